Background: an optimization exercise with open tools, aiming at small area and a short achievable clock period. Do not read the settings as production practice.
Where RTL was checked, it was by simulation tests only, not by an equivalence proof against the original.
Runs are listed by start time; runs that overlapped did not see each other's results, and the first one shown may already differ from the original design.
The series may have gaps, and a smaller design here may also do less where the tests do not look.
No functional check of the RTL was part of runs 2 to 4 and 8.
Power and IR drop assume default switching activity.

**flow/config.mk**
```make
export PLATFORM = sky130hd
export DESIGN_NAME = panda_exec
export DESIGN_NICKNAME = panda_exec
export VERILOG_FILES = /design/flow/design.v
export SDC_FILE = /design/flow/constraint.sdc
export NUM_CORES = 4
export LEC_CHECK = 0
export CAP_MARGIN = 20
export CORE_MARGIN = 2
export CORE_UTILIZATION = 40
export SLEW_MARGIN = 20
```
**flow/constraint.sdc**
```tcl
create_clock -name core_clock -period 7.5 [get_ports {clk_i}]
set_input_delay 1.5000 -clock core_clock [delete_from_list [all_inputs] [get_ports {clk_i}]]
set_output_delay 1.5000 -clock core_clock [all_outputs]
set_load 0.01 [all_outputs]
```
**flow/run.sh**
```bash
#!/bin/bash
# synth_recipe.tcl (not shown) runs the flow's synth.tcl, then flattens the netlist and writes it again
# the make line also repeats each setting of config.mk as NAME=value (left out here)
make -C /OpenROAD-flow-scripts/flow DESIGN_CONFIG=/design/flow/config.mk WORK_HOME=/design/flow/orfs CLKGATE_MAP_FILE= SYNTH_SCRIPT=/design/flow/synth_recipe.tcl finish
```
**flow/design.v**
```verilog
package panda_pkg;
  typedef enum logic [3:0] {
    ALU_ADD,
    ALU_SUB,
    ALU_AND,
    ALU_OR,
    ALU_XOR,
    ALU_SLL,
    ALU_SRL,
    ALU_SRA,
    ALU_EQ,
    ALU_NE,
    ALU_LT,
    ALU_LTU,
    ALU_GE,
    ALU_GEU
  } alu_operator_e;
  typedef enum logic [6:0] {
    OPCODE_LOAD     = 7'b0000011,
    OPCODE_MISC_MEM = 7'b0001111,
    OPCODE_OP_IMM   = 7'b0010011,
    OPCODE_AUIPC    = 7'b0010111,
    OPCODE_STORE    = 7'b0100011,
    OPCODE_OP       = 7'b0110011,
    OPCODE_LUI      = 7'b0110111,
    OPCODE_BRANCH   = 7'b1100011,
    OPCODE_JALR     = 7'b1100111,
    OPCODE_JAL      = 7'b1101111,
    OPCODE_SYSTEM   = 7'b1110011
  } opcode_e;
endpackage
module panda_adder #(
  parameter int unsigned Width = 32
) (
  input  logic [Width-1:0] operand_a_i,
  input  logic [Width-1:0] operand_b_i,
  input  logic             subtract_i,
  output logic [Width-1:0] result_o
);
  logic [Width:0] operand_a_ext;
  logic [Width:0] operand_b_ext;
  logic [Width:0] result_ext;
  assign operand_a_ext = {operand_a_i, 1'b1};
  assign operand_b_ext = {operand_b_i ^ {Width{subtract_i}}, subtract_i};
  assign result_ext    = $unsigned(operand_a_ext) + $unsigned(operand_b_ext);
  assign result_o      = result_ext[Width:1];
endmodule
module panda_comparator_sub #(
  parameter int unsigned Width = 32
) (
  input  logic [Width-1:0] sub_result_i,  
  input  logic             msb_a_i,       
  input  logic             msb_b_i,       
  input  logic             sign_i,        
  output logic             is_equal_o,    
  output logic             is_less_o      
);
  assign is_equal_o = sub_result_i == {Width{1'b0}};
  always_comb begin
    if (msb_a_i ^ msb_b_i) begin
      is_less_o = msb_b_i ^ sign_i;
    end else begin
      is_less_o = sub_result_i[Width-1];
    end
  end
endmodule
module panda_shifter #(
  parameter int unsigned Width       = 32,
  parameter int unsigned AmountWidth = $clog2(Width)
) (
  input  logic                   left_i,
  input  logic                   arithmetic_i,
  input  logic [      Width-1:0] operand_i,
  input  logic [AmountWidth-1:0] amount_i,
  output logic [      Width-1:0] result_o
);
  logic [Width-1:0] operand_rev;
  logic [  Width:0] operand_ext;
  logic [  Width:0] result_ext;
  logic [Width-1:0] result_rev;
  for (genvar i = 0; i < Width; i++) begin
    assign operand_rev[i] = operand_i[Width-1-i];
  end
  assign operand_ext[Width-1:0] = left_i ? operand_rev : operand_i;
  assign operand_ext[Width] = arithmetic_i & operand_ext[Width-1];
  assign result_ext         = $signed(operand_ext) >>> amount_i;
  for (genvar i = 0; i < Width; i++) begin
    assign result_rev[i] = result_ext[Width-1-i];
  end
  assign result_o = left_i ? result_rev : result_ext[Width-1:0];
endmodule
module panda_alu #(
  parameter int unsigned Width = 32
) (
  input  panda_pkg::alu_operator_e operator_i,
  input  logic [Width-1:0]         operand_a_i,
  input  logic [Width-1:0]         operand_b_i,
  output logic [Width-1:0]         result_o
);
  logic             adder_sub;
  logic [Width-1:0] adder_result;
  always_comb begin
    adder_sub = 1'b0;
    unique case (operator_i)
      panda_pkg::ALU_SUB,
      panda_pkg::ALU_EQ,
      panda_pkg::ALU_NE,
      panda_pkg::ALU_LT,
      panda_pkg::ALU_LTU,
      panda_pkg::ALU_GE,
      panda_pkg::ALU_GEU : adder_sub = 1'b1;
      default : ;
    endcase
  end
  panda_adder #(
    .Width(Width)
  ) i_adder (
    .operand_a_i(operand_a_i ),
    .operand_b_i(operand_b_i ),
    .subtract_i (adder_sub   ),
    .result_o   (adder_result)
  );
  logic cmp_signed;
  logic is_equal;
  logic is_less;
  logic cmp_result;
  always_comb begin
    cmp_signed = 1'b0;
    unique case (operator_i)
      panda_pkg::ALU_LT,
      panda_pkg::ALU_GE  : cmp_signed = 1'b1;
      default : ;
    endcase
  end
  panda_comparator_sub #(
    .Width(Width)
  ) i_comparator (
    .sub_result_i(adder_result        ),
    .msb_a_i     (operand_a_i[Width-1]),
    .msb_b_i     (operand_b_i[Width-1]),
    .sign_i      (cmp_signed          ),
    .is_equal_o  (is_equal            ),
    .is_less_o   (is_less             )
  );
  always_comb begin
    cmp_result = is_equal;
    unique case (operator_i)
      panda_pkg::ALU_EQ  : cmp_result = is_equal;
      panda_pkg::ALU_NE  : cmp_result = ~is_equal;
      panda_pkg::ALU_LT,
      panda_pkg::ALU_LTU : cmp_result = is_less;
      panda_pkg::ALU_GE,
      panda_pkg::ALU_GEU : cmp_result = ~is_less;
      default : ;
    endcase
  end
  logic                     shift_left;
  logic                     shift_arithmetic;
  logic [$clog2(Width)-1:0] shift_amount;
  logic [        Width-1:0] shift_result;
  assign shift_left       = operator_i == panda_pkg::ALU_SLL;
  assign shift_arithmetic = operator_i == panda_pkg::ALU_SRA;
  assign shift_amount     = operand_b_i[$clog2(Width)-1:0];
  panda_shifter #(
    .Width(Width)
  ) i_shifter (
    .left_i      (shift_left      ),
    .arithmetic_i(shift_arithmetic),
    .operand_i   (operand_a_i     ),
    .amount_i    (shift_amount    ),
    .result_o    (shift_result    )
  );
  always_comb begin : proc_result_mux
    result_o = '0;
    unique case (operator_i)
      panda_pkg::ALU_ADD,
      panda_pkg::ALU_SUB : result_o = adder_result;
      panda_pkg::ALU_AND : result_o = operand_a_i & operand_b_i;
      panda_pkg::ALU_OR  : result_o = operand_a_i | operand_b_i;
      panda_pkg::ALU_XOR : result_o = operand_a_i ^ operand_b_i;
      panda_pkg::ALU_SLL,
      panda_pkg::ALU_SRL,
      panda_pkg::ALU_SRA : result_o = shift_result;
      panda_pkg::ALU_EQ,
      panda_pkg::ALU_NE,
      panda_pkg::ALU_LT,
      panda_pkg::ALU_LTU,
      panda_pkg::ALU_GE,
      panda_pkg::ALU_GEU : result_o = {{Width-1{1'b0}}, cmp_result};
      default : ;
    endcase
  end : proc_result_mux
endmodule
module panda_register_file #(
  parameter int unsigned Width = 32,
  parameter int unsigned Depth = 32
) (
  input  logic                     clk_i,
  input  logic                     rst_ni,
  input  logic [$clog2(Depth)-1:0] rs1_addr_i,
  output logic [        Width-1:0] rs1_data_o,
  input  logic [$clog2(Depth)-1:0] rs2_addr_i,
  output logic [        Width-1:0] rs2_data_o,
  input  logic [$clog2(Depth)-1:0] rd_addr_i,
  input  logic [        Width-1:0] rd_data_i,
  input  logic                     rd_we_i
);
  logic [Depth-1:0][Width-1:0] registers;
  logic [Depth-1:1][Width-1:0] registers_tmp;
  logic [Depth-1:0]            we;
  assign registers[0]         = '0;
  assign registers[Depth-1:1] = registers_tmp;
  assign rs1_data_o = registers[rs1_addr_i];
  assign rs2_data_o = registers[rs2_addr_i];
  assign we = ({{Depth-1{1'b0}}, 1'b1} << rd_addr_i) & {Depth{rd_we_i}};
  always_ff @(posedge clk_i or negedge rst_ni) begin
    if (~rst_ni) begin
      registers_tmp <= '0;
    end else begin
      for (int i = 1; i < Depth; i++) begin
        if (we[i]) begin
          registers_tmp[i] <= rd_data_i;
        end
      end
    end
  end
endmodule
module panda_exec (
  input  logic        clk_i,
  input  logic        rst_ni,
  input  logic [ 3:0] operator_i,
  input  logic [ 4:0] rs1_addr_i,
  input  logic [ 4:0] rs2_addr_i,
  input  logic [ 4:0] rd_addr_i,
  input  logic        rd_we_i,
  input  logic        use_imm_i,
  input  logic [31:0] imm_i,
  output logic [31:0] result_o
);
  logic [31:0] rs1_data;
  logic [31:0] rs2_data;
  logic [31:0] operand_b;
  logic [31:0] alu_result;
  logic [31:0] result_q;
  panda_register_file #(
    .Width(32),
    .Depth(32)
  ) i_register_file (
    .clk_i     (clk_i     ),
    .rst_ni    (rst_ni    ),
    .rs1_addr_i(rs1_addr_i),
    .rs1_data_o(rs1_data  ),
    .rs2_addr_i(rs2_addr_i),
    .rs2_data_o(rs2_data  ),
    .rd_addr_i (rd_addr_i ),
    .rd_data_i (alu_result),
    .rd_we_i   (rd_we_i   )
  );
  assign operand_b = use_imm_i ? imm_i : rs2_data;
  panda_alu #(
    .Width(32)
  ) i_alu (
    .operator_i (panda_pkg::alu_operator_e'(operator_i)),
    .operand_a_i(rs1_data  ),
    .operand_b_i(operand_b ),
    .result_o   (alu_result)
  );
  always_ff @(posedge clk_i or negedge rst_ni) begin
    if (~rst_ni) begin
      result_q <= '0;
    end else begin
      result_q <= alu_result;
    end
  end
  assign result_o = result_q;
endmodule
```
==> results.txt, run 1 <==
Outcome: timing/DRC/antenna clean
CP endpoint: i_register_file.registers_tmp[32]
Site Rows: 145
Worst IR drop on VDD: 0.2012 mV
Non-filler cells, final: 8366
Post-synth ARST share: 1.000
Endpoint type of the worst setup path: register
Initial DRT Pass Iterations: 6
Kind of critical path: input port to register
Placed Area: 0.07078 mm^2
Initial DRC count: 7337
Die ar.: 0.1599 mm^2
Total Power: 20.44 mW
Yosys reg bits: 1024
Vias per std cell: 6.463
CP arrival: 7.95 ns
Clock slew at reported path FFs: 0.06 ns
Post-DRT Antenna Nets: 0
Worst path most repeated cell: buf_4
Clock root buffer: clkbuf_16
Pre-CTS WS: -0.8603 ns
Die H: 399.9 um
First-pass GRT wire length: 377.9 mm
Initial antenna violation count: 11
Area growth syn-to-layout: 19.49%
F_max: 137.8 MHz
Die X: 399.9 um
Final-report max-slew violation count: 0
Startpoint type of the worst setup path: input port
Post-synth EDFFs: 0
IO Pins: 87
RSZ-0062 raised after global routing: no
Syn. warnings: 4
Syn nets: 6051
Rel. slew slack: 0.1613
Maximum fanout along the worst path: 32
PortBufs: 86
Commonest non-fill, non-tap cell in the layout: dfrtp_1
Number of placed instances, taps included: 8149
Routed WL per cell: 31.36 um
CP Launch Point: rs2_addr_i[0]
Gr ovfl total: 0
Top-area cell type share of the netlist area: 0.4086
Area of the multi-input gates: 0.03492 mm^2
Final net count: 6364
CTS max path bufs: 3
Vias in the first global route: 52440
Critical-path top delay cell: or4b_1
Layout Skew: 0.06351 ns
CTS Sinks: 1024
Vias post-DR: 54070
# setup viols final: 0
Max-Cap Viols: 0
Period utilisation layout: 0.9675
Register Area: 0.02562 mm^2
Slowest Stage Delay on Critical Path: 0.61 ns
Htree depth: 3
Reg2reg start: i_register_file.registers_tmp[456]
Worst path cell trace: buf_8, buf_4, buf_12, mux4_2, mux4_2, mux2i_4, buf_4, o21ai_0, xnor2_1, buf_4, ha_1, a21o_1, a221o_1, buf_4, o41ai_1, o32ai_1, or4_1, nor4_4, a311oi_2, or4b_1, buf_12, a41oi_1
Ys flop type: dfrtp_1
Worst-Skew Late Latency: 0.80 ns
Pwr/cell area: 272.7 mW/mm^2
Post-route cell area: 0.07493 mm^2
Top cells by area, synth: dfrtp_1, mux4_2, o21ai_0
Hold crit path type: register to register
Min-delay src: i_register_file.registers_tmp[425]
Synthesized area: 0.06271 mm^2
Reg2reg setup slack: 0.95 ns
Share of post-route cells with drive strength above 1: 0.2822
Register area share after synthesis: 0.4086
Synth cell types: 95
CTS tree: done
HPWL after DPL: 180.0 mm
CTS Hold Bufs: 0
Syn avg cell area: 10.63 um^2
GRT Total Usage: 0.3265
Worst Path Required: 8.19 ns
Num CTS Buffers: 110
Gate Count Post-Synth: 5897
FF-to-FF End: i_register_file.registers_tmp[32]
Reg2reg path depth: 20
Most frequent cells in the layout: dfrtp_1, nand2_1, o21ai_0, buf_4, mux4_2
Fin util: 0.4802
Gpl congestion: 1.007
# DRC: 0
Pin count of the biggest net entering global routing: 180
Slew @ Worst Pin: 1.226 ns
Synth area leader: dfrtp_1
Static leakage: 31.95 nW
Min cycle time layout: 7.256 ns
Number of hold violations in the final report: 0
Fillers: 14200
Starting Density: 0.4019
Total Wirelength: 262.3 mm
Core area: 0.1560 mm^2
Final WS setup: 0.2439 ns
[stage by stage]
stage,TNS [ns],hold WS (ns)
6_report,0,0.4962
5_1_grt,0,0.5218
4_1_cts,0,0.4988
3_5_place_dp,-31.30,0.4853
3_3_place_gp,-35.15,0.4735
2_1_floorplan,-0.3382,0.4607
[what timing repair did]
item / CTS / global route
setup buffers: 0 / 4
setup endpoints to repair: 31 / 32
gates resized for setup: 1 / 8
gates cloned: 0 / 0
pin swaps: 0 / 1
[state kept, by name, summed over array words and instances, names as in the netlist]
register	cells
i_register_file.registers_tmp	992
result_q	32
[where the power goes]
group,switching [mW],internal [mW]
Sequential,0.889,6.65
Clock,2.54,3.52
Combinational,3.67,3.17
[worst min path at each step]
| stage | cells past startpoint | end |
|---|---|---|
| after CTS | 2 | i_register_file.registers_tmp[973] |
| after detailed placement | 2 | i_register_file.registers_tmp[425] |
| after global routing | 2 | i_register_file.registers_tmp[462] |
| after floorplan | 2 | i_register_file.registers_tmp[702] |
| after global placement | 2 | i_register_file.registers_tmp[686] |
| final | 2 | i_register_file.registers_tmp[425] |
[Yosys cell counts (11+ instances only)]
cell and instances:
and2_1 12, buf_2 81, a31oi_1 46, mux2_2 252, mux4_2 492, buf_4 20
inv_1 98, mux2i_1 246, and3_1 14, o21ai_0 647, dfrtp_1 1024, nand4_1 18
xnor2_1 42, buf_1 33, nor2_1 510, nor3_1 38, nand3_1 74, a211oi_1 25
ha_1 99, o22ai_1 75, o21ai_1 12, o21a_1 13, o211ai_1 34, nand2_1 756
a32oi_1 24, nand2b_1 13, a22oi_1 56, a21o_1 22, clkbuf_1 415, buf_6 15
xor2_1 13, nor4_1 11, o31ai_1 12, a21oi_1 212, nor2b_1 20, a41oi_1 27
a221oi_1 202, or2_2 12
[worst max-delay path: cells and delay by family]
| family | cells | cell delay [ns] |
|---|---|---|
| xor+xnor | 1 | 0.19 |
| fa+ha+maj | 1 | 0.34 |
| compound gates | 7 | 1.74 |
| simple gates | 3 | 1.48 |
| buf+inv | 7 | 1.22 |
| mux | 3 | 1.35 |
[cells by family after synthesis]
logic type	Yosys count	share of synthesized area
multiplexers	991	0.2616
flip-flops	1024	0.4086
AO/OA/AOI/OAI	1519	0.1540
AND/OR/NAND/NOR	1535	0.1026
XOR/XNOR	55	0.007682
adder cells (fa/ha/maj)	99	0.01975
buffers and inverters	674	0.04573
[final cells by class]
type / instances / area share
clock inverter: 63 / 0.01224
timing repair buffer: 770 / 0.09869
sequential: 1024 / 0.3420
inverter: 105 / 0.005293
tap: 2058 / 0.03436
clock buffer: 143 / 0.04133
antenna: 4 / 0.0001336
multi-input combinational: 4199 / 0.4660
[layer usage]
| metal | wire (um) | GRT usage |
|---|---|---|
| met1 | 103800 | 0.4434 |
| met2 | 114100 | 0.4838 |
| met5 | 105 | 0 |
| met4 | 15380 | 0.1616 |
| met3 | 28860 | 0.08581 |
==> inputs of run 2 (changes only) <==
==> flow/design.v (replaced) <==
package panda_pkg;
  typedef enum logic [3:0] {
    ALU_ADD,
    ALU_SUB,
    ALU_AND,
    ALU_OR,
    ALU_XOR,
    ALU_SLL,
    ALU_SRL,
    ALU_SRA,
    ALU_EQ,
    ALU_NE,
    ALU_LT,
    ALU_LTU,
    ALU_GE,
    ALU_GEU
  } alu_operator_e;
  typedef enum logic [6:0] {
    OPCODE_LOAD     = 7'b0000011,
    OPCODE_MISC_MEM = 7'b0001111,
    OPCODE_OP_IMM   = 7'b0010011,
    OPCODE_AUIPC    = 7'b0010111,
    OPCODE_STORE    = 7'b0100011,
    OPCODE_OP       = 7'b0110011,
    OPCODE_LUI      = 7'b0110111,
    OPCODE_BRANCH   = 7'b1100011,
    OPCODE_JALR     = 7'b1100111,
    OPCODE_JAL      = 7'b1101111,
    OPCODE_SYSTEM   = 7'b1110011
  } opcode_e;
endpackage
module panda_adder #(
  parameter int unsigned Width = 32
) (
  input  logic [Width-1:0] operand_a_i,
  input  logic [Width-1:0] operand_b_i,
  input  logic             subtract_i,
  output logic [Width-1:0] result_o
);
  logic [Width:0] operand_a_ext;
  logic [Width:0] operand_b_ext;
  logic [Width:0] result_ext;
  assign operand_a_ext = {operand_a_i, 1'b1};
  assign operand_b_ext = {operand_b_i ^ {Width{subtract_i}}, subtract_i};
  assign result_ext    = $unsigned(operand_a_ext) + $unsigned(operand_b_ext);
  assign result_o      = result_ext[Width:1];
endmodule
module panda_comparator_sub #(
  parameter int unsigned Width = 32
) (
  input  logic [Width-1:0] sub_result_i,  
  input  logic             msb_a_i,       
  input  logic             msb_b_i,       
  input  logic             sign_i,        
  output logic             is_equal_o,    
  output logic             is_less_o      
);
  assign is_equal_o = sub_result_i == {Width{1'b0}};
  always_comb begin
    if (msb_a_i ^ msb_b_i) begin
      is_less_o = msb_b_i ^ sign_i;
    end else begin
      is_less_o = sub_result_i[Width-1];
    end
  end
endmodule
module panda_shifter #(
  parameter int unsigned Width       = 32,
  parameter int unsigned AmountWidth = $clog2(Width)
) (
  input  logic                   left_i,
  input  logic                   arithmetic_i,
  input  logic [      Width-1:0] operand_i,
  input  logic [AmountWidth-1:0] amount_i,
  output logic [      Width-1:0] result_o
);
  logic [Width-1:0] operand_rev;
  logic [  Width:0] operand_ext;
  logic [  Width:0] result_ext;
  logic [Width-1:0] result_rev;
  for (genvar i = 0; i < Width; i++) begin
    assign operand_rev[i] = operand_i[Width-1-i];
  end
  assign operand_ext[Width-1:0] = left_i ? operand_rev : operand_i;
  assign operand_ext[Width] = arithmetic_i & operand_ext[Width-1];
  assign result_ext         = $signed(operand_ext) >>> amount_i;
  for (genvar i = 0; i < Width; i++) begin
    assign result_rev[i] = result_ext[Width-1-i];
  end
  assign result_o = left_i ? result_rev : result_ext[Width-1:0];
endmodule
module panda_alu (
  input  logic [ 3:0] operator_i,
  input  logic [31:0] operand_a_i,
  input  logic [31:0] operand_b_i,
  output logic [31:0] result_o
);
  logic [3:0] op;
  assign op = operator_i;
  logic        adder_sub;
  logic [31:0] adder_result;
  logic        carry;
  logic [33:0] adder_ext;
  assign adder_sub = (op == panda_pkg::ALU_SUB) | op[3];
  assign adder_ext = {1'b0, operand_a_i, 1'b1} +
                     {1'b0, operand_b_i ^ {32{adder_sub}}, adder_sub};
  assign adder_result = adder_ext[32:1];
  assign carry        = adder_ext[33];
  logic is_equal, is_less_u, is_less_s, cmp_result;
  assign is_equal  = operand_a_i == operand_b_i;
  assign is_less_u = ~carry;
  assign is_less_s = is_less_u ^ operand_a_i[31] ^ operand_b_i[31];
  always_comb begin
    unique case (op[2:0])
      3'd0:    cmp_result = is_equal;
      3'd1:    cmp_result = ~is_equal;
      3'd2:    cmp_result = is_less_s;
      3'd3:    cmp_result = is_less_u;
      3'd4:    cmp_result = ~is_less_s;
      3'd5:    cmp_result = ~is_less_u;
      default: cmp_result = 1'b0;
    endcase
  end
  logic [31:0] shift_result;
  panda_shifter #(.Width(32)) i_shifter (
    .left_i      (op == panda_pkg::ALU_SLL),
    .arithmetic_i(op == panda_pkg::ALU_SRA),
    .operand_i   (operand_a_i             ),
    .amount_i    (operand_b_i[4:0]        ),
    .result_o    (shift_result            )
  );
  always_comb begin
    result_o = '0;
    unique case (op)
      panda_pkg::ALU_ADD,
      panda_pkg::ALU_SUB : result_o = adder_result;
      panda_pkg::ALU_AND : result_o = operand_a_i & operand_b_i;
      panda_pkg::ALU_OR  : result_o = operand_a_i | operand_b_i;
      panda_pkg::ALU_XOR : result_o = operand_a_i ^ operand_b_i;
      panda_pkg::ALU_SLL,
      panda_pkg::ALU_SRL,
      panda_pkg::ALU_SRA : result_o = shift_result;
      panda_pkg::ALU_EQ,
      panda_pkg::ALU_NE,
      panda_pkg::ALU_LT,
      panda_pkg::ALU_LTU,
      panda_pkg::ALU_GE,
      panda_pkg::ALU_GEU : result_o = {31'b0, cmp_result};
      default : ;
    endcase
  end
endmodule
module panda_register_file (
  input  logic        clk_i,
  input  logic        rst_ni,
  input  logic [ 4:0] rs1_addr_i,
  input  logic [ 4:0] rs2_addr_i,
  input  logic        use_imm_i,
  input  logic [31:0] imm_i,
  input  logic [ 4:0] rd_addr_i,
  input  logic        rd_we_i,
  input  logic [31:0] result_q_i,    
  output logic [31:0] operand_a_o,
  output logic [31:0] operand_b_o
);
  logic [31:1][31:0] regs_q;
  logic [31:1]       valid_q;
  logic [ 4:0]       wr_addr_q;
  logic              wr_en_q;
  logic [31:1]       wen;
  always_ff @(posedge clk_i or negedge rst_ni) begin
    if (~rst_ni) begin
      wr_en_q   <= 1'b0;
      wr_addr_q <= '0;
    end else begin
      wr_en_q   <= rd_we_i & (rd_addr_i != 5'd0);
      wr_addr_q <= rd_addr_i;
    end
  end
  for (genvar i = 1; i < 32; i++) begin : g_wen
    assign wen[i] = wr_en_q & (wr_addr_q == i);
  end
  always_ff @(posedge clk_i or negedge rst_ni) begin
    if (~rst_ni) begin
      valid_q <= '0;
    end else begin
      valid_q <= valid_q | wen;
    end
  end
  always_ff @(posedge clk_i) begin
    for (int i = 1; i < 32; i++) begin
      if (wen[i]) begin
        regs_q[i] <= result_q_i;
      end
    end
  end
  logic [31:1] sel1, sel2;
  logic        byp1, byp2;
  for (genvar i = 1; i < 32; i++) begin : g_sel
    assign sel1[i] = (rs1_addr_i == i) & valid_q[i] & ~wen[i];
    assign sel2[i] = (rs2_addr_i == i) & valid_q[i] & ~wen[i] & ~use_imm_i;
  end
  assign byp1 = wr_en_q & (rs1_addr_i == wr_addr_q);
  assign byp2 = wr_en_q & (rs2_addr_i == wr_addr_q) & ~use_imm_i;
  always_comb begin
    operand_a_o = {32{byp1}} & result_q_i;
    operand_b_o = ({32{byp2}} & result_q_i) | ({32{use_imm_i}} & imm_i);
    for (int i = 1; i < 32; i++) begin
      operand_a_o = operand_a_o | ({32{sel1[i]}} & regs_q[i]);
      operand_b_o = operand_b_o | ({32{sel2[i]}} & regs_q[i]);
    end
  end
endmodule
module panda_exec (
  input  logic        clk_i,
  input  logic        rst_ni,
  input  logic [ 3:0] operator_i,
  input  logic [ 4:0] rs1_addr_i,
  input  logic [ 4:0] rs2_addr_i,
  input  logic [ 4:0] rd_addr_i,
  input  logic        rd_we_i,
  input  logic        use_imm_i,
  input  logic [31:0] imm_i,
  output logic [31:0] result_o
);
  logic [31:0] operand_a;
  logic [31:0] operand_b;
  logic [31:0] alu_result;
  logic [31:0] result_q;
  panda_register_file i_register_file (
    .clk_i      (clk_i     ),
    .rst_ni     (rst_ni    ),
    .rs1_addr_i (rs1_addr_i),
    .rs2_addr_i (rs2_addr_i),
    .use_imm_i  (use_imm_i ),
    .imm_i      (imm_i     ),
    .rd_addr_i  (rd_addr_i ),
    .rd_we_i    (rd_we_i   ),
    .result_q_i (result_q  ),
    .operand_a_o(operand_a ),
    .operand_b_o(operand_b )
  );
  panda_alu i_alu (
    .operator_i (operator_i),
    .operand_a_i(operand_a ),
    .operand_b_i(operand_b ),
    .result_o   (alu_result)
  );
  always_ff @(posedge clk_i or negedge rst_ni) begin
    if (~rst_ni) begin
      result_q <= '0;
    end else begin
      result_q <= alu_result;
    end
  end
  assign result_o = result_q;
endmodule
==> run 2 against run 1 <==
  * Synthesized area fell by 15%
  * Synthesized cell count decreased by 26%
  * Sequential share of layout area grew 12 points
  * Fmax increased by 2.2%
  * Non-clock buffer count grew 151
  * Critical endpoint is now result_q[26]
  * Global-route usage is 18 points higher
  * Power down 18%
  * Wire length is 36% higher
  * Count of clock-buffer cells in the layout fell by 10
  * Hold slack better by 0.0019 ns
  * Setup slack improved by 0.15 ns
  * Core utilization increased by 2.7 points
  * Still clean
==> results.txt, run 2 <==
Outcome: timing/DRC/antenna clean
Die H: 369.9 um (-7.5%)
F_max: 140.8 MHz (+2.2%)
Htree depth: 3 (unchanged)
Max reg flops: 992 (unchanged)
Vias in the first global route: 50280 (-4.1%)
HPWL after DPL: 240.8 mm (+34%)
CP arrival: 7.79 ns (-0.16 ns)
Pwr/cell area: 247.9 mW/mm^2 (-9.1%)
Pin count of the biggest net entering global routing: 63 (-65%)
Yosys reg bits: 1061 (+3.6%)
Slowest Stage Delay on Critical Path: 0.69 ns (+0.08 ns)
CTS Hold Bufs: 0 (unchanged)
Layout Skew: 0.05651 ns (-0.007003 ns)
Gpl congestion: 1.101 (+9.3%)
Site Rows: 134 (-7.6%)
Core area: 0.1331 mm^2 (-15%)
Number of hold violations in the final report: 0 (unchanged)
Gr ovfl total: 0 (unchanged)
Hold crit path type: register to register
Vias per std cell: 8.056 (+25%)
Ys flop type: edfxtp_1
Critical-path top delay cell: a2111oi_2
Slew @ Worst Pin: 1.252 ns (+0.02594 ns)
Initial DRC count: 13900 (+89%)
Clock slew at reported path FFs: 0.06 ns (about the same)
Worst path most repeated cell: buf_4
Postcts setup bufs: 0 (unchanged)
Non-filler cells, final: 6929 (-17%)
Number of placed instances, taps included: 6678 (-18%)
Syn. warnings: 3 (-1)
Area growth syn-to-layout: 26.18%
Num CTS Buffers: 114 (+3.6%)
Starting Density: 0.4023 (+0.0004078)
First-pass GRT wire length: 463.2 mm (+23%)
Vias post-DR: 55820 (+3.2%)
Post-synth top cells: edfxtp_1, a22oi_1, nand2_1
Commonest non-fill, non-tap cell in the layout: edfxtp_1
Startpoint type of the worst setup path: input port
Pre-CTS WS: -0.3796 ns (+0.4807 ns)
PortBufs: 86 (unchanged)
Synth cell types: 91 (-4.2%)
Final-report max-slew violation count: 0 (unchanged)
Max-Cap Viols: 0 (unchanged)
Kind of critical path: input port to register
Initial DRT Pass Iterations: 12 (+6)
Initial antenna violation count: 27 (+16)
Die ar.: 0.1368 mm^2 (-14%)
Post-cts sizing count: 0 (-1)
Syn nets: 4520 (-25%)
Static leakage: 23.46 nW (-27%)
Biggest regs: i_register_file.regs_q x992, result_q x32, i_register_file.valid_q x31
Syn avg cell area: 12.26 um^2 (+15%)
Post-synth ARST share: 0.06503 (-0.9350)
Most frequent cell after synthesis: edfxtp_1
Die X: 369.9 um (-7.5%)
Min cycle time layout: 7.103 ns (-0.1530 ns)
Gate Count Post-Synth: 4369 (-26%)
IO Pins: 87 (unchanged)
Post-DRT Antenna Nets: 0 (unchanged)
Total Wirelength: 355.9 mm (+36%)
Synth area leader: edfxtp_1
CTS max path bufs: 3 (unchanged)
Register area share after synthesis: 0.5884 (+0.1798)
Setup TNS: 0 ns (unchanged)
Top-area cell type share of the netlist area: 0.5562 (+0.1476)
# setup viols final: 0 (unchanged)
CTS Sinks: 1061 (+3.6%)
# DRC: 0 (unchanged)
Final net count: 5180 (-19%)
Period utilisation layout: 0.9471 (-0.02040)
Post-synth EDFFs: 992 (+992)
Top cells by area, synth: edfxtp_1, a22oi_1, a2111oi_0
Synthesized area: 0.05356 mm^2 (-15%)
Maximum fanout along the worst path: 9 (-72%)
Worst Path Required: 8.19 ns (about the same)
Rel. slew slack: 0.1435 (-0.01774)
RSZ-0062 raised after global routing: no
Clock root buffer: clkbuf_16
CTS tree: done
Biggest register: i_register_file.regs_q
Worst IR drop on VDD: 0.2041 mV (+1.5%)
Final WS setup: 0.3969 ns (+0.1530 ns)
Most frequent cells in the layout: edfxtp_1, buf_4, a22oi_1, nand2_1, a2111oi_0
Worst-Skew Late Latency: 0.83 ns (+0.03 ns)
Endpoint type of the worst setup path: register
Worst Hold Slack: 0.4981 ns (+0.001874 ns)
Share of post-route cells with drive strength above 1: 0.2330 (-0.04917)
Routed WL per cell: 51.37 um (+64%)
GRT Total Usage: 0.5064 (+0.1799)
==> run 2: cell count changes after synthesis, sizes merged, moves of 88 or more <==
cell | before | now
a2111oi | 7 | 248
a21oi | 212 | 96
a22o | 10 | 98
a22oi | 56 | 549
clkbuf | 416 | 257
dfrtp | 1024 | 69
edfxtp | 0 | 992
mux2 | 252 | 5
mux2i | 247 | 12
mux4 | 492 | 1
nand2 | 756 | 286
nand4 | 18 | 150
nor2 | 510 | 138
o21ai | 659 | 95
==> run 2: path summary, 6_finish.rpt <==
check                                              from                           to  cells after the start  slack [ns]
max in group asynchronous                        rst_ni                  result_q[6]                      2        5.41
min in group asynchronous                        rst_ni   i_register_file.valid_q[5]                      1        0.65
setup reg to reg           i_register_file.wr_addr_q[0]                 result_q[26]                     21        0.43
setup / recovery                          rs2_addr_i[2]                 result_q[26]                     25        0.40
hold / removal              i_register_file.valid_q[20]  i_register_file.valid_q[20]                      1        0.50
hold reg to reg             i_register_file.valid_q[20]  i_register_file.valid_q[20]                      1        0.50
==> run 2: worst max-delay path: cells and delay by family <==
family	cells	cell delay [ns]
compound gates	11	2.93
buf+inv	6	1.68
simple gates	5	1.14
fa+ha+maj	1	0.36
xor+xnor	2	0.17
==> run 2: cells by family (layout without fill, tap and decap cells) <==
kind of cell,count (synthesis),in the layout,share of synthesized area
other,0,33,0
muxes,18,18,0.003715
DFF,1061,1061,0.5884
adders and majority gates,96,96,0.02243
xor gates and xnor gates,71,71,0.01161
buffers and inverters,509,1268,0.03899
AOI/OAI and AO/OA,1603,1603,0.2365
and+or+nand+nor,1011,1011,0.09829
==> run 2: cell type report <==
type | count | area (um^2)
inverters | 132 | 498.0
well taps | 1768 | 2212
fillers | 11770 | 65540
clock inverters | 82 | 1016
multi-input cells | 2799 | 20820
clock buffers | 133 | 2997
flip-flops and latches | 1061 | 31520
diodes | 33 | 82.58
repair buffers | 921 | 8434
==> run 2: per-layer routing <==
layer,global-route usage,up-vias,routed length (um)
met2,0.6655,6866,133600
met4,0.3545,24,34400
li1,-,19740,-
met5,0.007692,-,436
met3,0.2525,1961,64070
met1,0.6397,27230,123400
==> run 2: through the flow <==
stage / utilization / area (um^2) / power (mW)
after global routing: 0.5070 / 67500 / 16.95
after global placement: 0.4761 / 63380 / 10.44
after detailed placement: 0.4763 / 63410 / 10.44
after floorplan: - / 53560 / 8.433
final: 0.5077 / 67580 / 16.75
after CTS: 0.5064 / 67420 / 16.44
==> run 2: where the power goes <==
group	leakage, nW	switching (mW)	total (mW)	internal [mW]
Combinational	11.6	2.34	3.50	1.15
Sequential	9.96	0.269	7.10	6.83
Clock	1.92	2.65	6.16	3.50
Total	23.5	5.27	16.8	11.5
==> inputs of run 3 (changes only) <==
--- a/flow/design.v
+++ b/flow/design.v
@@ -97,17 +97,33 @@
 );
   logic [3:0] op;
   assign op = operator_i;
-  logic        adder_sub;
-  logic [31:0] adder_result;
+  logic adder_sub;
+  assign adder_sub = (op == panda_pkg::ALU_SUB) | op[3];
+  logic [31:0] bx, p, g;
+  assign bx = operand_b_i ^ {32{adder_sub}};
+  assign p  = operand_a_i ^ bx;
+  assign g  = operand_a_i & bx;
+  logic [32:0] gs [6];
+  logic [32:0] ps [6];
+  assign gs[0] = {g, adder_sub};
+  assign ps[0] = {p, 1'b0};
+  for (genvar l = 0; l < 5; l++) begin : g_lvl
+    for (genvar i = 0; i < 33; i++) begin : g_bit
+      if (i >= (1 << l)) begin : g_node
+        assign gs[l+1][i] = gs[l][i] | (ps[l][i] & gs[l][i-(1<<l)]);
+        assign ps[l+1][i] = ps[l][i] & ps[l][i-(1<<l)];
+      end else begin : g_pass
+        assign gs[l+1][i] = gs[l][i];
+        assign ps[l+1][i] = ps[l][i];
+      end
+    end
+  end
+  logic [31:0] sum;
   logic        carry;
-  logic [33:0] adder_ext;
-  assign adder_sub = (op == panda_pkg::ALU_SUB) | op[3];
-  assign adder_ext = {1'b0, operand_a_i, 1'b1} +
-                     {1'b0, operand_b_i ^ {32{adder_sub}}, adder_sub};
-  assign adder_result = adder_ext[32:1];
-  assign carry        = adder_ext[33];
+  assign sum   = p ^ gs[5][31:0];
+  assign carry = gs[5][32] | (ps[5][32] & gs[5][0]);
   logic is_equal, is_less_u, is_less_s, cmp_result;
-  assign is_equal  = operand_a_i == operand_b_i;
+  assign is_equal  = &p;
   assign is_less_u = ~carry;
   assign is_less_s = is_less_u ^ operand_a_i[31] ^ operand_b_i[31];
   always_comb begin
@@ -129,85 +145,32 @@
     .amount_i    (operand_b_i[4:0]        ),
     .result_o    (shift_result            )
   );
+  logic op_add, op_and, op_or, op_xor, op_shift, op_cmp;
+  assign op_add   = (op == panda_pkg::ALU_ADD) | (op == panda_pkg::ALU_SUB);
+  assign op_and   = op == panda_pkg::ALU_AND;
+  assign op_or    = op == panda_pkg::ALU_OR;
+  assign op_xor   = op == panda_pkg::ALU_XOR;
+  assign op_shift = (op == panda_pkg::ALU_SLL) | (op == panda_pkg::ALU_SRL) |
+                    (op == panda_pkg::ALU_SRA);
+  assign op_cmp   = op[3] & ~(op[2] & op[1]);
+  assign result_o = ({32{op_add}}   & sum)          |
+                    ({32{op_and}}   & g)            |
+                    ({32{op_or}}    & (g | p))      |
+                    ({32{op_xor}}   & p)            |
+                    ({32{op_shift}} & shift_result) |
+                    {31'b0, op_cmp & cmp_result};
+endmodule
+module panda_rf_read #(
+  parameter int N = 32
+) (
+  input  logic [N-1:0]       sel_i,
+  input  logic [N-1:0][31:0] data_i,
+  output logic [31:0]        data_o
+);
   always_comb begin
-    result_o = '0;
-    unique case (op)
-      panda_pkg::ALU_ADD,
-      panda_pkg::ALU_SUB : result_o = adder_result;
-      panda_pkg::ALU_AND : result_o = operand_a_i & operand_b_i;
-      panda_pkg::ALU_OR  : result_o = operand_a_i | operand_b_i;
-      panda_pkg::ALU_XOR : result_o = operand_a_i ^ operand_b_i;
-      panda_pkg::ALU_SLL,
-      panda_pkg::ALU_SRL,
-      panda_pkg::ALU_SRA : result_o = shift_result;
-      panda_pkg::ALU_EQ,
-      panda_pkg::ALU_NE,
-      panda_pkg::ALU_LT,
-      panda_pkg::ALU_LTU,
-      panda_pkg::ALU_GE,
-      panda_pkg::ALU_GEU : result_o = {31'b0, cmp_result};
-      default : ;
-    endcase
-  end
-endmodule
-module panda_register_file (
-  input  logic        clk_i,
-  input  logic        rst_ni,
-  input  logic [ 4:0] rs1_addr_i,
-  input  logic [ 4:0] rs2_addr_i,
-  input  logic        use_imm_i,
-  input  logic [31:0] imm_i,
-  input  logic [ 4:0] rd_addr_i,
-  input  logic        rd_we_i,
-  input  logic [31:0] result_q_i,    
-  output logic [31:0] operand_a_o,
-  output logic [31:0] operand_b_o
-);
-  logic [31:1][31:0] regs_q;
-  logic [31:1]       valid_q;
-  logic [ 4:0]       wr_addr_q;
-  logic              wr_en_q;
-  logic [31:1]       wen;
-  always_ff @(posedge clk_i or negedge rst_ni) begin
-    if (~rst_ni) begin
-      wr_en_q   <= 1'b0;
-      wr_addr_q <= '0;
-    end else begin
-      wr_en_q   <= rd_we_i & (rd_addr_i != 5'd0);
-      wr_addr_q <= rd_addr_i;
-    end
-  end
-  for (genvar i = 1; i < 32; i++) begin : g_wen
-    assign wen[i] = wr_en_q & (wr_addr_q == i);
-  end
-  always_ff @(posedge clk_i or negedge rst_ni) begin
-    if (~rst_ni) begin
-      valid_q <= '0;
-    end else begin
-      valid_q <= valid_q | wen;
-    end
-  end
-  always_ff @(posedge clk_i) begin
-    for (int i = 1; i < 32; i++) begin
-      if (wen[i]) begin
-        regs_q[i] <= result_q_i;
-      end
-    end
-  end
-  logic [31:1] sel1, sel2;
-  logic        byp1, byp2;
-  for (genvar i = 1; i < 32; i++) begin : g_sel
-    assign sel1[i] = (rs1_addr_i == i) & valid_q[i] & ~wen[i];
-    assign sel2[i] = (rs2_addr_i == i) & valid_q[i] & ~wen[i] & ~use_imm_i;
-  end
-  assign byp1 = wr_en_q & (rs1_addr_i == wr_addr_q);
-  assign byp2 = wr_en_q & (rs2_addr_i == wr_addr_q) & ~use_imm_i;
-  always_comb begin
-    operand_a_o = {32{byp1}} & result_q_i;
-    operand_b_o = ({32{byp2}} & result_q_i) | ({32{use_imm_i}} & imm_i);
-    for (int i = 1; i < 32; i++) begin
-      operand_a_o = operand_a_o | ({32{sel1[i]}} & regs_q[i]);
-      operand_b_o = operand_b_o | ({32{sel2[i]}} & regs_q[i]);
+    data_o = '0;
+    for (int i = 0; i < N; i++) begin
+      data_o = data_o | ({32{sel_i[i]}} & data_i[i]);
     end
   end
 endmodule
@@ -223,22 +186,59 @@
   input  logic [31:0] imm_i,
   output logic [31:0] result_o
 );
-  logic [31:0] operand_a;
-  logic [31:0] operand_b;
-  logic [31:0] alu_result;
-  logic [31:0] result_q;
-  panda_register_file i_register_file (
-    .clk_i      (clk_i     ),
-    .rst_ni     (rst_ni    ),
-    .rs1_addr_i (rs1_addr_i),
-    .rs2_addr_i (rs2_addr_i),
-    .use_imm_i  (use_imm_i ),
-    .imm_i      (imm_i     ),
-    .rd_addr_i  (rd_addr_i ),
-    .rd_we_i    (rd_we_i   ),
-    .result_q_i (result_q  ),
-    .operand_a_o(operand_a ),
-    .operand_b_o(operand_b )
+  logic [31:0]       operand_a;
+  logic [31:0]       operand_b;
+  logic [31:0]       alu_result;
+  logic [31:0]       result_q;
+  logic [31:1][31:0] regs_q;
+  logic [31:1]       valid_q;
+  logic [ 4:0]       wr_addr_q;
+  logic              wr_en_q;
+  logic [31:1]       wen;
+  always_ff @(posedge clk_i or negedge rst_ni) begin
+    if (~rst_ni) begin
+      wr_en_q <= 1'b0;
+    end else begin
+      wr_en_q <= rd_we_i & (rd_addr_i != 5'd0);
+    end
+  end
+  always_ff @(posedge clk_i) begin
+    wr_addr_q <= rd_addr_i;
+  end
+  for (genvar i = 1; i < 32; i++) begin : g_wen
+    assign wen[i] = wr_en_q & (wr_addr_q == i);
+  end
+  always_ff @(posedge clk_i or negedge rst_ni) begin
+    if (~rst_ni) begin
+      valid_q <= '0;
+    end else begin
+      valid_q <= valid_q | wen;
+    end
+  end
+  always_ff @(posedge clk_i) begin
+    for (int i = 1; i < 32; i++) begin
+      if (wen[i]) begin
+        regs_q[i] <= result_q;
+      end
+    end
+  end
+  logic [31:1] sel1, sel2;
+  logic        byp1, byp2;
+  for (genvar i = 1; i < 32; i++) begin : g_sel
+    assign sel1[i] = (rs1_addr_i == i) & valid_q[i] & ~wen[i];
+    assign sel2[i] = (rs2_addr_i == i) & valid_q[i] & ~wen[i] & ~use_imm_i;
+  end
+  assign byp1 = wr_en_q & (rs1_addr_i == wr_addr_q);
+  assign byp2 = wr_en_q & (rs2_addr_i == wr_addr_q) & ~use_imm_i;
+  panda_rf_read #(.N(32)) i_read_a (
+    .sel_i ({sel1, byp1}),
+    .data_i({regs_q, result_q}),
+    .data_o(operand_a)
+  );
+  panda_rf_read #(.N(33)) i_read_b (
+    .sel_i ({sel2, byp2, use_imm_i}),
+    .data_i({regs_q, result_q, imm_i}),
+    .data_o(operand_b)
   );
   panda_alu i_alu (
     .operator_i (operator_i),
--- a/flow/config.mk
+++ b/flow/config.mk
@@ -5,7 +5,10 @@
 export SDC_FILE = /design/flow/constraint.sdc
 export NUM_CORES = 4
 export LEC_CHECK = 0
+export ABC_CLOCK_PERIOD_IN_PS = 4000
 export CAP_MARGIN = 20
 export CORE_MARGIN = 2
 export CORE_UTILIZATION = 40
+export SETUP_SLACK_MARGIN = 3.0
 export SLEW_MARGIN = 20
+export SYNTH_HIERARCHICAL = 1
==> run 3 against run 2 <==
  * Combinational power down 5%
  * Highest routed layer unchanged
  * Critical path type unchanged
  * Largest power group unchanged
  * Sequential cell count did not move
  * Count of clock-buffer cells in the layout fell by 14
  * Non-clock buffer count shrank 233
  * Synthesized area shrank 4.6%
  * Core utilization rose by 0.70 points
  * First-iteration DRC count decreased by 17%
  * Setup slack improved by 1.5 ns
  * Critical path depth shrank 1
  * Clock power down 8.6%
==> results.txt, run 3 <==
Site Rows: 131 (-2.2%)
Starting Density: 0.4017 (-0.0005711)
Vias per std cell: 7.641 (-5.1%)
CTS Sinks: 1061 (unchanged)
Pin count of the biggest net entering global routing: 64 (+1.6%)
# DRC: 0 (unchanged)
Met3 Track Usage GR: 0.1801 (-0.07241)
Commonest non-fill, non-tap cell in the layout: edfxtp_1
Post-synth top cells: a22oi_1, edfxtp_1, nand4_1
Static leakage: 22.07 nW (-5.9%)
Pre-CTS WS: 0.4835 ns (+0.8631 ns)
HPWL after DPL: 148.2 mm (-38%)
Synthesized area: 0.05110 mm^2 (-4.6%)
Synth area leader: edfxtp_1
Most frequent cells in the layout: edfxtp_1, a22oi_1, buf_4, nand4_1, clkbuf_16
Worst Hold Slack: 0.4729 ns (-0.02511 ns)
Maximum fanout along the worst path: 10 (+1)
Htree depth: 3 (unchanged)
Final-report max-slew violation count: 0 (unchanged)
F_max: 179.3 MHz (+27%)
Max reg flops: 992 (unchanged)
Number of hold violations in the final report: 0 (unchanged)
Non-filler cells, final: 6107 (-12%)
Area growth syn-to-layout: 28.11%
Syn. warnings: 12 (+9)
Register area share after synthesis: 0.6163 (+0.02782)
Final WS setup: 1.923 ns (+1.526 ns)
Hold crit path type: register to register
Gate Count Post-Synth: 3846 (-12%)
Share of post-route cells with drive strength above 1: 0.2895 (+0.05651)
Endpoint type of the worst setup path: register
Initial antenna violation count: 10 (-63%)
Min cycle time layout: 5.577 ns (-1.526 ns)
Fin util: 0.5146 (+0.006996)
Met2 usage: 0.5663 (-0.09912)
Clock root buffer: clkbuf_16
Gpl congestion: 0.9829 (-11%)
Clock slew at reported path FFs: 0.07 ns (about the same)
Die H: 361.4 um (-2.3%)
Setup TNS: 0 ns (unchanged)
Slew @ Worst Pin: 1.118 ns (-0.1344 ns)
Synth cell types: 94 (+3.3%)
Max-Cap Viols: 0 (unchanged)
Placed Area: 0.05703 mm^2 (-10%)
GRT busiest layer: met2
Initial DRC count: 11470 (-17%)
# setup viols final: 0 (unchanged)
Num CTS Buffers: 104 (-8.8%)
CTS max path bufs: 3 (unchanged)
Post-DRT Antenna Nets: 0 (unchanged)
Post-synth EDFFs: 992 (unchanged)
GRT Total Usage: 0.3987 (-0.1077)
Biggest register: regs_q
Final net count: 4469 (-14%)
Total Wirelength: 269.4 mm (-24%)
Startpoint type of the worst setup path: input port
Initial DRT Pass Iterations: 8 (-4)
Worst-Skew Late Latency: 0.73 ns (-0.10 ns)
Post-synth ARST share: 0.06032 (-0.004713)
Core area: 0.1272 mm^2 (-4.5%)
Die X: 361.4 um (-2.3%)
Met1 Usage GRT: 0.4714 (-0.1683)
Post-route cell area: 0.06546 mm^2 (-3.1%)
Yosys reg bits: 1061 (unchanged)
Ys flop type: edfxtp_1
Rel. slew slack: 0.2547 (+0.1112)
Top cells by area, synth: edfxtp_1, a22oi_1, dfrtp_1
Worst IR drop on VDD: 0.1484 mV (-27%)
IO Pins: 87 (unchanged)
Top-area cell type share of the netlist area: 0.5830 (+0.02676)
Vias post-DR: 46660 (-16%)
First-pass GRT wire length: 360.3 mm (-22%)
Number of placed instances, taps included: 5686 (-15%)
CP arrival: 6.24 ns (-1.55 ns)
Most frequent cell after synthesis: a22oi_1
Reg2reg setup slack: 2.12 ns (+1.69 ns)
RSZ-0062 raised after global routing: yes
Period utilisation layout: 0.7436 (-0.2035)
Gr ovfl total: 0 (unchanged)
Worst Path Required: 8.16 ns (-0.03 ns)
Pwr/cell area: 242.8 mW/mm^2 (-2.1%)
PortBufs: 86 (unchanged)
Die ar.: 0.1306 mm^2 (-4.5%)
Outcome: timing/DRC/antenna clean
CTS tree: done
Syn nets: 3965 (-12%)
Layout Skew: 0.05417 ns (-0.002335 ns)
Biggest regs: regs_q x992, result_q x32, valid_q x31
Syn avg cell area: 13.29 um^2 (+8.4%)
Total Power: 15.89 mW (-5.1%)
Fillers: 10660 (-9.4%)
Vias in the first global route: 44000 (-13%)
Kind of critical path: input port to register
Routed WL per cell: 44.12 um (-14%)
## run 3: cell types whose count changed after synthesis, sizes merged, moves of 50 or more
cell,before,now
a22o,98,5
a2111oi,248,1
clkbuf,257,126
nand4,150,238
nand3,161,49
a222oi,83,33
inv,132,80
mux2i,12,93
a22oi,549,997
nand2,286,116
a221oi,133,4
## run 3: layout make-up
type	instances	area (um^2)	share of cell area
flip-flops and latches	1061	31500	0.4813
multi-input cells	2415	20450	0.3124
repair buffers	688	7537	0.1151
clock buffers	119	2680	0.04094
well taps	1662	2079	0.03177
clock inverters	75	894.6	0.01367
inverters	80	300.3	0.004587
diodes	7	17.52	0.0002676
## run 3: cells by family after synthesis
group / Yosys count / share of synthesized area
flip-flops: 1061 / 0.6163
multiplexers: 157 / 0.04055
XOR/XNOR: 73 / 0.01251
AND/OR/NAND/NOR: 759 / 0.08335
AO/OA/AOI/OAI: 1361 / 0.1963
buffers and inverters: 371 / 0.03538
adder cells (fa/ha/maj): 64 / 0.01567
## run 3: repair_timing
item                                    4_1_cts  5_1_grt
gates resized for setup                     509       69
setup buffers                               174       23
endpoints found under the setup margin       32       32
hold buffers                                  0        0
pin swaps                                   165       49
cloned                                       22        1
## run 3: per-layer routing
metal	share of wire	vias to the layer above	wire, um
met4	0.10	10	26860
met3	0.18	1613	47210
met1	0.32	22490	86340
li1	-	17090	-
met2	0.40	5465	109000
met5	0.00025	-	67
## run 3: per-module statistics from Yosys (local to each module, per instance), excerpt
module / cells inside / area (um^2) / copies in the design / flip-flops and latches
panda_exec: 1297 / 32880 / 1 / 1061
panda_alu: 563 / 3900 / 1 / 0
## run 3: path summary, 6_finish.rpt
kind                               startpoint           end  cells after the start
worst min register to register    valid_q[31]   valid_q[31]                      1
worst min-delay path              valid_q[31]   valid_q[31]                      1
worst max register to register   wr_addr_q[2]   result_q[0]                     22
worst max-delay path            rs1_addr_i[0]   result_q[9]                     24
max in group asynchronous              rst_ni  result_q[19]                      2
min in group asynchronous              rst_ni   valid_q[10]                      1
## run 3: where the power goes
| group | switching, mW | internal [mW] |
|---|---|---|
| logic | 2.04 | 1.29 |
| registers | 0.0935 | 6.84 |
| clock network | 2.43 | 3.20 |
## run 3: worst max-delay path, cell delays in order
cell and delay, ns:
buf_8 0.08, buf_8 0.11, nand2_4 0.06, or2_4 0.27
buf_12 0.13, buf_12 0.12, nor3_4 0.76, buf_12 0.26
buf_4 0.15, a22oi_1 0.08, nand4_1 0.15, or4_4 0.27
buf_6 0.18, mux2i_1 0.09, mux4_2 0.59, a22oi_2 0.23
o211ai_1 0.13, mux2i_1 0.20, buf_4 0.17, mux2i_1 0.07
o22ai_1 0.19, a21oi_1 0.06, o21ai_1 0.16, buf_4 0.17
==> inputs of run 4 (changes only) <==
--- a/flow/design.v
+++ b/flow/design.v
@@ -64,30 +64,25 @@
     end
   end
 endmodule
-module panda_shifter #(
-  parameter int unsigned Width       = 32,
-  parameter int unsigned AmountWidth = $clog2(Width)
-) (
-  input  logic                   left_i,
-  input  logic                   arithmetic_i,
-  input  logic [      Width-1:0] operand_i,
-  input  logic [AmountWidth-1:0] amount_i,
-  output logic [      Width-1:0] result_o
-);
-  logic [Width-1:0] operand_rev;
-  logic [  Width:0] operand_ext;
-  logic [  Width:0] result_ext;
-  logic [Width-1:0] result_rev;
-  for (genvar i = 0; i < Width; i++) begin
-    assign operand_rev[i] = operand_i[Width-1-i];
-  end
-  assign operand_ext[Width-1:0] = left_i ? operand_rev : operand_i;
-  assign operand_ext[Width] = arithmetic_i & operand_ext[Width-1];
-  assign result_ext         = $signed(operand_ext) >>> amount_i;
-  for (genvar i = 0; i < Width; i++) begin
-    assign result_rev[i] = result_ext[Width-1-i];
-  end
-  assign result_o = left_i ? result_rev : result_ext[Width-1:0];
+module panda_shifter (
+  input  logic        arithmetic_i,
+  input  logic [31:0] operand_i,
+  input  logic [ 4:0] amount_i,
+  output logic [31:0] left_o,
+  output logic [31:0] right_o
+);
+  logic fill;
+  assign fill = arithmetic_i & operand_i[31];
+  logic [31:0] l [6];
+  logic [31:0] r [6];
+  assign l[0] = operand_i;
+  assign r[0] = operand_i;
+  for (genvar s = 0; s < 5; s++) begin : g_stage
+    assign l[s+1] = amount_i[s] ? {l[s][31-(1<<s):0], {(1<<s){1'b0}}} : l[s];
+    assign r[s+1] = amount_i[s] ? {{(1<<s){fill}}, r[s][31:(1<<s)]} : r[s];
+  end
+  assign left_o  = l[5];
+  assign right_o = r[5];
 endmodule
 module panda_alu (
   input  logic [ 3:0] operator_i,
@@ -137,27 +132,28 @@
       default: cmp_result = 1'b0;
     endcase
   end
-  logic [31:0] shift_result;
-  panda_shifter #(.Width(32)) i_shifter (
-    .left_i      (op == panda_pkg::ALU_SLL),
+  logic [31:0] shift_left, shift_right;
+  panda_shifter i_shifter (
     .arithmetic_i(op == panda_pkg::ALU_SRA),
     .operand_i   (operand_a_i             ),
     .amount_i    (operand_b_i[4:0]        ),
-    .result_o    (shift_result            )
-  );
-  logic op_add, op_and, op_or, op_xor, op_shift, op_cmp;
+    .left_o      (shift_left              ),
+    .right_o     (shift_right             )
+  );
+  logic op_add, op_and, op_or, op_xor, op_sll, op_sr, op_cmp;
   assign op_add   = (op == panda_pkg::ALU_ADD) | (op == panda_pkg::ALU_SUB);
   assign op_and   = op == panda_pkg::ALU_AND;
   assign op_or    = op == panda_pkg::ALU_OR;
   assign op_xor   = op == panda_pkg::ALU_XOR;
-  assign op_shift = (op == panda_pkg::ALU_SLL) | (op == panda_pkg::ALU_SRL) |
-                    (op == panda_pkg::ALU_SRA);
+  assign op_sll   = op == panda_pkg::ALU_SLL;
+  assign op_sr    = (op == panda_pkg::ALU_SRL) | (op == panda_pkg::ALU_SRA);
   assign op_cmp   = op[3] & ~(op[2] & op[1]);
   assign result_o = ({32{op_add}}   & sum)          |
                     ({32{op_and}}   & g)            |
                     ({32{op_or}}    & (g | p))      |
                     ({32{op_xor}}   & p)            |
-                    ({32{op_shift}} & shift_result) |
+                    ({32{op_sll}}   & shift_left)   |
+                    ({32{op_sr}}    & shift_right)  |
                     {31'b0, op_cmp & cmp_result};
 endmodule
 module panda_rf_read #(
==> run 4 against run 3 <==
  * Still clean
  * Sequential power about the same
  * Clock power decreased by 2%
  * Core utilization increased by 0.92 points
  * Setup slack improved by 0.34 ns
  * Power increased by 1.2%
  * Critical path depth decreased by 5
  * Largest power group unchanged
  * Highest routed layer unchanged
==> results.txt, run 4 <==
Outcome: timing/DRC/antenna clean
Vias per std cell: 7.778 (+1.8%)
Share of post-route cells with drive strength above 1: 0.3177 (+0.02813)
Max-Cap Viols: 0 (unchanged)
Period utilisation layout: 0.6980 (-0.04557)
Die H: 364.7 um (+0.90%)
Initial DRC count: 11220 (-2.2%)
CTS Hold Bufs: 0 (unchanged)
Endpoint type of the worst setup path: register
Worst IR drop on VDD: 0.1877 mV (+26%)
Register area share after synthesis: 0.6052 (-0.01111)
Synth cell types: 106 (+13%)
Core area: 0.1293 mm^2 (+1.7%)
Total Wirelength: 280.3 mm (+4.0%)
Syn avg cell area: 13.07 um^2 (-1.6%)
HPWL after DPL: 143.2 mm (-3.4%)
Layout Skew: 0.05288 ns (-0.001299 ns)
# setup viols final: 0 (unchanged)
Combinational share of power: 0.228 (+0.018)
Worst Path Required: 7.96 ns (-0.20 ns)
Post-synth ARST share: 0.06032 (unchanged)
CP arrival: 5.70 ns (-0.54 ns)
Routed WL per cell: 44.73 um (+1.4%)
Pin count of the biggest net entering global routing: 56 (-13%)
Internal power: 11.27 mW (-0.44%)
Clk pwr share: 0.342 (-0.012)
Hold crit path type: register to register
Worst-Skew Late Latency: 0.75 ns (+0.02 ns)
Top cells by area, synth: edfxtp_1, a22oi_1, dfrtp_1
Post-DRT Antenna Nets: 0 (unchanged)
Post-synth EDFFs: 992 (unchanged)
First-pass GRT wire length: 370.2 mm (+2.7%)
Top-area cell type share of the netlist area: 0.5725 (-0.01051)
Clock root buffer: clkbuf_16
Startpoint type of the worst setup path: register
F_max: 191.0 MHz (+6.5%)
Yosys reg bits: 1061 (unchanged)
Die ar.: 0.1330 mm^2 (+1.8%)
Gpl congestion: 0.9793 (-0.37%)
Commonest non-fill, non-tap cell in the layout: edfxtp_1
Register Area: 0.03151 mm^2 (about the same)
Gr ovfl total: 0 (unchanged)
Fillers: 10510 (-1.4%)
NetSw: 4.814 mW (+5.4%)
Total Power: 16.09 mW (+1.2%)
Syn. warnings: 15 (+3)
Flop pwr share: 0.430 (-0.006)
Initial antenna violation count: 11 (+1)
Rel. slew slack: 0.2112 (-0.04349)
Initial DRT Pass Iterations: 13 (+5)
Biggest register: regs_q
Final-report max-slew violation count: 0 (unchanged)
Ys flop type: edfxtp_1
Setup TNS: 0 ns (unchanged)
Synth area leader: edfxtp_1
CTS Sinks: 1061 (unchanged)
Gate Count Post-Synth: 3981 (+3.5%)
Most frequent cell after synthesis: a22oi_1
Number of hold violations in the final report: 0 (unchanged)
Vias post-DR: 48740 (+4.5%)
Area of the multi-input gates: 0.02233 mm^2 (+9.2%)
Net Sw Frac: 0.2992 (+0.01177)
Site Rows: 132 (+0.76%)
Number of placed instances, taps included: 5746 (+1.1%)
Vias in the first global route: 45140 (+2.6%)
Synthesized area: 0.05204 mm^2 (+1.8%)
Final net count: 4544 (+1.7%)
Static leakage: 22.36 nW (+1.3%)
Syn nets: 4100 (+3.4%)
Kind of critical path: register to register
Slew @ Worst Pin: 1.183 ns (+0.06523 ns)
Maximum fanout along the worst path: 6 (-4)
Max reg flops: 992 (unchanged)
Min cycle time layout: 5.235 ns (-0.3418 ns)
GRT Total Usage: 0.4043 (+0.005623)
Area growth syn-to-layout: 30.17%
Biggest regs: regs_q x992, result_q x32, valid_q x31
# DRC: 0 (unchanged)
RSZ-0062 raised after global routing: yes
Starting Density: 0.4024 (+0.0006487)
Most frequent cells in the layout: edfxtp_1, a22oi_1, buf_4, nand4_1, clkbuf_16
Num CTS Buffers: 106 (+1.9%)
Clock slew at reported path FFs: 0.06 ns (about the same)
CTS max path bufs: 3 (unchanged)
CTS tree: done
Htree depth: 3 (unchanged)
PortBufs: 86 (unchanged)
Post-synth top cells: a22oi_1, edfxtp_1, nand4_1
Non-filler cells, final: 6267 (+2.6%)
Pwr/cell area: 237.5 mW/mm^2 (-2.2%)
Die X: 364.7 um (+0.90%)
IO Pins: 87 (unchanged)
==> run 4: final cells by class <==
type                            instances  area share
Timing Repair Buffer                  648      0.1158
Sequential cell                      1061      0.4651
Clock inverter                         66    0.008866
Antenna cell                           11   0.0004064
Multi-Input combinational cell       2527      0.3297
Tap cell                             1742     0.03218
Clock buffer                          131     0.04315
Inverter                               81    0.004803
==> run 4: power groups by stage <==
stage | registers (mW) | clock network (mW) | logic (mW)
final | 6.92 | 5.50 | 3.67
after global routing | 6.93 | 5.68 | 3.75
after CTS | 6.91 | 5.46 | 3.22
after detailed placement | 7.02 | 0 | 2.68
after global placement | 7.03 | 0 | 2.68
after floorplan | 7.12 | 0 | 1.44
==> run 4: stage by stage <==
step	util	cell area (um^2)	worst slack [ns]	hold slack [ns]
after floorplan	-	52710	2.341	0.4324
after global placement	0.4423	57190	0.5818	0.4458
after detailed placement	0.4423	57200	0.5203	0.4467
after CTS	0.5093	65870	2.427	0.4670
after global routing	0.5236	67720	2.225	0.4875
final	0.5238	67740	2.265	0.4751
==> run 4: timing repair <==
action	CTS	global route
endpoints found under the setup margin	32	32
buffers inserted	209	69
cloned	28	7
resized for setup	563	236
pin swaps	188	171
==> run 4: final timing paths <==
| check | endpoint | startpoint | slack (ns) | cells past startpoint |
|---|---|---|---|---|
| max in group asynchronous | result_q[24] | rst_ni | 5.65 | 2 |
| min in group asynchronous | valid_q[17] | rst_ni | 0.76 | 1 |
| setup reg to reg | result_q[2] | wr_addr_q[1] | 2.26 | 19 |
| setup / recovery | result_q[2] | wr_addr_q[1] | 2.26 | 19 |
| hold / removal | valid_q[23] | valid_q[23] | 0.48 | 1 |
| hold reg to reg | valid_q[23] | valid_q[23] | 0.48 | 1 |
==> run 4: routing by layer <==
| metal | vias up | routed length (um) | global-route usage | part of all wire |
|---|---|---|---|---|
| met2 | 5811 | 111400 | 0.5689 | 0.40 |
| li1 | 17610 | - | - | - |
| met5 | - | 587 | 0.01561 | 0.0021 |
| met4 | 16 | 30140 | 0.3129 | 0.11 |
| met3 | 1824 | 50450 | 0.1936 | 0.18 |
| met1 | 23480 | 87680 | 0.4713 | 0.31 |
==> run 4: per-module statistics from Yosys, one instance, submodules excluded, excerpt <==
module / flip-flops and latches / cells / copies in the design / cell area (um^2)
panda_shifter: 0 / 481 / 1 / 4170
panda_exec: 1061 / 1297 / 1 / 32880
panda_alu: 0 / 632 / 1 / 4053
==> run 4: cells by family (layout without fill, tap and decap cells) <==
family,after synthesis,in the layout,share of synthesized area
flops,1061,1061,0.6052
compound gates,1424,1424,0.2032
buf+inv,394,926,0.03739
xor+xnor,52,52,0.008752
mux,148,148,0.04165
fa+ha+maj,64,64,0.01539
other cells,0,11,0
simple gates,838,839,0.08844
==> run 4: worst max-delay path: stages (launching register included) <==
cell and delay [ns]:
dfxtp_4 0.37, or4b_4 0.61, o21ai_4 0.25, buf_6 0.14
buf_6 0.09, buf_6 0.09, nor3_4 0.05, buf_12 0.16
buf_12 0.14, buf_6 0.12, a22oi_2 0.18, nand4_1 0.14
or4_4 0.69, buf_12 0.19, mux4_2 0.50, mux2i_2 0.20
o32a_1 0.18, nand3_2 0.13, a221oi_2 0.33, o211ai_1 0.39
==> inputs of run 5 (changes only) <==
--- a/flow/design.v
+++ b/flow/design.v
@@ -132,14 +132,19 @@
       default: cmp_result = 1'b0;
     endcase
   end
+  logic        fill;
+  logic [31:0] shl [6];
+  logic [31:0] shr [6];
+  assign fill   = (op == panda_pkg::ALU_SRA) & operand_a_i[31];
+  assign shl[0] = operand_a_i;
+  assign shr[0] = operand_a_i;
+  for (genvar s = 0; s < 5; s++) begin : g_shift
+    assign shl[s+1] = operand_b_i[s] ? {shl[s][31-(1<<s):0], {(1<<s){1'b0}}} : shl[s];
+    assign shr[s+1] = operand_b_i[s] ? {{(1<<s){fill}}, shr[s][31:(1<<s)]} : shr[s];
+  end
   logic [31:0] shift_left, shift_right;
-  panda_shifter i_shifter (
-    .arithmetic_i(op == panda_pkg::ALU_SRA),
-    .operand_i   (operand_a_i             ),
-    .amount_i    (operand_b_i[4:0]        ),
-    .left_o      (shift_left              ),
-    .right_o     (shift_right             )
-  );
+  assign shift_left  = shl[5];
+  assign shift_right = shr[5];
   logic op_add, op_and, op_or, op_xor, op_sll, op_sr, op_cmp;
   assign op_add   = (op == panda_pkg::ALU_ADD) | (op == panda_pkg::ALU_SUB);
   assign op_and   = op == panda_pkg::ALU_AND;
@@ -187,42 +192,40 @@
   logic [31:0]       alu_result;
   logic [31:0]       result_q;
   logic [31:1][31:0] regs_q;
-  logic [31:1]       valid_q;
+  logic [31:1]       valid_q;    
+  logic [31:1]       pend_q;     
+  logic [31:1]       ready;      
   logic [ 4:0]       wr_addr_q;
   logic              wr_en_q;
-  logic [31:1]       wen;
   always_ff @(posedge clk_i or negedge rst_ni) begin
     if (~rst_ni) begin
+      pend_q  <= '0;
+      valid_q <= '0;
       wr_en_q <= 1'b0;
     end else begin
+      for (int i = 1; i < 32; i++) begin
+        pend_q[i] <= rd_we_i & (rd_addr_i == i);
+      end
+      valid_q <= valid_q | pend_q;
       wr_en_q <= rd_we_i & (rd_addr_i != 5'd0);
     end
   end
   always_ff @(posedge clk_i) begin
     wr_addr_q <= rd_addr_i;
   end
-  for (genvar i = 1; i < 32; i++) begin : g_wen
-    assign wen[i] = wr_en_q & (wr_addr_q == i);
-  end
-  always_ff @(posedge clk_i or negedge rst_ni) begin
-    if (~rst_ni) begin
-      valid_q <= '0;
-    end else begin
-      valid_q <= valid_q | wen;
-    end
-  end
   always_ff @(posedge clk_i) begin
     for (int i = 1; i < 32; i++) begin
-      if (wen[i]) begin
+      if (pend_q[i]) begin
         regs_q[i] <= result_q;
       end
     end
   end
+  assign ready = valid_q & ~pend_q;
   logic [31:1] sel1, sel2;
   logic        byp1, byp2;
   for (genvar i = 1; i < 32; i++) begin : g_sel
-    assign sel1[i] = (rs1_addr_i == i) & valid_q[i] & ~wen[i];
-    assign sel2[i] = (rs2_addr_i == i) & valid_q[i] & ~wen[i] & ~use_imm_i;
+    assign sel1[i] = (rs1_addr_i == i) & ready[i];
+    assign sel2[i] = (rs2_addr_i == i) & ready[i] & ~use_imm_i;
   end
   assign byp1 = wr_en_q & (rs1_addr_i == wr_addr_q);
   assign byp2 = wr_en_q & (rs2_addr_i == wr_addr_q) & ~use_imm_i;
--- a/flow/config.mk
+++ b/flow/config.mk
@@ -5,10 +5,12 @@
 export SDC_FILE = /design/flow/constraint.sdc
 export NUM_CORES = 4
 export LEC_CHECK = 0
-export ABC_CLOCK_PERIOD_IN_PS = 4000
 export CAP_MARGIN = 20
 export CORE_MARGIN = 2
 export CORE_UTILIZATION = 40
+export CTS_CLUSTER_DIAMETER = 80
+export CTS_CLUSTER_SIZE = 24
 export SETUP_SLACK_MARGIN = 3.0
 export SLEW_MARGIN = 20
 export SYNTH_HIERARCHICAL = 1
+export TNS_END_PERCENT = 10
==> run 5 against run 4 <==
  * Still clean on timing, DRC and antenna
  * Design area decreased by 7.9%
  * Sequential share of layout area increased by 5.3 points
  * Sequential cell count increased by 31
  * Setup slack improved by 0.030 ns
  * Register-to-register slack improved by 0.50 ns
  * Synthesized cell count decreased by 3.0%
  * Highest routed layer unchanged
==> results.txt, run 5 <==
Clk pwr share: 0.270 (-0.072)
Most frequent cells in the layout: edfxtp_1, a22oi_1, buf_4, nand4_1, nor2_1
Ys flop type: edfxtp_1
# DRC: 0 (unchanged)
Setup TNS: 0 ns (unchanged)
Clock slew at reported path FFs: 0.10 ns (+0.04 ns)
Worst path most repeated cell: buf_4
Pwr/cell area: 222.6 mW/mm^2 (-6.3%)
Syn nets: 3981 (-2.9%)
GRT Total Usage: 0.3695 (-0.03477)
Synth area leader: edfxtp_1
PortBufs: 86 (unchanged)
Worst Hold Slack: 0.4693 ns (-0.005751 ns)
Starting Density: 0.4037 (+0.001264)
Post-synth EDFFs: 992 (unchanged)
Worst IR drop on VDD: 0.2175 mV (+16%)
Hold crit path type: register to register
Final net count: 4310 (-5.1%)
Register area share after synthesis: 0.6252 (+0.02008)
First-pass GRT wire length: 339.3 mm (-8.3%)
Kind of critical path: input port to register
Yosys reg bits: 1092 (+2.9%)
HPWL after DPL: 146.0 mm (+2.0%)
Min-delay src: valid_q[19]
Worst Path Required: 8.15 ns (+0.19 ns)
Gr ovfl total: 0 (unchanged)
CTS tree: done
# setup viols final: 0 (unchanged)
Flop pwr share: 0.510 (+0.080)
Post-synth top cells: a22oi_1, edfxtp_1, nand4_1
Num CTS Buffers: 58 (-45%)
NetSw: 4.172 mW (-13%)
Pin count of the biggest net entering global routing: 72 (+29%)
Critical-path top delay cell: mux4_2
Period utilisation layout: 0.6940 (-0.004021)
Share of post-route cells with drive strength above 1: 0.2504 (-0.06732)
Outcome: timing/DRC/antenna clean
Top-area cell type share of the netlist area: 0.5772 (+0.004775)
Syn avg cell area: 13.37 um^2 (+2.3%)
Combinational share of power: 0.220 (-0.008)
Post-DRT Antenna Nets: 0 (unchanged)
Static leakage: 20.70 nW (-7.4%)
Core area: 0.1278 mm^2 (-1.1%)
Number of placed instances, taps included: 5637 (-1.9%)
Vias post-DR: 44340 (-9.0%)
Final WS setup: 2.295 ns (+0.03016 ns)
Final-report max-slew violation count: 0 (unchanged)
Net Sw Frac: 0.3004 (+0.001196)
Top cells by area, synth: edfxtp_1, a22oi_1, dfrtp_1
Syn. warnings: 14 (-1)
Site Rows: 131 (-0.76%)
Vias in the first global route: 42180 (-6.6%)
Most frequent cell after synthesis: a22oi_1
Gpl congestion: 0.9977 (+1.9%)
Total Wirelength: 251.1 mm (-10%)
Slew @ Worst Pin: 1.099 ns (-0.08394 ns)
Reg2reg start: pend_q[27]
F_max: 192.1 MHz (+0.58%)
Commonest non-fill, non-tap cell in the layout: edfxtp_1
Number of hold violations in the final report: 0 (unchanged)
Area growth syn-to-layout: 20.92%
IO Pins: 87 (unchanged)
Post-synth ARST share: 0.08700 (+0.02668)
Synth cell types: 79 (-25%)
Gate Count Post-Synth: 3861 (-3.0%)
Endpoint type of the worst setup path: register
Total Power: 13.89 mW (-14%)
CP arrival: 5.85 ns (+0.15 ns)
Min cycle time layout: 5.205 ns (-0.03016 ns)
Die H: 363.2 um (-0.41%)
Vias per std cell: 7.525 (-3.3%)
Max reg flops: 992 (unchanged)
Worst-Skew Late Latency: 0.76 ns (about the same)
Rel. slew slack: 0.2672 (+0.05596)
Initial DRT Pass Iterations: 12 (-1)
Startpoint type of the worst setup path: input port
Internal power: 9.716 mW (-14%)
CTS max path bufs: 3 (unchanged)
Die X: 363.2 um (-0.41%)
Synthesized area: 0.05161 mm^2 (-0.83%)
Biggest regs: regs_q x992, result_q x32
CP Launch Point: rs2_addr_i[3]
Initial DRC count: 9704 (-14%)
RSZ-0062 raised after global routing: yes
Non-filler cells, final: 5893 (-6.0%)
Slowest Stage Delay on Critical Path: 0.59 ns (-0.10 ns)
Routed WL per cell: 42.61 um (-4.7%)
Pre-CTS WS: 0.4155 ns (-0.1047 ns)
Initial antenna violation count: 8 (-3)
Maximum fanout along the worst path: 32 (+26)
Htree depth: 2 (-1)
Biggest register: regs_q
Die ar.: 0.1319 mm^2 (-0.82%)
Worst path cell trace: buf_4, nor2_2, nand2_8, nor3_4, buf_4, a22oi_1, nand4_1, nor4_4, nand2_4, buf_6, buf_16, mux4_2, mux2i_1, buf_4, nor2_1, a21oi_1, buf_4, nor2_1, a211oi_1, o221ai_1, buf_4
Fillers: 11070 (+5.3%)
CTS Sinks: 1092 (+2.9%)
Clock root buffer: clkbuf_16
Layout Skew: 0.06076 ns (+0.007882 ns)
Max-Cap Viols: 0 (unchanged)
run 5: final timing paths:
kind | end | slack, ns | cells past startpoint
setup / recovery | result_q[13] | 2.29 | 21
min in group asynchronous | result_q[13] | 0.80 | 1
hold reg to reg | valid_q[19] | 0.47 | 1
hold / removal | valid_q[19] | 0.47 | 1
setup reg to reg | result_q[0] | 2.76 | 19
max in group asynchronous | pend_q[22] | 5.27 | 2
run 5: area by class of cell:
type | instances | area, um^2 | area share
flip-flops and latches | 1092 | 32300 | 0.5177
multi-input cells | 2408 | 20120 | 0.3225
repair buffers | 554 | 5734 | 0.09189
well taps | 1662 | 2079 | 0.03332
clock buffers | 81 | 1559 | 0.02498
clock inverters | 19 | 309.0 | 0.004953
inverters | 76 | 287.8 | 0.004612
diodes | 1 | 2.502 | 0.00004010
run 5: metal layers:
layer,track usage,share of wire
met2,0.5376,0.42
met5,0,0.00092
met4,0.2374,0.084
met3,0.1301,0.16
met1,0.4677,0.34
run 5: power by group through the flow:
stage	combinational, mW	clock [mW]	sequential, mW
after floorplan	1.27	0	7.36
after global placement	2.58	0	7.21
after detailed placement	2.59	0	7.21
after CTS	2.87	3.73	7.08
after global routing	3.19	3.94	7.09
final	3.06	3.75	7.08
run 5: cell families after synthesis:
group,share of synthesized area
AOI/OAI and AO/OA,0.1874
DFF,0.6252
and+or+nand+nor,0.08750
buffers and inverters,0.03307
muxes,0.03969
xor gates and xnor gates,0.01137
adders and majority gates,0.01576
run 5: Yosys stat by module, one instance, submodules excluded, a selection:
module | cells inside | area (um^2)
panda_exec | 1326 | 33640
panda_alu | 964 | 7025
run 5: worst max-delay path, delay by kind of cell:
kind                   cells  cell delay (ns)
multiplexers               2             0.79
AND/OR/NAND/NOR            8             1.38
buffers and inverters      7             1.41
AO/OA/AOI/OAI              4             0.72
run 5: timing repair:
item / 4_1_cts / 5_1_grt
buffers inserted: 116 / 30
endpoints found under the setup margin: 32 / 32
gates cloned: 7 / 2
gates resized for setup: 447 / 96
hold buffers: 0 / 0
hold endpoints to repair: 0 / 0
pin swaps: 133 / 68
run 5: through the flow:
step,util,area [um^2]
after floorplan,-,52150
after global placement,0.4428,56610
after detailed placement,0.4430,56630
after CTS,0.4819,61610
after global routing,0.4881,62400
final,0.4881,62400
==> inputs of run 6 (changes only) <==
--- a/flow/config.mk
+++ b/flow/config.mk
@@ -10,6 +10,7 @@
 export CORE_UTILIZATION = 40
 export CTS_CLUSTER_DIAMETER = 80
 export CTS_CLUSTER_SIZE = 24
+export GPL_TIMING_DRIVEN = 0
 export SETUP_SLACK_MARGIN = 3.0
 export SLEW_MARGIN = 20
 export SYNTH_HIERARCHICAL = 1
==> run 6 against run 5 <==
  * Still clean on timing, DRC and antenna
  * Via count up 6.5%
  * Combinational power is 14% lower
  * Critical path depth decreased by 3
  * Hold slack better by 0.0051 ns
  * Core utilization decreased by 0.40 points
  * Power decreased by 0.83%
  * Non-clock buffer count increased by 27
==> results.txt, run 6 <==
Outcome: timing/DRC/antenna clean
Maximum fanout along the worst path: 10 (-69%)
RSZ-0062 raised after global routing: yes
Area growth syn-to-layout: 19.93%
Post-synth ARST share: 0.08700 (unchanged)
CTS tree: done
Register Area: 0.03240 mm^2 (+0.30%)
Pin count of the biggest net entering global routing: 68 (-5.6%)
Post-DRT Antenna Nets: 0 (unchanged)
CTS Hold Bufs: 0 (unchanged)
Core area: 0.1278 mm^2 (unchanged)
Area of the multi-input gates: 0.01939 mm^2 (-3.6%)
Total Wirelength: 296.6 mm (+18%)
Post-synth top cells: a22oi_1, edfxtp_1, nand4_1
Non-filler cells, final: 5962 (+1.2%)
Final WS setup: 1.260 ns (-1.035 ns)
Worst-Skew Late Latency: 0.77 ns (about the same)
Post-route cell area: 0.06189 mm^2 (-0.81%)
Initial antenna violation count: 33 (+25)
Reg2reg setup slack: 1.38 ns (-1.38 ns)
Initial DRC count: 11510 (+19%)
Gate Count Post-Synth: 3861 (unchanged)
Pre-CTS WS: -2.027 ns (-2.442 ns)
CP delay by family, top: compound AO/OA/AOI/OAI gates
Worst path cell trace: dlygate4sd2_1, buf_6, nand3b_1, buf_4, nor3_4, buf_4, a22oi_1, nand4_1, or4_4, inv_2, ha_4, o21a_4, o22ai_4, a2bb2oi_4, o221ai_4, a2111oi_4, xnor2_2, o311ai_4
Worst Path Required: 8.07 ns (-0.08 ns)
Placed Area: 0.05637 mm^2 (-0.47%)
Syn avg cell area: 13.37 um^2 (unchanged)
Max-Cap Viols: 0 (unchanged)
Starting Density: 0.4037 (unchanged)
Die ar.: 0.1319 mm^2 (unchanged)
Rel. slew slack: 0.1567 (-0.1105)
Routed WL per cell: 49.75 um (+17%)
Top cells by area, synth: edfxtp_1, a22oi_1, dfrtp_1
Synth area leader: edfxtp_1
Number of placed instances, taps included: 5660 (+0.41%)
Clock slew at reported path FFs: 0.10 ns (about the same)
F_max: 160.3 MHz (-17%)
Fin util: 0.4841 (-0.003974)
# setup viols final: 0 (unchanged)
Syn. warnings: 14 (unchanged)
IO Pins: 87 (unchanged)
Most frequent cell after synthesis: a22oi_1
Die H: 363.2 um (unchanged)
CP Buf/Inv Count: 5 (-2)
Critical-path top delay cell: o311ai_4
Share of post-route cells with drive strength above 1: 0.2138 (-0.03656)
Worst Hold Slack: 0.4744 ns (+0.005099 ns)
CTS max path bufs: 3 (unchanged)
HPWL after DPL: 190.9 mm (+31%)
Vias per std cell: 7.924 (+5.3%)
Register area share after synthesis: 0.6252 (unchanged)
Top-area cell type share of the netlist area: 0.5772 (unchanged)
Biggest regs: regs_q x992, result_q x32
Post-synth EDFFs: 992 (unchanged)
Kind of critical path: input port to register
Vias in the first global route: 43070 (+2.1%)
Clock root buffer: clkbuf_16
Ys flop type: edfxtp_1
Endpoint type of the worst setup path: register
Htree depth: 2 (unchanged)
Synthesized area: 0.05161 mm^2 (unchanged)
Fillers: 11090 (+0.16%)
Worst IR drop on VDD: 0.2093 mV (-3.8%)
Die X: 363.2 um (unchanged)
Vias post-DR: 47240 (+6.5%)
Commonest non-fill, non-tap cell in the layout: edfxtp_1
Final-report max-slew violation count: 0 (unchanged)
Synth cell types: 79 (unchanged)
Most frequent cells in the layout: edfxtp_1, a22oi_1, nand4_1, buf_4, nor2_1
Hold crit path type: register to register
Number of hold violations in the final report: 0 (unchanged)
Yosys reg bits: 1092 (unchanged)
# DRC: 0 (unchanged)
Layout Skew: 0.05726 ns (-0.003495 ns)
Worst path most repeated cell: buf_4
Startpoint type of the worst setup path: input port
Gpl congestion: 1.021 (+2.3%)
Initial DRT Pass Iterations: 13 (+1)
Slowest Stage Delay on Critical Path: 0.76 ns (+0.17 ns)
Syn nets: 3981 (unchanged)
Static leakage: 20.56 nW (-0.69%)
Biggest register: regs_q
First-pass GRT wire length: 386.3 mm (+14%)
Slew @ Worst Pin: 1.265 ns (+0.1658 ns)
Site Rows: 131 (unchanged)
Final net count: 4335 (+0.58%)
CTS Sinks: 1092 (unchanged)
Min cycle time layout: 6.240 ns (+1.035 ns)
Setup TNS: 0 ns (unchanged)
Gr ovfl total: 0 (unchanged)
PortBufs: 82 (-4.7%)
CP arrival: 6.81 ns (+0.96 ns)
Pwr/cell area: 222.5 mW/mm^2 (about the same)
Period utilisation layout: 0.8320 (+0.1380)
Num CTS Buffers: 56 (-3.4%)
Max reg flops: 992 (unchanged)
Total Power: 13.77 mW (-0.83%)
GRT Total Usage: 0.4388 (+0.06929)
-- run 6: cell count changes in the layout (fill, tap and decap cells not counted), moves of 27 or more --
cell	delta
clkbuf_1	+52
a22oi_2	-39
diode_2	+38
a22oi_1	+39
ha_1	+27
buf_4	-154
buf_2	+33
clkbuf_4	+48
dfrtp_4	+31
-- run 6: Yosys stat by module, one instance, submodules excluded, excerpt --
module,flops+latches,cells inside,copies in the design
panda_exec,1092,1326,1
panda_alu,0,964,1
-- run 6: what timing repair did --
item,CTS,global route
setup buffers,147,10
cloned,1,0
resized for setup,526,71
endpoints found under the setup margin,32,32
pin swaps,91,38
-- run 6: layer usage --
metal,vias to the layer above,part of all wire,global-route usage
li1,16790,-,-
met1,23130,0.33,0.5252
met2,5720,0.40,0.5970
met3,1581,0.18,0.2262
met4,28,0.097,0.3268
met5,-,0.0012,0.007625
-- run 6: path summary, 6_finish.rpt --
check,from,endpoint,depth (start not counted)
max reg2reg,pend_q[13],result_q[0],20
min in group asynchronous,rst_ni,result_q[17],1
min,valid_q[28],valid_q[28],1
max in group asynchronous,rst_ni,pend_q[20],2
max,rs1_addr_i[2],result_q[0],18
min reg2reg,valid_q[28],valid_q[28],1
-- run 6: area by class of cell --
class / instances / area share
sequential: 1092 / 0.5235
timing repair buffer: 296 / 0.05296
antenna: 39 / 0.001577
buffer: 285 / 0.04162
clock inverter: 18 / 0.004205
multi-input combinational: 2408 / 0.3133
clock buffer: 86 / 0.02462
tap: 1662 / 0.03360
inverter: 76 / 0.004609
-- run 6: power by group --
| part | leakage, nW | total, mW | switching (mW) | internal [mW] |
|---|---|---|---|---|
| sequential | 10.3 | 7.40 | 0.397 | 7.00 |
| combinational | 9.41 | 2.64 | 1.71 | 0.928 |
| clock | 0.854 | 3.73 | 2.20 | 1.53 |
| total | 20.6 | 13.8 | 4.31 | 9.46 |
-- run 6: cells by family (layout without fill, tap and decap cells) --
| family | Yosys count | count (layout) | share of synthesized area |
|---|---|---|---|
| AO/OA/AOI/OAI | 1316 | 1316 | 0.1874 |
| XOR/XNOR | 67 | 67 | 0.01137 |
| other | 0 | 39 | 0 |
| AND/OR/NAND/NOR | 819 | 819 | 0.08750 |
| flip-flops | 1092 | 1092 | 0.6252 |
| adder cells (fa/ha/maj) | 65 | 65 | 0.01576 |
| multiplexers | 141 | 141 | 0.03969 |
| buffers and inverters | 361 | 761 | 0.03307 |
==> inputs of run 7 (changes only) <==
--- a/flow/config.mk
+++ b/flow/config.mk
@@ -7,10 +7,10 @@
 export LEC_CHECK = 0
 export CAP_MARGIN = 20
 export CORE_MARGIN = 2
-export CORE_UTILIZATION = 40
+export CORE_UTILIZATION = 50
 export CTS_CLUSTER_DIAMETER = 80
 export CTS_CLUSTER_SIZE = 24
-export GPL_TIMING_DRIVEN = 0
+export PLACE_DENSITY = 0.75
 export SETUP_SLACK_MARGIN = 3.0
 export SLEW_MARGIN = 20
 export SYNTH_HIERARCHICAL = 1
==> run 7 against run 6 <==
  * Critical path type is now register to register
  * Synthesized cell count did not move
  * Sequential power is 4.2% lower
  * Core utilization up 13 points
  * Global-route usage increased by 0.21 points
  * Non-clock buffer count fell by 14
  * Fmax is 18% higher
==> results.txt, run 7 <==
CP delay by family, top: buffers and inverters
Rel. slew slack: 0.2708 (+0.1142)
Syn avg cell area: 13.37 um^2 (unchanged)
Startpoint type of the worst setup path: register
Register area share after synthesis: 0.6252 (unchanged)
Ys flop type: edfxtp_1
Yosys reg bits: 1092 (unchanged)
Initial DRT Pass Iterations: 15 (+2)
Post-synth EDFFs: 992 (unchanged)
Slew @ Worst Pin: 1.094 ns (-0.1713 ns)
Gr ovfl total: 0 (unchanged)
Max reg flops: 992 (unchanged)
CTS tree: done
Min cycle time layout: 5.286 ns (-0.9542 ns)
Htree depth: 2 (unchanged)
Worst-Skew Late Latency: 0.72 ns (-0.05 ns)
# DRC: 0 (unchanged)
Fin util: 0.6113 (+0.1271)
Gpl congestion: 1.026 (+0.49%)
Final-report max-slew violation count: 0 (unchanged)
Share of post-route cells with drive strength above 1: 0.2505 (+0.03667)
Setup TNS: 0 ns (unchanged)
Num CTS Buffers: 52 (-7.1%)
Clock slew at reported path FFs: 0.10 ns (about the same)
GRT Total Usage: 0.4409 (+0.002132)
# setup viols final: 0 (unchanged)
Worst IR drop on VDD: 0.1849 mV (-12%)
Top cells by area, synth: edfxtp_1, a22oi_1, dfrtp_1
Die H: 325.3 um (-10%)
Biggest register: regs_q
RSZ-0062 raised after global routing: yes
Number of hold violations in the final report: 0 (unchanged)
Syn. warnings: 14 (unchanged)
Critical-path top delay cell: or4_4
Post-synth top cells: a22oi_1, edfxtp_1, nand4_1
Final net count: 4318 (-0.39%)
Pin count of the biggest net entering global routing: 56 (-18%)
Hold crit path type: register to register
Worst path cell trace: buf_4, nand2b_1, nor3_2, buf_6, bufbuf_16, a22oi_1, nand4_1, or4_4, buf_4, mux4_2, buf_4, mux2i_2, nor2_1, a21oi_1, o21ai_0, a21oi_1, o21ai_1, buf_4
IO Pins: 87 (unchanged)
Initial DRC count: 12680 (+10%)
Layout Skew: 0.05241 ns (-0.004856 ns)
Die X: 325.3 um (-10%)
Vias per std cell: 8.289 (+4.6%)
Core area: 0.1020 mm^2 (-20%)
Biggest regs: regs_q x992, result_q x32
Most frequent cells in the layout: edfxtp_1, a22oi_1, buf_4, nand4_1, nor2_1
Endpoint type of the worst setup path: register
Initial antenna violation count: 3 (-91%)
Area growth syn-to-layout: 20.86%
First-pass GRT wire length: 329.1 mm (-15%)
Synth cell types: 79 (unchanged)
Vias in the first global route: 43800 (+1.7%)
CTS max path bufs: 3 (unchanged)
CTS Sinks: 1092 (unchanged)
Vias post-DR: 46490 (-1.6%)
CP Buf/Inv Count: 6 (+1)
Period utilisation layout: 0.7048 (-0.1272)
F_max: 189.2 MHz (+18%)
Clock root buffer: clkbuf_16
Post-synth ARST share: 0.08700 (unchanged)
Top-area cell type share of the netlist area: 0.5772 (unchanged)
Worst path most repeated cell: buf_4
HPWL after DPL: 130.1 mm (-32%)
Total Wirelength: 241.8 mm (-18%)
Gate Count Post-Synth: 3861 (unchanged)
CP arrival: 5.89 ns (-0.92 ns)
Synth area leader: edfxtp_1
PortBufs: 86 (+4.9%)
Maximum fanout along the worst path: 34 (+24)
Site Rows: 117 (-11%)
Kind of critical path: register to register
CTS Hold Bufs: 0 (unchanged)
Max-Cap Viols: 0 (unchanged)
Pwr/cell area: 217.9 mW/mm^2 (-2.1%)
Syn nets: 3981 (unchanged)
Most frequent cell after synthesis: a22oi_1
Post-DRT Antenna Nets: 0 (unchanged)
Starting Density: 0.5058 (+0.1021)
Synthesized area: 0.05161 mm^2 (unchanged)
Commonest non-fill, non-tap cell in the layout: edfxtp_1
Routed WL per cell: 43.12 um (-13%)
Slowest Stage Delay on Critical Path: 0.66 ns (-0.10 ns)
Worst Path Required: 8.10 ns (+0.03 ns)
Die ar.: 0.1058 mm^2 (-20%)
Static leakage: 20.80 nW (+1.2%)
Fillers: 7479 (-33%)
Outcome: timing/DRC/antenna clean
run 7: changes by cell type in the layout (fill, tap and decap cells not counted), moves of 19 or more:
cell / delta
a22oi_1: -31
a22oi_2: +31
buf_12: +23
buf_2: -30
buf_4: +134
clkbuf_1: -36
clkbuf_2: -20
clkbuf_4: -48
dfrtp_4: -31
diode_2: -38
ha_1: -24
nor4_2: +19
xnor2_1: -23
xnor2_2: +23
run 7: final cells by class:
cell class	instances	area [um^2]	share of cell area
Sequential cell	1092	32300	0.5180
Antenna cell	1	2.502	0.00004012
Inverter	76	292.8	0.004694
Tap cell	1368	1712	0.02744
Timing Repair Buffer	567	6287	0.1008
Clock buffer	92	1494	0.02395
Clock inverter	4	61.31	0.0009830
Multi-Input combinational cell	2409	20220	0.3241
run 7: power by group:
part	switching, mW	internal [mW]	total (mW)
clock network	1.95	1.40	3.35
registers	0.0894	7.00	7.09
logic	1.97	1.19	3.15
total	4.00	9.59	13.6
run 7: final timing paths:
kind	from	to	slack, ns	cells after the start
max	pend_q[4]	result_q[12]	2.21	18
min	valid_q[15]	valid_q[15]	0.47	1
max reg2reg	pend_q[4]	result_q[12]	2.21	18
min reg2reg	valid_q[15]	valid_q[15]	0.47	1
max in group asynchronous	rst_ni	result_q[29]	5.28	2
min in group asynchronous	rst_ni	pend_q[15]	0.77	1
run 7: timing repair:
action                                  CTS  global route
pin swaps                               152            78
gates cloned                             17             0
endpoints found under the setup margin   32            32
resized for setup                       489            80
buffers inserted                        162            23
run 7: cell families after synthesis:
family | share of synthesized area
buffers and inverters | 0.03307
adder cells (fa/ha/maj) | 0.01576
multiplexers | 0.03969
XOR/XNOR | 0.01137
AO/OA/AOI/OAI | 0.1874
AND/OR/NAND/NOR | 0.08750
flip-flops | 0.6252
run 7: per-stage QoR:
| step | cells | area, um^2 | hold WS [ns] | worst slack (ns) | power [mW] |
|---|---|---|---|---|---|
| after floorplan | 3861 | 52150 | 0.4380 | 2.050 | 8.633 |
| after global placement | 5309 | 56100 | 0.4509 | 0.4659 | 9.682 |
| after detailed placement | 5310 | 56120 | 0.4508 | 0.3038 | 9.709 |
| after CTS | 5585 | 61770 | 0.4728 | 2.559 | 13.25 |
| after global routing | 5608 | 62370 | 0.4869 | 2.200 | 13.84 |
| final | 5609 | 62370 | 0.4734 | 2.214 | 13.59 |
run 7: modules after synthesis, one instance, submodules excluded, excerpt:
module	area, um^2	cells	flops+latches	copies in the design
panda_exec	33640	1326	1092	1
panda_alu	7025	964	0	1
run 7: metal layers:
metal  global-route usage  routed length [um]
met5              0.02129                 318
met4               0.3197               25930
met3               0.2409               48650
met2               0.5991               93960
met1               0.5237               72980
run 7: worst register-to-register path, stage by stage, from the launching register on:
cell,delay [ns]
dfrtp_2,0.35
buf_4,0.65
nand2b_1,0.39
nor3_2,0.09
buf_6,0.19
bufbuf_16,0.37
a22oi_1,0.18
nand4_1,0.11
or4_4,0.66
buf_4,0.24
mux4_2,0.52
buf_4,0.17
mux2i_2,0.24
nor2_1,0.08
a21oi_1,0.18
o21ai_0,0.16
a21oi_1,0.27
o21ai_1,0.13
buf_4,0.20
==> inputs of run 8 (changes only) <==
--- a/flow/design.v
+++ b/flow/design.v
@@ -88,7 +88,11 @@
   input  logic [ 3:0] operator_i,
   input  logic [31:0] operand_a_i,
   input  logic [31:0] operand_b_i,
-  output logic [31:0] result_o
+  output logic [31:0] arith_o,
+  output logic [31:0] shift_left_o,
+  output logic [31:0] shift_right_o,
+  output logic        sel_left_o,
+  output logic        sel_right_o
 );
   logic [3:0] op;
   assign op = operator_i;
@@ -142,24 +146,21 @@
     assign shl[s+1] = operand_b_i[s] ? {shl[s][31-(1<<s):0], {(1<<s){1'b0}}} : shl[s];
     assign shr[s+1] = operand_b_i[s] ? {{(1<<s){fill}}, shr[s][31:(1<<s)]} : shr[s];
   end
-  logic [31:0] shift_left, shift_right;
-  assign shift_left  = shl[5];
-  assign shift_right = shr[5];
-  logic op_add, op_and, op_or, op_xor, op_sll, op_sr, op_cmp;
+  assign shift_left_o  = shl[5];
+  assign shift_right_o = shr[5];
+  logic op_add, op_and, op_or, op_xor, op_cmp;
   assign op_add   = (op == panda_pkg::ALU_ADD) | (op == panda_pkg::ALU_SUB);
   assign op_and   = op == panda_pkg::ALU_AND;
   assign op_or    = op == panda_pkg::ALU_OR;
   assign op_xor   = op == panda_pkg::ALU_XOR;
-  assign op_sll   = op == panda_pkg::ALU_SLL;
-  assign op_sr    = (op == panda_pkg::ALU_SRL) | (op == panda_pkg::ALU_SRA);
   assign op_cmp   = op[3] & ~(op[2] & op[1]);
-  assign result_o = ({32{op_add}}   & sum)          |
-                    ({32{op_and}}   & g)            |
-                    ({32{op_or}}    & (g | p))      |
-                    ({32{op_xor}}   & p)            |
-                    ({32{op_sll}}   & shift_left)   |
-                    ({32{op_sr}}    & shift_right)  |
-                    {31'b0, op_cmp & cmp_result};
+  assign sel_left_o  = op == panda_pkg::ALU_SLL;
+  assign sel_right_o = (op == panda_pkg::ALU_SRL) | (op == panda_pkg::ALU_SRA);
+  assign arith_o = ({32{op_add}} & sum)     |
+                   ({32{op_and}} & g)       |
+                   ({32{op_or}}  & (g | p)) |
+                   ({32{op_xor}} & p)       |
+                   {31'b0, op_cmp & cmp_result};
 endmodule
 module panda_rf_read #(
   parameter int N = 32
@@ -189,8 +190,7 @@
 );
   logic [31:0]       operand_a;
   logic [31:0]       operand_b;
-  logic [31:0]       alu_result;
-  logic [31:0]       result_q;
+  logic [31:0]       result_q;    
   logic [31:1][31:0] regs_q;
   logic [31:1]       valid_q;    
   logic [31:1]       pend_q;     
@@ -239,18 +239,37 @@
     .data_i({regs_q, result_q, imm_i}),
     .data_o(operand_b)
   );
+  logic [31:0] arith, shift_left, shift_right;
+  logic        sel_left, sel_right;
   panda_alu i_alu (
-    .operator_i (operator_i),
-    .operand_a_i(operand_a ),
-    .operand_b_i(operand_b ),
-    .result_o   (alu_result)
+    .operator_i   (operator_i ),
+    .operand_a_i  (operand_a  ),
+    .operand_b_i  (operand_b  ),
+    .arith_o      (arith      ),
+    .shift_left_o (shift_left ),
+    .shift_right_o(shift_right),
+    .sel_left_o   (sel_left   ),
+    .sel_right_o  (sel_right  )
   );
+  logic [31:0] arith_q, shift_left_q, shift_right_q;
+  logic        sel_left_q, sel_right_q;
   always_ff @(posedge clk_i or negedge rst_ni) begin
     if (~rst_ni) begin
-      result_q <= '0;
+      arith_q     <= '0;
+      sel_left_q  <= 1'b0;
+      sel_right_q <= 1'b0;
     end else begin
-      result_q <= alu_result;
-    end
-  end
+      arith_q     <= arith;
+      sel_left_q  <= sel_left;
+      sel_right_q <= sel_right;
+    end
+  end
+  always_ff @(posedge clk_i) begin
+    shift_left_q  <= shift_left;
+    shift_right_q <= shift_right;
+  end
+  assign result_q = arith_q |
+                    ({32{sel_left_q}}  & shift_left_q) |
+                    ({32{sel_right_q}} & shift_right_q);
   assign result_o = result_q;
 endmodule
--- a/flow/config.mk
+++ b/flow/config.mk
@@ -7,10 +7,9 @@
 export LEC_CHECK = 0
 export CAP_MARGIN = 20
 export CORE_MARGIN = 2
-export CORE_UTILIZATION = 50
+export CORE_UTILIZATION = 40
 export CTS_CLUSTER_DIAMETER = 80
 export CTS_CLUSTER_SIZE = 24
-export PLACE_DENSITY = 0.75
 export SETUP_SLACK_MARGIN = 3.0
 export SLEW_MARGIN = 20
 export SYNTH_HIERARCHICAL = 1
==> run 8 against run 7 <==
  * Still clean
  * Count of clock-buffer cells in the layout fell by 15
  * Non-clock buffer count fell by 12
  * Via count barely moved
  * Critical endpoint is now arith_q[0]
  * Highest routed layer unchanged
==> results.txt, run 8 <==
First-pass GRT wire length: 346.0 mm (+5.2%)
GRT Total Usage: 0.3663 (-0.07466)
Gate Count Post-Synth: 4053 (+5.0%)
Initial DRC count: 10510 (-17%)
Pin count of the biggest net entering global routing: 108 (+93%)
Pwr/cell area: 231.7 mW/mm^2 (+6.3%)
Gr ovfl total: 0 (unchanged)
Number of hold violations in the final report: 0 (unchanged)
Critical-path top delay cell: nor4_4
Share of post-route cells with drive strength above 1: 0.2214 (-0.02905)
CTS tree: done
# DRC: 0 (unchanged)
Min cycle time layout: 5.559 ns (+0.2736 ns)
Syn. warnings: 14 (unchanged)
Routed WL per cell: 42.04 um (-2.5%)
CP arrival: 6.12 ns (+0.23 ns)
Initial antenna violation count: 9 (+6)
Worst path most repeated cell: buf_4
Post-synth ARST share: 0.08377 (-0.003231)
Rel. slew slack: 0.2336 (-0.03723)
Reg2reg setup slack: 2.17 ns (-0.04 ns)
Die ar.: 0.1354 mm^2 (+28%)
Area growth syn-to-layout: 20.16%
Vias post-DR: 46450 (-0.088%)
Die H: 367.9 um (+13%)
Period utilisation layout: 0.7413 (+0.03648)
Static leakage: 21.33 nW (+2.5%)
Initial DRT Pass Iterations: 10 (-5)
Yosys reg bits: 1158 (+6.0%)
Synth cell types: 82 (+3.8%)
Fin util: 0.4842 (-0.1271)
Register Area: 0.03364 mm^2 (+4.1%)
Worst Path Required: 8.06 ns (-0.04 ns)
Slowest Stage Delay on Critical Path: 0.58 ns (-0.08 ns)
RSZ-0062 raised after global routing: yes
Startpoint type of the worst setup path: input port
Starting Density: 0.4029 (-0.1028)
Max-Cap Viols: 0 (unchanged)
Kind of critical path: input port to register
Commonest non-fill, non-tap cell in the layout: edfxtp_1
Maximum fanout along the worst path: 14 (-59%)
Top cells by area, synth: edfxtp_1, a22oi_1, dfrtp_1
Most frequent cell after synthesis: a22oi_1
Reg2reg path depth: 21 (+3)
Endpoint type of the worst setup path: register
Outcome: timing/DRC/antenna clean
HPWL after DPL: 148.8 mm (+14%)
Die X: 367.9 um (+13%)
Hold crit path type: register to register
Syn nets: 4173 (+4.8%)
Biggest register: regs_q
Gpl congestion: 0.9913 (-3.4%)
Synth area leader: edfxtp_1
Worst IR drop on VDD: 0.1705 mV (-7.8%)
Total Power: 14.75 mW (+8.5%)
Min-delay src: valid_q[2]
Core area: 0.1315 mm^2 (+29%)
F_max: 179.9 MHz (-4.9%)
Top-area cell type share of the netlist area: 0.5623 (-0.01489)
Syn avg cell area: 13.07 um^2 (-2.2%)
Post-DRT Antenna Nets: 0 (unchanged)
# setup viols final: 0 (unchanged)
Site Rows: 133 (+14%)
Worst-Skew Late Latency: 0.73 ns (about the same)
Post-synth top cells: a22oi_1, edfxtp_1, nand4_1
Total Wirelength: 259.8 mm (+7.4%)
Slew @ Worst Pin: 1.150 ns (+0.05584 ns)
Hold depth: 1 (unchanged)
Num CTS Buffers: 67 (+29%)
Fillers: 11480 (+53%)
Vias per std cell: 7.519 (-9.3%)
CTS Sinks: 1158 (+6.0%)
Area of the multi-input gates: 0.01963 mm^2 (-2.9%)
IO Pins: 87 (unchanged)
FF-to-FF End: arith_q[0]
Final-report max-slew violation count: 0 (unchanged)
Reg2reg start: pend_q[9]
Htree depth: 3 (+1)
Post-synth EDFFs: 992 (unchanged)
Max reg flops: 992 (unchanged)
Synthesized area: 0.05297 mm^2 (+2.6%)
Layout Skew: 0.06582 ns (+0.01341 ns)
Clock root buffer: clkbuf_16
Setup TNS: 0 ns (unchanged)
PortBufs: 86 (unchanged)
Ys flop type: edfxtp_1
Vias in the first global route: 43070 (-1.7%)
CP Launch Point: rs1_addr_i[2]
Register area share after synthesis: 0.6342 (+0.009005)
Hold Path Sink: valid_q[2]
Most frequent cells in the layout: edfxtp_1, a22oi_1, buf_4, nand4_1, nor2_1
Worst path cell trace: buf_4, nand3b_1, buf_4, nor4_4, buf_4, a22oi_1, nand4_1, or4_1, inv_1, ha_4, a2111o_1, a21oi_2, o211ai_2, a211o_1, a21o_4, a2111o_1, and3_1, o21bai_1, a31oi_1
CTS max path bufs: 3 (unchanged)
Clock slew at reported path FFs: 0.09 ns (about the same)
Final net count: 4496 (+4.1%)
-- run 8: cell count changes after synthesis, moves of 8 or more --
cell,before,now
nand2b_1,47,55
o211ai_1,15,29
nand2_1,110,141
xnor2_1,56,40
nor2_1,138,158
mux4_2,50,13
a21oi_1,74,109
o21ai_0,87,106
nor3_1,68,58
dfxtp_1,5,69
a221o_1,1,33
clkbuf_1,133,150
-- run 8: modules after synthesis (local to each module, per instance), excerpt --
module | cells | times used | flip-flops and latches | cell area [um^2]
panda_exec | 1430 | 1 | 1158 | 35320
panda_alu | 1052 | 1 | 0 | 6718
-- run 8: area by class of cell --
type,count,area share
Antenna cell,6,0.0002359
Clock buffer,77,0.02809
Clock inverter,33,0.005602
Inverter,71,0.004246
Multi-Input combinational cell,2523,0.3084
Sequential cell,1158,0.5284
Tap cell,1755,0.03450
Timing Repair Buffer,555,0.09048
-- run 8: power breakdown --
| group | switching [mW] | total, mW | leakage (nW) | internal [mW] |
|---|---|---|---|---|
| registers | 0.0904 | 7.54 | 10.9 | 7.45 |
| clock network | 2.34 | 4.16 | 1.05 | 1.82 |
| logic | 2.01 | 3.04 | 9.39 | 1.04 |
| total | 4.44 | 14.7 | 21.3 | 10.3 |
-- run 8: cell families (layout without fill, tap and decap cells) --
| logic type | Yosys count | count (layout) | synth area share |
|---|---|---|---|
| xor gates and xnor gates | 49 | 49 | 0.008102 |
| AOI/OAI and AO/OA | 1424 | 1424 | 0.1963 |
| and+or+nand+nor | 876 | 877 | 0.08947 |
| adders and majority gates | 65 | 65 | 0.01535 |
| buffers and inverters | 373 | 736 | 0.03283 |
| other | 0 | 6 | 0 |
| muxes | 108 | 108 | 0.02374 |
| DFF | 1158 | 1158 | 0.6342 |
-- run 8: how the worst max path moves through the flow --
stage | slack [ns] | cells after the start | end
2_1_floorplan | 1.80 | 24 | arith_q[0]
3_3_place_gp | 0.46 | 21 | arith_q[0]
3_5_place_dp | 0.38 | 19 | arith_q[31]
4_1_cts | 2.15 | 24 | arith_q[0]
5_1_grt | 1.89 | 23 | arith_q[0]
6_report | 1.94 | 19 | arith_q[0]
-- run 8: worst max-delay path, delay by kind of cell --
family	cells	cell delay [ns]
AO/OA/AOI/OAI	9	2.12
AND/OR/NAND/NOR	5	1.29
adder cells (fa/ha/maj)	1	0.25
buffers and inverters	4	0.92
-- run 8: metrics by stage --
step / std cells / setup WS, ns / hold WS, ns / cell area (um^2)
detailed placement: 5877 / 0.3763 / 0.4505 / 57850
CTS: 6123 / 2.155 / 0.4724 / 62630
global route: 6172 / 1.891 / 0.4826 / 63640
global placement: 5875 / 0.4551 / 0.4493 / 57830
finish: 6178 / 1.941 / 0.4667 / 63650
floorplan: 4053 / 1.805 / 0.4380 / 53460
-- run 8: what timing repair did --
| action | 4_1_cts | 5_1_grt |
|---|---|---|
| buffers inserted | 128 | 43 |
| hold buffers | 0 | 0 |
| gates resized for setup | 300 | 104 |
| endpoints found under the hold margin | 0 | 0 |
| gates cloned | 8 | 6 |
| endpoints found under the setup margin | 109 | 110 |
| pin swaps | 124 | 65 |
-- run 8: per-layer routing --
metal	global-route usage	vias up	wire [um]
li1	-	17280	-
met2	0.5143	5207	104400
met4	0.2287	8	22730
met3	0.1586	1441	45620
met1	0.4620	22520	86860
met5	0	-	130
==> inputs of run 9 (changes only) <==
==> flow/design.v (replaced) <==
package panda_pkg;
  typedef enum logic [3:0] {
    ALU_ADD,
    ALU_SUB,
    ALU_AND,
    ALU_OR,
    ALU_XOR,
    ALU_SLL,
    ALU_SRL,
    ALU_SRA,
    ALU_EQ,
    ALU_NE,
    ALU_LT,
    ALU_LTU,
    ALU_GE,
    ALU_GEU
  } alu_operator_e;
  typedef enum logic [6:0] {
    OPCODE_LOAD     = 7'b0000011,
    OPCODE_MISC_MEM = 7'b0001111,
    OPCODE_OP_IMM   = 7'b0010011,
    OPCODE_AUIPC    = 7'b0010111,
    OPCODE_STORE    = 7'b0100011,
    OPCODE_OP       = 7'b0110011,
    OPCODE_LUI      = 7'b0110111,
    OPCODE_BRANCH   = 7'b1100011,
    OPCODE_JALR     = 7'b1100111,
    OPCODE_JAL      = 7'b1101111,
    OPCODE_SYSTEM   = 7'b1110011
  } opcode_e;
endpackage
module panda_adder (
  input  logic [31:0] operand_a_i,
  input  logic [31:0] operand_b_i,
  input  logic        subtract_i,
  output logic [31:0] p_o,
  output logic [31:0] g_o,
  output logic [31:0] sum_o,
  output logic        carry_o
);
  logic [31:0] pn, gn, gn0;
  panda_adder_pg i_pg (
    .operand_a_i(operand_a_i),
    .operand_b_i(operand_b_i),
    .subtract_i (subtract_i ),
    .pn_o       (pn         ),
    .gn_o       (gn         ),
    .gcn_o      (gn0        )
  );
  logic [31:0] g1, p1, g2n, p2n, g3, p3, g4n, p4n, g5, p5;
  panda_adder_pfx_n2p #(.D(1))  i_l1 (.gn_i(gn0), .pn_i(pn),  .g_o(g1),  .p_o(p1));
  panda_adder_pfx_p2n #(.D(2))  i_l2 (.g_i(g1),   .p_i(p1),   .gn_o(g2n), .pn_o(p2n));
  panda_adder_pfx_n2p #(.D(4))  i_l3 (.gn_i(g2n), .pn_i(p2n), .g_o(g3),  .p_o(p3));
  panda_adder_pfx_p2n #(.D(8))  i_l4 (.g_i(g3),   .p_i(p3),   .gn_o(g4n), .pn_o(p4n));
  panda_adder_pfx_n2p #(.D(16)) i_l5 (.gn_i(g4n), .pn_i(p4n), .g_o(g5),  .p_o(p5));
  assign sum_o   = ~pn ^ {g5[30:0], subtract_i};
  assign carry_o = g5[31];
  assign p_o     = ~pn;
  assign g_o     = ~gn;
endmodule
module panda_adder_pg (
  input  logic [31:0] operand_a_i,
  input  logic [31:0] operand_b_i,
  input  logic        subtract_i,
  output logic [31:0] pn_o,
  output logic [31:0] gn_o,
  output logic [31:0] gcn_o    
);
  logic [31:0] bx;
  assign bx    = operand_b_i ^ {32{subtract_i}};
  assign pn_o  = ~(operand_a_i ^ bx);
  assign gn_o  = ~(operand_a_i & bx);
  assign gcn_o = {gn_o[31:1],
                  ~((operand_a_i[0] & bx[0]) | ((operand_a_i[0] | bx[0]) & subtract_i))};
endmodule
module panda_adder_pfx_n2p #(
  parameter int D = 1
) (
  input  logic [31:0] gn_i,
  input  logic [31:0] pn_i,
  output logic [31:0] g_o,
  output logic [31:0] p_o
);
  for (genvar i = 0; i < 32; i++) begin : g_node
    if (i >= D) begin : g_comb
      assign g_o[i] = ~(gn_i[i] & (pn_i[i] | gn_i[i-D]));
      assign p_o[i] = ~(pn_i[i] | pn_i[i-D]);
    end else begin : g_pass
      assign g_o[i] = ~gn_i[i];
      assign p_o[i] = ~pn_i[i];
    end
  end
endmodule
module panda_adder_pfx_p2n #(
  parameter int D = 1
) (
  input  logic [31:0] g_i,
  input  logic [31:0] p_i,
  output logic [31:0] gn_o,
  output logic [31:0] pn_o
);
  for (genvar i = 0; i < 32; i++) begin : g_node
    if (i >= D) begin : g_comb
      assign gn_o[i] = ~(g_i[i] | (p_i[i] & g_i[i-D]));
      assign pn_o[i] = ~(p_i[i] & p_i[i-D]);
    end else begin : g_pass
      assign gn_o[i] = ~g_i[i];
      assign pn_o[i] = ~p_i[i];
    end
  end
endmodule
module panda_comparator_sub #(
  parameter int unsigned Width = 32
) (
  input  logic [Width-1:0] sub_result_i,  
  input  logic             msb_a_i,       
  input  logic             msb_b_i,       
  input  logic             sign_i,        
  output logic             is_equal_o,    
  output logic             is_less_o      
);
  assign is_equal_o = sub_result_i == {Width{1'b0}};
  always_comb begin
    if (msb_a_i ^ msb_b_i) begin
      is_less_o = msb_b_i ^ sign_i;
    end else begin
      is_less_o = sub_result_i[Width-1];
    end
  end
endmodule
module panda_shifter (
  input  logic        arithmetic_i,
  input  logic [31:0] operand_i,
  input  logic [ 4:0] amount_i,
  output logic [31:0] left_no,    
  output logic [31:0] right_no    
);
  logic fill;
  assign fill = arithmetic_i & operand_i[31];
  logic [31:0] l [6];
  logic [31:0] r [6];
  assign l[0] = operand_i;
  assign r[0] = operand_i;
  for (genvar s = 0; s < 5; s++) begin : g_stage
    panda_shift_stage #(.D(1 << s), .Left(1), .InvIn(s % 2)) i_left (
      .data_i  (l[s]       ),
      .amount_i(amount_i[s]),
      .fill_i  (1'b0       ),
      .data_o  (l[s+1]     )
    );
    panda_shift_stage #(.D(1 << s), .Left(0), .InvIn(s % 2)) i_right (
      .data_i  (r[s]                   ),
      .amount_i(amount_i[s]            ),
      .fill_i  (fill ^ ((s % 2) == 1)  ),
      .data_o  (r[s+1]                 )
    );
  end
  assign left_no  = l[5];
  assign right_no = r[5];
endmodule
module panda_shift_stage #(
  parameter int D     = 1,
  parameter bit Left  = 1'b0,
  parameter bit InvIn = 1'b0
) (
  input  logic [31:0] data_i,
  input  logic        amount_i,
  input  logic        fill_i,
  output logic [31:0] data_o
);
  logic [31:0] shifted;
  if (Left) begin : g_left
    assign shifted = {data_i[31-D:0], {D{InvIn}}};
  end else begin : g_right
    assign shifted = {{D{fill_i}}, data_i[31:D]};
  end
  assign data_o = ~(amount_i ? shifted : data_i);
endmodule
module panda_alu (
  input  logic [ 3:0] operator_i,
  input  logic [31:0] operand_a_i,
  input  logic [31:0] operand_b_i,
  output logic [31:0] result_o
);
  logic adder_sub, arithmetic;
  logic en_add, en_and, en_or, en_xor, en_sll, en_sr;
  logic en_eq, en_ne, en_lt, en_ltu, en_ge, en_geu;
  panda_alu_decode i_decode (
    .operator_i  (operator_i),
    .adder_sub_o (adder_sub ),
    .arithmetic_o(arithmetic),
    .en_o        ({en_add, en_and, en_or, en_xor, en_sll, en_sr,
                   en_eq, en_ne, en_lt, en_ltu, en_ge, en_geu})
  );
  logic [31:0] p, g, sum;
  logic        carry;
  panda_adder i_adder (
    .operand_a_i(operand_a_i),
    .operand_b_i(operand_b_i),
    .subtract_i (adder_sub  ),
    .p_o        (p          ),
    .g_o        (g          ),
    .sum_o      (sum        ),
    .carry_o    (carry      )
  );
  logic [31:0] shift_left_n, shift_right_n;
  panda_shifter i_shifter (
    .arithmetic_i(arithmetic      ),
    .operand_i   (operand_a_i     ),
    .amount_i    (operand_b_i[4:0]),
    .left_no     (shift_left_n    ),
    .right_no    (shift_right_n   )
  );
  logic cmp1, cmp0;
  panda_alu_compare i_compare (
    .p_i    (p                                   ),
    .signs_i(operand_a_i[31] ^ operand_b_i[31]   ),
    .en_i   ({en_eq, en_ne, en_lt, en_ltu, en_ge, en_geu}),
    .cmp1_o (cmp1                                ),
    .cmp0_o (cmp0                                )
  );
  panda_alu_select i_select (
    .en_i         ({en_add, en_and, en_or, en_xor, en_sll, en_sr}),
    .sum_i        (sum          ),
    .p_i          (p            ),
    .g_i          (g            ),
    .shift_left_ni (shift_left_n ),
    .shift_right_ni(shift_right_n),
    .carry_i      (carry        ),
    .cmp1_i       (cmp1         ),
    .cmp0_i       (cmp0         ),
    .result_o     (result_o     )
  );
endmodule
module panda_alu_decode (
  input  logic [ 3:0] operator_i,
  output logic        adder_sub_o,
  output logic        arithmetic_o,
  output logic [11:0] en_o    
);
  logic [3:0] op;
  assign op = operator_i;
  assign adder_sub_o  = (op == panda_pkg::ALU_SUB) | op[3];
  assign arithmetic_o = op == panda_pkg::ALU_SRA;
  assign en_o = {(op == panda_pkg::ALU_ADD) | (op == panda_pkg::ALU_SUB),
                 op == panda_pkg::ALU_AND,
                 op == panda_pkg::ALU_OR,
                 op == panda_pkg::ALU_XOR,
                 op == panda_pkg::ALU_SLL,
                 (op == panda_pkg::ALU_SRL) | (op == panda_pkg::ALU_SRA),
                 op == panda_pkg::ALU_EQ,
                 op == panda_pkg::ALU_NE,
                 op == panda_pkg::ALU_LT,
                 op == panda_pkg::ALU_LTU,
                 op == panda_pkg::ALU_GE,
                 op == panda_pkg::ALU_GEU};
endmodule
module panda_alu_compare (
  input  logic [31:0] p_i,
  input  logic        signs_i,    
  input  logic [ 5:0] en_i,       
  output logic        cmp1_o,     
  output logic        cmp0_o      
);
  logic is_equal, en_eq, en_ne, en_lt, en_ltu, en_ge, en_geu;
  assign {en_eq, en_ne, en_lt, en_ltu, en_ge, en_geu} = en_i;
  assign is_equal = &p_i;
  logic eq_res;
  assign eq_res = (en_eq & is_equal) | (en_ne & ~is_equal);
  assign cmp1_o = eq_res | (en_lt & signs_i)  | (en_ge & ~signs_i) | en_geu;
  assign cmp0_o = eq_res | (en_lt & ~signs_i) | (en_ge & signs_i)  | en_ltu;
endmodule
module panda_alu_select (
  input  logic [ 5:0] en_i,    
  input  logic [31:0] sum_i,
  input  logic [31:0] p_i,
  input  logic [31:0] g_i,
  input  logic [31:0] shift_left_ni,
  input  logic [31:0] shift_right_ni,
  input  logic        carry_i,
  input  logic        cmp1_i,
  input  logic        cmp0_i,
  output logic [31:0] result_o
);
  logic en_add, en_and, en_or, en_xor, en_sll, en_sr;
  assign {en_add, en_and, en_or, en_xor, en_sll, en_sr} = en_i;
  assign result_o = ({32{en_add}} & sum_i)           |
                    ({32{en_and}} & g_i)             |
                    ({32{en_or}}  & (g_i | p_i))     |
                    ({32{en_xor}} & p_i)             |
                    ({32{en_sll}} & ~shift_left_ni)  |
                    ({32{en_sr}}  & ~shift_right_ni) |
                    {31'b0, carry_i ? cmp1_i : cmp0_i};
endmodule
module panda_rf_read #(
  parameter int N = 32
) (
  input  logic [N-1:0]       sel_i,
  input  logic [N-1:0][31:0] data_i,
  output logic [31:0]        data_o
);
  always_comb begin
    data_o = '0;
    for (int i = 0; i < N; i++) begin
      data_o = data_o | ({32{sel_i[i]}} & data_i[i]);
    end
  end
endmodule
module panda_exec (
  input  logic        clk_i,
  input  logic        rst_ni,
  input  logic [ 3:0] operator_i,
  input  logic [ 4:0] rs1_addr_i,
  input  logic [ 4:0] rs2_addr_i,
  input  logic [ 4:0] rd_addr_i,
  input  logic        rd_we_i,
  input  logic        use_imm_i,
  input  logic [31:0] imm_i,
  output logic [31:0] result_o
);
  logic [31:0]       operand_a;
  logic [31:0]       operand_b;
  logic [31:0]       alu_result;
  logic [31:0]       result_q;
  logic [31:1][31:0] regs_q;
  logic [31:1]       valid_q;    
  logic [31:1]       pend_q;     
  logic [31:1]       ready;      
  logic [ 4:0]       wr_addr_q;
  logic              wr_en_q;
  always_ff @(posedge clk_i or negedge rst_ni) begin
    if (~rst_ni) begin
      pend_q  <= '0;
      valid_q <= '0;
      wr_en_q <= 1'b0;
    end else begin
      for (int i = 1; i < 32; i++) begin
        pend_q[i] <= rd_we_i & (rd_addr_i == i);
      end
      valid_q <= valid_q | pend_q;
      wr_en_q <= rd_we_i & (rd_addr_i != 5'd0);
    end
  end
  always_ff @(posedge clk_i) begin
    wr_addr_q <= rd_addr_i;
  end
  always_ff @(posedge clk_i) begin
    for (int i = 1; i < 32; i++) begin
      if (pend_q[i]) begin
        regs_q[i] <= result_q;
      end
    end
  end
  assign ready = valid_q & ~pend_q;
  logic [31:1] sel1, sel2;
  logic        byp1, byp2;
  for (genvar i = 1; i < 32; i++) begin : g_sel
    assign sel1[i] = (rs1_addr_i == i) & ready[i];
    assign sel2[i] = (rs2_addr_i == i) & ready[i] & ~use_imm_i;
  end
  assign byp1 = wr_en_q & (rs1_addr_i == wr_addr_q);
  assign byp2 = wr_en_q & (rs2_addr_i == wr_addr_q) & ~use_imm_i;
  panda_rf_read #(.N(32)) i_read_a (
    .sel_i ({sel1, byp1}),
    .data_i({regs_q, result_q}),
    .data_o(operand_a)
  );
  panda_rf_read #(.N(33)) i_read_b (
    .sel_i ({sel2, byp2, use_imm_i}),
    .data_i({regs_q, result_q, imm_i}),
    .data_o(operand_b)
  );
  panda_alu i_alu (
    .operator_i (operator_i),
    .operand_a_i(operand_a ),
    .operand_b_i(operand_b ),
    .result_o   (alu_result)
  );
  always_ff @(posedge clk_i or negedge rst_ni) begin
    if (~rst_ni) begin
      result_q <= '0;
    end else begin
      result_q <= alu_result;
    end
  end
  assign result_o = result_q;
endmodule
==> run 9 against run 8 <==
  * Die area fell by 0.89%
  * Largest power group unchanged
  * Count of clock-buffer cells in the layout fell by 7
  * Core utilization fell by 0.78 points
  * Global-route usage rose by 0.34 points
  * Sequential power fell by 5.8%
  * Non-clock buffer count fell by 78
  * Power fell by 5.1%
==> results.txt, run 9 <==
Outcome: timing/DRC/antenna clean
Die H: 366.3 um (-0.45%)
Endpoint type of the worst setup path: register
Register Area: 0.03231 mm^2 (-4.0%)
Combinational share of power: 0.233 (+0.027)
Maximum fanout along the worst path: 13 (-1)
Site Rows: 132 (-0.75%)
Area growth syn-to-layout: 17.81%
Initial antenna violation count: 10 (+1)
PortBufs: 86 (unchanged)
Commonest non-fill, non-tap cell in the layout: edfxtp_1
Clock root buffer: clkbuf_16
Post-DRT Antenna Nets: 0 (unchanged)
Period utilisation layout: 0.6756 (-0.06564)
Gr ovfl total: 0 (unchanged)
Total Wirelength: 258.7 mm (-0.41%)
Routed WL per cell: 43.01 um (+2.3%)
Flop pwr share: 0.508 (-0.003)
RSZ-0062 raised after global routing: yes
Vias in the first global route: 42340 (-1.7%)
Hold crit path type: register to register
GRT Total Usage: 0.3697 (+0.003388)
Final net count: 4322 (-3.9%)
Clk pwr share: 0.259 (-0.023)
Starting Density: 0.4044 (+0.001456)
Vias post-DR: 44820 (-3.5%)
Syn. warnings: 14 (unchanged)
Slew @ Worst Pin: 1.156 ns (+0.006042 ns)
Synthesized area: 0.05250 mm^2 (-0.90%)
Pin count of the biggest net entering global routing: 65 (-40%)
Min cycle time layout: 5.067 ns (-0.4923 ns)
Clock slew at reported path FFs: 0.09 ns (about the same)
Layout Skew: 0.05530 ns (-0.01052 ns)
CTS max path bufs: 3 (unchanged)
Num CTS Buffers: 57 (-15%)
Rel. slew slack: 0.2296 (-0.004028)
Biggest regs: regs_q x992, result_q x32
Area of the multi-input gates: 0.01948 mm^2 (-0.78%)
Setup TNS: 0 ns (unchanged)
Htree depth: 2 (-1)
Fillers: 11440 (-0.32%)
Share of post-route cells with drive strength above 1: 0.2226 (+0.001144)
Worst-Skew Late Latency: 0.76 ns (+0.03 ns)
Internal power: 9.585 mW (-7.0%)
# setup viols final: 0 (unchanged)
Worst IR drop on VDD: 0.2109 mV (+24%)
Hold depth: 1 (unchanged)
Startpoint type of the worst setup path: input port
Syn nets: 4085 (-2.1%)
Kind of critical path: input port to register
Static leakage: 21.09 nW (-1.1%)
CTS tree: done
First-pass GRT wire length: 345.0 mm (-0.29%)
NetSw: 4.405 mW (-0.73%)
Gate Count Post-Synth: 3998 (-1.4%)
Worst Path Required: 8.08 ns (+0.02 ns)
Reg2reg path depth: 20 (-4.8%)
Total Power: 13.99 mW (-5.1%)
Pwr/cell area: 226.2 mW/mm^2 (-2.4%)
Die ar.: 0.1342 mm^2 (-0.89%)
Die X: 366.3 um (-0.45%)
F_max: 197.4 MHz (+9.7%)
CP arrival: 5.65 ns (-0.47 ns)
Worst Hold Slack: 0.4722 ns (+0.005575 ns)
Biggest register: regs_q
Net Sw Frac: 0.3149 (+0.01400)
# DRC: 0 (unchanged)
Max-Cap Viols: 0 (unchanged)
Initial DRT Pass Iterations: 12 (+2)
Initial DRC count: 10640 (+1.2%)
CTS Sinks: 1092 (-5.7%)
Syn avg cell area: 13.13 um^2 (+0.47%)
Core area: 0.1298 mm^2 (-1.3%)
Number of hold violations in the final report: 0 (unchanged)
Most frequent cells in the layout: edfxtp_1, a22oi_1, mux2i_1, buf_4, nand4_1
HPWL after DPL: 141.0 mm (-5.3%)
Vias per std cell: 7.453 (-0.87%)
IO Pins: 87 (unchanged)
Final-report max-slew violation count: 0 (unchanged)
Max reg flops: 992 (unchanged)
CTS Hold Bufs: 0 (unchanged)
Gpl congestion: 1.019 (+2.8%)
## run 9: worst max-delay path, stage by stage
cell and delay, ns:
buf_4 0.13, buf_12 0.12, and2b_4 0.30, nand2_4 0.12, nor4_4 0.30, buf_6 0.23, buf_12 0.23, a22oi_1 0.13
nand4_1 0.14, nor4_4 0.07, nand2_4 0.22, buf_12 0.22, mux2i_2 0.29, mux2i_2 0.13, mux2i_1 0.27, mux2i_1 0.13
mux2i_2 0.33, inv_1 0.08, a222oi_1 0.58, nand2_1 0.10
## run 9: metal layers
layer	share of wire	routed length [um]	GRT usage	up-vias
met1	0.33	85210	0.4542	21800
met4	0.093	24060	0.2612	6
met3	0.18	45650	0.1601	1416
met2	0.40	103700	0.5190	5005
li1	-	-	-	16590
met5	0.00020	53	0	-
## run 9: metrics by stage
stage,cells,setup WS (ns),util,cell area (um^2)
floorplan,3998,2.955,-,52990
global placement,5741,0.3814,0.4329,56200
detailed placement,5741,0.4025,0.4329,56200
CTS,5991,2.561,0.4720,61270
global route,6006,2.364,0.4763,61830
finish,6014,2.433,0.4764,61850
## run 9: layout make-up
type | instances | area share
Antenna cell | 8 | 0.0003237
Clock buffer | 70 | 0.02418
Clock inverter | 18 | 0.003945
Inverter | 225 | 0.01420
Multi-Input combinational cell | 2382 | 0.3150
Sequential cell | 1092 | 0.5224
Tap cell | 1742 | 0.03524
Timing Repair Buffer | 477 | 0.08479
## run 9: final timing paths
kind	start	endpoint	slack (ns)
min in group asynchronous	rst_ni	result_q[26]	0.83
max in group asynchronous	rst_ni	pend_q[22]	5.25
max reg2reg	pend_q[16]	result_q[18]	2.64
min reg2reg	valid_q[23]	valid_q[23]	0.47
max	use_imm_i	result_q[18]	2.43
min	valid_q[23]	valid_q[23]	0.47
## run 9: power by group through the flow
stage          clock network (mW)  logic [mW]  registers (mW)
2_1_floorplan                   0        1.40            7.39
3_3_place_gp                    0        2.63            7.23
3_5_place_dp                    0        2.63            7.23
4_1_cts                      3.60        3.05            7.10
5_1_grt                      3.79        3.38            7.11
6_report                     3.63        3.26            7.10
## run 9: what timing repair did
item | in CTS | in global routing
gates resized for setup | 429 | 87
buffers inserted | 146 | 12
gates cloned | 16 | 3
endpoints found under the setup margin | 32 | 32
pin swaps | 138 | 38
==> inputs of run 10 (changes only) <==
--- a/flow/design.v
+++ b/flow/design.v
@@ -33,17 +33,30 @@
   input  logic [31:0] operand_a_i,
   input  logic [31:0] operand_b_i,
   input  logic        subtract_i,
-  output logic [31:0] p_o,
-  output logic [31:0] g_o,
+  output logic [31:0] p_o,      
+  output logic [31:0] g_o,      
+  output logic [31:0] t_o,      
   output logic [31:0] sum_o,
   output logic        carry_o
 );
-  logic [31:0] pn, gn, gn0;
-  panda_adder_pg i_pg (
-    .operand_a_i(operand_a_i),
+  logic [31:0] bx, pn, gn, gn0;
+  panda_adder_bx i_bx (
     .operand_b_i(operand_b_i),
     .subtract_i (subtract_i ),
-    .pn_o       (pn         ),
+    .bx_o       (bx         )
+  );
+  panda_adder_p i_p (
+    .operand_a_i(operand_a_i),
+    .bx_i       (bx         ),
+    .p_o        (p_o        ),
+    .pn_o       (pn         )
+  );
+  panda_adder_g i_g (
+    .operand_a_i(operand_a_i),
+    .bx_i       (bx         ),
+    .subtract_i (subtract_i ),
+    .g_o        (g_o        ),
+    .t_o        (t_o        ),
     .gn_o       (gn         ),
     .gcn_o      (gn0        )
   );
@@ -55,23 +68,37 @@
   panda_adder_pfx_n2p #(.D(16)) i_l5 (.gn_i(g4n), .pn_i(p4n), .g_o(g5),  .p_o(p5));
   assign sum_o   = ~pn ^ {g5[30:0], subtract_i};
   assign carry_o = g5[31];
-  assign p_o     = ~pn;
-  assign g_o     = ~gn;
 endmodule
-module panda_adder_pg (
-  input  logic [31:0] operand_a_i,
+module panda_adder_bx (
   input  logic [31:0] operand_b_i,
   input  logic        subtract_i,
-  output logic [31:0] pn_o,
+  output logic [31:0] bx_o
+);
+  assign bx_o = operand_b_i ^ {32{subtract_i}};
+endmodule
+module panda_adder_p (
+  input  logic [31:0] operand_a_i,
+  input  logic [31:0] bx_i,
+  output logic [31:0] p_o,
+  output logic [31:0] pn_o
+);
+  assign p_o  = operand_a_i ^ bx_i;
+  assign pn_o = ~(operand_a_i ^ bx_i);
+endmodule
+module panda_adder_g (
+  input  logic [31:0] operand_a_i,
+  input  logic [31:0] bx_i,
+  input  logic        subtract_i,
+  output logic [31:0] g_o,
+  output logic [31:0] t_o,
   output logic [31:0] gn_o,
   output logic [31:0] gcn_o    
 );
-  logic [31:0] bx;
-  assign bx    = operand_b_i ^ {32{subtract_i}};
-  assign pn_o  = ~(operand_a_i ^ bx);
-  assign gn_o  = ~(operand_a_i & bx);
+  assign g_o   = operand_a_i & bx_i;
+  assign t_o   = operand_a_i | bx_i;
+  assign gn_o  = ~(operand_a_i & bx_i);
   assign gcn_o = {gn_o[31:1],
-                  ~((operand_a_i[0] & bx[0]) | ((operand_a_i[0] | bx[0]) & subtract_i))};
+                  ~((operand_a_i[0] & bx_i[0]) | ((operand_a_i[0] | bx_i[0]) & subtract_i))};
 endmodule
 module panda_adder_pfx_n2p #(
   parameter int D = 1
@@ -132,31 +159,33 @@
   input  logic        arithmetic_i,
   input  logic [31:0] operand_i,
   input  logic [ 4:0] amount_i,
-  output logic [31:0] left_no,    
-  output logic [31:0] right_no    
+  output logic [31:0] left_o,
+  output logic [31:0] right_o
 );
   logic fill;
   assign fill = arithmetic_i & operand_i[31];
   logic [31:0] l [6];
   logic [31:0] r [6];
-  assign l[0] = operand_i;
-  assign r[0] = operand_i;
+  logic [31:0] operand_n;
+  panda_shift_inv i_inv (.data_i(operand_i), .data_no(operand_n));
+  assign l[0] = operand_n;
+  assign r[0] = operand_n;
   for (genvar s = 0; s < 5; s++) begin : g_stage
-    panda_shift_stage #(.D(1 << s), .Left(1), .InvIn(s % 2)) i_left (
+    panda_shift_stage #(.D(1 << s), .Left(1), .InvIn((s + 1) % 2)) i_left (
       .data_i  (l[s]       ),
       .amount_i(amount_i[s]),
       .fill_i  (1'b0       ),
       .data_o  (l[s+1]     )
     );
-    panda_shift_stage #(.D(1 << s), .Left(0), .InvIn(s % 2)) i_right (
+    panda_shift_stage #(.D(1 << s), .Left(0), .InvIn((s + 1) % 2)) i_right (
       .data_i  (r[s]                   ),
       .amount_i(amount_i[s]            ),
-      .fill_i  (fill ^ ((s % 2) == 1)  ),
+      .fill_i  (fill ^ ((s % 2) == 0)  ),
       .data_o  (r[s+1]                 )
     );
   end
-  assign left_no  = l[5];
-  assign right_no = r[5];
+  assign left_o  = l[5];
+  assign right_o = r[5];
 endmodule
 module panda_shift_stage #(
   parameter int D     = 1,
@@ -176,6 +205,12 @@
   end
   assign data_o = ~(amount_i ? shifted : data_i);
 endmodule
+module panda_shift_inv (
+  input  logic [31:0] data_i,
+  output logic [31:0] data_no
+);
+  assign data_no = ~data_i;
+endmodule
 module panda_alu (
   input  logic [ 3:0] operator_i,
   input  logic [31:0] operand_a_i,
@@ -192,7 +227,7 @@
     .en_o        ({en_add, en_and, en_or, en_xor, en_sll, en_sr,
                    en_eq, en_ne, en_lt, en_ltu, en_ge, en_geu})
   );
-  logic [31:0] p, g, sum;
+  logic [31:0] p, g, t, sum;
   logic        carry;
   panda_adder i_adder (
     .operand_a_i(operand_a_i),
@@ -200,16 +235,17 @@
     .subtract_i (adder_sub  ),
     .p_o        (p          ),
     .g_o        (g          ),
+    .t_o        (t          ),
     .sum_o      (sum        ),
     .carry_o    (carry      )
   );
-  logic [31:0] shift_left_n, shift_right_n;
+  logic [31:0] shift_left, shift_right;
   panda_shifter i_shifter (
     .arithmetic_i(arithmetic      ),
     .operand_i   (operand_a_i     ),
     .amount_i    (operand_b_i[4:0]),
-    .left_no     (shift_left_n    ),
-    .right_no    (shift_right_n   )
+    .left_o      (shift_left      ),
+    .right_o     (shift_right     )
   );
   logic cmp1, cmp0;
   panda_alu_compare i_compare (
@@ -219,17 +255,19 @@
     .cmp1_o (cmp1                                ),
     .cmp0_o (cmp0                                )
   );
-  panda_alu_select i_select (
-    .en_i         ({en_add, en_and, en_or, en_xor, en_sll, en_sr}),
-    .sum_i        (sum          ),
-    .p_i          (p            ),
-    .g_i          (g            ),
-    .shift_left_ni (shift_left_n ),
-    .shift_right_ni(shift_right_n),
-    .carry_i      (carry        ),
-    .cmp1_i       (cmp1         ),
-    .cmp0_i       (cmp0         ),
-    .result_o     (result_o     )
+  logic [31:0] t1n, t2n, t3n;
+  logic        t4n;
+  panda_alu_aoi22 i_sel_add (.a_i(sum), .sa_i(en_add), .b_i(p), .sb_i(en_xor), .y_no(t1n));
+  panda_alu_aoi22 i_sel_log (.a_i(g),   .sa_i(en_and), .b_i(t), .sb_i(en_or),  .y_no(t2n));
+  panda_alu_aoi22 i_sel_sh  (.a_i(shift_left),  .sa_i(en_sll),
+                             .b_i(shift_right), .sb_i(en_sr), .y_no(t3n));
+  panda_alu_cmp_mux i_sel_cmp (.carry_i(carry), .cmp1_i(cmp1), .cmp0_i(cmp0), .y_no(t4n));
+  panda_alu_nand i_sel_out (
+    .t1n_i   (t1n     ),
+    .t2n_i   (t2n     ),
+    .t3n_i   (t3n     ),
+    .t4n_i   (t4n     ),
+    .result_o(result_o)
   );
 endmodule
 module panda_alu_decode (
@@ -270,39 +308,112 @@
   assign cmp1_o = eq_res | (en_lt & signs_i)  | (en_ge & ~signs_i) | en_geu;
   assign cmp0_o = eq_res | (en_lt & ~signs_i) | (en_ge & signs_i)  | en_ltu;
 endmodule
-module panda_alu_select (
-  input  logic [ 5:0] en_i,    
-  input  logic [31:0] sum_i,
-  input  logic [31:0] p_i,
-  input  logic [31:0] g_i,
-  input  logic [31:0] shift_left_ni,
-  input  logic [31:0] shift_right_ni,
-  input  logic        carry_i,
-  input  logic        cmp1_i,
-  input  logic        cmp0_i,
+module panda_alu_aoi22 (
+  input  logic [31:0] a_i,
+  input  logic        sa_i,
+  input  logic [31:0] b_i,
+  input  logic        sb_i,
+  output logic [31:0] y_no
+);
+  assign y_no = ~(({32{sa_i}} & a_i) | ({32{sb_i}} & b_i));
+endmodule
+module panda_alu_cmp_mux (
+  input  logic carry_i,
+  input  logic cmp1_i,
+  input  logic cmp0_i,
+  output logic y_no
+);
+  assign y_no = ~(carry_i ? cmp1_i : cmp0_i);
+endmodule
+module panda_alu_nand (
+  input  logic [31:0] t1n_i,
+  input  logic [31:0] t2n_i,
+  input  logic [31:0] t3n_i,
+  input  logic        t4n_i,     
   output logic [31:0] result_o
 );
-  logic en_add, en_and, en_or, en_xor, en_sll, en_sr;
-  assign {en_add, en_and, en_or, en_xor, en_sll, en_sr} = en_i;
-  assign result_o = ({32{en_add}} & sum_i)           |
-                    ({32{en_and}} & g_i)             |
-                    ({32{en_or}}  & (g_i | p_i))     |
-                    ({32{en_xor}} & p_i)             |
-                    ({32{en_sll}} & ~shift_left_ni)  |
-                    ({32{en_sr}}  & ~shift_right_ni) |
-                    {31'b0, carry_i ? cmp1_i : cmp0_i};
+  assign result_o = ~(t1n_i & t2n_i & t3n_i & {31'h7fffffff, t4n_i});
 endmodule
 module panda_rf_read #(
-  parameter int N = 32
+  parameter bit Extra = 1'b0    
 ) (
-  input  logic [N-1:0]       sel_i,
-  input  logic [N-1:0][31:0] data_i,
-  output logic [31:0]        data_o
+  input  logic [31:0]       sel_i,
+  input  logic [31:0][31:0] data_i,
+  input  logic [31:0]       extra_i,    
+  output logic [31:0]       data_o
+);
+  logic [15:0][31:0] s1n;    
+  logic [ 3:0][31:0] s2;     
+  logic [ 1:0][31:0] s3n;    
+  for (genvar k = 0; k < 16; k++) begin : g_s1
+    panda_rf_aoi22 i_aoi (
+      .a_i (data_i[2*k]  ),
+      .sa_i(sel_i[2*k]   ),
+      .b_i (data_i[2*k+1]),
+      .sb_i(sel_i[2*k+1] ),
+      .y_no(s1n[k]       )
+    );
+  end
+  for (genvar k = 0; k < 4; k++) begin : g_s2
+    panda_rf_nand4 i_nand (
+      .a_ni(s1n[4*k]  ),
+      .b_ni(s1n[4*k+1]),
+      .c_ni(s1n[4*k+2]),
+      .d_ni(s1n[4*k+3]),
+      .y_o (s2[k]     )
+    );
+  end
+  for (genvar k = 0; k < 2; k++) begin : g_s3
+    panda_rf_nor2 i_nor (
+      .a_i (s2[2*k]  ),
+      .b_i (s2[2*k+1]),
+      .y_no(s3n[k]   )
+    );
+  end
+  if (Extra) begin : g_extra
+    assign data_o = ~(s3n[0] & s3n[1] & ~extra_i);
+  end else begin : g_plain
+    assign data_o = ~(s3n[0] & s3n[1]);
+  end
+endmodule
+module panda_rf_aoi22 (
+  input  logic [31:0] a_i,
+  input  logic        sa_i,
+  input  logic [31:0] b_i,
+  input  logic        sb_i,
+  output logic [31:0] y_no
+);
+  assign y_no = ~(({32{sa_i}} & a_i) | ({32{sb_i}} & b_i));
+endmodule
+module panda_rf_nand4 (
+  input  logic [31:0] a_ni,
+  input  logic [31:0] b_ni,
+  input  logic [31:0] c_ni,
+  input  logic [31:0] d_ni,
+  output logic [31:0] y_o
+);
+  assign y_o = ~(a_ni & b_ni & c_ni & d_ni);
+endmodule
+module panda_rf_nor2 (
+  input  logic [31:0] a_i,
+  input  logic [31:0] b_i,
+  output logic [31:0] y_no
 );
-  always_comb begin
-    data_o = '0;
-    for (int i = 0; i < N; i++) begin
-      data_o = data_o | ({32{sel_i[i]}} & data_i[i]);
+  assign y_no = ~(a_i | b_i);
+endmodule
+module panda_rf_decode #(
+  parameter bit Gate = 1'b0
+) (
+  input  logic [ 4:0] addr_i,
+  input  logic [31:1] ready_i,
+  input  logic        gate_i,
+  output logic [31:1] sel_o
+);
+  for (genvar i = 1; i < 32; i++) begin : g_sel
+    if (Gate) begin : g_gated
+      assign sel_o[i] = (addr_i == i) & ready_i[i] & ~gate_i;
+    end else begin : g_plain
+      assign sel_o[i] = (addr_i == i) & ready_i[i];
     end
   end
 endmodule
@@ -354,21 +465,31 @@
   assign ready = valid_q & ~pend_q;
   logic [31:1] sel1, sel2;
   logic        byp1, byp2;
-  for (genvar i = 1; i < 32; i++) begin : g_sel
-    assign sel1[i] = (rs1_addr_i == i) & ready[i];
-    assign sel2[i] = (rs2_addr_i == i) & ready[i] & ~use_imm_i;
-  end
+  panda_rf_decode #(.Gate(1'b0)) i_decode_a (
+    .addr_i (rs1_addr_i),
+    .ready_i(ready     ),
+    .gate_i (1'b0      ),
+    .sel_o  (sel1      )
+  );
+  panda_rf_decode #(.Gate(1'b1)) i_decode_b (
+    .addr_i (rs2_addr_i),
+    .ready_i(ready     ),
+    .gate_i (use_imm_i ),
+    .sel_o  (sel2      )
+  );
   assign byp1 = wr_en_q & (rs1_addr_i == wr_addr_q);
   assign byp2 = wr_en_q & (rs2_addr_i == wr_addr_q) & ~use_imm_i;
-  panda_rf_read #(.N(32)) i_read_a (
-    .sel_i ({sel1, byp1}),
-    .data_i({regs_q, result_q}),
-    .data_o(operand_a)
-  );
-  panda_rf_read #(.N(33)) i_read_b (
-    .sel_i ({sel2, byp2, use_imm_i}),
-    .data_i({regs_q, result_q, imm_i}),
-    .data_o(operand_b)
+  panda_rf_read #(.Extra(1'b0)) i_read_a (
+    .sel_i  ({sel1, byp1}),
+    .data_i ({regs_q, result_q}),
+    .extra_i('0),
+    .data_o (operand_a)
+  );
+  panda_rf_read #(.Extra(1'b1)) i_read_b (
+    .sel_i  ({sel2, byp2}),
+    .data_i ({regs_q, result_q}),
+    .extra_i({32{use_imm_i}} & imm_i),
+    .data_o (operand_b)
   );
   panda_alu i_alu (
     .operator_i (operator_i),
==> run 10 against run 9 <==
  * Still clean on timing, DRC and antenna
  * Synthesized cell count rose by 2.2%
  * Combinational power down 1%
  * Clock power is 3% lower
  * Via count shrank 8.6%
==> results.txt, run 10 <==
Die ar.: 0.1366 mm^2 (+1.8%)
Initial DRT Pass Iterations: 7 (-5)
GRT Total Usage: 0.2832 (-0.08646)
Area of the multi-input gates: 0.02145 mm^2 (+10%)
Reg2reg start: pend_q[25]
Routed WL per cell: 33.15 um (-23%)
Max-Cap Viols: 0 (unchanged)
Worst-Skew Late Latency: 0.73 ns (-0.03 ns)
Total Wirelength: 202.9 mm (-22%)
Final WS setup: 2.851 ns (+0.4178 ns)
Number of hold violations in the final report: 0 (unchanged)
Fin util: 0.4678 (-0.008662)
# setup viols final: 0 (unchanged)
Endpoint type of the worst setup path: register
CTS max path bufs: 3 (unchanged)
Startpoint type of the worst setup path: input port
Layout Skew: 0.05459 ns (-0.0007080 ns)
Biggest register: regs_q
Site Rows: 134 (+1.5%)
Commonest non-fill, non-tap cell in the layout: a22oi_1
# DRC: 0 (unchanged)
Pin count of the biggest net entering global routing: 65 (unchanged)
Rel. slew slack: 0.3265 (+0.09691)
Min cycle time layout: 4.649 ns (-0.4178 ns)
Pwr/cell area: 222.7 mW/mm^2 (-1.5%)
Syn nets: 4142 (+1.4%)
Max reg flops: 992 (unchanged)
Non-filler cells, final: 6121 (+1.8%)
HPWL after DPL: 129.4 mm (-8.2%)
Syn. warnings: 12 (-2)
CTS tree: done
Most frequent cells in the layout: a22oi_1, edfxtp_1, mux2i_1, buf_4, nand4_1
Register Area: 0.03233 mm^2 (about the same)
Area growth syn-to-layout: 16.46%
Syn avg cell area: 13.08 um^2 (-0.37%)
Worst Path Required: 8.11 ns (+0.03 ns)
Synthesized area: 0.05347 mm^2 (+1.9%)
First-pass GRT wire length: 281.0 mm (-19%)
Hold crit path type: register to register
PortBufs: 86 (unchanged)
Fillers: 11890 (+4.0%)
Starting Density: 0.4017 (-0.002747)
Worst path most repeated cell: mux2i_1
Kind of critical path: input port to register
Initial DRC count: 6082 (-43%)
RSZ-0062 raised after global routing: yes
Num CTS Buffers: 55 (-3.5%)
Post-DRT Antenna Nets: 0 (unchanged)
Core area: 0.1331 mm^2 (+2.5%)
Final net count: 4374 (+1.2%)
Total Power: 13.87 mW (-0.86%)
Die X: 369.6 um (+0.91%)
Initial antenna violation count: 10 (unchanged)
Final-report max-slew violation count: 0 (unchanged)
Maximum fanout along the worst path: 16 (+3)
Period utilisation layout: 0.6199 (-0.05571)
Share of post-route cells with drive strength above 1: 0.2239 (+0.001296)
Gr ovfl total: 0 (unchanged)
Htree depth: 2 (unchanged)
Biggest regs: regs_q x992, result_q x32
Setup TNS: 0 ns (unchanged)
Slowest Stage Delay on Critical Path: 0.34 ns (-0.24 ns)
Vias in the first global route: 39040 (-7.8%)
Outcome: timing/DRC/antenna clean
Clock root buffer: clkbuf_16
Pre-CTS WS: 0.6198 ns (+0.2173 ns)
Gpl congestion: 0.9704 (-4.7%)
F_max: 215.1 MHz (+9.0%)
CP Launch Point: rs2_addr_i[0]
Vias post-DR: 40950 (-8.6%)
CP delay by family, top: simple AND/OR/NAND/NOR gates
Die H: 369.6 um (+0.91%)
Slew @ Worst Pin: 1.010 ns (-0.1454 ns)
Gate Count Post-Synth: 4087 (+2.2%)
Critical-path top delay cell: mux2i_1
Min-delay src: valid_q[13]
Static leakage: 20.48 nW (-2.9%)
Vias per std cell: 6.690 (-10%)
CP Buf/Inv Count: 7 (+1)
IO Pins: 87 (unchanged)
CTS Sinks: 1092 (unchanged)
Number of placed instances, taps included: 5861 (+2.1%)
Worst IR drop on VDD: 0.2020 mV (-4.2%)
CP arrival: 5.26 ns (-0.39 ns)
Worst path cell trace: buf_8, nor2b_2, buf_6, and3_4, buf_12, buf_4, a22oi_2, nand4_1, nor2_4, nand3b_1, buf_8, buf_16, mux2i_1, mux2i_2, buf_4, mux2i_1, mux2i_1, mux2i_1, a22oi_1, nand3_1
Clock slew at reported path FFs: 0.11 ns (+0.02 ns)
-- run 10: repair_timing --
item                                    in CTS  in global routing
hold buffers                                 0                  0
gates resized for setup                    569                207
pin swaps                                  145                136
setup buffers                               99                 48
endpoints found under the setup margin      32                 32
gates cloned                                13                  9
-- run 10: area by class of cell --
type,count,share of cell area
Sequential cell,1092,0.5192
Multi-Input combinational cell,2645,0.3445
Timing Repair Buffer,430,0.06796
Tap cell,1768,0.03553
Clock buffer,74,0.02359
Inverter,95,0.005787
Clock inverter,15,0.003436
Antenna cell,2,0.00008037
-- run 10: worst reg2reg max path: cells and delay by family (launching register included) --
family | cells | cell delay [ns]
and+or+nand+nor | 7 | 1.41
buffers and inverters | 4 | 1.09
AOI/OAI and AO/OA | 5 | 0.92
xor gates and xnor gates | 3 | 0.67
DFF | 1 | 0.35
-- run 10: through the flow --
step,hold slack (ns),cell area [um^2]
final,0.4659,62270
after global placement,0.4420,55790
after global routing,0.4789,62260
after floorplan,0.4278,53480
after CTS,0.4659,60780
after detailed placement,0.4418,55790
-- run 10: worst paths after layout --
check | slack (ns) | depth (start not counted) | endpoint
setup / recovery | 2.85 | 20 | result_q[16]
hold / removal | 0.47 | 1 | valid_q[13]
setup reg to reg | 2.95 | 19 | result_q[12]
hold reg to reg | 0.47 | 1 | valid_q[13]
max in group asynchronous | 5.32 | 2 | pend_q[3]
min in group asynchronous | 0.80 | 1 | result_q[4]
-- run 10: power by group --
group          switching (mW)  internal [mW]  total [mW]
Sequential              0.120           7.00        7.12
Clock                    2.04           1.50        3.53
Combinational            2.10           1.12        3.22
Total                    4.26           9.61        13.9
-- run 10: layer usage --
layer	vias to the layer above	part of all wire	wire length, um	track usage
met5	-	0.00047	96	0
met4	14	0.046	9405	0.1066
met3	514	0.11	21820	0.05772
met2	2681	0.47	94810	0.4573
met1	20830	0.38	76810	0.3761
li1	16910	-	-	-
==> inputs of run 11 (changes only) <==
--- a/flow/design.v
+++ b/flow/design.v
@@ -247,9 +247,19 @@
     .left_o      (shift_left      ),
     .right_o     (shift_right     )
   );
+  logic [31:0] e;
+  logic [ 7:0] e8n;
+  logic [ 3:0] e16;
+  logic [ 1:0] e32n;
+  logic        is_equal;
+  panda_alu_xnor i_eq1 (.a_i(operand_a_i), .b_i(operand_b_i), .y_o(e));
+  panda_alu_nand4 #(.N(8)) i_eq2 (.a_i(e), .y_no(e8n));
+  panda_alu_nor2 #(.N(4)) i_eq3 (.a_ni(e8n), .y_o(e16));
+  panda_alu_nand2 #(.N(2)) i_eq4 (.a_i(e16), .y_no(e32n));
+  assign is_equal = ~(e32n[0] | e32n[1]);
   logic cmp1, cmp0;
   panda_alu_compare i_compare (
-    .p_i    (p                                   ),
+    .eq_i   (is_equal                            ),
     .signs_i(operand_a_i[31] ^ operand_b_i[31]   ),
     .en_i   ({en_eq, en_ne, en_lt, en_ltu, en_ge, en_geu}),
     .cmp1_o (cmp1                                ),
@@ -294,7 +304,7 @@
                  op == panda_pkg::ALU_GEU};
 endmodule
 module panda_alu_compare (
-  input  logic [31:0] p_i,
+  input  logic        eq_i,       
   input  logic        signs_i,    
   input  logic [ 5:0] en_i,       
   output logic        cmp1_o,     
@@ -302,7 +312,7 @@
 );
   logic is_equal, en_eq, en_ne, en_lt, en_ltu, en_ge, en_geu;
   assign {en_eq, en_ne, en_lt, en_ltu, en_ge, en_geu} = en_i;
-  assign is_equal = &p_i;
+  assign is_equal = eq_i;
   logic eq_res;
   assign eq_res = (en_eq & is_equal) | (en_ne & ~is_equal);
   assign cmp1_o = eq_res | (en_lt & signs_i)  | (en_ge & ~signs_i) | en_geu;
@@ -334,6 +344,43 @@
 );
   assign result_o = ~(t1n_i & t2n_i & t3n_i & {31'h7fffffff, t4n_i});
 endmodule
+module panda_alu_xnor (
+  input  logic [31:0] a_i,
+  input  logic [31:0] b_i,
+  output logic [31:0] y_o
+);
+  assign y_o = ~(a_i ^ b_i);
+endmodule
+module panda_alu_nand4 #(
+  parameter int N = 8
+) (
+  input  logic [4*N-1:0] a_i,
+  output logic [  N-1:0] y_no
+);
+  for (genvar k = 0; k < N; k++) begin : g_k
+    assign y_no[k] = ~(&a_i[4*k +: 4]);
+  end
+endmodule
+module panda_alu_nor2 #(
+  parameter int N = 4
+) (
+  input  logic [2*N-1:0] a_ni,
+  output logic [  N-1:0] y_o
+);
+  for (genvar k = 0; k < N; k++) begin : g_k
+    assign y_o[k] = ~(|a_ni[2*k +: 2]);
+  end
+endmodule
+module panda_alu_nand2 #(
+  parameter int N = 2
+) (
+  input  logic [2*N-1:0] a_i,
+  output logic [  N-1:0] y_no
+);
+  for (genvar k = 0; k < N; k++) begin : g_k
+    assign y_no[k] = ~(&a_i[2*k +: 2]);
+  end
+endmodule
 module panda_rf_read #(
   parameter bit Extra = 1'b0    
 ) (
--- a/flow/config.mk
+++ b/flow/config.mk
@@ -10,7 +10,7 @@
 export CORE_UTILIZATION = 40
 export CTS_CLUSTER_DIAMETER = 80
 export CTS_CLUSTER_SIZE = 24
-export SETUP_SLACK_MARGIN = 3.0
+export SETUP_SLACK_MARGIN = 4.0
 export SLEW_MARGIN = 20
 export SYNTH_HIERARCHICAL = 1
 export TNS_END_PERCENT = 10
==> run 11 against run 10 <==
  * Via count up 5.6%
  * Design area up 1.4%
  * Synthesized area grew 0.52%
  * Final cell count grew 2.2%
  * Synthesized cell count is 0.83% higher
  * Register-to-register slack worse by 0.098 ns
  * Highest routed layer unchanged
  * Critical path depth fell by 2
  * Sequential cell count stayed put
  * Core utilization up 0.51 points
  * Wire length rose by 11%
  * Power grew 0.69%
==> results.txt, run 11 <==
CTS Sinks: 1092 (unchanged)
Endpoint type of the worst setup path: register
PortBufs: 86 (unchanged)
Total Wirelength: 225.9 mm (+11%)
Min-delay src: valid_q[31]
Gate Count Post-Synth: 4121 (+0.83%)
Die X: 370.6 um (+0.26%)
Biggest register: regs_q
Non-filler cells, final: 6255 (+2.2%)
Met1 Usage GRT: 0.4356 (+0.05955)
Num CTS Buffers: 55 (unchanged)
Worst-Skew Late Latency: 0.72 ns (about the same)
IO Pins: 87 (unchanged)
# DRC: 0 (unchanged)
Die ar.: 0.1373 mm^2 (+0.52%)
Synthesized area: 0.05375 mm^2 (+0.52%)
GRT busiest layer: met2
Outcome: timing/DRC/antenna clean
Worst Path Required: 8.07 ns (-0.04 ns)
Pwr/cell area: 221.3 mW/mm^2 (-0.65%)
Hold Path Sink: valid_q[31]
Min cycle time layout: 4.648 ns (-0.001410 ns)
Syn nets: 4176 (+0.82%)
Number of placed instances, taps included: 5912 (+0.87%)
Core area: 0.1335 mm^2 (+0.25%)
Hold crit path type: register to register
FF-to-FF End: result_q[0]
Period utilisation layout: 0.6197 (about the same)
Final-report max-slew violation count: 0 (unchanged)
Fillers: 11890 (-0.059%)
CTS max path bufs: 3 (unchanged)
Layout Skew: 0.05356 ns (-0.001033 ns)
Hold depth: 1 (unchanged)
Reg2reg setup slack: 2.85 ns (-0.10 ns)
Slew @ Worst Pin: 0.9911 ns (-0.01920 ns)
Kind of critical path: register to register
Reg2reg start: pend_q[30]
Syn. warnings: 12 (unchanged)
Setup TNS: 0 ns (unchanged)
Routed WL per cell: 36.12 um (+9.0%)
Initial DRC count: 8008 (+32%)
Clock root buffer: clkbuf_16
Worst IR drop on VDD: 0.1697 mV (-16%)
HPWL after DPL: 128.9 mm (-0.37%)
Rel. slew slack: 0.3393 (+0.01280)
Static leakage: 20.95 nW (+2.3%)
CTS tree: done
Share of post-route cells with drive strength above 1: 0.2381 (+0.01424)
RSZ-0062 raised after global routing: yes
F_max: 215.1 MHz (about the same)
Maximum fanout along the worst path: 34 (+18)
Site Rows: 134 (unchanged)
Critical-path top delay cell: nor2b_1
Gr ovfl total: 0 (unchanged)
GRT Total Usage: 0.3183 (+0.03513)
Met3 Track Usage GR: 0.1077 (+0.05000)
Reg2reg path depth: 18 (-1)
# setup viols final: 0 (unchanged)
Gpl congestion: 1.040 (+7.1%)
Initial DRT Pass Iterations: 6 (-1)
Vias post-DR: 43240 (+5.6%)
Area growth syn-to-layout: 17.42%
Commonest non-fill, non-tap cell in the layout: a22oi_1
Worst path cell trace: buf_6, nor2b_1, and3_4, buf_4, a22oi_1, nand4_1, nor2_4, nand2_4, buf_4, xnor2_1, nand4_1, nor2_1, nand2_1, nor2_2, mux2_4, or3_1, mux2i_1, nand4_1
Post-DRT Antenna Nets: 0 (unchanged)
Starting Density: 0.4027 (+0.001081)
Worst path most repeated cell: nand4_1
Pin count of the biggest net entering global routing: 65 (unchanged)
CP Launch Point: pend_q[30]
Biggest regs: regs_q x992, result_q x32
Initial antenna violation count: 25 (+15)
First-pass GRT wire length: 309.7 mm (+10%)
Die H: 370.6 um (+0.26%)
Syn avg cell area: 13.04 um^2 (-0.31%)
Startpoint type of the worst setup path: register
Max-Cap Viols: 0 (unchanged)
Slowest Stage Delay on Critical Path: 0.74 ns (+0.40 ns)
Met2 usage: 0.4471 (-0.01017)
Vias per std cell: 6.913 (+3.3%)
Final net count: 4482 (+2.5%)
Htree depth: 2 (unchanged)
CP arrival: 5.22 ns (-0.04 ns)
Max reg flops: 992 (unchanged)
Number of hold violations in the final report: 0 (unchanged)
Most frequent cells in the layout: a22oi_1, edfxtp_1, buf_4, mux2i_1, nand4_1
Vias in the first global route: 40410 (+3.5%)
Clock slew at reported path FFs: 0.09 ns (-0.02 ns)
==> run 11: what timing repair did <==
item                       CTS  global route
setup buffers              178             6
gates cloned                41             1
hold buffers                 0             0
gates resized for setup    639            35
hold endpoints to repair     0             0
setup endpoints to repair   64            64
pin swaps                  218            13
==> run 11: routing by layer <==
metal | vias to the layer above | share of wire
met5 | - | 0.00046
met4 | 16 | 0.062
met3 | 747 | 0.15
met2 | 3646 | 0.41
met1 | 21610 | 0.38
li1 | 17220 | -
==> run 11: report_power, final <==
part	total, mW	switching, mW	internal [mW]
Sequential	7.10	0.108	7.00
Combinational	3.28	2.16	1.12
Clock	3.58	2.04	1.54
==> run 11: worst max path at each step <==
stage | cells after the start | endpoint | slack [ns]
final | 18 | result_q[0] | 2.85
after global routing | 19 | result_q[24] | 2.81
after CTS | 17 | result_q[0] | 3.11
after detailed placement | 19 | result_q[21] | 0.95
after global placement | 16 | result_q[25] | 0.90
after floorplan | 18 | result_q[29] | 3.18
==> run 11: per-stage QoR <==
step / area, um^2 / power, mW / hold WS (ns) / utilization / setup slack, ns
global route: 63090 / 14.29 / 0.4784 / 0.4727 / 2.813
global placement: 56650 / 9.814 / 0.4403 / 0.4244 / 0.9023
finish: 63110 / 13.97 / 0.4649 / 0.4729 / 2.852
floorplan: 54200 / 8.868 / 0.4278 / - / 3.179
detailed placement: 56650 / 9.819 / 0.4405 / 0.4244 / 0.9478
CTS: 62860 / 13.79 / 0.4627 / 0.4710 / 3.113
==> run 11: final cells by class <==
type / instances / area (um^2) / area share
clock buffer: 91 / 1585 / 0.02512
sequential: 1092 / 32300 / 0.5119
tap: 1768 / 2212 / 0.03505
multi-input combinational: 2704 / 21440 / 0.3398
inverter: 95 / 367.9 / 0.005829
antenna: 14 / 35.03 / 0.0005551
timing repair buffer: 479 / 4994 / 0.07912
clock inverter: 12 / 168.9 / 0.002676
==> run 11: worst max-delay path: cells and delay by family (launching register included) <==
family	cells	cell delay (ns)
simple gates	11	2.67
flops	1	0.40
xor+xnor	1	0.11
compound gates	1	0.11
mux	2	0.47
buf+inv	3	0.69
==> inputs of run 12 (changes only) <==
--- a/flow/design.v
+++ b/flow/design.v
@@ -215,6 +215,7 @@
   input  logic [ 3:0] operator_i,
   input  logic [31:0] operand_a_i,
   input  logic [31:0] operand_b_i,
+  input  logic [ 4:0] shamt_i,       
   output logic [31:0] result_o
 );
   logic adder_sub, arithmetic;
@@ -243,23 +244,13 @@
   panda_shifter i_shifter (
     .arithmetic_i(arithmetic      ),
     .operand_i   (operand_a_i     ),
-    .amount_i    (operand_b_i[4:0]),
+    .amount_i    (shamt_i         ),
     .left_o      (shift_left      ),
     .right_o     (shift_right     )
   );
-  logic [31:0] e;
-  logic [ 7:0] e8n;
-  logic [ 3:0] e16;
-  logic [ 1:0] e32n;
-  logic        is_equal;
-  panda_alu_xnor i_eq1 (.a_i(operand_a_i), .b_i(operand_b_i), .y_o(e));
-  panda_alu_nand4 #(.N(8)) i_eq2 (.a_i(e), .y_no(e8n));
-  panda_alu_nor2 #(.N(4)) i_eq3 (.a_ni(e8n), .y_o(e16));
-  panda_alu_nand2 #(.N(2)) i_eq4 (.a_i(e16), .y_no(e32n));
-  assign is_equal = ~(e32n[0] | e32n[1]);
   logic cmp1, cmp0;
   panda_alu_compare i_compare (
-    .eq_i   (is_equal                            ),
+    .p_i    (p                                   ),
     .signs_i(operand_a_i[31] ^ operand_b_i[31]   ),
     .en_i   ({en_eq, en_ne, en_lt, en_ltu, en_ge, en_geu}),
     .cmp1_o (cmp1                                ),
@@ -304,7 +295,7 @@
                  op == panda_pkg::ALU_GEU};
 endmodule
 module panda_alu_compare (
-  input  logic        eq_i,       
+  input  logic [31:0] p_i,
   input  logic        signs_i,    
   input  logic [ 5:0] en_i,       
   output logic        cmp1_o,     
@@ -312,7 +303,7 @@
 );
   logic is_equal, en_eq, en_ne, en_lt, en_ltu, en_ge, en_geu;
   assign {en_eq, en_ne, en_lt, en_ltu, en_ge, en_geu} = en_i;
-  assign is_equal = eq_i;
+  assign is_equal = &p_i;
   logic eq_res;
   assign eq_res = (en_eq & is_equal) | (en_ne & ~is_equal);
   assign cmp1_o = eq_res | (en_lt & signs_i)  | (en_ge & ~signs_i) | en_geu;
@@ -344,56 +335,20 @@
 );
   assign result_o = ~(t1n_i & t2n_i & t3n_i & {31'h7fffffff, t4n_i});
 endmodule
-module panda_alu_xnor (
-  input  logic [31:0] a_i,
-  input  logic [31:0] b_i,
-  output logic [31:0] y_o
-);
-  assign y_o = ~(a_i ^ b_i);
-endmodule
-module panda_alu_nand4 #(
-  parameter int N = 8
-) (
-  input  logic [4*N-1:0] a_i,
-  output logic [  N-1:0] y_no
-);
-  for (genvar k = 0; k < N; k++) begin : g_k
-    assign y_no[k] = ~(&a_i[4*k +: 4]);
-  end
-endmodule
-module panda_alu_nor2 #(
-  parameter int N = 4
-) (
-  input  logic [2*N-1:0] a_ni,
-  output logic [  N-1:0] y_o
-);
-  for (genvar k = 0; k < N; k++) begin : g_k
-    assign y_o[k] = ~(|a_ni[2*k +: 2]);
-  end
-endmodule
-module panda_alu_nand2 #(
-  parameter int N = 2
-) (
-  input  logic [2*N-1:0] a_i,
-  output logic [  N-1:0] y_no
-);
-  for (genvar k = 0; k < N; k++) begin : g_k
-    assign y_no[k] = ~(&a_i[2*k +: 2]);
-  end
-endmodule
 module panda_rf_read #(
-  parameter bit Extra = 1'b0    
+  parameter bit Extra = 1'b0,   
+  parameter int W     = 32
 ) (
-  input  logic [31:0]       sel_i,
-  input  logic [31:0][31:0] data_i,
-  input  logic [31:0]       extra_i,    
-  output logic [31:0]       data_o
-);
-  logic [15:0][31:0] s1n;    
-  logic [ 3:0][31:0] s2;     
-  logic [ 1:0][31:0] s3n;    
+  input  logic [31:0]        sel_i,
+  input  logic [31:0][W-1:0] data_i,
+  input  logic [W-1:0]       extra_i,    
+  output logic [W-1:0]       data_o
+);
+  logic [15:0][W-1:0] s1n;    
+  logic [ 3:0][W-1:0] s2;     
+  logic [ 1:0][W-1:0] s3n;    
   for (genvar k = 0; k < 16; k++) begin : g_s1
-    panda_rf_aoi22 i_aoi (
+    panda_rf_aoi22 #(.W(W)) i_aoi (
       .a_i (data_i[2*k]  ),
       .sa_i(sel_i[2*k]   ),
       .b_i (data_i[2*k+1]),
@@ -402,7 +357,7 @@
     );
   end
   for (genvar k = 0; k < 4; k++) begin : g_s2
-    panda_rf_nand4 i_nand (
+    panda_rf_nand4 #(.W(W)) i_nand (
       .a_ni(s1n[4*k]  ),
       .b_ni(s1n[4*k+1]),
       .c_ni(s1n[4*k+2]),
@@ -411,7 +366,7 @@
     );
   end
   for (genvar k = 0; k < 2; k++) begin : g_s3
-    panda_rf_nor2 i_nor (
+    panda_rf_nor2 #(.W(W)) i_nor (
       .a_i (s2[2*k]  ),
       .b_i (s2[2*k+1]),
       .y_no(s3n[k]   )
@@ -423,28 +378,34 @@
     assign data_o = ~(s3n[0] & s3n[1]);
   end
 endmodule
-module panda_rf_aoi22 (
-  input  logic [31:0] a_i,
-  input  logic        sa_i,
-  input  logic [31:0] b_i,
-  input  logic        sb_i,
-  output logic [31:0] y_no
+module panda_rf_aoi22 #(
+  parameter int W = 32
+) (
+  input  logic [W-1:0] a_i,
+  input  logic         sa_i,
+  input  logic [W-1:0] b_i,
+  input  logic         sb_i,
+  output logic [W-1:0] y_no
 );
-  assign y_no = ~(({32{sa_i}} & a_i) | ({32{sb_i}} & b_i));
+  assign y_no = ~(({W{sa_i}} & a_i) | ({W{sb_i}} & b_i));
 endmodule
-module panda_rf_nand4 (
-  input  logic [31:0] a_ni,
-  input  logic [31:0] b_ni,
-  input  logic [31:0] c_ni,
-  input  logic [31:0] d_ni,
-  output logic [31:0] y_o
+module panda_rf_nand4 #(
+  parameter int W = 32
+) (
+  input  logic [W-1:0] a_ni,
+  input  logic [W-1:0] b_ni,
+  input  logic [W-1:0] c_ni,
+  input  logic [W-1:0] d_ni,
+  output logic [W-1:0] y_o
 );
   assign y_o = ~(a_ni & b_ni & c_ni & d_ni);
 endmodule
-module panda_rf_nor2 (
-  input  logic [31:0] a_i,
-  input  logic [31:0] b_i,
-  output logic [31:0] y_no
+module panda_rf_nor2 #(
+  parameter int W = 32
+) (
+  input  logic [W-1:0] a_i,
+  input  logic [W-1:0] b_i,
+  output logic [W-1:0] y_no
 );
   assign y_no = ~(a_i | b_i);
 endmodule
@@ -478,24 +439,26 @@
 );
   logic [31:0]       operand_a;
   logic [31:0]       operand_b;
+  logic [ 4:0]       shamt;       
   logic [31:0]       alu_result;
   logic [31:0]       result_q;
   logic [31:1][31:0] regs_q;
-  logic [31:1]       valid_q;    
   logic [31:1]       pend_q;     
-  logic [31:1]       ready;      
+  logic [31:1]       ready_q;    
+  logic [31:1]       pend_d;
   logic [ 4:0]       wr_addr_q;
   logic              wr_en_q;
+  for (genvar i = 1; i < 32; i++) begin : g_pend
+    assign pend_d[i] = rd_we_i & (rd_addr_i == i);
+  end
   always_ff @(posedge clk_i or negedge rst_ni) begin
     if (~rst_ni) begin
       pend_q  <= '0;
-      valid_q <= '0;
+      ready_q <= '0;
       wr_en_q <= 1'b0;
     end else begin
-      for (int i = 1; i < 32; i++) begin
-        pend_q[i] <= rd_we_i & (rd_addr_i == i);
-      end
-      valid_q <= valid_q | pend_q;
+      pend_q  <= pend_d;
+      ready_q <= (ready_q | pend_q) & ~pend_d;
       wr_en_q <= rd_we_i & (rd_addr_i != 5'd0);
     end
   end
@@ -509,18 +472,17 @@
       end
     end
   end
-  assign ready = valid_q & ~pend_q;
   logic [31:1] sel1, sel2;
   logic        byp1, byp2;
   panda_rf_decode #(.Gate(1'b0)) i_decode_a (
     .addr_i (rs1_addr_i),
-    .ready_i(ready     ),
+    .ready_i(ready_q   ),
     .gate_i (1'b0      ),
     .sel_o  (sel1      )
   );
   panda_rf_decode #(.Gate(1'b1)) i_decode_b (
     .addr_i (rs2_addr_i),
-    .ready_i(ready     ),
+    .ready_i(ready_q   ),
     .gate_i (use_imm_i ),
     .sel_o  (sel2      )
   );
@@ -532,16 +494,28 @@
     .extra_i('0),
     .data_o (operand_a)
   );
+  logic [31:0][4:0] regs_lo;
+  assign regs_lo[0] = result_q[4:0];
+  for (genvar i = 1; i < 32; i++) begin : g_lo
+    assign regs_lo[i] = regs_q[i][4:0];
+  end
   panda_rf_read #(.Extra(1'b1)) i_read_b (
     .sel_i  ({sel2, byp2}),
     .data_i ({regs_q, result_q}),
     .extra_i({32{use_imm_i}} & imm_i),
     .data_o (operand_b)
   );
+  panda_rf_read #(.Extra(1'b1), .W(5)) i_read_shamt (
+    .sel_i  ({sel2, byp2}),
+    .data_i (regs_lo),
+    .extra_i({5{use_imm_i}} & imm_i[4:0]),
+    .data_o (shamt)
+  );
   panda_alu i_alu (
     .operator_i (operator_i),
     .operand_a_i(operand_a ),
     .operand_b_i(operand_b ),
+    .shamt_i    (shamt     ),
     .result_o   (alu_result)
   );
   always_ff @(posedge clk_i or negedge rst_ni) begin
--- a/flow/config.mk
+++ b/flow/config.mk
@@ -10,7 +10,7 @@
 export CORE_UTILIZATION = 40
 export CTS_CLUSTER_DIAMETER = 80
 export CTS_CLUSTER_SIZE = 24
-export SETUP_SLACK_MARGIN = 4.0
+export SETUP_SLACK_MARGIN = 3.0
 export SLEW_MARGIN = 20
 export SYNTH_HIERARCHICAL = 1
 export TNS_END_PERCENT = 10
==> run 12 against run 11 <==
  * Combinational power grew 9.1%
  * Sequential cell count is the same
  * Count of clock-buffer cells in the layout shrank 6
  * Largest power group unchanged
  * Clock skew shrank 0.0053 ns
  * Non-clock buffer count shrank 17
  * Synthesized cell count grew 2.0%
  * Global-route usage is essentially flat
==> results.txt, run 12 <==
Outcome: timing/DRC/antenna clean
CP Buf/Inv Count: 2 (-1)
Initial DRT Pass Iterations: 10 (+4)
Biggest regs: regs_q x992, result_q x32
Endpoint type of the worst setup path: register
Final-report max-slew violation count: 0 (unchanged)
Worst path cell trace: buf_2, buf_6, and4b_4, and3_2, a22oi_1, nand4_1, nor2_2, nand3b_1, xor2_2, xnor2_2, nor2_1, a21oi_1, o21ai_1, a21oi_1, o21ai_2, xnor2_1, a22oi_1, nand3_1
Reg2reg setup slack: 3.25 ns (+0.40 ns)
Gpl congestion: 1.005 (-3.3%)
Die H: 372.1 um (+0.42%)
CTS tree: done
Site Rows: 135 (+0.75%)
FF-to-FF End: result_q[30]
Syn avg cell area: 12.90 um^2 (-1.1%)
GRT Total Usage: 0.3184 (about the same)
Routed WL per cell: 35.90 um (-0.61%)
Most frequent cells in the layout: a22oi_1, edfxtp_1, buf_4, nand4_1, mux2i_1
Startpoint type of the worst setup path: input port
CTS Hold Bufs: 0 (unchanged)
Hold crit path type: register to register
Layout Skew: 0.04828 ns (-0.005279 ns)
F_max: 204.8 MHz (-4.8%)
Gr ovfl total: 0 (unchanged)
Post-DRT Antenna Nets: 0 (unchanged)
Die ar.: 0.1385 mm^2 (+0.84%)
Biggest register: regs_q
Clock root buffer: clkbuf_16
Area of the multi-input gates: 0.02143 mm^2 (about the same)
Hold Path Sink: regs_q[94]
Critical-path top delay cell: nor2_2
Critical path depth: 18 (unchanged)
CTS Sinks: 1092 (unchanged)
CTS max path bufs: 3 (unchanged)
Max reg flops: 992 (unchanged)
Htree depth: 2 (unchanged)
Maximum fanout along the worst path: 13 (-62%)
Initial antenna violation count: 18 (-28%)
Num CTS Buffers: 54 (-1.8%)
Max-Cap Viols: 0 (unchanged)
Fin util: 0.4630 (-0.009901)
Starting Density: 0.4017 (-0.001082)
Vias per std cell: 6.913 (about the same)
Fillers: 11950 (+0.56%)
Commonest non-fill, non-tap cell in the layout: a22oi_1
Slew @ Worst Pin: 1.191 ns (+0.1996 ns)
Clock slew at reported path FFs: 0.10 ns (about the same)
Core area: 0.1350 mm^2 (+1.1%)
Slowest Stage Delay on Critical Path: 0.38 ns (-0.36 ns)
Period utilisation layout: 0.6510 (+0.03131)
# setup viols final: 0 (unchanged)
HPWL after DPL: 139.4 mm (+8.2%)
PortBufs: 86 (unchanged)
Register Area: 0.03231 mm^2 (about the same)
Gate Count Post-Synth: 4202 (+2.0%)
Total Wirelength: 226.5 mm (+0.23%)
Kind of critical path: input port to register
Vias in the first global route: 40800 (+0.97%)
CP delay by family, top: simple AND/OR/NAND/NOR gates
Share of post-route cells with drive strength above 1: 0.2008 (-0.03730)
RSZ-0062 raised after global routing: yes
Min cycle time layout: 4.883 ns (+0.2348 ns)
Hold depth: 0 (-1)
Worst-Skew Late Latency: 0.74 ns (+0.02 ns)
Die X: 372.1 um (+0.42%)
Worst Hold Slack: 0.5060 ns (+0.04106 ns)
Syn. warnings: 12 (unchanged)
Rel. slew slack: 0.2062 (-0.1331)
Min-delay src: pend_q[3]
Pwr/cell area: 230.3 mW/mm^2 (+4.1%)
Area growth syn-to-layout: 15.27%
Final net count: 4527 (+1.0%)
Worst Path Required: 8.10 ns (+0.03 ns)
Vias post-DR: 43610 (+0.84%)
Initial DRC count: 7793 (-2.7%)
Number of hold violations in the final report: 0 (unchanged)
CP arrival: 5.48 ns (+0.26 ns)
Worst IR drop on VDD: 0.2172 mV (+28%)
Reg2reg path depth: 15 (-3)
Syn nets: 4257 (+1.9%)
Reg2reg start: ready_q[29]
First-pass GRT wire length: 311.5 mm (+0.56%)
Pin count of the biggest net entering global routing: 65 (unchanged)
Synthesized area: 0.05421 mm^2 (+0.85%)
Setup TNS: 0 ns (unchanged)
Static leakage: 20.73 nW (-1.1%)
# DRC: 0 (unchanged)
IO Pins: 87 (unchanged)
## run 12: per-layer routing
| metal | part of all wire | GRT usage | vias up |
|---|---|---|---|
| li1 | - | - | 17580 |
| met1 | 0.37 | 0.4140 | 21820 |
| met2 | 0.43 | 0.4753 | 3514 |
| met3 | 0.13 | 0.08318 | 683 |
| met4 | 0.076 | 0.1956 | 6 |
| met5 | 0.00014 | 0 | - |
## run 12: metrics by stage
step	area [um^2]	power (mW)	cells	setup WS, ns
6_report	62490	14.39	6308	2.617
4_1_cts	61990	14.17	6279	2.884
3_5_place_dp	56860	10.42	6013	0.4849
3_3_place_gp	56860	10.42	6013	0.4170
2_1_floorplan	54220	9.177	4202	3.023
5_1_grt	62460	14.76	6298	2.580
## run 12: how the worst max path moves through the flow
stage	from	endpoint	slack (ns)
floorplan	rs2_addr_i[4]	result_q[29]	3.02
global placement	rs2_addr_i[2]	result_q[23]	0.42
detailed placement	rs2_addr_i[2]	result_q[23]	0.48
CTS	rs1_addr_i[4]	result_q[0]	2.88
global route	rs2_addr_i[3]	result_q[20]	2.58
finish	rs2_addr_i[3]	result_q[30]	2.62
## run 12: what timing repair did
| action | 4_1_cts | 5_1_grt |
|---|---|---|
| gates cloned | 28 | 2 |
| setup buffers | 142 | 12 |
| endpoints found under the setup margin | 32 | 32 |
| pin swaps | 115 | 29 |
| gates resized for setup | 454 | 58 |
## run 12: where the power goes
group          switching (mW)  total [mW]  internal [mW]
Combinational            2.40        3.58           1.17
Clock                    2.04        3.47           1.43
Sequential              0.227        7.34           7.12
Total                    4.67        14.4           9.72
## run 12: final cells by class
cell class / instances / area share
multi-input cells: 2767 / 0.3429
inverters: 95 / 0.005707
diodes: 15 / 0.0006007
clock inverters: 11 / 0.002283
repair buffers: 462 / 0.07174
well taps: 1781 / 0.03566
flip-flops and latches: 1092 / 0.5171
clock buffers: 85 / 0.02399
==> inputs of run 13 (changes only) <==
--- a/flow/design.v
+++ b/flow/design.v
@@ -215,7 +215,6 @@
   input  logic [ 3:0] operator_i,
   input  logic [31:0] operand_a_i,
   input  logic [31:0] operand_b_i,
-  input  logic [ 4:0] shamt_i,       
   output logic [31:0] result_o
 );
   logic adder_sub, arithmetic;
@@ -244,7 +243,7 @@
   panda_shifter i_shifter (
     .arithmetic_i(arithmetic      ),
     .operand_i   (operand_a_i     ),
-    .amount_i    (shamt_i         ),
+    .amount_i    (operand_b_i[4:0]),
     .left_o      (shift_left      ),
     .right_o     (shift_right     )
   );
@@ -336,19 +335,18 @@
   assign result_o = ~(t1n_i & t2n_i & t3n_i & {31'h7fffffff, t4n_i});
 endmodule
 module panda_rf_read #(
-  parameter bit Extra = 1'b0,   
-  parameter int W     = 32
+  parameter bit Extra = 1'b0    
 ) (
-  input  logic [31:0]        sel_i,
-  input  logic [31:0][W-1:0] data_i,
-  input  logic [W-1:0]       extra_i,    
-  output logic [W-1:0]       data_o
-);
-  logic [15:0][W-1:0] s1n;    
-  logic [ 3:0][W-1:0] s2;     
-  logic [ 1:0][W-1:0] s3n;    
+  input  logic [31:0]       sel_i,
+  input  logic [31:0][31:0] data_i,
+  input  logic [31:0]       extra_i,    
+  output logic [31:0]       data_o
+);
+  logic [15:0][31:0] s1n;    
+  logic [ 3:0][31:0] s2;     
+  logic [ 1:0][31:0] s3n;    
   for (genvar k = 0; k < 16; k++) begin : g_s1
-    panda_rf_aoi22 #(.W(W)) i_aoi (
+    panda_rf_aoi22 i_aoi (
       .a_i (data_i[2*k]  ),
       .sa_i(sel_i[2*k]   ),
       .b_i (data_i[2*k+1]),
@@ -357,7 +355,7 @@
     );
   end
   for (genvar k = 0; k < 4; k++) begin : g_s2
-    panda_rf_nand4 #(.W(W)) i_nand (
+    panda_rf_nand4 i_nand (
       .a_ni(s1n[4*k]  ),
       .b_ni(s1n[4*k+1]),
       .c_ni(s1n[4*k+2]),
@@ -366,7 +364,7 @@
     );
   end
   for (genvar k = 0; k < 2; k++) begin : g_s3
-    panda_rf_nor2 #(.W(W)) i_nor (
+    panda_rf_nor2 i_nor (
       .a_i (s2[2*k]  ),
       .b_i (s2[2*k+1]),
       .y_no(s3n[k]   )
@@ -378,34 +376,28 @@
     assign data_o = ~(s3n[0] & s3n[1]);
   end
 endmodule
-module panda_rf_aoi22 #(
-  parameter int W = 32
-) (
-  input  logic [W-1:0] a_i,
-  input  logic         sa_i,
-  input  logic [W-1:0] b_i,
-  input  logic         sb_i,
-  output logic [W-1:0] y_no
+module panda_rf_aoi22 (
+  input  logic [31:0] a_i,
+  input  logic        sa_i,
+  input  logic [31:0] b_i,
+  input  logic        sb_i,
+  output logic [31:0] y_no
 );
-  assign y_no = ~(({W{sa_i}} & a_i) | ({W{sb_i}} & b_i));
+  assign y_no = ~(({32{sa_i}} & a_i) | ({32{sb_i}} & b_i));
 endmodule
-module panda_rf_nand4 #(
-  parameter int W = 32
-) (
-  input  logic [W-1:0] a_ni,
-  input  logic [W-1:0] b_ni,
-  input  logic [W-1:0] c_ni,
-  input  logic [W-1:0] d_ni,
-  output logic [W-1:0] y_o
+module panda_rf_nand4 (
+  input  logic [31:0] a_ni,
+  input  logic [31:0] b_ni,
+  input  logic [31:0] c_ni,
+  input  logic [31:0] d_ni,
+  output logic [31:0] y_o
 );
   assign y_o = ~(a_ni & b_ni & c_ni & d_ni);
 endmodule
-module panda_rf_nor2 #(
-  parameter int W = 32
-) (
-  input  logic [W-1:0] a_i,
-  input  logic [W-1:0] b_i,
-  output logic [W-1:0] y_no
+module panda_rf_nor2 (
+  input  logic [31:0] a_i,
+  input  logic [31:0] b_i,
+  output logic [31:0] y_no
 );
   assign y_no = ~(a_i | b_i);
 endmodule
@@ -439,7 +431,6 @@
 );
   logic [31:0]       operand_a;
   logic [31:0]       operand_b;
-  logic [ 4:0]       shamt;       
   logic [31:0]       alu_result;
   logic [31:0]       result_q;
   logic [31:1][31:0] regs_q;
@@ -494,28 +485,16 @@
     .extra_i('0),
     .data_o (operand_a)
   );
-  logic [31:0][4:0] regs_lo;
-  assign regs_lo[0] = result_q[4:0];
-  for (genvar i = 1; i < 32; i++) begin : g_lo
-    assign regs_lo[i] = regs_q[i][4:0];
-  end
   panda_rf_read #(.Extra(1'b1)) i_read_b (
     .sel_i  ({sel2, byp2}),
     .data_i ({regs_q, result_q}),
     .extra_i({32{use_imm_i}} & imm_i),
     .data_o (operand_b)
   );
-  panda_rf_read #(.Extra(1'b1), .W(5)) i_read_shamt (
-    .sel_i  ({sel2, byp2}),
-    .data_i (regs_lo),
-    .extra_i({5{use_imm_i}} & imm_i[4:0]),
-    .data_o (shamt)
-  );
   panda_alu i_alu (
     .operator_i (operator_i),
     .operand_a_i(operand_a ),
     .operand_b_i(operand_b ),
-    .shamt_i    (shamt     ),
     .result_o   (alu_result)
   );
   always_ff @(posedge clk_i or negedge rst_ni) begin
==> run 13 against run 12 <==
  * Still clean on timing, DRC and antenna
  * Via count down 5.3%
  * Global-route usage fell by 1.6 points
  * Die area fell by 1.7%
  * Critical path type unchanged
==> results.txt, run 13 <==
Final net count: 4282 (-5.4%)
Hold crit path type: register to register
F_max: 210.6 MHz (+2.9%)
Pwr/cell area: 236.8 mW/mm^2 (+2.8%)
Gr ovfl total: 0 (unchanged)
Syn nets: 4137 (-2.8%)
Vias post-DR: 41310 (-5.3%)
Initial DRT Pass Iterations: 8 (-2)
Starting Density: 0.4043 (+0.002675)
Fillers: 11770 (-1.5%)
Max reg flops: 992 (unchanged)
RSZ-0062 raised after global routing: yes
CTS Sinks: 1092 (unchanged)
Slew @ Worst Pin: 1.224 ns (+0.03309 ns)
Die H: 369.0 um (-0.84%)
Post-DRT Antenna Nets: 0 (unchanged)
Setup TNS: 0 ns (unchanged)
Rel. slew slack: 0.1841 (-0.02206)
Die ar.: 0.1362 mm^2 (-1.7%)
Endpoint type of the worst setup path: register
Commonest non-fill, non-tap cell in the layout: a22oi_1
Internal power: 9.772 mW (+0.51%)
Pin count of the biggest net entering global routing: 65 (unchanged)
# DRC: 0 (unchanged)
Outcome: timing/DRC/antenna clean
Biggest regs: regs_q x992, result_q x32
Initial antenna violation count: 13 (-5)
Most frequent cells in the layout: a22oi_1, edfxtp_1, mux2i_1, nand4_1, buf_4
Vias in the first global route: 39110 (-4.2%)
Layout Skew: 0.05009 ns (+0.001810 ns)
Num CTS Buffers: 57 (+5.6%)
Period utilisation layout: 0.6330 (-0.01804)
First-pass GRT wire length: 294.5 mm (-5.5%)
Clk pwr share: 0.250 (+0.009)
PortBufs: 86 (unchanged)
Combinational share of power: 0.241 (-0.008)
Initial DRC count: 7251 (-7.0%)
Total Power: 14.40 mW (about the same)
IO Pins: 87 (unchanged)
HPWL after DPL: 133.3 mm (-4.4%)
Synthesized area: 0.05329 mm^2 (-1.7%)
Static leakage: 20.01 nW (-3.4%)
Worst IR drop on VDD: 0.1954 mV (-10%)
Area growth syn-to-layout: 14.10%
Net Sw Frac: 0.3214 (-0.002964)
Worst-Skew Late Latency: 0.72 ns (-0.02 ns)
# setup viols final: 0 (unchanged)
Register Area: 0.03231 mm^2 (about the same)
Routed WL per cell: 35.74 um (-0.45%)
Site Rows: 133 (-1.5%)
Clock root buffer: clkbuf_16
Share of post-route cells with drive strength above 1: 0.1871 (-0.01374)
Max-Cap Viols: 0 (unchanged)
Gpl congestion: 0.9713 (-3.4%)
Syn. warnings: 12 (unchanged)
Maximum fanout along the worst path: 18 (+5)
Final-report max-slew violation count: 0 (unchanged)
Total Wirelength: 215.5 mm (-4.9%)
Syn avg cell area: 13.05 um^2 (+1.2%)
CTS max path bufs: 3 (unchanged)
Area of the multi-input gates: 0.02062 mm^2 (-3.8%)
Startpoint type of the worst setup path: input port
GRT Total Usage: 0.3025 (-0.01593)
Clock slew at reported path FFs: 0.10 ns (about the same)
Kind of critical path: input port to register
CTS tree: done
NetSw: 4.627 mW (-0.84%)
Die X: 369.0 um (-0.84%)
Biggest register: regs_q
Number of hold violations in the final report: 0 (unchanged)
Min cycle time layout: 4.747 ns (-0.1353 ns)
Fin util: 0.4613 (-0.001662)
Core area: 0.1318 mm^2 (-2.3%)
Vias per std cell: 6.851 (-0.89%)
Htree depth: 2 (unchanged)
Flop pwr share: 0.509 (about the same)
Worst Path Required: 8.05 ns (-0.05 ns)
CP arrival: 5.30 ns (-0.18 ns)
Gate Count Post-Synth: 4082 (-2.9%)
[run 13: changes by cell type in the layout (fill, tap and decap cells not counted), sizes merged, moves of 2 or more]
cell and delta:
buf -123, a22oi -80, nand4 -20, nor2 -10, and3 -9, diode -7
clkbuf -6, nand3b -5, bufbuf +3, clkinv +3, clkinvlp +3, clkdlybuf4s15 -2
[run 13: timing repair]
| action | 4_1_cts | 5_1_grt |
|---|---|---|
| hold buffers | 0 | 0 |
| setup buffers | 60 | 24 |
| cloned | 14 | 6 |
| pin swaps | 90 | 50 |
| setup endpoints to repair | 32 | 32 |
| endpoints found under the hold margin | 0 | 0 |
| gates resized for setup | 527 | 96 |
[run 13: path summary, 6_finish.rpt]
path | cells after the start | from | slack, ns | endpoint
hold reg to reg | 0 | pend_q[31] | 0.52 | regs_q[990]
min in group asynchronous | 1 | rst_ni | 0.87 | result_q[21]
setup / recovery | 19 | use_imm_i | 2.75 | result_q[24]
hold / removal | 0 | pend_q[31] | 0.52 | regs_q[990]
setup reg to reg | 17 | ready_q[24] | 3.26 | result_q[25]
max in group asynchronous | 2 | rst_ni | 5.31 | pend_q[2]
[run 13: power by group through the flow]
stage          Combinational (mW)  Clock, mW  Sequential (mW)
2_1_floorplan                1.61          0             7.55
3_3_place_gp                 2.93          0             7.42
3_5_place_dp                 2.93          0             7.42
4_1_cts                      3.28       3.62             7.30
5_1_grt                      3.65       3.83             7.34
6_report                     3.46       3.60             7.33
[run 13: through the flow]
stage	hold slack, ns	cell area, um^2	std cells	worst slack, ns
finish	0.5158	60800	6029	2.753
global route	0.5298	60780	6021	2.697
CTS	0.5171	60070	5991	2.921
detailed placement	0.4937	55500	5819	0.5657
global placement	0.4844	55500	5819	0.5370
floorplan	0.4654	53290	4082	3.004
[run 13: critical path: stages]
cell and delay (ns):
buf_12 0.13, nor4b_4 0.41, and3_1 0.27, buf_8 0.23
buf_8 0.21, a22oi_1 0.09, nand4_1 0.16, nor2_4 0.08
nand3b_1 0.17, buf_6 0.21, buf_4 0.15, buf_16 0.17
mux2i_1 0.10, mux2i_1 0.25, mux2i_1 0.13, mux2i_1 0.20
mux2i_1 0.11, a22oi_2 0.47, nand3_1 0.16
[run 13: cell type report]
type / instances / area share
tap: 1755 / 0.03611
multi-input combinational: 2642 / 0.3392
sequential: 1092 / 0.5314
clock inverter: 18 / 0.004239
antenna: 8 / 0.0003293
clock buffer: 80 / 0.02529
timing repair buffer: 339 / 0.05760
inverter: 95 / 0.005906
[run 13: metal layers]
metal,up-vias,part of all wire,track usage
met1,20920,0.37,0.4002
met4,4,0.052,0.1331
met5,-,0.00013,0
met2,3096,0.45,0.4754
met3,548,0.12,0.06875
li1,16740,-,-
==> inputs of run 14 (changes only) <==
--- a/flow/design.v
+++ b/flow/design.v
@@ -409,12 +409,58 @@
   input  logic        gate_i,
   output logic [31:1] sel_o
 );
+  logic [ 3:0] lo_n;     
+  logic [ 7:0] hi_n;     
+  logic [31:1] rdy_n;    
+  logic [4:0] addr_n;
+  panda_rf_inv i_inv (.a_i(addr_i), .y_no(addr_n));
+  panda_rf_predec i_predec (.addr_i(addr_i), .addr_ni(addr_n), .lo_no(lo_n), .hi_no(hi_n));
+  panda_rf_ready #(.Gate(Gate)) i_ready (.ready_i(ready_i), .gate_i(gate_i), .rdy_no(rdy_n));
+  panda_rf_sel i_sel (.lo_ni(lo_n), .hi_ni(hi_n), .rdy_ni(rdy_n), .sel_o(sel_o));
+endmodule
+module panda_rf_inv (
+  input  logic [4:0] a_i,
+  output logic [4:0] y_no
+);
+  assign y_no = ~a_i;
+endmodule
+module panda_rf_predec (
+  input  logic [4:0] addr_i,
+  input  logic [4:0] addr_ni,
+  output logic [3:0] lo_no,
+  output logic [7:0] hi_no
+);
+  for (genvar k = 0; k < 4; k++) begin : g_lo
+    assign lo_no[k] = ~((k & 1 ? addr_i[0] : addr_ni[0]) &
+                        (k & 2 ? addr_i[1] : addr_ni[1]));
+  end
+  for (genvar m = 0; m < 8; m++) begin : g_hi
+    assign hi_no[m] = ~((m & 1 ? addr_i[2] : addr_ni[2]) &
+                        (m & 2 ? addr_i[3] : addr_ni[3]) &
+                        (m & 4 ? addr_i[4] : addr_ni[4]));
+  end
+endmodule
+module panda_rf_ready #(
+  parameter bit Gate = 1'b0
+) (
+  input  logic [31:1] ready_i,
+  input  logic        gate_i,
+  output logic [31:1] rdy_no
+);
+  if (Gate) begin : g_gated
+    assign rdy_no = ~ready_i | {31{gate_i}};
+  end else begin : g_plain
+    assign rdy_no = ~ready_i;
+  end
+endmodule
+module panda_rf_sel (
+  input  logic [ 3:0] lo_ni,
+  input  logic [ 7:0] hi_ni,
+  input  logic [31:1] rdy_ni,
+  output logic [31:1] sel_o
+);
   for (genvar i = 1; i < 32; i++) begin : g_sel
-    if (Gate) begin : g_gated
-      assign sel_o[i] = (addr_i == i) & ready_i[i] & ~gate_i;
-    end else begin : g_plain
-      assign sel_o[i] = (addr_i == i) & ready_i[i];
-    end
+    assign sel_o[i] = ~(lo_ni[i % 4] | hi_ni[i / 4] | rdy_ni[i]);
   end
 endmodule
 module panda_exec (
==> run 14 against run 13 <==
  * Still clean on timing, DRC and antenna
  * Combinational power grew 3%
  * Design area increased by 0.67%
  * Sequential share of layout area shrank 0.34 points
  * Fmax down 0.65%
  * Power barely moved
  * Die area increased by 0.69%
  * Clock power shrank 1%
  * Largest power group unchanged
==> results.txt, run 14 <==
Outcome: timing/DRC/antenna clean
Clock slew at reported path FFs: 0.09 ns (about the same)
Total Wirelength: 207.4 mm (-3.7%)
CP Buf/Inv Count: 5 (-1)
Biggest regs: regs_q x992, result_q x32
Worst-Skew Late Latency: 0.73 ns (about the same)
Pin count of the biggest net entering global routing: 65 (unchanged)
CTS Sinks: 1092 (unchanged)
Kind of critical path: input port to register
Static leakage: 20.27 nW (+1.3%)
Period utilisation layout: 0.6371 (+0.004111)
Initial DRC count: 7378 (+1.8%)
Worst Path Required: 8.05 ns (about the same)
Vias in the first global route: 38670 (-1.1%)
Syn nets: 4206 (+1.7%)
Setup TNS: 0 ns (unchanged)
HPWL after DPL: 132.6 mm (-0.56%)
Post-DRT Antenna Nets: 0 (unchanged)
CP arrival: 5.33 ns (+0.03 ns)
Routed WL per cell: 33.96 um (-5.0%)
Critical-path top delay cell: a22oi_2
RSZ-0062 raised after global routing: yes
IO Pins: 87 (unchanged)
Total Power: 14.40 mW (about the same)
Number of placed instances, taps included: 5919 (+1.7%)
Htree depth: 2 (unchanged)
Max-Cap Viols: 0 (unchanged)
Gate Count Post-Synth: 4151 (+1.7%)
PortBufs: 86 (unchanged)
Area growth syn-to-layout: 14.07% (about the same)
Share of post-route cells with drive strength above 1: 0.1781 (-0.008934)
Hold crit path type: register to register
F_max: 209.3 MHz (-0.65%)
Most frequent cells in the layout: a22oi_1, edfxtp_1, mux2i_1, nand4_1, nor2_1
Die X: 370.3 um (+0.35%)
Gpl congestion: 1.010 (+4.0%)
Non-filler cells, final: 6107 (+1.3%)
Number of hold violations in the final report: 0 (unchanged)
Starting Density: 0.4026 (-0.001734)
Vias per std cell: 6.720 (-1.9%)
Biggest register: regs_q
Max reg flops: 992 (unchanged)
Syn. warnings: 12 (unchanged)
Site Rows: 134 (+0.75%)
CTS tree: done
Clock root buffer: clkbuf_16
Final net count: 4344 (+1.4%)
First-pass GRT wire length: 288.6 mm (-2.0%)
Startpoint type of the worst setup path: input port
# DRC: 0 (unchanged)
Pwr/cell area: 235.2 mW/mm^2 (-0.68%)
Slowest Stage Delay on Critical Path: 0.34 ns (-0.13 ns)
Endpoint type of the worst setup path: register
Die H: 370.3 um (+0.35%)
Vias post-DR: 41040 (-0.64%)
CP delay by family, top: simple AND/OR/NAND/NOR gates
GRT Total Usage: 0.2938 (-0.008641)
Initial DRT Pass Iterations: 7 (-1)
Num CTS Buffers: 56 (-1.8%)
CTS Hold Bufs: 0 (unchanged)
Min cycle time layout: 4.778 ns (+0.03083 ns)
Gr ovfl total: 0 (unchanged)
Maximum fanout along the worst path: 32 (+14)
Initial antenna violation count: 7 (-6)
Worst path cell trace: clkdlybuf4s15_2, inv_1, nand2_2, buf_6, nor3_4, buf_12, a22oi_1, nand4_1, nor2_4, nand2_1, inv_1, mux2i_1, mux2i_1, mux2i_1, mux2i_1, nor2_1, a22oi_2, nand3_1
Syn avg cell area: 12.93 um^2 (-0.97%)
CTS max path bufs: 3 (unchanged)
Worst IR drop on VDD: 0.1977 mV (+1.2%)
Die ar.: 0.1371 mm^2 (+0.69%)
Commonest non-fill, non-tap cell in the layout: a22oi_1
Synthesized area: 0.05366 mm^2 (+0.70%)
Reg2reg setup slack: 3.23 ns (-0.03 ns)
Core area: 0.1333 mm^2 (+1.1%)
# setup viols final: 0 (unchanged)
Final-report max-slew violation count: 0 (unchanged)
Slew @ Worst Pin: 1.249 ns (+0.02517 ns)
Layout Skew: 0.03850 ns (-0.01159 ns)
Rel. slew slack: 0.1674 (-0.01678)
Worst path most repeated cell: mux2i_1
-- run 14: stage by stage --
step	instance area [um^2]	hold slack [ns]	worst slack, ns	util
floorplan	53680	0.4822	3.002	-
global placement	56340	0.4981	0.4040	0.4227
detailed placement	56370	0.5061	0.4342	0.4229
CTS	61130	0.5277	2.926	0.4586
global route	61200	0.5685	2.619	0.4592
finish	61210	0.5273	2.722	0.4592
-- run 14: cell type report --
| class | instances | area (um^2) |
|---|---|---|
| Multi-Input combinational cell | 2654 | 20740 |
| Inverter | 136 | 543.0 |
| Tap cell | 1768 | 2212 |
| Clock inverter | 12 | 180.2 |
| Timing Repair Buffer | 349 | 3632 |
| Clock buffer | 91 | 1574 |
| Fill cell | 11900 | 72080 |
| Sequential cell | 1092 | 32320 |
| Antenna cell | 5 | 12.51 |
-- run 14: what timing repair did --
action	in CTS	in global routing
gates cloned	6	0
buffers inserted	74	0
pin swaps	92	14
setup endpoints to repair	32	32
resized for setup	524	10
-- run 14: worst min-delay path, delay by kind of cell, from the launching register on --
kind | cells | cell delay [ns]
flops | 1 | 0.37
simple gates | 2 | 0.12
-- run 14: path summary, 6_finish.rpt --
| kind | start | to | cells past startpoint |
|---|---|---|---|
| max reg2reg | wr_addr_q[1] | result_q[0] | 17 |
| max | rs1_addr_i[1] | result_q[15] | 18 |
| min reg2reg | ready_q[7] | ready_q[7] | 2 |
| min | ready_q[7] | ready_q[7] | 2 |
| min in group asynchronous | rst_ni | result_q[31] | 1 |
| max in group asynchronous | rst_ni | pend_q[20] | 2 |
-- run 14: report_power, final --
group	total (mW)	internal (mW)	switching [mW]
Clock	3.56	1.49	2.06
Sequential	7.29	7.12	0.177
Combinational	3.55	1.13	2.41
Total	14.4	9.74	4.65
-- run 14: metal layers --
metal | GRT usage | vias to the layer above | share of wire
met5 | 0.001399 | - | 0.000058
met4 | 0.1501 | 2 | 0.057
met3 | 0.06399 | 455 | 0.12
met2 | 0.4361 | 3010 | 0.43
met1 | 0.4047 | 20740 | 0.39
li1 | - | 16840 | -
==> inputs of run 15 (changes only) <==
--- a/flow/design.v
+++ b/flow/design.v
@@ -409,58 +409,12 @@
   input  logic        gate_i,
   output logic [31:1] sel_o
 );
-  logic [ 3:0] lo_n;     
-  logic [ 7:0] hi_n;     
-  logic [31:1] rdy_n;    
-  logic [4:0] addr_n;
-  panda_rf_inv i_inv (.a_i(addr_i), .y_no(addr_n));
-  panda_rf_predec i_predec (.addr_i(addr_i), .addr_ni(addr_n), .lo_no(lo_n), .hi_no(hi_n));
-  panda_rf_ready #(.Gate(Gate)) i_ready (.ready_i(ready_i), .gate_i(gate_i), .rdy_no(rdy_n));
-  panda_rf_sel i_sel (.lo_ni(lo_n), .hi_ni(hi_n), .rdy_ni(rdy_n), .sel_o(sel_o));
-endmodule
-module panda_rf_inv (
-  input  logic [4:0] a_i,
-  output logic [4:0] y_no
-);
-  assign y_no = ~a_i;
-endmodule
-module panda_rf_predec (
-  input  logic [4:0] addr_i,
-  input  logic [4:0] addr_ni,
-  output logic [3:0] lo_no,
-  output logic [7:0] hi_no
-);
-  for (genvar k = 0; k < 4; k++) begin : g_lo
-    assign lo_no[k] = ~((k & 1 ? addr_i[0] : addr_ni[0]) &
-                        (k & 2 ? addr_i[1] : addr_ni[1]));
-  end
-  for (genvar m = 0; m < 8; m++) begin : g_hi
-    assign hi_no[m] = ~((m & 1 ? addr_i[2] : addr_ni[2]) &
-                        (m & 2 ? addr_i[3] : addr_ni[3]) &
-                        (m & 4 ? addr_i[4] : addr_ni[4]));
-  end
-endmodule
-module panda_rf_ready #(
-  parameter bit Gate = 1'b0
-) (
-  input  logic [31:1] ready_i,
-  input  logic        gate_i,
-  output logic [31:1] rdy_no
-);
-  if (Gate) begin : g_gated
-    assign rdy_no = ~ready_i | {31{gate_i}};
-  end else begin : g_plain
-    assign rdy_no = ~ready_i;
-  end
-endmodule
-module panda_rf_sel (
-  input  logic [ 3:0] lo_ni,
-  input  logic [ 7:0] hi_ni,
-  input  logic [31:1] rdy_ni,
-  output logic [31:1] sel_o
-);
   for (genvar i = 1; i < 32; i++) begin : g_sel
-    assign sel_o[i] = ~(lo_ni[i % 4] | hi_ni[i / 4] | rdy_ni[i]);
+    if (Gate) begin : g_gated
+      assign sel_o[i] = (addr_i == i) & ready_i[i] & ~gate_i;
+    end else begin : g_plain
+      assign sel_o[i] = (addr_i == i) & ready_i[i];
+    end
   end
 endmodule
 module panda_exec (
--- a/flow/config.mk
+++ b/flow/config.mk
@@ -13,4 +13,4 @@
 export SETUP_SLACK_MARGIN = 3.0
 export SLEW_MARGIN = 20
 export SYNTH_HIERARCHICAL = 1
-export TNS_END_PERCENT = 10
+export TNS_END_PERCENT = 30
==> run 15 against run 14 <==
  * Largest power group unchanged
  * Critical endpoint is now result_q[24]
  * Critical path type unchanged
  * Critical path depth is 3 lower
  * Core utilization is 0.23 points higher
  * Count of clock-buffer cells in the layout is 11 lower
  * Clock power is 1% higher
  * Hold slack worse by 0.010 ns
==> results.txt, run 15 <==
Outcome: timing/DRC/antenna clean
Biggest regs: regs_q x992, result_q x32
CTS Sinks: 1092 (unchanged)
Gr ovfl total: 0 (unchanged)
Syn. warnings: 12 (unchanged)
Maximum fanout along the worst path: 11 (-66%)
Worst Path Required: 8.06 ns (about the same)
Htree depth: 2 (unchanged)
Number of hold violations in the final report: 0 (unchanged)
GRT Total Usage: 0.3029 (+0.009036)
# setup viols final: 0 (unchanged)
Final net count: 4290 (-1.2%)
Reg2reg path depth: 17 (unchanged)
Vias per std cell: 6.864 (+2.1%)
Startpoint type of the worst setup path: input port
Clock root buffer: clkbuf_16
Post-route cell area: 0.06082 mm^2 (-0.63%)
Initial antenna violation count: 15 (+8)
CP arrival: 5.34 ns (about the same)
Site Rows: 133 (-0.75%)
Biggest register: regs_q
Setup TNS: 0 ns (unchanged)
Internal power: 9.777 mW (+0.35%)
Min-delay src: pend_q[31]
Min cycle time layout: 4.784 ns (+0.005860 ns)
Worst-Skew Late Latency: 0.73 ns (about the same)
Placed Area: 0.05550 mm^2 (-1.5%)
Period utilisation layout: 0.6379 (+0.0007813)
CP endpoint: result_q[24]
IO Pins: 87 (unchanged)
Vias post-DR: 41420 (+0.92%)
Flop pwr share: 0.509 (+0.002)
Gpl congestion: 0.9713 (-3.9%)
Routed WL per cell: 35.69 um (+5.1%)
Max reg flops: 992 (unchanged)
Slew @ Worst Pin: 1.239 ns (-0.009838 ns)
Syn avg cell area: 13.05 um^2 (+0.98%)
Kind of critical path: input port to register
Gate Count Post-Synth: 4082 (-1.7%)
Rel. slew slack: 0.1739 (+0.006559)
NetSw: 4.630 mW (-0.52%)
CP Launch Point: rs1_addr_i[2]
Share of post-route cells with drive strength above 1: 0.1862 (+0.008116)
Die X: 369.0 um (-0.34%)
Worst Hold Slack: 0.5169 ns (-0.01040 ns)
Layout Skew: 0.04750 ns (+0.009006 ns)
Die H: 369.0 um (-0.34%)
PortBufs: 86 (unchanged)
Combinational share of power: 0.241 (-0.005)
# DRC: 0 (unchanged)
Initial DRT Pass Iterations: 9 (+2)
Pwr/cell area: 236.9 mW/mm^2 (+0.70%)
Synthesized area: 0.05329 mm^2 (-0.69%)
CTS tree: done
Final-report max-slew violation count: 0 (unchanged)
Worst IR drop on VDD: 0.1957 mV (-1.1%)
Initial DRC count: 7452 (+1.0%)
Pin count of the biggest net entering global routing: 65 (unchanged)
CTS max path bufs: 3 (unchanged)
Net Sw Frac: 0.3214 (-0.001902)
Die ar.: 0.1362 mm^2 (-0.69%)
Core area: 0.1318 mm^2 (-1.1%)
Clk pwr share: 0.250 (+0.003)
Commonest non-fill, non-tap cell in the layout: a22oi_1
Area growth syn-to-layout: 14.14% (about the same)
Static leakage: 20.04 nW (-1.1%)
Starting Density: 0.4043 (+0.001734)
Most frequent cells in the layout: a22oi_1, edfxtp_1, mux2i_1, nand4_1, buf_4
Total Wirelength: 215.4 mm (+3.8%)
HPWL after DPL: 133.3 mm (+0.56%)
RSZ-0062 raised after global routing: yes
First-pass GRT wire length: 294.6 mm (+2.1%)
F_max: 209.0 MHz (-0.12%)
CTS Hold Bufs: 0 (unchanged)
Reg2reg start: ready_q[24]
Vias in the first global route: 39100 (+1.1%)
Num CTS Buffers: 57 (+1.8%)
Syn nets: 4137 (-1.6%)
Endpoint type of the worst setup path: register
Max-Cap Viols: 0 (unchanged)
Reg2reg setup slack: 3.32 ns (+0.09 ns)
Hold crit path type: register to register
FF-to-FF End: result_q[25]
Clock slew at reported path FFs: 0.10 ns (about the same)
Post-DRT Antenna Nets: 0 (unchanged)
run 15: how the worst min path moves through the flow:
stage                             end  slack, ns  cells past startpoint
after floorplan           ready_q[10]       0.47                      2
after global placement    ready_q[12]       0.48                      2
after detailed placement  ready_q[12]       0.49                      2
after CTS                 ready_q[12]       0.52                      2
after global routing      regs_q[958]       0.53                      0
final                     regs_q[990]       0.52                      0
run 15: timing repair:
item | 4_1_cts | 5_1_grt
pin swaps | 95 | 40
setup endpoints to repair | 32 | 32
gates cloned | 14 | 6
gates resized for setup | 540 | 77
buffers inserted | 60 | 32
run 15: final cells by class:
class	instances	area (um^2)
well taps	1755	2196
fillers	11770	70970
repair buffers	347	3538
clock inverters	18	257.7
multi-input cells	2642	20610
inverters	95	359.1
diodes	5	12.51
clock buffers	80	1538
flip-flops and latches	1092	32310
run 15: metal layers:
metal	vias up	GRT usage	part of all wire
met1	20890	0.4021	0.37
met2	3225	0.4751	0.45
met3	553	0.06646	0.13
li1	16740	-	-
met4	10	0.1358	0.053
met5	-	0	0.00080
run 15: critical path, stage by stage:
cell             delay, ns
clkdlybuf4s15_2       0.34
and3b_2               0.36
and3_2                0.45
a22oi_1               0.25
nand4_1               0.16
nor2_2                0.31
nand2_2               0.24
inv_1                 0.21
mux2i_1               0.12
mux2i_1               0.27
mux2i_1               0.14
mux2i_1               0.21
mux2i_1               0.11
a22oi_2               0.48
nand3_1               0.16
run 15: stage by stage:
stage / setup slack, ns / total power, mW / util / cells
floorplan: 3.004 / 9.153 / - / 4082
global placement: 0.5370 / 10.34 / 0.4211 / 5819
detailed placement: 0.5657 / 10.35 / 0.4211 / 5819
CTS: 2.921 / 14.22 / 0.4562 / 5991
global route: 2.709 / 14.82 / 0.4614 / 6029
finish: 2.716 / 14.41 / 0.4615 / 6034
run 15: power groups by stage:
stage	registers, mW	logic (mW)	clock network, mW
3_5_place_dp	7.42	2.93	0
3_3_place_gp	7.42	2.93	0
2_1_floorplan	7.55	1.61	0
5_1_grt	7.33	3.65	3.83
4_1_cts	7.30	3.29	3.62
6_report	7.33	3.47	3.61
==> inputs of run 16 (changes only) <==
--- a/flow/design.v
+++ b/flow/design.v
@@ -247,9 +247,19 @@
     .left_o      (shift_left      ),
     .right_o     (shift_right     )
   );
+  logic [31:0] e;
+  logic [ 7:0] e8n;
+  logic [ 3:0] e16;
+  logic [ 1:0] e32n;
+  logic        is_equal;
+  panda_alu_xnor i_eq1 (.a_i(operand_a_i), .b_i(operand_b_i), .y_o(e));
+  panda_alu_nand4 #(.N(8)) i_eq2 (.a_i(e), .y_no(e8n));
+  panda_alu_nor2 #(.N(4)) i_eq3 (.a_ni(e8n), .y_o(e16));
+  panda_alu_nand2 #(.N(2)) i_eq4 (.a_i(e16), .y_no(e32n));
+  assign is_equal = ~(e32n[0] | e32n[1]);
   logic cmp1, cmp0;
   panda_alu_compare i_compare (
-    .p_i    (p                                   ),
+    .eq_i   (is_equal                            ),
     .signs_i(operand_a_i[31] ^ operand_b_i[31]   ),
     .en_i   ({en_eq, en_ne, en_lt, en_ltu, en_ge, en_geu}),
     .cmp1_o (cmp1                                ),
@@ -294,7 +304,7 @@
                  op == panda_pkg::ALU_GEU};
 endmodule
 module panda_alu_compare (
-  input  logic [31:0] p_i,
+  input  logic        eq_i,       
   input  logic        signs_i,    
   input  logic [ 5:0] en_i,       
   output logic        cmp1_o,     
@@ -302,7 +312,7 @@
 );
   logic is_equal, en_eq, en_ne, en_lt, en_ltu, en_ge, en_geu;
   assign {en_eq, en_ne, en_lt, en_ltu, en_ge, en_geu} = en_i;
-  assign is_equal = &p_i;
+  assign is_equal = eq_i;
   logic eq_res;
   assign eq_res = (en_eq & is_equal) | (en_ne & ~is_equal);
   assign cmp1_o = eq_res | (en_lt & signs_i)  | (en_ge & ~signs_i) | en_geu;
@@ -334,6 +344,43 @@
 );
   assign result_o = ~(t1n_i & t2n_i & t3n_i & {31'h7fffffff, t4n_i});
 endmodule
+module panda_alu_xnor (
+  input  logic [31:0] a_i,
+  input  logic [31:0] b_i,
+  output logic [31:0] y_o
+);
+  assign y_o = ~(a_i ^ b_i);
+endmodule
+module panda_alu_nand4 #(
+  parameter int N = 8
+) (
+  input  logic [4*N-1:0] a_i,
+  output logic [  N-1:0] y_no
+);
+  for (genvar k = 0; k < N; k++) begin : g_k
+    assign y_no[k] = ~(&a_i[4*k +: 4]);
+  end
+endmodule
+module panda_alu_nor2 #(
+  parameter int N = 4
+) (
+  input  logic [2*N-1:0] a_ni,
+  output logic [  N-1:0] y_o
+);
+  for (genvar k = 0; k < N; k++) begin : g_k
+    assign y_o[k] = ~(|a_ni[2*k +: 2]);
+  end
+endmodule
+module panda_alu_nand2 #(
+  parameter int N = 2
+) (
+  input  logic [2*N-1:0] a_i,
+  output logic [  N-1:0] y_no
+);
+  for (genvar k = 0; k < N; k++) begin : g_k
+    assign y_no[k] = ~(&a_i[2*k +: 2]);
+  end
+endmodule
 module panda_rf_read #(
   parameter bit Extra = 1'b0    
 ) (
--- a/flow/config.mk
+++ b/flow/config.mk
@@ -13,4 +13,4 @@
 export SETUP_SLACK_MARGIN = 3.0
 export SLEW_MARGIN = 20
 export SYNTH_HIERARCHICAL = 1
-export TNS_END_PERCENT = 30
+export TNS_END_PERCENT = 10
==> run 16 against run 15 <==
  * Via count grew 1.5%
  * Clock skew up 0.0029 ns
  * Design area grew 3.9%
  * First-iteration DRC count is 6.4% lower
  * Final cell count grew 3.3%
  * Fmax is 2.1% higher
  * Global-route usage grew 0.42 points
  * Setup slack improved by 0.099 ns
  * Sequential share of layout area down 2.0 points
  * Critical endpoint is now result_q[0]
  * Highest routed layer unchanged
==> results.txt, run 16 <==
Period utilisation layout: 0.6247 (-0.01313)
Core area: 0.1331 mm^2 (+1.0%)
Starting Density: 0.4024 (-0.001932)
Slew @ Worst Pin: 1.195 ns (-0.04448 ns)
Pwr/cell area: 237.7 mW/mm^2 (+0.34%)
Initial antenna violation count: 11 (-4)
Die ar.: 0.1369 mm^2 (+0.52%)
Commonest non-fill, non-tap cell in the layout: a22oi_1
Layout Skew: 0.05042 ns (+0.002914 ns)
Most frequent cells in the layout: a22oi_1, edfxtp_1, buf_4, mux2i_1, nand4_1
Share of post-route cells with drive strength above 1: 0.2336 (+0.04734)
Clock slew at reported path FFs: 0.08 ns (-0.02 ns)
Biggest register: regs_q
Pin count of the biggest net entering global routing: 65 (unchanged)
Slowest Stage Delay on Critical Path: 0.35 ns (-0.13 ns)
Min cycle time layout: 4.686 ns (-0.09851 ns)
CTS max path bufs: 3 (unchanged)
Total Power: 15.02 mW (+4.3%)
Gr ovfl total: 0 (unchanged)
Worst-Skew Late Latency: 0.75 ns (+0.02 ns)
Die H: 370.0 um (+0.26%)
RSZ-0062 raised after global routing: yes
Fillers: 11700 (-0.59%)
Rel. slew slack: 0.2036 (+0.02965)
CTS Hold Bufs: 0 (unchanged)
Kind of critical path: input port to register
CTS Sinks: 1092 (unchanged)
Post-DRT Antenna Nets: 0 (unchanged)
Flop pwr share: 0.489 (-0.020)
Biggest regs: regs_q x992, result_q x32
Endpoint type of the worst setup path: register
PortBufs: 86 (unchanged)
Final-report max-slew violation count: 0 (unchanged)
Internal power: 10.16 mW (+3.9%)
Number of placed instances, taps included: 5922 (+1.8%)
Worst path most repeated cell: o21ai_2
Clk pwr share: 0.258 (+0.008)
Htree depth: 2 (unchanged)
Routed WL per cell: 34.98 um (-2.0%)
IO Pins: 87 (unchanged)
GRT Total Usage: 0.3071 (+0.004198)
Combinational share of power: 0.253 (+0.012)
Syn. warnings: 12 (unchanged)
Critical-path top delay cell: nand4_1
Vias in the first global route: 39630 (+1.3%)
NetSw: 4.869 mW (+5.1%)
Number of hold violations in the final report: 0 (unchanged)
F_max: 213.4 MHz (+2.1%)
Syn nets: 4171 (+0.82%)
Net Sw Frac: 0.3240 (+0.002655)
Max-Cap Viols: 0 (unchanged)
Die X: 370.0 um (+0.26%)
Initial DRT Pass Iterations: 6 (-3)
Maximum fanout along the worst path: 12 (+1)
CP Buf/Inv Count: 4 (+2)
Clock root buffer: clkbuf_16
Static leakage: 21.15 nW (+5.5%)
Setup TNS: 0 ns (unchanged)
CP arrival: 5.25 ns (-0.09 ns)
Vias post-DR: 42030 (+1.5%)
Non-filler cells, final: 6233 (+3.3%)
First-pass GRT wire length: 300.3 mm (+1.9%)
Startpoint type of the worst setup path: input port
Site Rows: 134 (+0.75%)
Final net count: 4464 (+4.1%)
Worst IR drop on VDD: 0.2222 mV (+14%)
Max reg flops: 992 (unchanged)
Worst path cell trace: buf_16, and4b_4, and3_4, buf_12, a22oi_1, nand4_1, nor2_4, nand3b_1, xor2_2, xnor2_2, o21ai_2, a21oi_2, buf_4, o21ai_2, a21oi_2, o21ai_2, buf_4, mux2i_1, nand4_1
Total Wirelength: 218.1 mm (+1.2%)
CP delay by family, top: simple AND/OR/NAND/NOR gates
HPWL after DPL: 137.5 mm (+3.2%)
Synthesized area: 0.05357 mm^2 (+0.52%)
Syn avg cell area: 13.01 um^2 (-0.31%)
Vias per std cell: 6.743 (-1.8%)
Worst Path Required: 8.07 ns (about the same)
Hold crit path type: register to register
# DRC: 0 (unchanged)
Initial DRC count: 6972 (-6.4%)
Gpl congestion: 0.9984 (+2.8%)
# setup viols final: 0 (unchanged)
Outcome: timing/DRC/antenna clean
CTS tree: done
Area growth syn-to-layout: 18.01%
Num CTS Buffers: 60 (+5.3%)
Gate Count Post-Synth: 4116 (+0.83%)
[run 16: path summary, 6_finish.rpt]
check | startpoint | endpoint | slack [ns] | cells after the start
worst max-delay path | use_imm_i | result_q[0] | 2.81 | 19
worst min-delay path | ready_q[8] | ready_q[8] | 0.51 | 2
worst max register to register | ready_q[24] | result_q[0] | 3.24 | 18
worst min register to register | ready_q[8] | ready_q[8] | 0.51 | 2
max in group asynchronous | rst_ni | pend_q[12] | 5.38 | 2
min in group asynchronous | rst_ni | result_q[19] | 0.79 | 1
[run 16: routing by layer]
layer	global-route usage	part of all wire
met4	0.1364	0.056
met3	0.07152	0.12
met5	0	0.00022
met2	0.4775	0.45
met1	0.4096	0.38
[run 16: through the flow]
step / area (um^2) / hold WS, ns / util / setup slack [ns]
2_1_floorplan: 53600 / 0.4654 / - / 2.970
3_3_place_gp: 56320 / 0.4865 / 0.4231 / 0.5204
3_5_place_dp: 56320 / 0.4965 / 0.4231 / 0.5846
4_1_cts: 61680 / 0.5179 / 0.4633 / 2.933
5_1_grt: 63200 / 0.5501 / 0.4748 / 2.738
6_report: 63210 / 0.5102 / 0.4748 / 2.814
[run 16: worst register-to-register path: cells and delay by family, from the launching register on]
kind	cells	cell delay (ns)
xor+xnor	2	0.51
buf+inv	4	0.68
compound gates	6	0.94
mux	1	0.15
simple gates	5	1.28
flops	1	0.57
[run 16: repair_timing]
| item | in CTS | in global routing |
|---|---|---|
| gates resized for setup | 570 | 213 |
| pin swaps | 135 | 194 |
| setup buffers | 108 | 59 |
| gates cloned | 19 | 6 |
| setup endpoints to repair | 32 | 32 |
[run 16: area by class of cell]
cell class                 count  area, um^2  area share
tap                         1768        2212     0.03499
inverter                      95       356.6    0.005641
sequential                  1092       32300      0.5110
timing repair buffer         486        4886     0.07729
multi-input combinational   2674       21410      0.3386
antenna                        4       10.01   0.0001583
clock buffer                  90        1645     0.02603
clock inverter                24       391.6    0.006195
[run 16: power by group through the flow]
stage	Combinational [mW]	Clock, mW	Sequential [mW]
2_1_floorplan	1.66	0	7.55
3_3_place_gp	3.00	0	7.44
3_5_place_dp	3.01	0	7.44
4_1_cts	3.42	3.89	7.33
5_1_grt	3.98	4.10	7.35
6_report	3.80	3.88	7.35
==> inputs of run 17 (changes only) <==
--- a/flow/config.mk
+++ b/flow/config.mk
@@ -10,6 +10,7 @@
 export CORE_UTILIZATION = 40
 export CTS_CLUSTER_DIAMETER = 80
 export CTS_CLUSTER_SIZE = 24
+export GPL_ROUTABILITY_DRIVEN = 0
 export SETUP_SLACK_MARGIN = 3.0
 export SLEW_MARGIN = 20
 export SYNTH_HIERARCHICAL = 1
==> run 17 against run 16 <==
  * Critical path depth down 1
  * Fmax down 1.7%
  * Clock power down 8.2%
  * Global-route usage down 0.13 points
  * Synthesized area unchanged
  * Die area unchanged
  * Non-clock buffer count down 63
  * Register-to-register slack worse by 0.08 ns
  * Design area down 2.5%
  * Largest cell class unchanged
==> results.txt, run 17 <==
Outcome: timing/DRC/antenna clean
Worst IR drop on VDD: 0.2241 mV (+0.88%)
Htree depth: 2 (unchanged)
Vias per std cell: 6.848 (+1.6%)
First-pass GRT wire length: 298.1 mm (-0.71%)
Die H: 370.0 um (unchanged)
Endpoint type of the worst setup path: register
Worst-Skew Late Latency: 0.74 ns (about the same)
Total Power: 14.45 mW (-3.8%)
Biggest register: regs_q
Setup TNS: 0 ns (unchanged)
PortBufs: 86 (unchanged)
RSZ-0062 raised after global routing: yes
CP arrival: 5.33 ns (+0.08 ns)
CTS Sinks: 1092 (unchanged)
Period utilisation layout: 0.6358 (+0.01109)
Site Rows: 134 (unchanged)
IO Pins: 87 (unchanged)
F_max: 209.7 MHz (-1.7%)
Number of hold violations in the final report: 0 (unchanged)
Vias in the first global route: 39600 (-0.068%)
Max-Cap Viols: 0 (unchanged)
Die ar.: 0.1369 mm^2 (unchanged)
Biggest regs: regs_q x992, result_q x32
Rel. slew slack: 0.1643 (-0.03924)
Initial antenna violation count: 21 (+10)
Synthesized area: 0.05357 mm^2 (unchanged)
Gr ovfl total: 0 (unchanged)
Final-report max-slew violation count: 0 (unchanged)
Area growth syn-to-layout: 15.01%
Hold crit path type: register to register
Syn avg cell area: 13.01 um^2 (unchanged)
GRT Total Usage: 0.3058 (-0.001301)
Clock slew at reported path FFs: 0.10 ns (+0.02 ns)
Static leakage: 20.51 nW (-3.0%)
CTS tree: done
Syn. warnings: 12 (unchanged)
Post-DRT Antenna Nets: 0 (unchanged)
Num CTS Buffers: 56 (-6.7%)
Commonest non-fill, non-tap cell in the layout: a22oi_1
Most frequent cells in the layout: a22oi_1, edfxtp_1, mux2i_1, nand4_1, buf_4
Critical-path top delay cell: o21ai_1
Starting Density: 0.4024 (unchanged)
Total Wirelength: 218.8 mm (+0.35%)
Initial DRC count: 7749 (+11%)
Max reg flops: 992 (unchanged)
# setup viols final: 0 (unchanged)
Startpoint type of the worst setup path: input port
Fin util: 0.4628 (-0.01206)
Worst Path Required: 8.06 ns (about the same)
CTS max path bufs: 3 (unchanged)
Pin count of the biggest net entering global routing: 65 (unchanged)
Layout Skew: 0.05081 ns (+0.0003943 ns)
Core area: 0.1331 mm^2 (unchanged)
Maximum fanout along the worst path: 12 (unchanged)
Clock root buffer: clkbuf_16
Slowest Stage Delay on Critical Path: 0.34 ns (about the same)
Gate Count Post-Synth: 4116 (unchanged)
Vias post-DR: 42100 (+0.18%)
# DRC: 0 (unchanged)
Syn nets: 4171 (unchanged)
Initial DRT Pass Iterations: 7 (+1)
Pwr/cell area: 234.6 mW/mm^2 (-1.3%)
Slew @ Worst Pin: 1.254 ns (+0.05885 ns)
Kind of critical path: input port to register
Die X: 370.0 um (unchanged)
Worst Hold Slack: 0.5156 ns (+0.005376 ns)
Final net count: 4400 (-1.4%)
Min cycle time layout: 4.769 ns (+0.08320 ns)
Worst path cell trace: buf_16, and4bb_4, and3_4, clkbuf_16, a22oi_1, nand4_1, nor2_2, nand3b_1, xor2_2, nand2_1, o21ai_1, a21oi_2, o21ai_2, a21oi_2, o21ai_2, xnor2_1, a22oi_1, nand3_1
Reg2reg setup slack: 3.16 ns (-0.08 ns)
Share of post-route cells with drive strength above 1: 0.2005 (-0.03312)
HPWL after DPL: 133.9 mm (-2.6%)
Routed WL per cell: 35.59 um (+1.7%)
## run 17: timing repair
| action | CTS | global route |
|---|---|---|
| hold endpoints to repair | 0 | 0 |
| buffers inserted | 84 | 31 |
| pin swaps | 93 | 69 |
| cloned | 20 | 6 |
| resized for setup | 468 | 145 |
| hold buffers | 0 | 0 |
| endpoints found under the setup margin | 32 | 32 |
## run 17: critical path, delay by kind of cell
family / cells / cell delay, ns
AOI/OAI and AO/OA: 7 / 1.34
xor gates and xnor gates: 2 / 0.40
buffers and inverters: 2 / 0.35
and+or+nand+nor: 7 / 1.73
## run 17: area by class of cell
class,instances,area [um^2]
antenna,5,12.51
clock buffer,72,1495
clock inverter,16,215.2
fill,11850,71510
inverter,95,364.1
multi-input combinational,2677,20710
sequential,1092,32310
tap,1768,2212
timing repair buffer,423,4293
## run 17: final timing paths
kind / start / to / cells after the start
min in group asynchronous: rst_ni / result_q[21] / 1
setup reg to reg: ready_q[28] / result_q[29] / 18
max in group asynchronous: rst_ni / pend_q[27] / 2
hold / removal: ready_q[21] / ready_q[21] / 2
setup / recovery: use_imm_i / result_q[29] / 18
hold reg to reg: ready_q[21] / ready_q[21] / 2
## run 17: per-stage QoR
step | instance area (um^2) | setup slack (ns) | instances
2_1_floorplan | 53600 | 2.970 | 4116
3_3_place_gp | 56210 | 0.7157 | 5914
3_5_place_dp | 56210 | 0.7254 | 5914
4_1_cts | 60680 | 2.981 | 6106
5_1_grt | 61600 | 2.728 | 6143
6_report | 61610 | 2.731 | 6148
## run 17: metal layers
metal  GRT usage  share of wire  vias up
met5           0        0.00042        -
met4      0.1736          0.067       14
met3     0.08417           0.13      701
met2      0.4740           0.45     3363
met1      0.3855           0.36    21030
li1            -              -    16990
## run 17: where the power goes
part	switching [mW]	internal, mW	total, mW
Combinational	2.34	1.20	3.54
Sequential	0.236	7.12	7.35
Clock	2.07	1.48	3.56
==> inputs of run 18 (changes only) <==
--- a/flow/design.v
+++ b/flow/design.v
@@ -215,6 +215,7 @@
   input  logic [ 3:0] operator_i,
   input  logic [31:0] operand_a_i,
   input  logic [31:0] operand_b_i,
+  input  logic        shamt0_i,      
   output logic [31:0] result_o
 );
   logic adder_sub, arithmetic;
@@ -243,7 +244,7 @@
   panda_shifter i_shifter (
     .arithmetic_i(arithmetic      ),
     .operand_i   (operand_a_i     ),
-    .amount_i    (operand_b_i[4:0]),
+    .amount_i    ({operand_b_i[4:1], shamt0_i}),
     .left_o      (shift_left      ),
     .right_o     (shift_right     )
   );
@@ -382,18 +383,19 @@
   end
 endmodule
 module panda_rf_read #(
-  parameter bit Extra = 1'b0    
+  parameter bit Extra = 1'b0,   
+  parameter int W     = 32
 ) (
-  input  logic [31:0]       sel_i,
-  input  logic [31:0][31:0] data_i,
-  input  logic [31:0]       extra_i,    
-  output logic [31:0]       data_o
-);
-  logic [15:0][31:0] s1n;    
-  logic [ 3:0][31:0] s2;     
-  logic [ 1:0][31:0] s3n;    
+  input  logic [31:0]        sel_i,
+  input  logic [31:0][W-1:0] data_i,
+  input  logic [W-1:0]       extra_i,    
+  output logic [W-1:0]       data_o
+);
+  logic [15:0][W-1:0] s1n;    
+  logic [ 3:0][W-1:0] s2;     
+  logic [ 1:0][W-1:0] s3n;    
   for (genvar k = 0; k < 16; k++) begin : g_s1
-    panda_rf_aoi22 i_aoi (
+    panda_rf_aoi22 #(.W(W)) i_aoi (
       .a_i (data_i[2*k]  ),
       .sa_i(sel_i[2*k]   ),
       .b_i (data_i[2*k+1]),
@@ -402,7 +404,7 @@
     );
   end
   for (genvar k = 0; k < 4; k++) begin : g_s2
-    panda_rf_nand4 i_nand (
+    panda_rf_nand4 #(.W(W)) i_nand (
       .a_ni(s1n[4*k]  ),
       .b_ni(s1n[4*k+1]),
       .c_ni(s1n[4*k+2]),
@@ -411,7 +413,7 @@
     );
   end
   for (genvar k = 0; k < 2; k++) begin : g_s3
-    panda_rf_nor2 i_nor (
+    panda_rf_nor2 #(.W(W)) i_nor (
       .a_i (s2[2*k]  ),
       .b_i (s2[2*k+1]),
       .y_no(s3n[k]   )
@@ -423,28 +425,34 @@
     assign data_o = ~(s3n[0] & s3n[1]);
   end
 endmodule
-module panda_rf_aoi22 (
-  input  logic [31:0] a_i,
-  input  logic        sa_i,
-  input  logic [31:0] b_i,
-  input  logic        sb_i,
-  output logic [31:0] y_no
+module panda_rf_aoi22 #(
+  parameter int W = 32
+) (
+  input  logic [W-1:0] a_i,
+  input  logic         sa_i,
+  input  logic [W-1:0] b_i,
+  input  logic         sb_i,
+  output logic [W-1:0] y_no
 );
-  assign y_no = ~(({32{sa_i}} & a_i) | ({32{sb_i}} & b_i));
+  assign y_no = ~(({W{sa_i}} & a_i) | ({W{sb_i}} & b_i));
 endmodule
-module panda_rf_nand4 (
-  input  logic [31:0] a_ni,
-  input  logic [31:0] b_ni,
-  input  logic [31:0] c_ni,
-  input  logic [31:0] d_ni,
-  output logic [31:0] y_o
+module panda_rf_nand4 #(
+  parameter int W = 32
+) (
+  input  logic [W-1:0] a_ni,
+  input  logic [W-1:0] b_ni,
+  input  logic [W-1:0] c_ni,
+  input  logic [W-1:0] d_ni,
+  output logic [W-1:0] y_o
 );
   assign y_o = ~(a_ni & b_ni & c_ni & d_ni);
 endmodule
-module panda_rf_nor2 (
-  input  logic [31:0] a_i,
-  input  logic [31:0] b_i,
-  output logic [31:0] y_no
+module panda_rf_nor2 #(
+  parameter int W = 32
+) (
+  input  logic [W-1:0] a_i,
+  input  logic [W-1:0] b_i,
+  output logic [W-1:0] y_no
 );
   assign y_no = ~(a_i | b_i);
 endmodule
@@ -538,10 +546,23 @@
     .extra_i({32{use_imm_i}} & imm_i),
     .data_o (operand_b)
   );
+  logic [31:0] regs_b0;
+  logic        shamt0;
+  assign regs_b0[0] = result_q[0];
+  for (genvar i = 1; i < 32; i++) begin : g_b0
+    assign regs_b0[i] = regs_q[i][0];
+  end
+  panda_rf_read #(.Extra(1'b1), .W(1)) i_read_shamt0 (
+    .sel_i  ({sel2, byp2}),
+    .data_i (regs_b0),
+    .extra_i(use_imm_i & imm_i[0]),
+    .data_o (shamt0)
+  );
   panda_alu i_alu (
     .operator_i (operator_i),
     .operand_a_i(operand_a ),
     .operand_b_i(operand_b ),
+    .shamt0_i   (shamt0    ),
     .result_o   (alu_result)
   );
   always_ff @(posedge clk_i or negedge rst_ni) begin
--- a/flow/config.mk
+++ b/flow/config.mk
@@ -10,7 +10,6 @@
 export CORE_UTILIZATION = 40
 export CTS_CLUSTER_DIAMETER = 80
 export CTS_CLUSTER_SIZE = 24
-export GPL_ROUTABILITY_DRIVEN = 0
 export SETUP_SLACK_MARGIN = 3.0
 export SLEW_MARGIN = 20
 export SYNTH_HIERARCHICAL = 1
==> run 18 against run 17 <==
  * Design area up 1.9%
  * Global-route usage up 0.058 points
  * Synthesized area up 0.46%
  * Core utilization up 0.77 points
  * Sequential power up 0.5%
  * Wire length up 1.9%
  * Power up 3.7%
  * Non-clock buffer count down 3
==> results.txt, run 18 <==
Pre-CTS WS: 0.7037 ns (-0.02175 ns)
Num CTS Buffers: 60 (+7.1%)
CTS Sinks: 1092 (unchanged)
Die H: 370.8 um (+0.23%)
Fillers: 11890 (+0.29%)
Initial DRC count: 7394 (-4.6%)
Initial antenna violation count: 15 (-29%)
Hold crit path type: register to register
Outcome: timing/DRC/antenna clean
Vias post-DR: 42770 (+1.6%)
Biggest regs: regs_q x992, result_q x32
Area growth syn-to-layout: 16.68%
Total Wirelength: 223.0 mm (+1.9%)
NetSw: 4.827 mW (+3.8%)
Reg2reg start: ready_q[21]
Layout Skew: 0.04788 ns (-0.002936 ns)
Slew @ Worst Pin: 1.224 ns (-0.02938 ns)
Top layer in use: met5
Internal power: 10.16 mW (+3.6%)
Pin count of the biggest net entering global routing: 65 (unchanged)
Hold depth: 2 (unchanged)
Htree depth: 2 (unchanged)
First-pass GRT wire length: 299.7 mm (+0.53%)
Fin util: 0.4705 (+0.007725)
Syn. warnings: 12 (unchanged)
Post-route cell area: 0.06279 mm^2 (+1.9%)
Most frequent cells in the layout: a22oi_1, edfxtp_1, mux2i_1, nand4_1, buf_4
Min-delay src: ready_q[13]
Critical-path top delay cell: a22oi_2
Synthesized area: 0.05382 mm^2 (+0.46%)
Combinational share of power: 0.243 (-0.002)
Net Sw Frac: 0.3220 (+0.0003322)
Worst IR drop on VDD: 0.2232 mV (-0.42%)
Max-Cap Viols: 0 (unchanged)
Vias per std cell: 6.899 (+0.75%)
Maximum fanout along the worst path: 16 (+4)
F_max: 210.1 MHz (+0.21%)
Flop pwr share: 0.493 (-0.016)
Clk pwr share: 0.265 (+0.019)
Worst path most repeated cell: mux2i_1
PortBufs: 86 (unchanged)
Max reg flops: 992 (unchanged)
FF-to-FF End: result_q[31]
Share of post-route cells with drive strength above 1: 0.2268 (+0.02633)
# DRC: 0 (unchanged)
Initial DRT Pass Iterations: 9 (+2)
Vias in the first global route: 39300 (-0.75%)
Reg2reg path depth: 16 (-2)
Setup TNS: 0 ns (unchanged)
IO Pins: 87 (unchanged)
Routed WL per cell: 35.97 um (+1.1%)
Startpoint type of the worst setup path: input port
CTS max path bufs: 3 (unchanged)
Gate Count Post-Synth: 4140 (+0.58%)
Pwr/cell area: 238.7 mW/mm^2 (+1.7%)
Kind of critical path: input port to register
Hold Path Sink: ready_q[13]
CTS tree: done
Clock slew at reported path FFs: 0.10 ns (about the same)
Worst-Skew Late Latency: 0.74 ns (about the same)
Endpoint type of the worst setup path: register
Number of hold violations in the final report: 0 (unchanged)
Period utilisation layout: 0.6345 (-0.001345)
Site Rows: 134 (unchanged)
Clock root buffer: clkbuf_16
Core area: 0.1335 mm^2 (+0.25%)
# setup viols final: 0 (unchanged)
CP arrival: 5.34 ns (about the same)
Min cycle time layout: 4.759 ns (-0.01009 ns)
Total Power: 14.99 mW (+3.7%)
Area of the multi-input gates: 0.02154 mm^2 (+4.0%)
Starting Density: 0.4032 (+0.0008453)
Placed Area: 0.05595 mm^2 (-0.47%)
Syn nets: 4195 (+0.58%)
RSZ-0062 raised after global routing: yes
Detailed-routed wire length on met3: 30.66 mm (+7.3%)
Worst path cell trace: buf_16, nor4b_4, buf_4, and3_4, a22oi_1, nand4_1, nor2_4, nand3b_1, buf_4, clkbuf_16, mux2i_1, mux2i_1, mux2i_1, mux2i_1, a22oi_2, nand3_1
Static leakage: 20.84 nW (+1.6%)
Reg2reg setup slack: 3.35 ns (+0.19 ns)
Final net count: 4448 (+1.1%)
Biggest register: regs_q
Routed length on met2: 96.49 mm (-1.2%)
Final-report max-slew violation count: 0 (unchanged)
Die ar.: 0.1375 mm^2 (+0.46%)
Gpl congestion: 0.9705
Final WS setup: 2.741 ns (+0.01009 ns)
Slowest Stage Delay on Critical Path: 0.49 ns (+0.15 ns)
Register Area: 0.03230 mm^2 (about the same)
Rel. slew slack: 0.1839 (+0.01959)
HPWL after DPL: 130.2 mm (-2.8%)
Commonest non-fill, non-tap cell in the layout: a22oi_1
Worst Path Required: 8.08 ns (+0.02 ns)
GRT Total Usage: 0.3064 (+0.0005757)
Die X: 370.8 um (+0.23%)
Syn avg cell area: 13.00 um^2 (-0.12%)
Met1 WL: 82.48 mm (+5.8%)
CTS Hold Bufs: 0 (unchanged)
Post-DRT Antenna Nets: 0 (unchanged)
Gr ovfl total: 0 (unchanged)
run 18: cell count changes in the layout (fill, tap and decap cells not counted), sizes merged, moves of 4 or more:
cell and change:
bufinv +5, clkbuf +5, nand4 +4, buf -5, a22oi +16, bufbuf -4
and3 +20
run 18: timing repair:
| item | in CTS | in global routing |
|---|---|---|
| pin swaps | 121 | 157 |
| buffers inserted | 89 | 83 |
| hold endpoints to repair | 0 | 0 |
| cloned | 38 | 14 |
| setup endpoints to repair | 32 | 32 |
| resized for setup | 465 | 245 |
run 18: worst max-delay path by stage:
stage | end | slack [ns] | cells after the start | startpoint
2_1_floorplan | result_q[29] | 2.95 | 18 | rs2_addr_i[4]
3_3_place_gp | result_q[0] | 0.72 | 19 | rs2_addr_i[0]
3_5_place_dp | result_q[0] | 0.70 | 19 | rs2_addr_i[0]
4_1_cts | result_q[0] | 2.96 | 18 | rs1_addr_i[2]
5_1_grt | result_q[31] | 2.80 | 16 | use_imm_i
6_report | result_q[31] | 2.74 | 16 | use_imm_i
run 18: final cells by class:
| class | instances | share of cell area |
|---|---|---|
| flip-flops and latches | 1092 | 0.5145 |
| clock inverters | 25 | 0.007512 |
| diodes | 5 | 0.0001993 |
| repair buffers | 420 | 0.06822 |
| multi-input cells | 2724 | 0.3431 |
| clock buffers | 71 | 0.02540 |
| inverters | 95 | 0.005898 |
| well taps | 1768 | 0.03523 |
run 18: stage by stage:
| stage | instances | hold WS [ns] |
|---|---|---|
| after detailed placement | 5875 | 0.4871 |
| after global placement | 5875 | 0.4841 |
| final | 6200 | 0.5308 |
| after global routing | 6198 | 0.5806 |
| after CTS | 6098 | 0.5241 |
| after floorplan | 4140 | 0.4654 |
run 18: power groups by stage:
stage	clock (mW)	sequential [mW]	combinational, mW
floorplan	0	7.55	1.67
global placement	0	7.44	2.92
detailed placement	0	7.45	2.95
CTS	3.98	7.35	3.27
global route	4.18	7.39	3.81
finish	3.97	7.39	3.64
run 18: critical path: cells and delay by family:
kind	cells	cell delay (ns)
simple gates	6	1.54
mux	4	0.83
compound gates	2	0.63
buf+inv	4	0.79
run 18: layer usage:
layer,vias up,track usage
met2,3483,0.4583
met3,590,0.08539
met5,-,0.003846
met1,21470,0.4096
li1,17220,-
met4,12,0.1483
==> inputs of run 19 (changes only) <==
--- a/flow/config.mk
+++ b/flow/config.mk
@@ -10,6 +10,7 @@
 export CORE_UTILIZATION = 40
 export CTS_CLUSTER_DIAMETER = 80
 export CTS_CLUSTER_SIZE = 24
+export GPL_ROUTABILITY_DRIVEN = 0
 export SETUP_SLACK_MARGIN = 3.0
 export SLEW_MARGIN = 20
 export SYNTH_HIERARCHICAL = 1
==> run 19 against run 18 <==
  * Still clean on timing, DRC and antenna
  * Core utilization grew 0.72 points
  * Clock power decreased by 9.1%
  * Critical path type unchanged
  * Final cell count is 0.87% higher
  * Setup slack improved by 0.16 ns
  * Highest routed layer unchanged
  * Sequential cell count is the same
  * Die area is the same
  * Combinational power increased by 6.0%
  * Count of clock-buffer cells in the layout up 20
==> results.txt, run 19 <==
Outcome: timing/DRC/antenna clean
F_max: 217.5 MHz (+3.5%)
Post-DRT Antenna Nets: 0 (unchanged)
Total Power: 14.87 mW (-0.77%)
Num CTS Buffers: 56 (-6.7%)
Layout Skew: 0.03935 ns (-0.008529 ns)
Critical-path top delay cell: a22oi_2
Non-filler cells, final: 6254 (+0.87%)
Starting Density: 0.4032 (unchanged)
Final net count: 4486 (+0.85%)
Final-report max-slew violation count: 0 (unchanged)
Net Sw Frac: 0.3289 (+0.006825)
HPWL after DPL: 129.0 mm (-0.93%)
CP Buf/Inv Count: 5 (+1)
Synthesized area: 0.05382 mm^2 (unchanged)
Max-Cap Viols: 0 (unchanged)
Biggest register: regs_q
CP delay by family, top: simple AND/OR/NAND/NOR gates
Worst Path Required: 8.09 ns (about the same)
Clock root buffer: clkbuf_16
Met2 usage: 0.4644 (+0.006028)
Startpoint type of the worst setup path: input port
Kind of critical path: input port to register
CTS tree: done
PortBufs: 86 (unchanged)
CP arrival: 5.18 ns (-0.16 ns)
GRT Total Usage: 0.3131 (+0.006719)
Worst path cell trace: buf_16, and4bb_4, and3_4, buf_6, a22oi_2, nand4_1, nor2_4, nand3b_1, buf_4, buf_4, bufbuf_16, mux2i_1, mux2i_1, mux2i_1, a22oi_2, nand3_1
Worst Hold Slack: 0.5143 ns (-0.01645 ns)
Placed Area: 0.05594 mm^2 (about the same)
Fin util: 0.4777 (+0.007181)
Syn avg cell area: 13.00 um^2 (unchanged)
Biggest regs: regs_q x992, result_q x32
# DRC: 0 (unchanged)
RSZ-0062 raised after global routing: yes
Clock slew at reported path FFs: 0.10 ns (about the same)
Met3 Track Usage GR: 0.1024 (+0.01703)
Area growth syn-to-layout: 18.47%
Pwr/cell area: 233.3 mW/mm^2 (-2.3%)
Rel. slew slack: 0.1850 (+0.001095)
# setup viols final: 0 (unchanged)
Max reg flops: 992 (unchanged)
IO Pins: 87 (unchanged)
Htree depth: 2 (unchanged)
Slowest Stage Delay on Critical Path: 0.36 ns (-0.13 ns)
Static leakage: 21.16 nW (+1.5%)
NetSw: 4.891 mW (+1.3%)
Vias per std cell: 7.029 (+1.9%)
Syn nets: 4195 (unchanged)
Flop pwr share: 0.498 (+0.005)
Vias post-DR: 43960 (+2.8%)
GRT busiest layer: met2
Combinational share of power: 0.259 (+0.016)
Most frequent cells in the layout: a22oi_1, edfxtp_1, buf_4, nand4_1, mux2i_1
Routed WL per cell: 36.94 um (+2.7%)
Number of placed instances, taps included: 5880 (+0.085%)
Clk pwr share: 0.243 (-0.022)
Syn. warnings: 12 (unchanged)
First-pass GRT wire length: 305.1 mm (+1.8%)
Met1 Usage GRT: 0.4103 (+0.0006714)
Period utilisation layout: 0.6132 (-0.02133)
Pre-CTS WS: 0.9062 ns (+0.2026 ns)
Maximum fanout along the worst path: 32 (+16)
Final WS setup: 2.901 ns (+0.1600 ns)
Number of hold violations in the final report: 0 (unchanged)
Vias in the first global route: 40060 (+1.9%)
Internal power: 9.982 mW (-1.8%)
Core area: 0.1335 mm^2 (unchanged)
Min cycle time layout: 4.599 ns (-0.1600 ns)
Worst IR drop on VDD: 0.1872 mV (-16%)
Setup TNS: 0 ns (unchanged)
Die H: 370.8 um (unchanged)
Die X: 370.8 um (unchanged)
Die ar.: 0.1375 mm^2 (unchanged)
Post-route cell area: 0.06375 mm^2 (+1.5%)
CTS max path bufs: 3 (unchanged)
Pin count of the biggest net entering global routing: 65 (unchanged)
Worst-Skew Late Latency: 0.73 ns (about the same)
Site Rows: 134 (unchanged)
Share of post-route cells with drive strength above 1: 0.2498 (+0.02304)
Hold crit path type: register to register
Slew @ Worst Pin: 1.222 ns (-0.001642 ns)
Worst path most repeated cell: mux2i_1
Gr ovfl total: 0 (unchanged)
Initial antenna violation count: 15 (unchanged)
CTS Sinks: 1092 (unchanged)
Endpoint type of the worst setup path: register
Commonest non-fill, non-tap cell in the layout: a22oi_1
Gate Count Post-Synth: 4140 (unchanged)
Total Wirelength: 231.0 mm (+3.6%)
Initial DRT Pass Iterations: 9 (unchanged)
Initial DRC count: 8710 (+18%)
-- run 19: path summary, 6_finish.rpt --
kind                              from            to  slack (ns)  cells past startpoint
max                          use_imm_i   result_q[6]        2.90                     16
min                          pend_q[8]    ready_q[8]        0.51                      2
max reg2reg                ready_q[24]   result_q[6]        3.35                     15
min reg2reg                  pend_q[8]    ready_q[8]        0.51                      2
max in group asynchronous       rst_ni    pend_q[13]        5.27                      2
min in group asynchronous       rst_ni  result_q[30]        0.85                      1
-- run 19: area by class of cell --
| cell class | instances | area, um^2 |
|---|---|---|
| Fill cell | 11670 | 69710 |
| Sequential cell | 1092 | 32300 |
| Inverter | 95 | 360.3 |
| Antenna cell | 7 | 17.52 |
| Multi-Input combinational cell | 2730 | 22290 |
| Clock inverter | 15 | 188.9 |
| Clock buffer | 91 | 1575 |
| Timing Repair Buffer | 456 | 4805 |
| Tap cell | 1768 | 2212 |
-- run 19: repair_timing --
| action | 4_1_cts | 5_1_grt |
|---|---|---|
| endpoints found under the setup margin | 32 | 32 |
| gates resized for setup | 490 | 408 |
| buffers inserted | 94 | 104 |
| cloned | 40 | 23 |
| hold buffers | 0 | 0 |
| pin swaps | 90 | 270 |
-- run 19: worst reg2reg max path, delay by kind of cell (launching register included) --
family	cells	cell delay, ns
compound gates	2	0.52
buf+inv	5	1.06
flops	1	0.60
mux	3	0.51
simple gates	5	1.33
-- run 19: per-layer routing --
layer	wire length (um)	vias up
met5	259	-
met4	15330	12
met3	34380	796
met2	99010	3908
met1	82010	21920
li1	-	17330
-- run 19: power by group through the flow --
stage	Combinational [mW]	Sequential, mW	Clock [mW]
finish	3.86	7.41	3.61
global route	4.01	7.40	3.78
CTS	3.21	7.36	3.60
detailed placement	2.90	7.44	0
global placement	2.88	7.44	0
floorplan	1.67	7.55	0

[what the ideal ports hide]
The flow's constraints put no driver on any port. The routed layouts listed below were extracted and timed again, unchanged, in two steps. Step 1, drivers: a clkbuf_16 drives clk_i and a buf_2 each remaining input, both assumed. Step 2 times the ports against the registers' clock, not the clock port: input delays grow and output delays shrink by t, the midpoint of the rising clock arrivals with the driver on. a / b / c = ideal ports / drivers / drivers and shift; a / b = the first two.
| run | t (ns) | setup slack, ns | worst register clock-pin slew, ns | pins driven straight from the clock port |
|---|---|---|---|---|
| run 1 | 0.839 | 0.244 / 0.264 / -0.575 | 0.07 / 0.07 | 1 |
| run 2 | 0.891 | 0.397 / 0.427 / -0.426 | 0.07 / 0.07 | 1 |
| run 3 | 0.774 | 1.923 / 1.934 / 1.159 | 0.08 / 0.08 | 1 |
| run 4 | 0.810 | 2.265 / 2.265 / 1.504 | 0.08 / 0.08 | 1 |
| run 5 | 0.807 | 2.295 / 2.336 / 1.528 | 0.11 / 0.11 | 1 |
| run 6 | 0.822 | 1.260 / 1.279 / 0.457 | 0.11 / 0.11 | 1 |
| run 7 | 0.768 | 2.214 / 2.214 / 1.507 | 0.11 / 0.11 | 1 |
| run 8 | 0.775 | 1.941 / 1.997 / 1.222 | 0.10 / 0.10 | 1 |
| run 9 | 0.806 | 2.433 / 2.482 / 1.676 | 0.11 / 0.11 | 1 |
| run 10 | 0.772 | 2.851 / 2.652 / 1.879 | 0.11 / 0.11 | 1 |
| run 11 | 0.778 | 2.852 / 2.852 / 2.122 | 0.11 / 0.11 | 1 |
| run 12 | 0.796 | 2.617 / 2.483 / 1.687 | 0.10 / 0.10 | 1 |
| run 13 | 0.769 | 2.753 / 2.762 / 1.993 | 0.10 / 0.10 | 1 |
| run 14 | 0.792 | 2.722 / 2.670 / 1.879 | 0.11 / 0.11 | 1 |
| run 15 | 0.774 | 2.716 / 2.766 / 1.992 | 0.11 / 0.11 | 1 |
| run 16 | 0.796 | 2.814 / 2.748 / 1.952 | 0.10 / 0.10 | 1 |
| run 17 | 0.796 | 2.731 / 2.670 / 1.874 | 0.10 / 0.10 | 1 |
| run 18 | 0.788 | 2.741 / 2.634 / 1.846 | 0.11 / 0.11 | 1 |
| run 19 | 0.789 | 2.901 / 2.746 / 1.957 | 0.11 / 0.11 | 1 |
With both steps, setup timing fails in run 1 and run 2, where it was met with ideal ports. The setup slack of run 10, which loses most, moves by -0.199 ns with the drivers and by -0.972 ns with both steps.
